What follows belongs to an exercise in optimizing a design on an open flow for small area; a production flow would make more cautious choices.
RTL that was checked went through simulation tests only; none was proved equivalent to the original.
The runs stand in the order in which they began. Some may have run side by side, so a run need not build on the results above it, and the first need not be the original design.
The series may have gaps, and a smaller design here may also do less where the tests do not look.
The RTL of run 3 was laid out without a check of its function.
Power is estimated from default activity; no workload was simulated.

--- flow/run.sh ---
#!/bin/bash
# synth_recipe.tcl (not shown) runs the flow's synth.tcl, then flattens the netlist and writes it again
# the make line also repeats each setting of config.mk as NAME=value (left out here)
make -C /OpenROAD-flow-scripts/flow DESIGN_CONFIG=/design/flow/config.mk WORK_HOME=/design/flow/orfs CLKGATE_MAP_FILE= SYNTH_SCRIPT=/design/flow/synth_recipe.tcl finish
--- flow/config.mk ---
export PLATFORM = sky130hd
export DESIGN_NAME = top
export DESIGN_NICKNAME = top
export VERILOG_FILES = /design/flow/design.v
export SDC_FILE = /design/flow/constraint.sdc
export NUM_CORES = 4
export LEC_CHECK = 0
export CAP_MARGIN = 20
export CORE_MARGIN = 2
export CORE_UTILIZATION = 40
export SLEW_MARGIN = 20
--- flow/constraint.sdc ---
create_clock -name core_clock -period 40.0 [get_ports {fastclk}]
set_input_delay 8.0000 -clock core_clock [delete_from_list [all_inputs] [get_ports {fastclk}]]
set_output_delay 8.0000 -clock core_clock [all_outputs]
set_load 0.01 [all_outputs]
--- flow/design.v ---
module pwm_led #(
  parameter integer CLK_HZ      = 25_000_000,
  parameter integer PWM_FREQ_HZ = 1_000,
  parameter integer MIN_MM      = 50,     
  parameter integer MAX_MM      = 1000    
)(
  input  wire        clk,
  input  wire        rstn,        
  input  wire [15:0] distance,    
  output wire [3:0]  leds         
);
  localparam integer PWM_PERIOD = (CLK_HZ / PWM_FREQ_HZ);  
  function integer clog2;
    input integer value; integer i;
    begin
      clog2 = 0;
      for (i = value-1; i > 0; i = i >> 1) clog2 = clog2 + 1;
    end
  endfunction
  localparam integer CNT_W = (PWM_PERIOD <= 1) ? 1 : clog2(PWM_PERIOD);
  reg [CNT_W-1:0] pwm_cnt;
  reg [CNT_W-1:0] duty0, duty1, duty2, duty3;
  integer denom;
  integer rel;             
  integer scaled;          
  integer lvl;             
  integer frac_num;        
  integer numer;
  integer partial;         
  localparam integer full = PWM_PERIOD - 1;
  always @(posedge clk) begin
    denom = MAX_MM - MIN_MM;
    if (denom <= 0) begin
      duty0 <= 0;
      duty1 <= 0;
      duty2 <= 0;
      duty3 <= 0;
    end else begin
      if ($unsigned(distance) <= MIN_MM) begin
        rel = 0;
      end else if ($unsigned(distance) >= MAX_MM) begin
        rel = denom;
      end else begin
        rel = $signed($unsigned(distance)) - MIN_MM;
      end
      if (rel == denom) begin
        duty0 <= full;
        duty1 <= full;
        duty2 <= full;
        duty3 <= full;
      end else begin
        scaled = rel * 4;  
        lvl = scaled / denom;          
        frac_num = scaled % denom;     
        numer = frac_num * full;
        partial = (numer + (denom/2)) / denom;  
        case (lvl)
          0: begin duty0 <= partial; duty1 <= 0;      duty2 <= 0;      duty3 <= 0;      end
          1: begin duty0 <= full;    duty1 <= partial; duty2 <= 0;      duty3 <= 0;      end
          2: begin duty0 <= full;    duty1 <= full;    duty2 <= partial; duty3 <= 0;      end
          3: begin duty0 <= full;    duty1 <= full;    duty2 <= full;    duty3 <= partial; end
          default: begin duty0 <= 0; duty1 <= 0; duty2 <= 0; duty3 <= 0; end
        endcase
      end
    end
  end
  always @(posedge clk) begin
    if (!rstn) pwm_cnt <= {CNT_W{1'b0}};
    else begin
      if (pwm_cnt == (PWM_PERIOD - 1)) pwm_cnt <= {CNT_W{1'b0}};
      else pwm_cnt <= pwm_cnt + 1'b1;
    end
  end
  assign leds[0] = (pwm_cnt < duty0);
  assign leds[1] = (pwm_cnt < duty1);
  assign leds[2] = (pwm_cnt < duty2);
  assign leds[3] = (pwm_cnt < duty3);
endmodule
module top(
    input wire fastclk,  
    input wire rstn,
    input wire sda_in,   
    output reg sda_t,    
    output reg scl_t,    
	output wire [3:0] led
);
    localparam integer HALF = 125;  
    reg [15:0] por;
    wire rst = (!rstn) || (por != 16'hFFFF);
    always @(posedge fastclk)
        if (!rstn) por <= 16'd0;
        else if (por != 16'hFFFF) por <= por + 16'd1;
    localparam [6:0] ADDRESS7 = 7'h29;  
    localparam [7:0] REG_TESTE = 8'hC2;  
    localparam integer GAP_TCKS = 500;  
    reg [15:0] cnt;     
    reg [3:0] state;   
    reg [3:0] bitidx;  
    reg [7:0] tx_byte;      
    reg [7:0] rx_byte;      
    reg rx_ready;           
    reg ack_ok;
    reg [31:0] gap;         
    reg [1:0] desired_read_len;   
    reg [1:0] rx_remaining;       
    reg [1:0] rx_byte_idx;        
    localparam [3:0]
        S_IDLE = 4'd0,
        S_START = 4'd1,
        S_TX_BIT_PRE = 4'd2,  
        S_TX_BIT_HIGH = 4'd3,  
        S_TX_ACK = 4'd4,  
        S_STOP = 4'd5,
        S_REP_START = 4'd6,
        S_RX_BIT_PRE = 4'd7,  
        S_RX_BIT_HIGH = 4'd8,  
        S_RX_LAST_ACK = 4'd9, 
        S_DONE = 4'd10;
    reg [3:0] fstate;
    reg ack_from_slave;
    reg send_data_after_reg;  
    reg [7:0] write_data;     
    reg [7:0] reg_target;     
    reg [2:0] seq_state;      
    reg [7:0] msb, lsb;
    reg [15:0] distance;
    localparam [2:0]
        SEQ_IDLE      = 3'd0,
        SEQ_START_WR  = 3'd1,
        SEQ_POLL_INT  = 3'd2,
        SEQ_READ_MSB  = 3'd3, 
        SEQ_CLEAR_INT = 3'd5,
        SEQ_DONE      = 3'd6;
    always @(posedge fastclk) begin
        if (rst) begin
            cnt <= 16'd0;
            state <= S_IDLE;
            tx_byte <= {ADDRESS7, 1'b0};  
            bitidx <= 4'd7;
            sda_t <= 1'b1;
            scl_t <= 1'b1;
            gap <= 32'd0;
            rx_byte <= 8'd0;
            ack_from_slave <= 1'b1;
            rx_ready <= 1'b0;
            ack_ok <= 1'b1;
            send_data_after_reg <= 1'b0;
            write_data <= 8'h00;
            reg_target <= REG_TESTE;
            seq_state <= SEQ_IDLE;
            msb <= 8'h00;
            lsb <= 8'h00;
            distance <= 16'h0000;
            desired_read_len <= 2'd1;
            rx_remaining     <= 2'd0;
            rx_byte_idx      <= 2'd0;
        end else begin
            if (cnt < HALF-1) cnt <= cnt + 16'd1;
            else cnt <= 16'd0;
            rx_ready <= 1'b0;
            case (state)
                S_IDLE: begin
                    sda_t <= 1'b1;
                    scl_t <= 1'b1;
                    if (cnt == 16'd0) begin
                        if (gap < GAP_TCKS) gap <= gap + 32'd1;
                        else begin
                            gap <= 32'd0;
                            tx_byte <= {ADDRESS7, 1'b0};
                            bitidx <= 4'd7;
                            state <= S_START;
                            cnt <= 16'd0;
                        end
                    end
                end
                S_START: begin
                    sda_t <= 1'b0;  
                    scl_t <= 1'b1;  
                    if (cnt == HALF-1) begin
                        state <= S_TX_BIT_PRE;
                        cnt <= 16'd0;
                    end
                end
                S_TX_BIT_PRE: begin
                    scl_t <= 1'b0;  
                    if (cnt == 16'd0) begin
                        sda_t <= tx_byte[bitidx] ? 1'b1 : 1'b0;
                    end
                    if (cnt == HALF-1) begin
                        state <= S_TX_BIT_HIGH;
                        cnt <= 16'd0;
                    end
                end
                S_TX_BIT_HIGH: begin
                    if (cnt == 16'd0) scl_t <= 1'b1;  
                    if (cnt == HALF-1) begin
                        scl_t <= 1'b0;
                        if (bitidx == 0) begin
                            state <= S_TX_ACK;
                            cnt <= 16'd0;
                        end else begin
                            bitidx <= bitidx - 1'b1;
                            state <= S_TX_BIT_PRE;
                            cnt <= 16'd0;
                        end
                    end
                end
                S_TX_ACK: begin
                    if (cnt == 16'd0) begin
                        sda_t <= 1'b1; 
                        scl_t <= 1'b0;
                    end
                    if (cnt == (HALF/4)) scl_t <= 1'b1;
                    if (cnt == (HALF/2)) ack_from_slave <= sda_in;  
                    if (cnt == HALF-1) begin
                        scl_t <= 1'b0;
                        if (tx_byte == {ADDRESS7,1'b0}) begin
                            tx_byte <= reg_target; bitidx <= 4'd7;
                            state <= S_TX_BIT_PRE; cnt <= 16'd0;
                        end else if (tx_byte == reg_target) begin
                            if (send_data_after_reg) begin
                                tx_byte <= write_data; bitidx <= 4'd7;
                                send_data_after_reg <= 1'b0;
                                state <= S_TX_BIT_PRE; cnt <= 16'd0;
                            end else begin
                                state <= S_STOP; cnt <= 16'd0;
                            end
                        end else if (tx_byte == {ADDRESS7,1'b1}) begin
                            bitidx <= 4'd7; rx_byte <= 8'h00;
                            state <= S_RX_BIT_PRE; cnt <= 16'd0;
                        end else begin
                            state <= S_STOP; cnt <= 16'd0;
                        end
                    end
                end
                S_STOP: begin
                    if (cnt == 16'd0) begin
                        scl_t <= 1'b1;
                        sda_t <= 1'b0;
                    end
                    if (cnt == (HALF/4)) begin
                        sda_t <= 1'b1;  
                        if (tx_byte == reg_target) begin
                            gap <= 32'd0;
                            tx_byte <= {ADDRESS7, 1'b1};
                            rx_remaining <= (desired_read_len == 0) ? 2'd1 : desired_read_len;
                            rx_byte_idx  <= 2'd0;
                            state <= S_REP_START;
                        end else begin
                            rx_ready <= 1'b1;
                            state <= S_DONE;
                        end
                        cnt <= 16'd0;
                    end
                end
                S_REP_START: begin
                    if (cnt == 16'd0) begin
                        sda_t <= 1'b1;
                        scl_t <= 1'b1;
                    end
                    if (gap < (GAP_TCKS/20)) gap <= gap + 32'd1;
                    else begin
                        sda_t <= 1'b0;
                        scl_t <= 1'b1;
                        bitidx <= 4'd7;
                        cnt <= 16'd0;
                        state <= S_TX_BIT_PRE;
                    end
                end
                S_RX_BIT_PRE: begin
                    scl_t <= 1'b0;
                    if (cnt == 16'd0) begin
                        sda_t <= 1'b1;  
                    end
                    if (cnt == HALF-1) begin
                        state <= S_RX_BIT_HIGH;
                        cnt <= 16'd0;
                    end
                end
                S_RX_BIT_HIGH: begin
                    if (cnt == 16'd0) scl_t <= 1'b1;
                    if (cnt == (HALF/2)) begin
                        rx_byte[bitidx] <= sda_in;
                    end
                    if (cnt == HALF-1) begin
                        scl_t <= 1'b0;
                        if (bitidx == 0) begin
                            state <= S_RX_LAST_ACK;
                            cnt <= 16'd0;
                        end else begin
                            bitidx <= bitidx - 1'b1;
                            state <= S_RX_BIT_PRE;
                            cnt <= 16'd0;
                        end
                    end
                end
                S_RX_LAST_ACK: begin
                    if (cnt == 16'd0) begin
                        if (rx_byte_idx == 2'd0) msb <= rx_byte; else lsb <= rx_byte;
                        if (rx_remaining > 1) sda_t <= 1'b0; else sda_t <= 1'b1;  
                        scl_t <= 1'b0;
                    end
                    if (cnt == (HALF/4)) scl_t <= 1'b1;
                    if (cnt == HALF-1) begin
                        scl_t <= 1'b0;
                        if (rx_remaining > 1) begin
                            rx_remaining <= rx_remaining - 1'b1;
                            rx_byte_idx  <= rx_byte_idx + 1'b1;
                            bitidx <= 4'd7;
                            state  <= S_RX_BIT_PRE;
                            cnt    <= 16'd0;
                        end else begin
                            state <= S_STOP;
                            cnt   <= 16'd0;
                        end
                    end
                end
                S_DONE: begin
                    if (cnt == 16'd0) begin
                        if (gap < GAP_TCKS) gap <= gap + 32'd1;
                        else begin
                            gap <= 32'd0;
                            tx_byte <= {ADDRESS7, 1'b0};
                            bitidx <= 4'd7;
                            state <= S_IDLE;
                        end
                    end
                end
                default: begin
                    state <= S_IDLE;
                end
            endcase
            case (seq_state)
                SEQ_IDLE: begin
                    reg_target <= 8'h00;  
                    send_data_after_reg <= 1'b1;
                    write_data <= 8'h01;
                    desired_read_len <= 2'd1;
                    seq_state <= SEQ_START_WR;
                end
                SEQ_START_WR: begin
                    if (rx_ready) begin
                        reg_target <= 8'h13;  
                        send_data_after_reg <= 1'b0;
                        desired_read_len <= 2'd1;
                        seq_state <= SEQ_POLL_INT;
                    end
                end
                SEQ_POLL_INT: begin
                    if (rx_ready) begin
                        if (rx_byte != 8'h00) begin
                            reg_target <= 8'h1E;  
                            send_data_after_reg <= 1'b0;
                            desired_read_len <= 2'd2;  
                            seq_state <= SEQ_READ_MSB;
                        end else begin
                            reg_target <= 8'h13;
                            send_data_after_reg <= 1'b0;
                            desired_read_len <= 2'd1;
                        end
                    end
                end
                SEQ_READ_MSB: begin
                    if (rx_ready) begin
                        reg_target <= 8'h0B;
                        send_data_after_reg <= 1'b1;
                        write_data <= 8'h01;
                        desired_read_len <= 2'd1;
                        seq_state <= SEQ_CLEAR_INT;
                    end
                end
                SEQ_CLEAR_INT: begin
                    if (rx_ready) begin
						if({msb, lsb} != 16'h0014) begin
                        distance <= {msb, lsb};
						end
                        seq_state <= SEQ_DONE;
                    end
                end
                SEQ_DONE: begin
                    seq_state <= SEQ_IDLE;
                end
                default: seq_state <= SEQ_IDLE;
            endcase
        end
    end
	pwm_led #(
	  .CLK_HZ(25_000_000),
	  .PWM_FREQ_HZ(1000),
	  .MIN_MM(50),
	  .MAX_MM(1000)
	) u_bar (
	  .clk      (fastclk),
	  .rstn     (!rst),       
	  .distance (distance),
	  .leds     (led)       
	);
endmodule
==> parameters.txt, run 1 <==
Parameter                              Value

Timing
  Accumulated negative setup slack    0 ns
  Fin crit share    91.1%
  Shortest period the worst path allows    36.44 ns
  Count of final setup violators    0
  Number of hold-slack violations in the final timing report    0
  Count of final max-slew check failures    0
  Maximum operating frequency    27.4 MHz
  Worst slew margin relative to its limit    28.5%
  Setup repair after global routing missed its margin    false
  Tightest Pin Transition    1.07 ns
  Setup clock skew after layout    0.0343 ns

GRT
  Vias in the first global route    24191
  Global-route wire length before repair    121 mm
  Antenna violations before repair    0
  GR Util All Layers    19.1%
  Largest net degree at the start of global routing    63
  Total congestion overflow after global routing    0

Worst setup path
  Endpoint kind of the worst setup timing path    flop
  Data required time at the worst endpoint    40.36 ns
  Largest stage delay on the critical path    0.84 ns
  Highest-delay cell along the critical path    a211oi_2
  Classification of the worst setup path    flop to flop
  CP max FO    51
  Category of the worst setup path launch point    flop
  CP most frequent cell    ha_1
  Worst EP arrival    36.81 ns

Synthesis
  Post-synthesis cell type count    129
  Ys Warns    2
  Number of synthesized flops with an enable pin    0
  Sequential element share of the synthesized area    15.1%
  Share of synthesized registers carrying an async set or reset    0%
  Average instance area after synthesis    7.62 µm²
  Area leader, netlist    dfxtp_1
  Post-synthesis instance area    28400 µm²
  Dominant register cell in the synthesized netlist    dfxtp_1
  Gate count of the mapped netlist    3721
  Flip-flop and latch count after synthesis    214
  Largest cells by area after synthesis    dfxtp_1 (15%), ha_1 (9.4%), fa_1 (8.3%), xnor2_1 (6.0%), nor2_1 (5.3%)
  Post-synth top area share    15.1%

Layout
  Final cell count without fillers    4604
  Flip-flop count of the largest register, all copies and words added    32
  Number of nets in the final layout    3984
  Area overhead of the layout relative to synthesis    5.69%
  Leading cell types in the layout, fill and taps excluded    nor2_1 (402), inv_1 (356), nand2_1 (262)
  Commonest non-fill, non-tap cell in the layout    nor2_1
  Most flops, register    gap
  Share of layout cells above drive strength 1    5.92%
  Antenna diode count    0

Placement
  Placed cell count    4566
  Port-buffer cells    8
  Detailed placement HPWL    57.0 mm
  Global placer's final weighted congestion    0.894

CTS
  Clock transition at the registers of the reported paths    0.06 ns
  CTS sink count    214
  Deepest level of the CTS H-tree    1
  Max clock buf depth    3
  Clock tree from TritonCTS    built
  Post-CTS Repair Setup Buffers    0
  Post-CTS sizing    0
  Clock root cell    clkbuf_16
  Source-to-sink clock delay at the later pin of the worst-skew pair    0.53 ns
  Number of hold buffers added after cts    0
  CTS buffer count    23

Floorplan
  Placeable Area    70100 µm²
  Die width    270 µm
  Initial core utilization    40.4%
  Total Die Area    73100 µm²
  Vertical die dimension    270 µm
  Count of standard-cell rows    97
  Number of primary I/O pins    9

Job
  Maximum capacitance violations    0

Routing
  Top layer in use    met4
  DR DRC count    0
  Detail Route met3 WL    2.65 mm
  Count of nets left with antenna violations after detail routing    0
  Routed length per placed instance    15.6 µm
  Met2 routed WL    32.1 mm
  Via count of the routed design    25952
  Met1 WL    36.0 mm
  Initial drt markers    1990
  Router iterations before antenna repair    6
  Via count normalized by instance count    5.64
  Total routed wirelength    72.0 mm

Worst hold path
  Path category of the worst min-delay check    flop to flop

Outcome
  Status    finished clean
## layer usage
layer | up-vias | track usage, %
met4 | 0 | 3.62
met2 | 540 | 31.4
met1 | 12193 | 27.5
met5 | - | 0
met3 | 74 | 1.44
li1 | 13145 | -
## cell usage after synthesis (34+ instances only)
library cell  number
o211ai_1          37
clkbuf_1          95
mux2i_1           85
nand2b_1          50
inv_1            356
nor4_1            34
nor2b_1           37
a21oi_1          240
nor2_1           402
and2_1            42
ha_1             213
o21ai_0          164
fa_1             117
xor2_1            70
nor3_1           102
nand4_1           34
a21o_1            48
nand3_1          119
xnor2_1          193
a31oi_1           52
o21a_1            42
and3_1            51
nand2_1          262
dfxtp_1          214
## area by class of cell
class | instances | area, µm²
inverter | 359 | 1350
clock inverter | 7 | 71.3
fill | 7320 | 40200
tap | 940 | 1180
clock buffer | 31 | 646
sequential | 214 | 4280
multi-input combinational | 3022 | 22200
timing repair buffer | 31 | 253
## critical path, delay by kind of cell (launching register included)
family | cells | cell delay (ns)
flops | 1 | 0.39
buf+inv | 6 | 1.26
compound gates | 49 | 16.45
simple gates | 36 | 8.64
mux | 4 | 1.74
xor+xnor | 11 | 4.37
fa+ha+maj | 9 | 3.32
## cells by family after synthesis
logic type      count (synthesis)  share of synthesized area (%)
compound gates                988                           24.6
xor+xnor                      275                           8.92
fa+ha+maj                     339                           18.0
buf+inv                       500                           6.91
flops                         214                           15.1
mux                           110                           4.08
other cells                     1                         0.0132
simple gates                 1294                           22.5
## metrics by stage
stage | worst slack [ns] | hold slack (ns) | util [%] | cell area [µm²]
detailed placement | 4.02 | 0.451 | 41.7 | 29300
global route | 0.335 | 0.478 | 42.7 | 30000
floorplan | 11.23 | 0.430 | - | 28400
CTS | 3.87 | 0.460 | 42.7 | 30000
global placement | 5.02 | 0.445 | 41.7 | 29300
finish | 3.56 | 0.457 | 42.7 | 30000
## worst paths after layout
kind,start,to,slack (ns),cells past startpoint
setup / recovery,distance[1],u_bar.duty0[4],3.56,115
setup reg to reg,distance[1],u_bar.duty0[4],3.56,115
hold reg to reg,rx_byte_idx[1],rx_byte_idx[1],0.46,2
hold / removal,rx_byte_idx[1],rx_byte_idx[1],0.46,2
Power of run 1 is not shown: default switching activity piles up to over one toggle a cycle in this logic, so the estimate is an artifact.
==> inputs of run 2 (changes only) <==
==> flow/design.v (replaced) <==
module pwm_led(
    input  wire        clk,
    input  wire        rstn,
    output wire        rst,      
    input  wire [15:0] dval,     
    input  wire        init,     
    input  wire        run,      
    input  wire        upd,      
    output wire        dec,      
    output wire [3:0]  leds
);
    reg [14:0] pwm;
    reg pe;
    reg on;
    assign rst = !rstn || !on;
    wire pwm_end = (pwm == 15'd24999);
    always @(posedge clk) begin
        if (!rstn) begin
            on <= 1'b0;
            {pe, pwm} <= 16'd1;
        end else if (!on) begin
            {pe, pwm} <= {pe, pwm} + 16'd1;
            if ({pe, pwm} == 16'hFFFF) on <= 1'b1;
        end else
            pwm <= pwm_end ? 15'd0 : pwm + 15'd1;
    end
    reg [2:0]  lvl_w;
    reg [14:0] p_w;
    reg [9:0]  r_w;
    reg [15:0] d;
    wire active = run && (dval > 16'd50) && !lvl_w[2];
    wire c = (r_w >= 10'd704);
    wire [14:0] pp = p_w + 15'd105 + {14'd0, c};
    wire w = (pp >= 15'd24999);
    always @(posedge clk) begin
        if (init) begin
            lvl_w <= 3'd0;
            p_w <= 15'd0;
            r_w <= 10'd475;
        end else if (active) begin
            r_w <= c ? r_w - 10'd704 : r_w + 10'd246;
            p_w <= w ? pp - 15'd24999 : pp;
            lvl_w <= lvl_w + {2'd0, w};
        end
    end
    assign dec = active;
    reg rst_d;
    reg [2:0]  lvl;
    reg [14:0] p;
    always @(posedge clk) begin
        rst_d <= rst;
        if (rst_d) begin
            lvl <= 3'd0;
            p <= 15'd0;
        end else if (upd) begin
            lvl <= lvl_w;
            p <= p_w;
        end
    end
    wire full = !pwm_end;
    wire part = (pwm < p);
    assign leds[0] = (lvl > 3'd0) ? full : (lvl == 3'd0) & part;
    assign leds[1] = (lvl > 3'd1) ? full : (lvl == 3'd1) & part;
    assign leds[2] = (lvl > 3'd2) ? full : (lvl == 3'd2) & part;
    assign leds[3] = (lvl > 3'd3) ? full : (lvl == 3'd3) & part;
endmodule
module top(
    input wire fastclk,  
    input wire rstn,
    input wire sda_in,   
    output reg sda_t,    
    output reg scl_t,    
    output wire [3:0] led
);
    localparam [3:0]
        S_IDLE = 4'd0, S_START = 4'd1, S_TXP = 4'd2, S_TXH = 4'd3, S_TXA = 4'd4,
        S_STOP = 4'd5, S_REP = 4'd6, S_RXP = 4'd7, S_RXH = 4'd8, S_RXA = 4'd9,
        S_DONE = 4'd10;
    localparam [1:0] T_W00 = 2'd0, T_R13 = 2'd1, T_R1E = 2'd3, T_W0B = 2'd2;
    wire rst, dec;             
    reg [3:0] state;
    reg [6:0] cnt;        
    reg [8:0] gap;        
    reg [2:0] bitidx;
    reg [1:0] pos;        
    reg [1:0] txn;
    reg [15:0] sh;        
    wire is_rd = txn[0];
    wire c0   = (cnt == 7'd0);
    wire c31  = (cnt == 7'd31);
    wire c62  = (cnt == 7'd62);
    wire c124 = (cnt == 7'd124);
    reg [7:0] txb;
    always @* begin
        case (pos)
            2'd0: txb = 8'h52;
            2'd1: case (txn)
                      T_W00: txb = 8'h00;
                      T_R13: txb = 8'h13;
                      T_R1E: txb = 8'h1E;
                      default: txb = 8'h0B;
                  endcase
            default: txb = is_rd ? 8'h53 : 8'h01;
        endcase
    end
    wire ack2 = (txn == T_R1E) && (pos == 2'd2);  
    always @(posedge fastclk) begin
        if (rst) begin
            state <= S_IDLE;
            cnt <= 7'd0;
            gap <= 9'd0;
            bitidx <= 3'd7;
            pos <= 2'd0;
            txn <= T_W00;
            sda_t <= 1'b1;
            scl_t <= 1'b1;
            sh <= 16'd0;
        end else begin
            cnt <= c124 ? 7'd0 : cnt + 7'd1;
            case (state)
                S_IDLE, S_DONE: begin
                    if (c0) begin
                        if (gap != 9'd500) gap <= gap + 9'd1;
                        else begin
                            gap <= 9'd0;
                            pos <= 2'd0;
                            bitidx <= 3'd7;
                            if (state == S_IDLE) begin
                                state <= S_START;
                                cnt <= 7'd0;
                            end else state <= S_IDLE;
                        end
                    end
                end
                S_START: begin
                    if (c0) sda_t <= 1'b0;
                    if (c124) state <= S_TXP;
                end
                S_TXP: begin
                    if (c0) begin
                        scl_t <= 1'b0;
                        sda_t <= txb[bitidx];
                    end
                    if (c124) state <= S_TXH;
                end
                S_TXH, S_RXH: begin
                    if (c0) scl_t <= 1'b1;
                    if (c62 && state == S_RXH) sh <= {sh[14:0], sda_in};
                    if (c124) begin
                        scl_t <= 1'b0;
                        bitidx <= bitidx - 3'd1;
                        if (bitidx == 3'd0) state <= (state == S_TXH) ? S_TXA : S_RXA;
                        else state <= (state == S_TXH) ? S_TXP : S_RXP;
                    end
                end
                S_TXA, S_RXA: begin
                    if (c0) sda_t <= (state == S_RXA) ? !ack2 : 1'b1;
                    if (c31) scl_t <= 1'b1;
                    if (c124) begin
                        scl_t <= 1'b0;
                        bitidx <= 3'd7;
                        if (state == S_RXA) begin
                            if (ack2) begin
                                pos <= 2'd3;
                                state <= S_RXP;
                            end else state <= S_STOP;
                        end else if (pos == 2'd0) begin
                            pos <= 2'd1;
                            state <= S_TXP;
                        end else if (pos == 2'd1) begin
                            if (is_rd) state <= S_STOP;
                            else begin
                                pos <= 2'd2;
                                state <= S_TXP;
                            end
                        end else begin
                            state <= is_rd ? S_RXP : S_STOP;
                        end
                    end
                end
                S_STOP: begin
                    if (c0) begin
                        scl_t <= 1'b1;
                        sda_t <= 1'b0;
                    end
                    if (c31) begin
                        sda_t <= 1'b1;
                        cnt <= 7'd0;
                        if (pos == 2'd1) begin
                            pos <= 2'd2;
                            gap <= 9'd25;
                            state <= S_REP;
                        end else begin
                            state <= S_DONE;
                            case (txn)
                                T_W00: txn <= T_R13;
                                T_R13: if (sh[7:0] != 8'd0) txn <= T_R1E;
                                T_R1E: txn <= T_W0B;
                                default: txn <= T_W00;
                            endcase
                        end
                    end
                end
                S_REP: begin
                    if (cnt == 7'd25) begin
                        sda_t <= 1'b0;
                        cnt <= 7'd0;
                        bitidx <= 3'd7;
                        state <= S_TXP;
                    end
                end
                S_RXP: begin
                    if (c0) sda_t <= 1'b1;
                    if (c124) state <= S_RXH;
                end
                default: state <= S_IDLE;
            endcase
            if (dec) sh <= sh - 16'd1;
        end
    end
    wire upd = (state == S_DONE) && (txn == T_W00) && (cnt == 7'd1) && (gap == 9'd1) &&
               (sh != 16'h0014);
    pwm_led u_bar (
        .clk   (fastclk),
        .rstn  (rstn),
        .rst   (rst),
        .dval  (sh),
        .init  (txn == T_R1E),
        .run   (txn == T_W0B),
        .upd   (upd),
        .dec   (dec),
        .leds  (led)
    );
endmodule
==> run 2 against run 1 <==
  * Via count decreased by 76%
  * Highest routed layer unchanged
  * Non-clock buffer count fell by 18
  * First-iteration DRC count is 81% lower
==> parameters.txt, run 2 <==
Parameter                              Value

Outcome
  Status    finished clean

Synthesis
  Flip-flop and latch count after synthesis    108
  Top cell types by occurrence after synthesis    nor2_1 (111), dfxtp_1 (108), nand2_1 (74), a21oi_1 (67), o21ai_0 (67)
  Dominant register cell in the synthesized netlist    dfxtp_1
  Average instance area after synthesis    7.76 µm²
  Post-synthesis cell type count    79
  Most used standard cell by instance count after synthesis    nor2_1
  Mux cell area share after synthesis    4.41%
  Area leader, netlist    dfxtp_1
  Share of synthesized cell area in and, or, nand and nor gates    25.3%
  Arithmetic-cell share of the synthesized area counting full adders, half adders and majority gates    7.82%
  XOR/XNOR Fraction of Synth Area    4.63%
  Sequential element share of the synthesized area    30.9%
  Main combinational cell family by area after synthesis    simple AND/OR/NAND/NOR gates
  Number of synthesized flops with an enable pin    0
  Compound-gate portion of the synthesized area    22.0%
  Post-synth top area share    30.9%
  Ys Warns    2
  Largest cells by area after synthesis    dfxtp_1 (31%), ha_1 (7.7%), nor2_1 (5.9%), a21oi_1 (4.8%), o21ai_0 (4.8%)
  Share of synthesized registers carrying an async set or reset    0%
  Gate count of the mapped netlist    903
  Post-synthesis instance area    7000 µm²

Worst setup path
  Critical-path cell list    inv_1, ha_1, a21o_1, a21o_1, a21o_1, a21o_1, a211oi_1, o21ai_0, o31ai_1, clkdlybuf4s50_1
  CP max FO    3
  Family with the most delay on the worst path    compound AO/OA/AOI/OAI gates
  RR Startpoint    u_bar.r_w[7]
  Sum of buffers and inverters on the critical path    2
  Largest stage delay on the critical path    0.57 ns
  Crit path launch    u_bar.p[1]
  Critical path destination    led[3]
  Data required time at the worst endpoint    32.00 ns
  Reg-to-reg setup timing slack    35.75 ns
  Number of logic stages on the critical path including buffering    10
  CP most frequent cell    a21o_1
  Category of the worst setup path launch point    flop
  Worst R2R Path Depth    13
  Highest-delay cell along the critical path    clkdlybuf4s50_1
  Capture instance of the worst register-to-register path    u_bar.p_w[4]
  Classification of the worst setup path    flop to output port
  Endpoint kind of the worst setup timing path    output port
  Worst EP arrival    3.10 ns

Layout
  Multi-input logic area    4500 µm²
  Total area of sequential cells    2160 µm²
  Number of nets in the final layout    928
  Area overhead of the layout relative to synthesis    6.81%
  Antenna diode count    0
  Number of fill cells in the layout    1719
  Cell area after layout    7480 µm²
  Share of the core filled with cells    43.4%
  Leading cell types in the layout, fill and taps excluded    nor2_1 (111), dfxtp_1 (108), nand2_1 (74)
  Flip-flop count of the largest register, all copies and words added    16
  Most flops, register    sh
  Commonest non-fill, non-tap cell in the layout    nor2_1
  Share of layout cells above drive strength 1    5.08%

Routing
  Via count normalized by instance count    5.60
  Routed length per placed instance    14.6 µm
  Router iterations before antenna repair    5
  DR DRC count    0
  Count of nets left with antenna violations after detail routing    0
  Total routed wirelength    16.2 mm
  Via count of the routed design    6219
  Initial drt markers    377

Floorplan
  Total Die Area    18600 µm²
  Placeable Area    17200 µm²
  Initial core utilization    40.6%
  Count of standard-cell rows    48
  Number of primary I/O pins    9
  Die width    136 µm
  Vertical die dimension    136 µm

Timing
  Fin crit share    27.8%
  Maximum operating frequency    90.1 MHz
  Accumulated negative setup slack    0 ns
  Tightest Pin Transition    0.889 ns
  Number of hold-slack violations in the final timing report    0
  Count of final setup violators    0
  Post-route worst hold slack    0.487 ns
  Worst slew margin relative to its limit    40.3%
  Setup clock skew after layout    0.00849 ns
  Count of final max-slew check failures    0
  Setup repair after global routing missed its margin    false
  Shortest period the worst path allows    11.10 ns

GRT
  Antenna violations before repair    0
  Largest net degree at the start of global routing    41
  GR Util All Layers    18.4%
  Total congestion overflow after global routing    0
  Vias in the first global route    5732
  Global-route wire length before repair    27.8 mm

Placement
  Port-buffer cells    8
  Detailed placement HPWL    11.5 mm
  Global placer's final weighted congestion    0.847
  Post-detailed-placement cell area    7220 µm²

CTS
  Clock tree from TritonCTS    built
  Deepest level of the CTS H-tree    3
  Max clock buf depth    2
  Number of hold buffers added after cts    0
  CTS sink count    108
  Clock transition at the registers of the reported paths    0.07 ns
  Post-CTS sizing    0
  Source-to-sink clock delay at the later pin of the worst-skew pair    0.36 ns
  Clock root cell    clkbuf_16
  CTS buffer count    9
  Post-CTS Repair Setup Buffers    0

Worst hold path
  Path category of the worst min-delay check    flop to flop

Job
  Maximum capacitance violations    0
run 2: cell types whose count changed after synthesis, sizes merged, moves of 52 or more:
cell and delta:
ha -170, dfxtp -106, nor2 -293, nand2 -190
nand3 -92, mux2i -62, inv -318, xor2 -52
xnor2 -181, o21ai -136, fa -117, nor3 -76
a21oi -177, clkbuf -63
run 2: worst reg2reg max path, stage by stage, from the launching register on:
cell and delay [ns]:
dfxtp_1 0.37, ha_1 0.24, o21ai_1 0.48, ha_1 0.25
inv_1 0.04, ha_1 0.30, and3_1 0.31, o21ai_0 0.22
xnor2_1 0.24, o211ai_1 0.36, and2_1 0.32, or4_1 0.48
a31oi_1 0.19, mux2_2 0.35
run 2: stage by stage:
| step | setup slack (ns) | std cells |
|---|---|---|
| after floorplan | 29.94 | 903 |
| after CTS | 28.92 | 1111 |
| after detailed placement | 29.08 | 1096 |
| final | 28.90 | 1111 |
| after global routing | 28.65 | 1111 |
| after global placement | 29.20 | 1096 |
run 2: kinds of logic (layout without fill, tap and decap cells):
| logic type | after synthesis | count (layout) |
|---|---|---|
| AO/OA/AOI/OAI | 237 | 237 |
| XOR/XNOR | 37 | 37 |
| adder cells (fa/ha/maj) | 44 | 44 |
| buffers and inverters | 87 | 70 |
| flip-flops | 108 | 108 |
| multiplexers | 30 | 30 |
| AND/OR/NAND/NOR | 360 | 360 |
run 2: worst min-delay path by stage:
stage                                end  slack [ns]  cells after the start            from
after floorplan                    sh[0]        0.44                      1           sh[0]
after global placement    u_bar.lvl_w[1]        0.47                      2  u_bar.lvl_w[1]
after detailed placement  u_bar.lvl_w[0]        0.48                      2  u_bar.lvl_w[0]
after CTS                 u_bar.lvl_w[0]        0.49                      2  u_bar.lvl_w[0]
after global routing      u_bar.lvl_w[0]        0.49                      2  u_bar.lvl_w[0]
final                     u_bar.lvl_w[0]        0.49                      2  u_bar.lvl_w[0]
run 2: area by class of cell:
cell class | count | share of cell area (%)
sequential | 108 | 28.9
timing repair buffer | 13 | 1.57
clock inverter | 5 | 0.401
inverter | 42 | 2.11
tap | 225 | 3.76
clock buffer | 10 | 3.06
multi-input combinational | 708 | 60.2
run 2: routing by layer:
layer	routed length, µm	global-route usage (%)
met5	0	0
met2	7520	30.1
met3	621	3.28
met4	168	5.38
met1	7900	24.8
Power of run 2 is not shown: the default activity estimate is doubtful for this run.
==> inputs of run 3 (changes only) <==
==> flow/design.v (replaced) <==
module pwm_led(
    input  wire        clk,
    input  wire        rstn,
    output wire        rst,      
    input  wire        upd,      
    input  wire [2:0]  lvl_n,    
    input  wire [14:0] p_n,      
    output wire [3:0]  leds
);
    reg [14:0] pwm;
    reg pe;
    reg on;
    assign rst = !rstn || !on;
    wire pwm_end = (pwm == 15'd24999);
    always @(posedge clk) begin
        if (!rstn) begin
            on <= 1'b0;
            {pe, pwm} <= 16'd1;
        end else if (!on) begin
            {pe, pwm} <= {pe, pwm} + 16'd1;
            if ({pe, pwm} == 16'hFFFF) on <= 1'b1;
        end else
            pwm <= pwm_end ? 15'd0 : pwm + 15'd1;
    end
    reg rst_d;
    reg [2:0]  lvl;
    reg [14:0] p;
    always @(posedge clk) begin
        rst_d <= rst;
        if (rst_d) begin
            lvl <= 3'd0;
            p <= 15'd0;
        end else if (upd) begin
            lvl <= lvl_n;
            p <= p_n;
        end
    end
    wire full = !pwm_end;
    wire part = (pwm < p);
    assign leds[0] = (lvl > 3'd0) ? full : (lvl == 3'd0) & part;
    assign leds[1] = (lvl > 3'd1) ? full : (lvl == 3'd1) & part;
    assign leds[2] = (lvl > 3'd2) ? full : (lvl == 3'd2) & part;
    assign leds[3] = (lvl > 3'd3) ? full : (lvl == 3'd3) & part;
endmodule
module top(
    input wire fastclk,  
    input wire rstn,
    input wire sda_in,   
    output reg sda_t,    
    output reg scl_t,    
    output wire [3:0] led
);
    localparam [2:0] S_GAP = 3'd0, S_START = 3'd1, S_P = 3'd2, S_H = 3'd3,
                     S_A = 3'd4, S_STOP = 3'd5, S_REP = 3'd6;
    localparam [1:0] T_W00 = 2'b00, T_R13 = 2'b01, T_R1E = 2'b11, T_W0B = 2'b10;
    wire rst;
    reg [2:0] state;
    reg rx;               
    reg [6:0] cnt;        
    reg [9:0] gap;
    localparam [9:0] G_1 = 10'd1, G_501 = 10'd694, G_1001 = 10'd712;
    wire [9:0] gap_n = {gap[8:0], ~(gap[9] ^ gap[6])};
    reg [2:0] bitidx;
    reg [1:0] pos;        
    reg [1:0] txn;
    reg big;              
    reg [9:0]  sh;        
    reg [9:0]  r_w;
    reg [14:0] p_w;
    reg [2:0]  lvl_w;
    reg c;                
    reg w;                
    reg cy;               
    reg lc;               
    reg act;              
    wire rd = txn[0];
    wire c0   = (cnt == 7'd0);
    wire c31  = (cnt == 7'd31);
    wire c62  = (cnt == 7'd62);
    wire c124 = (cnt == 7'd124);
    wire c25  = (cnt == 7'd25);
    wire p0 = (pos == 2'd0), p1 = (pos == 2'd1), p2 = pos[1];
    reg txbit;
    always @* begin
        case (bitidx)
            3'd6: txbit = p0 | (p2 & rd);
            3'd4: txbit = p0 | rd;
            3'd3: txbit = p1 & txn[1];
            3'd2: txbit = p1 & txn[1] & txn[0];
            3'd1: txbit = p0 | (p2 & rd) | (p1 & (txn != T_W00));
            3'd0: txbit = p2 | (p1 & (txn[1] ^ txn[0]));
            default: txbit = 1'b0;
        endcase
    end
    wire ack2 = rx && !pos[0] && txn[1];  
    wire gap_end = (gap == G_1001);
    wire [1:0] fld = cnt[5:4];
    wire [3:0] j = cnt[3:0];
    wire fend = fld[1] ? (j == 4'd14) : (j == 4'd9);
    wire win = act && !cnt[6] && (fld != 2'd3) && (fld[1] ? (j != 4'd15) : (j <= 4'd9));
    reg k1, l1, k2, l2;
    always @* begin
        l1 = (j == 4'd6) || (j == 4'd8);                                
        k1 = c ? l1 : (j == 4'd1) || (j == 4'd2) || (j == 4'd4) ||
                      (j == 4'd5) || (j == 4'd6) || (j == 4'd7);        
        l2 = (j == 4'd1) || (j == 4'd6) || (j == 4'd7) || (j == 4'd9) ||
             (j == 4'd10) || (j == 4'd11) || (j == 4'd12);              
        k2 = w ? l2 : (j == 4'd0) || (j == 4'd3) || (j == 4'd5) || (j == 4'd6);  
    end
    wire ka = (fld == 2'd0) | (fld[0] ? k1 : k2);
    wire la = fld[0] ? l1 : l2;
    wire a = sh[0];
    wire sum = a ^ ka ^ cy;
    wire cyo = (a & ka) | (a & cy) | (ka & cy);
    wire lco = (sum & la) | (sum & lc) | (la & lc);
    always @(posedge fastclk) begin
        if (rst) begin
            state <= S_GAP;
            cnt <= 7'd0;
            gap <= G_501;
            bitidx <= 3'd7;
            txn <= T_W00;
            sda_t <= 1'b1;
            scl_t <= 1'b1;
        end else begin
            cnt <= c124 ? 7'd0 : cnt + 7'd1;
            case (state)
                S_GAP: begin
                    if (c0) begin
                        if (gap_end) begin
                            gap <= 10'd0;
                            pos <= 2'd0;
                            rx <= 1'b0;
                            state <= S_START;
                            cnt <= 7'd0;
                        end else gap <= gap_n;
                    end
                end
                S_START: begin
                    if (c0) sda_t <= 1'b0;
                    if (c124) state <= S_P;
                end
                S_P: begin
                    if (c0) begin
                        scl_t <= 1'b0;
                        sda_t <= rx | txbit;
                    end
                    if (c124) state <= S_H;
                end
                S_H: begin
                    if (c0) scl_t <= 1'b1;
                    if (c124) begin
                        scl_t <= 1'b0;
                        bitidx <= bitidx - 3'd1;
                        state <= (bitidx == 3'd0) ? S_A : S_P;
                    end
                end
                S_A: begin
                    if (c0) begin
                        sda_t <= !ack2;
                        if (ack2) big <= |sh[7:2];
                    end
                    if (c31) scl_t <= 1'b1;
                    if (c124) begin
                        scl_t <= 1'b0;
                        state <= S_P;
                        if (rx) begin
                            if (ack2) pos <= 2'd3;
                            else state <= S_STOP;
                        end else if (pos == 2'd0) begin
                            pos <= 2'd1;
                        end else if (pos == 2'd1) begin
                            if (rd) state <= S_STOP;
                            else pos <= 2'd2;
                        end else begin
                            if (rd) rx <= 1'b1;
                            else state <= S_STOP;
                        end
                    end
                end
                S_STOP: begin
                    if (c0) begin
                        scl_t <= 1'b1;
                        sda_t <= 1'b0;
                    end
                    if (c31) begin
                        sda_t <= 1'b1;
                        cnt <= 7'd0;
                        if (pos == 2'd1) begin
                            pos <= 2'd2;
                            state <= S_REP;
                        end else begin
                            state <= S_GAP;
                            txn[0] <= !txn[1];
                            txn[1] <= txn[0] & (txn[1] | (sh[7:0] != 8'd0));
                        end
                    end
                end
                default: begin  
                    if (c25) begin
                        sda_t <= 1'b0;
                        cnt <= 7'd0;
                        state <= S_P;
                    end else gap <= gap_n;
                end
            endcase
        end
        if (state == S_H && c62 && rx)
            sh <= {sh[8:0], sda_in};
        else if (win)
            {p_w, r_w, sh} <= {sum, p_w, r_w, sh[9:1]};
        if (txn == T_R1E) begin
            p_w <= 15'd0;
            r_w <= 10'd475;
            lvl_w <= 3'd0;
            c <= 1'b0;
            w <= 1'b0;
            cy <= 1'b0;
        end else if (win) begin
            cy <= fend ? (fld[0] & c) : cyo;
            lc <= (fld == 2'd0) ? 1'b0 : lco;
            if (fend && fld[0]) c <= lco;
            if (fend && fld[1]) begin
                w <= lco;
                lvl_w <= lvl_w + {2'd0, w};
            end
        end
        if (c124)
            act <= (txn == T_W0B) && (big || (sh > 10'd50)) && !lvl_w[2];
    end
    wire upd = (state == S_GAP) && (txn == T_W00) && (cnt == 7'd1) && (gap == G_1) &&
               !(!big && sh == 10'h014);
    pwm_led u_bar (
        .clk   (fastclk),
        .rstn  (rstn),
        .rst   (rst),
        .upd   (upd),
        .lvl_n (lvl_w),
        .p_n   (p_w),
        .leds  (led)
    );
endmodule
--- a/flow/config.mk
+++ b/flow/config.mk
@@ -8,4 +8,5 @@
 export CAP_MARGIN = 20
 export CORE_MARGIN = 2
 export CORE_UTILIZATION = 40
+export CTS_BUF_LIST = sky130_fd_sc_hd__clkbuf_8
 export SLEW_MARGIN = 20
==> run 3 against run 2 <==
  * Final cell count down 26%
  * Flip-flop and latch count up 2
  * Critical path type unchanged
  * Via count shrank 28%
  * Worst setup slack better by 0.27 ns
  * Largest cell class unchanged
  * Die area is 18% lower
  * Cell area down 18%
  * Synthesized area decreased by 18%
  * Synthesized cell count decreased by 28%
  * Global-route usage down 1.9 points
  * Register-to-register slack improved by 1.5 ns
  * Sequential share of layout area rose by 9.6 points
==> parameters.txt, run 3 <==
Parameter                              Value

Outcome
  Status    finished clean

Routing
  Met1 WL    5.82 mm
  Routed length per placed instance    14.3 µm
  Via count of the routed design    4477
  Count of nets left with antenna violations after detail routing    0
  DR DRC count    0
  Via count normalized by instance count    5.43
  Top layer in use    met4
  Router iterations before antenna repair    5
  Met2 routed WL    5.43 mm
  Initial drt markers    251
  Detail Route met3 WL    404 µm
  Total routed wirelength    11.8 mm

Worst setup path
  Data required time at the worst endpoint    32.00 ns
  Worst R2R Path Depth    5
  Worst EP arrival    2.83 ns
  Number of logic stages on the critical path including buffering    7
  Highest-delay cell along the critical path    clkdlybuf4s50_1
  Classification of the worst setup path    flop to output port
  Family with the most delay on the worst path    compound AO/OA/AOI/OAI gates
  Largest stage delay on the critical path    0.58 ns
  Category of the worst setup path launch point    flop
  Critical-path cell list    ha_1, a21o_1, a211o_1, a41oi_1, o31ai_1, o31ai_1, clkdlybuf4s50_1
  Capture instance of the worst register-to-register path    cnt[4]
  CP most frequent cell    o31ai_1
  Reg-to-reg setup timing slack    37.21 ns
  RR Startpoint    cnt[2]
  CP max FO    6
  Sum of buffers and inverters on the critical path    1
  Endpoint kind of the worst setup timing path    output port
  Crit path launch    u_bar.pwm[4]

Synthesis
  Area leader, netlist    dfxtp_1
  Post-synth top area share    32.8%
  Dominant register cell in the synthesized netlist    dfxtp_1
  Gate count of the mapped netlist    650
  Top cell types by occurrence after synthesis    dfxtp_1 (94), nand2_1 (87), nor2_1 (79), inv_1 (34)
  Compound-gate portion of the synthesized area    13.4%
  Flip-flop and latch count after synthesis    110
  Arithmetic-cell share of the synthesized area counting full adders, half adders and majority gates    6.86%
  Largest cells by area after synthesis    dfxtp_1 (33%), edfxtp_1 (8.4%), ha_1 (6.3%), nand2_1 (5.7%), mux2i_1 (5.4%)
  Post-synthesis instance area    5730 µm²
  Post-synthesis cell type count    67
  XOR/XNOR Fraction of Synth Area    3.21%
  Main combinational cell family by area after synthesis    simple AND/OR/NAND/NOR gates
  Most used standard cell by instance count after synthesis    dfxtp_1
  Average instance area after synthesis    8.82 µm²
  Share of synthesized registers carrying an async set or reset    0%
  Share of synthesized cell area in and, or, nand and nor gates    22.5%
  Sequential element share of the synthesized area    41.2%
  Number of synthesized flops with an enable pin    16
  Ys Warns    2
  Mux cell area share after synthesis    7.38%

Floorplan
  Initial core utilization    41.1%
  Count of standard-cell rows    43
  Placeable Area    13900 µm²
  Total Die Area    15300 µm²
  Die width    124 µm
  Vertical die dimension    124 µm
  Number of primary I/O pins    9

Layout
  Area overhead of the layout relative to synthesis    6.99%
  Leading cell types in the layout, fill and taps excluded    dfxtp_1 (94), nand2_1 (87), nor2_1 (79)
  Multi-input logic area    3090 µm²
  Final cell count without fillers    824
  Share of layout cells above drive strength 1    6.83%
  Antenna diode count    0
  Cell area after layout    6130 µm²
  Number of fill cells in the layout    1341
  Number of nets in the final layout    672
  Commonest non-fill, non-tap cell in the layout    dfxtp_1
  Total area of sequential cells    2360 µm²

Worst hold path
  Path category of the worst min-delay check    flop to flop
  End of the worst hold path    r_w[2]
  Min-Delay Path Depth    2
  Beginning of the worst hold path    r_w[3]

Placement
  Placed cell count    808
  Port-buffer cells    8
  Global placer's final weighted congestion    0.825
  Post-detailed-placement cell area    5910 µm²
  Detailed placement HPWL    8.34 mm

Timing
  Count of final max-slew check failures    0
  Worst slew margin relative to its limit    51.9%
  Number of hold-slack violations in the final timing report    0
  Accumulated negative setup slack    0 ns
  Setup repair after global routing missed its margin    false
  Setup clock skew after layout    0.0117 ns
  Maximum operating frequency    92.3 MHz
  Count of final setup violators    0
  Shortest period the worst path allows    10.83 ns
  Tightest Pin Transition    0.716 ns
  Fin crit share    27.1%

Pwr
  Pwr Density    30.4 nW/µm²
  Max VDD drop    0.0153 mV
  Standby leakage power    0.00230 µW

GRT
  Total congestion overflow after global routing    0
  Antenna violations before repair    0
  GR Util All Layers    16.5%
  Vias in the first global route    4112
  Global-route wire length before repair    20.0 mm
  Largest net degree at the start of global routing    33

Job
  Maximum capacitance violations    0

CTS
  Post-CTS sizing    0
  Deepest level of the CTS H-tree    3
  Clock transition at the registers of the reported paths    0.11 ns
  Clock root cell    clkbuf_8
  CTS sink count    110
  CTS buffer count    9
  Max clock buf depth    2
  Clock tree from TritonCTS    built
  Source-to-sink clock delay at the later pin of the worst-skew pair    0.39 ns
  Post-CTS Repair Setup Buffers    0
  Number of hold buffers added after cts    0
## run 3: cell types whose count changed after synthesis, moves of 12 or more
cell      change
o21ai_0      -46
dfxtp_1      -14
nand3_1      -18
nor3_1       -20
nand2_1      +13
nor2_1       -32
ha_1         -14
edfxtp_1     +16
a21oi_1      -36
nor2b_1      -12
clkbuf_1     -13
## run 3: final cells by class
class	instances	area share (%)
Multi-Input combinational cell	471	50.4
Tap cell	180	3.67
Inverter	34	2.08
Clock buffer	9	2.02
Timing Repair Buffer	13	1.92
Sequential cell	110	38.5
Clock inverter	7	1.33
## run 3: how the worst max path moves through the flow
stage | endpoint | slack (ns)
after global placement | led[2] | 29.62
after floorplan | led[2] | 30.20
after detailed placement | led[3] | 29.57
after global routing | led[3] | 28.96
final | led[3] | 29.17
after CTS | led[3] | 29.12
## run 3: cells by family after synthesis
family                   after synthesis
multiplexers                          41
flip-flops                           110
AO/OA/AOI/OAI                        114
buffers and inverters                 69
XOR/XNOR                              21
adder cells (fa/ha/maj)               31
AND/OR/NAND/NOR                      264
## run 3: through the flow
step                      util, %  power [µW]  setup WS [ns]  hold WS, ns
after floorplan                 -         117          30.20        0.432
after global placement       42.4         119          29.62        0.443
after detailed placement     42.4         119          29.57        0.452
after CTS                    43.9         189          29.12        0.469
after global routing         44.0         194          28.96        0.494
final                        44.0         186          29.17        0.463
## run 3: worst reg2reg max path, delay by kind of cell, from the launching register on
| kind | cells | cell delay [ns] |
|---|---|---|
| DFF | 1 | 0.71 |
| and+or+nand+nor | 2 | 0.56 |
| AOI/OAI and AO/OA | 3 | 1.40 |
## run 3: where the power goes
group          internal (µW)  switching, µW  leakage [µW]  total [µW]
logic                   1.79           1.79       0.00125        3.58
clock network           29.9           40.5      0.000102        70.4
registers                112          0.484      0.000944         113
## run 3: layer usage
metal  global-route usage [%]  vias to the layer above
met2                     25.7                       53
met3                     4.49                        7
met5                        0                        -
met1                     22.5                     2162
li1                         -                     2255
met4                     4.40                        0
==> inputs of run 4 (changes only) <==
--- a/flow/design.v
+++ b/flow/design.v
@@ -22,12 +22,10 @@
         end else
             pwm <= pwm_end ? 15'd0 : pwm + 15'd1;
     end
-    reg rst_d;
     reg [2:0]  lvl;
     reg [14:0] p;
     always @(posedge clk) begin
-        rst_d <= rst;
-        if (rst_d) begin
+        if (!on) begin
             lvl <= 3'd0;
             p <= 15'd0;
         end else if (upd) begin
@@ -56,29 +54,23 @@
     wire rst;
     reg [2:0] state;
     reg rx;               
-    reg [6:0] cnt;        
+    reg [2:0] hi;         
+    reg [4:0] lo;         
     reg [9:0] gap;
     localparam [9:0] G_1 = 10'd1, G_501 = 10'd694, G_1001 = 10'd712;
     wire [9:0] gap_n = {gap[8:0], ~(gap[9] ^ gap[6])};
     reg [2:0] bitidx;
     reg [1:0] pos;        
     reg [1:0] txn;
-    reg big;              
-    reg [9:0]  sh;        
-    reg [9:0]  r_w;
-    reg [14:0] p_w;
-    reg [2:0]  lvl_w;
-    reg c;                
-    reg w;                
-    reg cy;               
-    reg lc;               
-    reg act;              
+    reg [9:0] sh;         
     wire rd = txn[0];
-    wire c0   = (cnt == 7'd0);
-    wire c31  = (cnt == 7'd31);
-    wire c62  = (cnt == 7'd62);
-    wire c124 = (cnt == 7'd124);
-    wire c25  = (cnt == 7'd25);
+    wire lo0 = (lo == 5'd0);
+    wire lo24 = (lo == 5'd24);
+    wire c0   = (hi == 3'd0) && lo0;
+    wire c31  = (hi == 3'd1) && (lo == 5'd6);
+    wire c62  = (hi == 3'd2) && (lo == 5'd12);
+    wire c124 = (hi == 3'd4) && lo24;
+    wire c25  = (hi == 3'd1) && lo0;
     wire p0 = (pos == 2'd0), p1 = (pos == 2'd1), p2 = pos[1];
     reg txbit;
     always @* begin
@@ -94,36 +86,81 @@
     end
     wire ack2 = rx && !pos[0] && txn[1];  
     wire gap_end = (gap == G_1001);
-    wire [1:0] fld = cnt[5:4];
-    wire [3:0] j = cnt[3:0];
-    wire fend = fld[1] ? (j == 4'd14) : (j == 4'd9);
-    wire win = act && !cnt[6] && (fld != 2'd3) && (fld[1] ? (j != 4'd15) : (j <= 4'd9));
-    reg k1, l1, k2, l2;
+    reg [24:0] X;
+    reg [2:0]  lvl_w;
+    reg c;                
+    reg w;                
+    reg cy;               
+    reg lc;               
+    reg bw;               
+    reg act_q;
+    reg ip;
+    wire run = (txn == T_W0B);
+    wire act = lo0 ? run && (ip || ((sh > 10'd50) && !lvl_w[2])) : act_q;
+    wire fr = (lo <= 5'd9);   
+    reg kr, lr, kp, lp;
     always @* begin
-        l1 = (j == 4'd6) || (j == 4'd8);                                
-        k1 = c ? l1 : (j == 4'd1) || (j == 4'd2) || (j == 4'd4) ||
-                      (j == 4'd5) || (j == 4'd6) || (j == 4'd7);        
-        l2 = (j == 4'd1) || (j == 4'd6) || (j == 4'd7) || (j == 4'd9) ||
-             (j == 4'd10) || (j == 4'd11) || (j == 4'd12);              
-        k2 = w ? l2 : (j == 4'd0) || (j == 4'd3) || (j == 4'd5) || (j == 4'd6);  
-    end
-    wire ka = (fld == 2'd0) | (fld[0] ? k1 : k2);
-    wire la = fld[0] ? l1 : l2;
-    wire a = sh[0];
+        lr = (lo == 5'd6) || (lo == 5'd8);                                       
+        kr = ip ? (lo != 5'd2) && (lo != 5'd5) && (lo != 5'd9)                   
+           : c ? lr : (lo == 5'd1) || (lo == 5'd2) || (lo == 5'd4) ||
+                      (lo == 5'd5) || (lo == 5'd6) || (lo == 5'd7);              
+        lp = (lo == 5'd11) || (lo == 5'd16) || (lo == 5'd17) || (lo == 5'd19) ||
+             (lo == 5'd20) || (lo == 5'd21) || (lo == 5'd22);                    
+        kp = !ip && (w ? lp : (lo == 5'd10) || (lo == 5'd13) || (lo == 5'd15) ||
+                               (lo == 5'd16));                                   
+    end
+    wire ka = act && (fr ? kr : kp);
+    wire la = fr ? lr : lp;
+    wire a = X[0] & !ip;
     wire sum = a ^ ka ^ cy;
     wire cyo = (a & ka) | (a & cy) | (ka & cy);
     wire lco = (sum & la) | (sum & lc) | (la & lc);
+    wire sdec = act && !ip && fr;    
+    wire s0 = sh[0] ^ bw;
+    always @(posedge fastclk) begin
+        X <= {sum, X[24:1]};
+        act_q <= act;
+        if (txn == T_R1E) begin
+            c <= 1'b0;
+            w <= 1'b0;
+            cy <= 1'b0;
+            ip <= 1'b1;
+            if (state == S_A && c0 && ack2) lvl_w <= {|sh[7:2], 2'b00};
+        end else if (act) begin
+            if (lo == 5'd9) begin
+                cy <= c;
+                lc <= lco;
+                if (!ip) c <= lco;
+            end else if (lo24) begin
+                cy <= 1'b0;
+                lc <= 1'b0;
+                ip <= 1'b0;
+                if (!ip) begin
+                    w <= lco;
+                    lvl_w <= lvl_w + {2'd0, w};
+                end
+            end else begin
+                cy <= cyo;
+                lc <= lco;
+            end
+        end
+        bw <= lo24 | (bw & !(sdec & sh[0]));
+    end
     always @(posedge fastclk) begin
         if (rst) begin
             state <= S_GAP;
-            cnt <= 7'd0;
+            hi <= 3'd0;
+            lo <= 5'd0;
             gap <= G_501;
             bitidx <= 3'd7;
             txn <= T_W00;
             sda_t <= 1'b1;
             scl_t <= 1'b1;
         end else begin
-            cnt <= c124 ? 7'd0 : cnt + 7'd1;
+            if (lo24) begin
+                lo <= 5'd0;
+                hi <= (hi == 3'd4) ? 3'd0 : hi + 3'd1;
+            end else lo <= lo + 5'd1;
             case (state)
                 S_GAP: begin
                     if (c0) begin
@@ -132,7 +169,8 @@
                             pos <= 2'd0;
                             rx <= 1'b0;
                             state <= S_START;
-                            cnt <= 7'd0;
+                            hi <= 3'd0;
+                            lo <= 5'd0;
                         end else gap <= gap_n;
                     end
                 end
@@ -156,10 +194,7 @@
                     end
                 end
                 S_A: begin
-                    if (c0) begin
-                        sda_t <= !ack2;
-                        if (ack2) big <= |sh[7:2];
-                    end
+                    if (c0) sda_t <= !ack2;
                     if (c31) scl_t <= 1'b1;
                     if (c124) begin
                         scl_t <= 1'b0;
@@ -185,7 +220,8 @@
                     end
                     if (c31) begin
                         sda_t <= 1'b1;
-                        cnt <= 7'd0;
+                        hi <= 3'd0;
+                        lo <= 5'd0;
                         if (pos == 2'd1) begin
                             pos <= 2'd2;
                             state <= S_REP;
@@ -199,7 +235,8 @@
                 default: begin  
                     if (c25) begin
                         sda_t <= 1'b0;
-                        cnt <= 7'd0;
+                        hi <= 3'd0;
+                        lo <= 5'd0;
                         state <= S_P;
                     end else gap <= gap_n;
                 end
@@ -207,36 +244,18 @@
         end
         if (state == S_H && c62 && rx)
             sh <= {sh[8:0], sda_in};
-        else if (win)
-            {p_w, r_w, sh} <= {sum, p_w, r_w, sh[9:1]};
-        if (txn == T_R1E) begin
-            p_w <= 15'd0;
-            r_w <= 10'd475;
-            lvl_w <= 3'd0;
-            c <= 1'b0;
-            w <= 1'b0;
-            cy <= 1'b0;
-        end else if (win) begin
-            cy <= fend ? (fld[0] & c) : cyo;
-            lc <= (fld == 2'd0) ? 1'b0 : lco;
-            if (fend && fld[0]) c <= lco;
-            if (fend && fld[1]) begin
-                w <= lco;
-                lvl_w <= lvl_w + {2'd0, w};
-            end
-        end
-        if (c124)
-            act <= (txn == T_W0B) && (big || (sh > 10'd50)) && !lvl_w[2];
-    end
-    wire upd = (state == S_GAP) && (txn == T_W00) && (cnt == 7'd1) && (gap == G_1) &&
-               !(!big && sh == 10'h014);
+        else if (sdec)
+            sh <= {s0, sh[9:1]};
+    end
+    wire upd = (state == S_GAP) && (txn == T_W00) && (hi == 3'd0) && (lo == 5'd1) &&
+               (gap == G_1) && !(!lvl_w[2] && sh == 10'h014);
     pwm_led u_bar (
         .clk   (fastclk),
         .rstn  (rstn),
         .rst   (rst),
         .upd   (upd),
         .lvl_n (lvl_w),
-        .p_n   (p_w),
+        .p_n   (X[15:1]),
         .leds  (led)
     );
 endmodule
==> flow/flow/run.sh (new file) <==
#!/bin/bash
# Own layout flow: the standard synthesis, then the combinational logic
# re-mapped for area by Yosys/ABC (registers untouched), then the standard
# layout from the floorplan on. Each tool's output goes to a log file here.
set -euo pipefail
W=$PWD
R=$W/orfs/results/$FLOW_PLATFORM/top/base
LIB=$FLOW_HOME/platforms/$FLOW_PLATFORM/lib/sky130_fd_sc_hd__tt_025C_1v80.lib
YOSYS=$(command -v yosys || true)
[[ -n "$YOSYS" ]] || YOSYS=$FLOW_HOME/../tools/install/yosys/bin/yosys

bash standard.sh synth > $W/1_standard_synth.log 2>&1
cp $R/1_2_yosys.v $W/standard_synth.v
sed -e "s#@LIB@#$LIB#g" -e "s#@IN@#$W/standard_synth.v#g" -e "s#@TOP@#$FLOW_TOP#g" \
    -e "s#@ABC@#$W/flow/strong.abc#g" -e "s#@OUT@#$W/post_synth.v#g" $W/flow/post.ys > $W/post.ys
$YOSYS -s $W/post.ys > $W/2_post_synth_yosys.log 2>&1
cp $W/post_synth.v $R/1_2_yosys.v
rm -f $R/1_synth.odb $R/1_synth.sdc
bash standard.sh > $W/3_standard_layout.log 2>&1
==> flow/flow/post.ys (new file) <==
# Re-map the combinational logic of the standard synthesis with a stronger
# area-oriented ABC script. Flip-flops are kept as they are (same instances,
# names and cell types); only the logic between them is re-optimised.
read_liberty -ignore_miss_func @LIB@
setattr -mod -set keep_hierarchy 1 sky130_fd_sc_hd__df* sky130_fd_sc_hd__edf* sky130_fd_sc_hd__sdf* sky130_fd_sc_hd__sedf* sky130_fd_sc_hd__dl*
read_verilog @IN@
hierarchy -top @TOP@
flatten @TOP@
opt_clean
select @TOP@
abc -liberty @LIB@ -dont_use *lpflow* -dont_use *probe* -dont_use *clkbuf* -dont_use *clkinv* -dont_use *conb* -script @ABC@
opt_clean -purge
hilomap -singleton -hicell sky130_fd_sc_hd__conb_1 HI -locell sky130_fd_sc_hd__conb_1 LO
splitnets
opt_clean -purge
insbuf -buf sky130_fd_sc_hd__buf_4 A X
rename -enumerate
tee -o @OUT@.stat stat -liberty @LIB@
write_verilog -noattr -noexpr -nohex -nodec -selected @OUT@
==> flow/flow/strong.abc (new file) <==
&get -n
&st
&syn2
&dch -f
&nf -R 1000
&put
mfs2
&get -n
&st
&dch -f
&nf -R 1000
&put
==> flow/standard.sh (new file) <==
#!/bin/bash
# synth_recipe.tcl (not shown) runs the flow's synth.tcl, then flattens the netlist and writes it again
# the make line also repeats each setting of config.mk as NAME=value (left out here)
make -C /OpenROAD-flow-scripts/flow DESIGN_CONFIG=/design/flow/config.mk WORK_HOME=/design/flow/orfs CLKGATE_MAP_FILE= SYNTH_SCRIPT=/design/flow/synth_recipe.tcl "${@:-finish}"
removed: flow/run.sh
==> run 4 against run 3 <==
  * Global-route usage decreased by 0.23 points
  * Clock-buffer cell count unchanged
  * Flip-flop and latch count up 1
  * Via count is 13% lower
  * Die area fell by 17%
  * Register-to-register slack worse by 0.14 ns
  * Worst hold slack got worse by 0.13 ns
  * Final cell count decreased by 14%
  * Clock skew up 0.0025 ns
  * Cell area shrank 15%
  * Critical path depth increased by 6
  * Critical path type unchanged
  * Critical endpoint is now led[2]
  * Largest cell class is now sequential cells
==> parameters.txt, run 4 <==
Parameter                              Value

CTS
  Deepest level of the CTS H-tree    3
  Post-CTS Repair Setup Buffers    0
  Clock root cell    clkbuf_8
  Post-CTS sizing    0
  Max clock buf depth    2
  Number of hold buffers added after cts    0
  Clock tree from TritonCTS    built
  Source-to-sink clock delay at the later pin of the worst-skew pair    0.38 ns
  CTS sink count    111
  Clock transition at the registers of the reported paths    0.10 ns
  CTS buffer count    9

Timing
  Accumulated negative setup slack    0 ns
  Maximum operating frequency    89.7 MHz
  Count of final max-slew check failures    0
  Setup clock skew after layout    0.0142 ns
  Worst slew margin relative to its limit    57.6%
  Fin crit share    27.9%
  Count of final setup violators    0
  Tightest Pin Transition    0.635 ns
  Number of hold-slack violations in the final timing report    0
  Setup repair after global routing missed its margin    false
  Shortest period the worst path allows    11.15 ns

Worst setup path
  Worst EP arrival    3.15 ns
  Data required time at the worst endpoint    32.00 ns
  Endpoint kind of the worst setup timing path    output port
  Category of the worst setup path launch point    flop
  CP max FO    5
  Classification of the worst setup path    flop to output port

Outcome
  Status    finished clean

Synthesis
  Average instance area after synthesis    8.72 µm²
  Gate count of the mapped netlist    543
  Post-synthesis instance area    4740 µm²
  Ys Warns    2

Routing
  Routed length per placed instance    14.1 µm
  DR DRC count    0
  Via count normalized by instance count    5.50
  Count of nets left with antenna violations after detail routing    0
  Via count of the routed design    3894
  Total routed wirelength    9.98 mm
  Initial drt markers    247
  Router iterations before antenna repair    4

Floorplan
  Number of primary I/O pins    9
  Die width    113 µm
  Count of standard-cell rows    39
  Initial core utilization    41.3%
  Vertical die dimension    113 µm
  Placeable Area    11500 µm²
  Total Die Area    12700 µm²

GRT
  Antenna violations before repair    0
  Vias in the first global route    3626
  Total congestion overflow after global routing    0
  Largest net degree at the start of global routing    31
  Global-route wire length before repair    17.0 mm
  GR Util All Layers    16.3%

Layout
  Commonest non-fill, non-tap cell in the layout    dfxtp_1
  Antenna diode count    0
  Most flops, register    X
  Number of fill cells in the layout    1100
  Area overhead of the layout relative to synthesis    9.75%
  Flip-flop count of the largest register, all copies and words added    25
  Leading cell types in the layout, fill and taps excluded    dfxtp_1 (94), nor2_1 (71), nand2_1 (62)
  Number of nets in the final layout    563
  Share of layout cells above drive strength 1    3.01%

Placement
  Global placer's final weighted congestion    0.802
  Detailed placement HPWL    6.99 mm
  Port-buffer cells    8

Job
  Maximum capacitance violations    0

Worst hold path
  Path category of the worst min-delay check    flop to flop
-- run 4: changes by cell type in the layout (fill, tap and decap cells not counted), sizes merged, moves of 9 or more --
| cell | change |
|---|---|
| nand3b | -9 |
| a21oi | +17 |
| o21ai | +22 |
| nor3 | +12 |
| inv | -13 |
| mux2i | -31 |
| ha | -29 |
| nand2 | -25 |
-- run 4: metrics by stage --
step / cell area (µm²) / hold slack (ns) / util, % / std cells / worst slack, ns
after CTS: 5190 / 0.338 / 45.2 / 707 / 28.84
after global routing: 5200 / 0.343 / 45.3 / 708 / 28.69
after detailed placement: 4970 / 0.313 / 43.4 / 691 / 29.26
after floorplan: 4740 / 0.310 / - / 543 / 29.95
after global placement: 4970 / 0.311 / 43.4 / 691 / 29.33
final: 5200 / 0.335 / 45.3 / 708 / 28.85
-- run 4: final cells by class --
| cell class | instances | area, µm² | share of cell area, % |
|---|---|---|---|
| flip-flops and latches | 111 | 2390 | 46.0 |
| multi-input cells | 405 | 2230 | 42.9 |
| well taps | 143 | 179 | 3.44 |
| clock buffers | 9 | 124 | 2.38 |
| repair buffers | 10 | 98.8 | 1.90 |
| clock inverters | 7 | 90.1 | 1.73 |
| inverters | 23 | 86.3 | 1.66 |
-- run 4: worst paths after layout --
kind                              startpoint      to  slack, ns  cells past startpoint
worst min register to register         X[18]   X[17]       0.33                      0
worst min-delay path                   X[18]   X[17]       0.33                      0
worst max-delay path            u_bar.pwm[0]  led[2]      28.85                     13
worst max register to register         lo[4]   lo[1]      37.07                      9
-- run 4: layer usage --
metal | global-route usage [%] | vias up | wire [µm]
met5 | 0 | - | 0
met4 | 5.20 | 0 | 96
met3 | 4.87 | 10 | 421
met2 | 26.1 | 69 | 4650
met1 | 21.1 | 1809 | 4820
li1 | - | 2006 | -
-- run 4: critical path, cell delays in order (launching register included) --
cell and delay, ns:
dfxtp_1 0.36, nand2b_1 0.16, maj3_1 0.35, a21oi_1 0.12, or2_0 0.12, a31oi_1 0.07
a221oi_1 0.23, o41ai_1 0.14, nand4_1 0.09, o221ai_1 0.15, nor3_1 0.22, a21oi_1 0.07
o21ai_0 0.16, clkdlybuf4s50_1 0.56
Power of run 4 is not shown: the default activity estimate is doubtful for this run.
==> inputs of run 5 (changes only) <==
--- a/flow/flow/run.sh
+++ b/flow/flow/run.sh
@@ -16,4 +16,6 @@
 $YOSYS -s $W/post.ys > $W/2_post_synth_yosys.log 2>&1
 cp $W/post_synth.v $R/1_2_yosys.v
 rm -f $R/1_synth.odb $R/1_synth.sdc
+# clock tree: the flow's buffer list, without dummy loads
+if [[ -f $W/flow/cts_args ]]; then export CTS_ARGS="$(cat $W/flow/cts_args)"; fi
 bash standard.sh > $W/3_standard_layout.log 2>&1
==> flow/flow/cts_args (new file) <==
-sink_clustering_enable -repair_clock_nets -buf_list sky130_fd_sc_hd__clkbuf_8 -dont_use_dummy_load
--- a/flow/flow/post.ys
+++ b/flow/flow/post.ys
@@ -6,6 +6,9 @@
 read_verilog @IN@
 hierarchy -top @TOP@
 flatten @TOP@
+select @TOP@
+rename -hide w:*.*
+select -clear
 opt_clean
 select @TOP@
 abc -liberty @LIB@ -dont_use *lpflow* -dont_use *probe* -dont_use *clkbuf* -dont_use *clkinv* -dont_use *conb* -script @ABC@
@@ -13,7 +16,8 @@
 hilomap -singleton -hicell sky130_fd_sc_hd__conb_1 HI -locell sky130_fd_sc_hd__conb_1 LO
 splitnets
 opt_clean -purge
+rename -enumerate -pattern _q%_
 insbuf -buf sky130_fd_sc_hd__buf_4 A X
-rename -enumerate
+rename -enumerate -pattern _q%_
 tee -o @OUT@.stat stat -liberty @LIB@
 write_verilog -noattr -noexpr -nohex -nodec -selected @OUT@
==> run 5 against run 4 <==
  * Maximum frequency hardly changed
  * Non-clock buffer count stayed put
  * Sequential share of layout area is 0.81 points higher
  * Via count is 0.23% higher
  * Still clean on timing, DRC and antenna
==> parameters.txt, run 5 <==
Parameter                              Value

CTS
  CTS sink count    111
  Clock tree from TritonCTS    built
  Post-CTS sizing    0
  CTS buffer count    9
  Clock transition at the registers of the reported paths    0.11 ns
  Max clock buf depth    2
  Number of hold buffers added after cts    0
  Clock root cell    clkbuf_8
  Source-to-sink clock delay at the later pin of the worst-skew pair    0.38 ns
  Post-CTS Repair Setup Buffers    0
  Deepest level of the CTS H-tree    3

Layout
  Cell area after layout    5110 µm²
  Multi-input logic area    2230 µm²
  Leading cell types in the layout, fill and taps excluded    dfxtp_1 (94), nor2_1 (71), nand2_1 (62)
  Most flops, register    X
  Flip-flop count of the largest register, all copies and words added    25
  Area overhead of the layout relative to synthesis    8.54%
  Number of nets in the final layout    563
  Antenna diode count    0
  Commonest non-fill, non-tap cell in the layout    dfxtp_1
  Final cell count without fillers    701
  Share of layout cells above drive strength 1    1.97%
  Number of fill cells in the layout    1132
  Total area of sequential cells    2390 µm²

Worst setup path
  Critical-path cell list    nand2b_1, maj3_1, a21oi_1, or2_0, a31oi_1, a221oi_1, o41ai_1, nand4_1, o221ai_1, nor3_1, a21oi_1, o21ai_0, clkdlybuf4s50_1
  CP most frequent cell    a21oi_1
  Sum of buffers and inverters on the critical path    1
  Family with the most delay on the worst path    compound AO/OA/AOI/OAI gates
  Capture instance of the worst register-to-register path    lo[1]
  Crit path launch    u_bar.pwm[0]
  Endpoint kind of the worst setup timing path    output port
  Data required time at the worst endpoint    32.00 ns
  Worst EP arrival    3.15 ns
  Reg-to-reg setup timing slack    37.06 ns
  Category of the worst setup path launch point    flop
  Classification of the worst setup path    flop to output port
  CP max FO    5
  RR Startpoint    lo[4]
  Highest-delay cell along the critical path    clkdlybuf4s50_1
  Largest stage delay on the critical path    0.56 ns
  Worst R2R Path Depth    9

Synthesis
  Average instance area after synthesis    8.73 µm²
  Ys Warns    2
  Post-synthesis instance area    4710 µm²
  Gate count of the mapped netlist    539

Timing
  Setup clock skew after layout    0.0225 ns
  Shortest period the worst path allows    11.15 ns
  Final Worst Setup Slack    28.85 ns
  Worst slew margin relative to its limit    55.5%
  Accumulated negative setup slack    0 ns
  Count of final setup violators    0
  Maximum operating frequency    89.7 MHz
  Tightest Pin Transition    0.658 ns
  Count of final max-slew check failures    0
  Fin crit share    27.9%
  Setup repair after global routing missed its margin    false
  Number of hold-slack violations in the final timing report    0

GRT
  Antenna violations before repair    0
  Global-route wire length before repair    16.8 mm
  Total congestion overflow after global routing    0
  Largest net degree at the start of global routing    31
  Vias in the first global route    3504
  GR Util All Layers    16.2%

Worst hold path
  Path category of the worst min-delay check    flop to flop
  Min-Delay Path Depth    0
  End of the worst hold path    X[19]
  Beginning of the worst hold path    X[20]

Floorplan
  Number of primary I/O pins    9
  Total Die Area    12600 µm²
  Initial core utilization    41.0%
  Vertical die dimension    112 µm
  Count of standard-cell rows    39
  Die width    112 µm
  Placeable Area    11500 µm²

Placement
  Global placer's final weighted congestion    0.823
  Port-buffer cells    8
  Post-detailed-placement cell area    4970 µm²
  Setup slack at placement    29.21 ns
  Placed cell count    691
  Detailed placement HPWL    7.02 mm

Routing
  Count of nets left with antenna violations after detail routing    0
  Total routed wirelength    9.97 mm
  Initial drt markers    218
  Router iterations before antenna repair    5
  Via count normalized by instance count    5.57
  Via count of the routed design    3903
  Routed length per placed instance    14.2 µm
  DR DRC count    0

Job
  Maximum capacitance violations    0

Outcome
  Status    finished clean
run 5: area by class of cell:
type | count | share of cell area [%]
tap | 143 | 3.50
multi-input combinational | 405 | 43.6
clock buffer | 9 | 2.43
sequential | 111 | 46.8
inverter | 23 | 1.69
timing repair buffer | 10 | 1.94
run 5: worst max-delay path by stage:
stage | endpoint | slack (ns) | cells past startpoint
global route | led[2] | 28.53 | 13
floorplan | led[2] | 29.93 | 12
detailed placement | led[2] | 29.21 | 13
CTS | led[2] | 28.79 | 13
global placement | led[2] | 29.31 | 13
finish | led[2] | 28.85 | 13
run 5: layer usage:
metal	vias up	wire (µm)	track usage (%)
met4	0	163	5.12
met1	1822	4870	21.4
li1	2008	-	-
met3	14	348	4.81
met5	-	0	0
met2	59	4590	25.8
run 5: worst register-to-register path: cells and delay by family (launching register included):
family | cells | cell delay (ns)
simple gates | 7 | 2.06
compound gates | 2 | 0.38
flops | 1 | 0.41
run 5: stage by stage:
step           hold slack (ns)  utilization (%)
3_5_place_dp             0.312             43.4
3_3_place_gp             0.311             43.4
2_1_floorplan            0.310                -
5_1_grt                  0.317             44.5
4_1_cts                  0.317             44.4
6_report                 0.322             44.5
Power of run 5 is not shown: the default activity estimate is doubtful for this run.
==> inputs of run 6 (changes only) <==
==> flow/flow/run.sh (replaced) <==
#!/bin/bash
# Own layout flow: the standard synthesis, then the combinational logic
# re-mapped for area by Yosys/ABC (registers untouched, result proven equal to
# the standard netlist, else the standard netlist is kept), then the standard flow's
# standard layout from the floorplan on. Each tool's output goes to a log file here.
set -euo pipefail
W=$PWD
R=$W/orfs/results/$FLOW_PLATFORM/top/base
LIB=$FLOW_HOME/platforms/$FLOW_PLATFORM/lib/sky130_fd_sc_hd__tt_025C_1v80.lib
YOSYS=$(command -v yosys || true)
[[ -n "$YOSYS" ]] || YOSYS=$FLOW_HOME/../tools/install/yosys/bin/yosys

bash standard.sh synth > $W/1_standard_synth.log 2>&1
cp $R/1_2_yosys.v $W/standard_synth.v
sed -e "s#@LIB@#$LIB#g" -e "s#@IN@#$W/standard_synth.v#g" -e "s#@TOP@#$FLOW_TOP#g" \
    -e "s#@ABC@#$W/flow/area.abc#g" -e "s#@OUT@#$W/post_synth.v#g" $W/flow/post.ys > $W/post.ys
sed -e "s#@LIB@#$LIB#g" -e "s#@GOLD@#$W/standard_synth.v#g" -e "s#@GATE@#$W/post_synth.v#g" \
    -e "s#@TOP@#$FLOW_TOP#g" $W/flow/equiv.ys > $W/equiv.ys
if $YOSYS -s $W/post.ys > $W/2_post_synth_yosys.log 2>&1 &&
   $YOSYS -s $W/equiv.ys > $W/3_post_synth_equiv.log 2>&1; then
  cp $W/post_synth.v $R/1_2_yosys.v
  rm -f $R/1_synth.odb $R/1_synth.sdc
  echo "re-mapped netlist used" > $W/post_synth_status.txt
else
  echo "re-mapping failed or not proven: standard netlist kept" > $W/post_synth_status.txt
fi
# clock tree: the flow's buffer list, without dummy loads
if [[ -f $W/flow/cts_args ]]; then export CTS_ARGS="$(cat $W/flow/cts_args)"; fi
bash standard.sh > $W/4_standard_layout.log 2>&1
==> flow/flow/area.abc (new file) <==
strash
&get -n
&deepsyn -T 60
&put
dch -f
amap
mfs2
&get -n
&st
&dch -f
&nf -R 1000
&put
==> flow/flow/equiv.ys (new file) <==
# Prove the re-mapped netlist equal to the standard synthesis (same registers).
read_liberty -ignore_miss_func @LIB@
read_verilog @GOLD@
rename @TOP@ gold
read_verilog @GATE@
rename @TOP@ gate
flatten gold gate
opt_clean
equiv_make gold gate equiv
hierarchy -top equiv
equiv_simple -seq 2
equiv_induct
equiv_status -assert
removed: flow/flow/strong.abc
==> run 6 against run 5 <==
  * First-iteration DRC count is 13% higher
  * Die area down 5.0%
  * Flip-flop and latch count unchanged
  * Final cell count decreased by 10%
  * Routed wire length fell by 13%
  * Maximum frequency decreased by 10%
  * Global-route usage fell by 0.23 points
  * Critical endpoint is now led[1]
  * Highest routed layer unchanged
==> parameters.txt, run 6 <==
Parameter                              Value

Layout
  Number of nets in the final layout    493
  Total area of sequential cells    2390 µm²
  Cell area after layout    4860 µm²
  Area overhead of the layout relative to synthesis    8.83%
  Number of fill cells in the layout    1055
  Leading cell types in the layout, fill and taps excluded    dfxtp_1 (94), nor2_1 (58), nand2_1 (52)
  Flip-flop count of the largest register, all copies and words added    25
  Antenna diode count    0
  Multi-input logic area    2010 µm²
  Most flops, register    X
  Commonest non-fill, non-tap cell in the layout    dfxtp_1
  Share of layout cells above drive strength 1    2.25%

Worst setup path
  Data required time at the worst endpoint    32.00 ns
  Highest-delay cell along the critical path    clkdlybuf4s50_1
  Sum of buffers and inverters on the critical path    3
  Family with the most delay on the worst path    compound AO/OA/AOI/OAI gates
  CP max FO    3
  Worst EP arrival    4.43 ns
  Critical-path cell list    inv_1, a22oi_1, a2bb2oi_1, a21boi_0, o21a_1, o2bb2ai_1, nor2_1, o21ai_0, maj3_1, nor2_1, o21ai_0, nor2_1, o21ai_0, maj3_1, nor2_1, o21ai_0, nor2_1, o21ai_0, maj3_1, inv_1, nand2_1, o31ai_1, clkdlybuf4s50_1
  Largest stage delay on the critical path    0.59 ns
  Endpoint kind of the worst setup timing path    output port
  Category of the worst setup path launch point    flop
  Classification of the worst setup path    flop to output port

Placement
  Detailed placement HPWL    6.36 mm
  Post-detailed-placement cell area    4730 µm²
  Port-buffer cells    8
  Global placer's final weighted congestion    0.843

Routing
  DR DRC count    0
  Count of nets left with antenna violations after detail routing    0
  Via count of the routed design    3376
  Router iterations before antenna repair    5
  Via count normalized by instance count    5.38
  Total routed wirelength    8.71 mm
  Initial drt markers    246
  Routed length per placed instance    13.9 µm

CTS
  CTS buffer count    9
  Clock root cell    clkbuf_8
  Max clock buf depth    2
  Source-to-sink clock delay at the later pin of the worst-skew pair    0.38 ns
  Deepest level of the CTS H-tree    3
  CTS sink count    111
  Post-CTS Repair Setup Buffers    0
  Clock transition at the registers of the reported paths    0.08 ns
  Clock tree from TritonCTS    built
  Number of hold buffers added after cts    0
  Post-CTS sizing    0

Floorplan
  Number of primary I/O pins    9
  Die width    110 µm
  Initial core utilization    41.2%
  Placeable Area    10800 µm²
  Total Die Area    12000 µm²
  Vertical die dimension    110 µm
  Count of standard-cell rows    38

Timing
  Tightest Pin Transition    0.958 ns
  Post-route worst hold slack    0.332 ns
  Count of final setup violators    0
  Count of final max-slew check failures    0
  Worst slew margin relative to its limit    36.1%
  Accumulated negative setup slack    0 ns
  Maximum operating frequency    80.4 MHz
  Shortest period the worst path allows    12.43 ns
  Fin crit share    31.1%
  Setup repair after global routing missed its margin    false
  Setup clock skew after layout    0.0325 ns
  Number of hold-slack violations in the final timing report    0

GRT
  Vias in the first global route    3119
  Global-route wire length before repair    15.0 mm
  Largest net degree at the start of global routing    21
  Total congestion overflow after global routing    0
  Antenna violations before repair    0
  GR Util All Layers    16.0%

Job
  Maximum capacitance violations    0

Outcome
  Status    finished clean

Synthesis
  Post-synthesis instance area    4460 µm²
  Average instance area after synthesis    9.50 µm²
  Ys Warns    2
  Gate count of the mapped netlist    470

Worst hold path
  Path category of the worst min-delay check    flop to flop
-- run 6: cell types whose count changed in the layout (fill, tap and decap cells not counted), sizes merged, moves of 4 or more --
cell and change:
nand2 -10, nand4 -5, nor2 -13, a21oi -19, a22o +21, mux2i +5, a211oi -8, o21ai -20
nand3 -6, and2 +4, a31oi -5, inv -4, o22a +4, a221oi -4
-- run 6: final timing paths --
path         slack [ns]       end  startpoint  cells after the start
max               27.57    led[1]  u_bar.p[1]                     23
min                0.33     X[15]       X[16]                      0
max reg2reg       36.94  state[2]       lo[2]                     10
min reg2reg        0.33     X[15]       X[16]                      0
-- run 6: routing by layer --
layer  vias up  global-route usage [%]  share of wire, %
met4         0                    4.07               1.3
met2        38                    24.9                44
li1       1742                       -                 -
met3         9                    4.68               4.5
met1      1587                    21.8                50
met5         -                       0                 0
-- run 6: per-stage QoR --
step	utilization [%]	setup WS, ns	cells
finish	44.8	27.57	628
global route	44.8	27.14	628
CTS	44.7	27.57	628
detailed placement	43.6	27.99	619
global placement	43.6	28.08	619
floorplan	-	28.68	470
-- run 6: layout make-up --
cell class | instances | share of cell area (%)
Clock buffer | 9 | 2.55
Inverter | 19 | 1.47
Multi-Input combinational cell | 340 | 41.3
Sequential cell | 111 | 49.3
Tap cell | 140 | 3.61
Timing Repair Buffer | 9 | 1.80
Power of run 6 is not shown: the default activity estimate is doubtful for this run.
==> inputs of run 7 (changes only) <==
--- a/flow/design.v
+++ b/flow/design.v
@@ -54,23 +54,29 @@
     wire rst;
     reg [2:0] state;
     reg rx;               
-    reg [2:0] hi;         
-    reg [4:0] lo;         
+    reg [6:0] cnt;        
     reg [9:0] gap;
     localparam [9:0] G_1 = 10'd1, G_501 = 10'd694, G_1001 = 10'd712;
     wire [9:0] gap_n = {gap[8:0], ~(gap[9] ^ gap[6])};
     reg [2:0] bitidx;
     reg [1:0] pos;        
     reg [1:0] txn;
-    reg [9:0] sh;         
+    reg [9:0]  sh;        
+    reg [9:0]  r_w;
+    reg [14:0] p_w;
+    reg [2:0]  lvl_w;
+    reg c;                
+    reg w;                
+    reg cy;               
+    reg lc;               
+    reg act;              
+    reg ip;               
     wire rd = txn[0];
-    wire lo0 = (lo == 5'd0);
-    wire lo24 = (lo == 5'd24);
-    wire c0   = (hi == 3'd0) && lo0;
-    wire c31  = (hi == 3'd1) && (lo == 5'd6);
-    wire c62  = (hi == 3'd2) && (lo == 5'd12);
-    wire c124 = (hi == 3'd4) && lo24;
-    wire c25  = (hi == 3'd1) && lo0;
+    wire c0   = (cnt == 7'd0);
+    wire c31  = (cnt == 7'd31);
+    wire c62  = (cnt == 7'd62);
+    wire c124 = (cnt == 7'd124);
+    wire c25  = (cnt == 7'd25);
     wire p0 = (pos == 2'd0), p1 = (pos == 2'd1), p2 = pos[1];
     reg txbit;
     always @* begin
@@ -86,81 +92,37 @@
     end
     wire ack2 = rx && !pos[0] && txn[1];  
     wire gap_end = (gap == G_1001);
-    reg [24:0] X;
-    reg [2:0]  lvl_w;
-    reg c;                
-    reg w;                
-    reg cy;               
-    reg lc;               
-    reg bw;               
-    reg act_q;
-    reg ip;
-    wire run = (txn == T_W0B);
-    wire act = lo0 ? run && (ip || ((sh > 10'd50) && !lvl_w[2])) : act_q;
-    wire fr = (lo <= 5'd9);   
-    reg kr, lr, kp, lp;
+    wire [1:0] fld = cnt[5:4];
+    wire [3:0] j = cnt[3:0];
+    wire fend = fld[1] ? (j == 4'd14) : (j == 4'd9);
+    wire win = act && !cnt[6] && (fld != 2'd3) && (fld[1] ? (j != 4'd15) : (j <= 4'd9));
+    reg k1, l1, k2, l2;
     always @* begin
-        lr = (lo == 5'd6) || (lo == 5'd8);                                       
-        kr = ip ? (lo != 5'd2) && (lo != 5'd5) && (lo != 5'd9)                   
-           : c ? lr : (lo == 5'd1) || (lo == 5'd2) || (lo == 5'd4) ||
-                      (lo == 5'd5) || (lo == 5'd6) || (lo == 5'd7);              
-        lp = (lo == 5'd11) || (lo == 5'd16) || (lo == 5'd17) || (lo == 5'd19) ||
-             (lo == 5'd20) || (lo == 5'd21) || (lo == 5'd22);                    
-        kp = !ip && (w ? lp : (lo == 5'd10) || (lo == 5'd13) || (lo == 5'd15) ||
-                               (lo == 5'd16));                                   
-    end
-    wire ka = act && (fr ? kr : kp);
-    wire la = fr ? lr : lp;
-    wire a = X[0] & !ip;
+        l1 = (j == 4'd6) || (j == 4'd8);                                
+        k1 = c ? l1 : (j == 4'd1) || (j == 4'd2) || (j == 4'd4) ||
+                      (j == 4'd5) || (j == 4'd6) || (j == 4'd7);        
+        l2 = (j == 4'd1) || (j == 4'd6) || (j == 4'd7) || (j == 4'd9) ||
+             (j == 4'd10) || (j == 4'd11) || (j == 4'd12);              
+        k2 = w ? l2 : (j == 4'd0) || (j == 4'd3) || (j == 4'd5) || (j == 4'd6);  
+    end
+    wire k475 = (j != 4'd2) && (j != 4'd5) && (j != 4'd9);
+    wire ka = ip ? (fld == 2'd1) & k475 : (fld == 2'd0) | (fld[0] ? k1 : k2);
+    wire la = fld[0] ? l1 : l2;
+    wire a = sh[0] & !(ip & (fld != 2'd0));
     wire sum = a ^ ka ^ cy;
     wire cyo = (a & ka) | (a & cy) | (ka & cy);
     wire lco = (sum & la) | (sum & lc) | (la & lc);
-    wire sdec = act && !ip && fr;    
-    wire s0 = sh[0] ^ bw;
-    always @(posedge fastclk) begin
-        X <= {sum, X[24:1]};
-        act_q <= act;
-        if (txn == T_R1E) begin
-            c <= 1'b0;
-            w <= 1'b0;
-            cy <= 1'b0;
-            ip <= 1'b1;
-            if (state == S_A && c0 && ack2) lvl_w <= {|sh[7:2], 2'b00};
-        end else if (act) begin
-            if (lo == 5'd9) begin
-                cy <= c;
-                lc <= lco;
-                if (!ip) c <= lco;
-            end else if (lo24) begin
-                cy <= 1'b0;
-                lc <= 1'b0;
-                ip <= 1'b0;
-                if (!ip) begin
-                    w <= lco;
-                    lvl_w <= lvl_w + {2'd0, w};
-                end
-            end else begin
-                cy <= cyo;
-                lc <= lco;
-            end
-        end
-        bw <= lo24 | (bw & !(sdec & sh[0]));
-    end
     always @(posedge fastclk) begin
         if (rst) begin
             state <= S_GAP;
-            hi <= 3'd0;
-            lo <= 5'd0;
+            cnt <= 7'd0;
             gap <= G_501;
             bitidx <= 3'd7;
             txn <= T_W00;
             sda_t <= 1'b1;
             scl_t <= 1'b1;
         end else begin
-            if (lo24) begin
-                lo <= 5'd0;
-                hi <= (hi == 3'd4) ? 3'd0 : hi + 3'd1;
-            end else lo <= lo + 5'd1;
+            cnt <= c124 ? 7'd0 : cnt + 7'd1;
             case (state)
                 S_GAP: begin
                     if (c0) begin
@@ -169,8 +131,7 @@
                             pos <= 2'd0;
                             rx <= 1'b0;
                             state <= S_START;
-                            hi <= 3'd0;
-                            lo <= 5'd0;
+                            cnt <= 7'd0;
                         end else gap <= gap_n;
                     end
                 end
@@ -194,7 +155,9 @@
                     end
                 end
                 S_A: begin
-                    if (c0) sda_t <= !ack2;
+                    if (c0) begin
+                        sda_t <= !ack2;
+                    end
                     if (c31) scl_t <= 1'b1;
                     if (c124) begin
                         scl_t <= 1'b0;
@@ -220,8 +183,7 @@
                     end
                     if (c31) begin
                         sda_t <= 1'b1;
-                        hi <= 3'd0;
-                        lo <= 5'd0;
+                        cnt <= 7'd0;
                         if (pos == 2'd1) begin
                             pos <= 2'd2;
                             state <= S_REP;
@@ -235,8 +197,7 @@
                 default: begin  
                     if (c25) begin
                         sda_t <= 1'b0;
-                        hi <= 3'd0;
-                        lo <= 5'd0;
+                        cnt <= 7'd0;
                         state <= S_P;
                     end else gap <= gap_n;
                 end
@@ -244,18 +205,38 @@
         end
         if (state == S_H && c62 && rx)
             sh <= {sh[8:0], sda_in};
-        else if (sdec)
-            sh <= {s0, sh[9:1]};
-    end
-    wire upd = (state == S_GAP) && (txn == T_W00) && (hi == 3'd0) && (lo == 5'd1) &&
-               (gap == G_1) && !(!lvl_w[2] && sh == 10'h014);
+        else if (win)
+            {p_w, r_w, sh} <= {sum, p_w, r_w, sh[9:1]};
+        if (txn == T_R1E) begin
+            c <= 1'b0;
+            w <= 1'b0;
+            cy <= 1'b0;
+            ip <= 1'b1;
+            if (state == S_A && c0 && ack2) lvl_w <= {|sh[7:2], 2'b00};
+        end else if (win) begin
+            cy <= fend ? (fld[0] & c) : cyo;
+            lc <= (fld == 2'd0) ? 1'b0 : lco;
+            if (fend && fld[1]) ip <= 1'b0;
+            if (!ip) begin
+                if (fend && fld[0]) c <= lco;
+                if (fend && fld[1]) begin
+                    w <= lco;
+                    lvl_w <= lvl_w + {2'd0, w};
+                end
+            end
+        end
+        if (c124)
+            act <= (txn == T_W0B) && (ip || ((sh > 10'd50) && !lvl_w[2]));
+    end
+    wire upd = (state == S_GAP) && (txn == T_W00) && (cnt == 7'd1) && (gap == G_1) &&
+               !(!lvl_w[2] && sh == 10'h014);
     pwm_led u_bar (
         .clk   (fastclk),
         .rstn  (rstn),
         .rst   (rst),
         .upd   (upd),
         .lvl_n (lvl_w),
-        .p_n   (X[15:1]),
+        .p_n   (p_w),
         .leds  (led)
     );
 endmodule
==> flow/run.sh (new file) <==
#!/bin/bash
# synth_recipe.tcl (not shown) runs the flow's synth.tcl, then flattens the netlist and writes it again
# the make line also repeats each setting of config.mk as NAME=value (left out here)
make -C /OpenROAD-flow-scripts/flow DESIGN_CONFIG=/design/flow/config.mk WORK_HOME=/design/flow/orfs CLKGATE_MAP_FILE= SYNTH_SCRIPT=/design/flow/synth_recipe.tcl finish
removed: flow/flow/run.sh
removed: flow/flow/area.abc
removed: flow/flow/cts_args
removed: flow/flow/equiv.ys
removed: flow/flow/post.ys
removed: flow/standard.sh
==> run 7 against run 6 <==
  * Still clean on timing, DRC and antenna
  * Register-to-register slack worse by 0.21 ns
  * Critical path depth is 16 lower
  * Utilization is 0.94 points lower
  * Flip-flop and latch count is 2 lower
  * Cell area is 24% higher
  * Die area is 24% higher
  * Synthesized cell count is 21% higher
  * Global-route usage is 0.13 points higher
  * Highest routed layer unchanged
==> parameters.txt, run 7 <==
Parameter                              Value

Placement
  Detailed placement HPWL    7.98 mm
  Global placer's final weighted congestion    0.855
  Placed cell count    737
  Port-buffer cells    8
  Setup slack at placement    29.60 ns

Pwr
  Switching Power    43.5 µW
  Standby leakage power    0.00200 µW
  Proportion of power drawn by the clock network    37.6%
  Switching power as a share of total power    22.8%
  Max VDD drop    0.0139 mV
  Sequential share of power    60.5%
  Part of the power in combinational logic    1.9%
  Internal Power    147 µW
  Pwr Density    31.7 nW/µm²

Routing
  DR DRC count    0
  Via count normalized by instance count    5.46
  Routed length per placed instance    15.0 µm
  Total routed wirelength    11.3 mm
  Via count of the routed design    4109
  Count of nets left with antenna violations after detail routing    0
  Router iterations before antenna repair    5
  Initial drt markers    307

Floorplan
  Count of standard-cell rows    43
  Number of primary I/O pins    9
  Die width    122 µm
  Initial core utilization    40.6%
  Placeable Area    13700 µm²
  Total Die Area    14900 µm²
  Vertical die dimension    122 µm

Timing
  Final Worst Setup Slack    29.19 ns
  Setup clock skew after layout    0.0137 ns
  Tightest Pin Transition    0.968 ns
  Count of final max-slew check failures    0
  Count of final setup violators    0
  Number of hold-slack violations in the final timing report    0
  Shortest period the worst path allows    10.81 ns
  Worst slew margin relative to its limit    35.4%
  Fin crit share    27.0%
  Maximum operating frequency    92.5 MHz
  Setup repair after global routing missed its margin    false
  Accumulated negative setup slack    0 ns

Synthesis
  Sequential element share of the synthesized area    46.9%
  Most used standard cell by instance count after synthesis    dfxtp_1
  Gate count of the mapped netlist    571
  Average instance area after synthesis    9.76 µm²
  Post-synthesis instance area    5570 µm²
  Post-synth top area share    23.7%
  Ys Warns    2
  Area leader, netlist    dfxtp_1
  Number of synthesized flops with an enable pin    43
  Share of synthesized registers carrying an async set or reset    0%
  Flip-flop and latch count after synthesis    109
  Post-synthesis cell type count    62
  Dominant register cell in the synthesized netlist    dfxtp_1
  Top cell types by occurrence after synthesis    dfxtp_1 (66), nor2_1 (58), edfxtp_1 (43), nand2_1 (39), inv_1 (32)
  Largest cells by area after synthesis    dfxtp_1 (24%), edfxtp_1 (23%), ha_1 (6.5%), mux2i_1 (4.8%), nor2_1 (3.9%)

Worst setup path
  CP most frequent cell    a21oi_1
  Reg-to-reg setup timing slack    36.73 ns
  CP max FO    6
  Endpoint kind of the worst setup timing path    output port
  Family with the most delay on the worst path    compound AO/OA/AOI/OAI gates
  Classification of the worst setup path    flop to output port
  Critical-path cell list    ha_1, a21oi_1, a21oi_1, o41ai_1, o2111ai_1, o21ai_0, clkdlybuf4s50_1
  Highest-delay cell along the critical path    clkdlybuf4s50_1
  Largest stage delay on the critical path    0.56 ns
  Worst EP arrival    2.81 ns
  Data required time at the worst endpoint    32.00 ns
  Sum of buffers and inverters on the critical path    1
  Category of the worst setup path launch point    flop

CTS
  Clock tree from TritonCTS    built
  Source-to-sink clock delay at the later pin of the worst-skew pair    0.39 ns
  Clock transition at the registers of the reported paths    0.11 ns
  Clock root cell    clkbuf_8
  Post-CTS Repair Setup Buffers    0
  Deepest level of the CTS H-tree    3
  CTS sink count    109
  Max clock buf depth    2
  Number of hold buffers added after cts    0
  Post-CTS sizing    0
  CTS buffer count    9

Layout
  Area overhead of the layout relative to synthesis    7.97%
  Number of nets in the final layout    601
  Antenna diode count    0
  Final cell count without fillers    753
  Leading cell types in the layout, fill and taps excluded    dfxtp_1 (66), nor2_1 (58), edfxtp_1 (43)
  Commonest non-fill, non-tap cell in the layout    dfxtp_1
  Number of fill cells in the layout    1320
  Share of layout cells above drive strength 1    7.50%

GRT
  Vias in the first global route    3885
  Total congestion overflow after global routing    0
  Antenna violations before repair    0
  GR Util All Layers    16.1%
  Largest net degree at the start of global routing    26
  Global-route wire length before repair    19.0 mm

Worst hold path
  Path category of the worst min-delay check    flop to flop

Outcome
  Status    finished clean

Job
  Maximum capacitance violations    0
==> run 7: final timing paths <==
check,start,endpoint,cells past startpoint
worst max-delay path,u_bar.pwm[2],led[2],7
worst max register to register,cnt[0],w,10
worst min-delay path,r_w[7],r_w[6],0
worst min register to register,r_w[7],r_w[6],0
==> run 7: layer usage <==
metal / GRT usage [%] / up-vias / wire (µm) / part of all wire (%)
met5: 0 / - / 0 / 0
met4: 6.61 / 0 / 186 / 1.7
met3: 3.04 / 13 / 368 / 3.3
met2: 24.3 / 73 / 5020 / 45
met1: 22.7 / 1991 / 5690 / 51
li1: - / 2032 / - / -
==> run 7: cells by family (layout without fill, tap and decap cells) <==
group           count (synthesis)  count (layout)  synth area share (%)
simple gates                  217             217                  20.0
buf+inv                        58              60                  4.24
mux                            39              39                  7.27
compound gates                 95              95                  11.1
xor+xnor                       22              22                  3.46
flops                         109             109                  46.9
fa+ha+maj                      31              31                  7.05
==> run 7: final cells by class <==
cell class / count / area [µm²] / area share, %
flip-flops and latches: 109 / 2610 / 43.4
repair buffers: 12 / 110 / 1.83
well taps: 180 / 225 / 3.74
clock inverters: 7 / 88.8 / 1.48
multi-input cells: 404 / 2740 / 45.5
inverters: 32 / 120 / 2.00
clock buffers: 9 / 124 / 2.06
==> run 7: through the flow <==
stage	utilization (%)	hold slack, ns	power (µW)	cell area [µm²]
after floorplan	-	0.400	120	5570
after global placement	42.3	0.402	121	5810
after detailed placement	42.3	0.406	121	5810
after CTS	43.9	0.423	193	6020
after global routing	43.9	0.439	198	6020
final	43.9	0.421	191	6020
==> run 7: power groups by stage <==
stage / Clock [µW] / Combinational [µW] / Sequential, µW
floorplan: 0 / 2.38 / 118
global placement: 0 / 3.43 / 118
detailed placement: 0 / 3.57 / 118
CTS: 74.5 / 3.60 / 115
global route: 78.4 / 4.01 / 115
finish: 71.7 / 3.55 / 115
==> inputs of run 8 (changes only) <==
==> flow/design.v (replaced) <==
module pwm_led(
    input  wire        clk,
    input  wire        rstn,
    output wire        rst,      
    input  wire        upd,      
    input  wire [2:0]  lvl_n,    
    input  wire [14:0] p_n,      
    output wire [3:0]  leds
);
    reg [14:0] pwm;
    reg pe;
    reg on;
    assign rst = !rstn || !on;
    wire pwm_end = (pwm == 15'd24999);
    always @(posedge clk) begin
        if (!rstn) begin
            on <= 1'b0;
            {pe, pwm} <= 16'd1;
        end else if (!on) begin
            {pe, pwm} <= {pe, pwm} + 16'd1;
            if ({pe, pwm} == 16'hFFFF) on <= 1'b1;
        end else
            pwm <= pwm_end ? 15'd0 : pwm + 15'd1;
    end
    reg [2:0]  lvl;
    reg [14:0] p;
    always @(posedge clk) begin
        if (!on) lvl <= 3'd7;
        else if (upd) lvl <= lvl_n;
        if (upd) p <= p_n;
    end
    wire full = !pwm_end && (lvl != 3'd7);
    wire part = (pwm < p);
    assign leds[0] = (lvl > 3'd0) ? full : (lvl == 3'd0) & part;
    assign leds[1] = (lvl > 3'd1) ? full : (lvl == 3'd1) & part;
    assign leds[2] = (lvl > 3'd2) ? full : (lvl == 3'd2) & part;
    assign leds[3] = (lvl > 3'd3) ? full : (lvl == 3'd3) & part;
endmodule
module top(
    input wire fastclk,  
    input wire rstn,
    input wire sda_in,   
    output reg sda_t,    
    output reg scl_t,    
    output wire [3:0] led
);
    localparam [2:0] S_GAP = 3'd0, S_START = 3'd1, S_P = 3'd2, S_H = 3'd3,
                     S_A = 3'd4, S_STOP = 3'd5, S_REP = 3'd6;
    localparam [1:0] T_W00 = 2'b00, T_R13 = 2'b01, T_R1E = 2'b11, T_W0B = 2'b10;
    wire rst;
    reg [2:0] state;
    reg [2:0] hi;         
    reg [4:0] lo;         
    reg [9:0] gap;
    localparam [9:0] G_1 = 10'd1, G_25 = 10'd17, G_501 = 10'd694, G_1001 = 10'd712;
    wire [9:0] gap_n = {gap[8:0], ~(gap[9] ^ gap[6])};
    wire [2:0] bitidx = gap[2:0];
    wire [1:0] pos = gap[4:3];    
    wire rx = gap[5];             
    reg [1:0] txn;
    reg [9:0] sh;         
    wire rd = txn[0];
    wire lo0 = (lo == 5'd0);
    wire lo24 = (lo == 5'd24);
    wire c0   = (hi == 3'd0) && lo0;
    wire c31  = (hi == 3'd1) && (lo == 5'd6);
    wire c62  = (hi == 3'd2) && (lo == 5'd12);
    wire c124 = (hi == 3'd4) && lo24;
    wire c25  = (hi == 3'd1) && lo0;
    wire p0 = (pos == 2'd0), p1 = (pos == 2'd1), p2 = pos[1];
    reg txbit;
    always @* begin
        case (bitidx)
            3'd6: txbit = p0 | (p2 & rd);
            3'd4: txbit = p0 | rd;
            3'd3: txbit = p1 & txn[1];
            3'd2: txbit = p1 & txn[1] & txn[0];
            3'd1: txbit = p0 | (p2 & rd) | (p1 & (txn != T_W00));
            3'd0: txbit = p2 | (p1 & (txn[1] ^ txn[0]));
            default: txbit = 1'b0;
        endcase
    end
    wire ack2 = rx && !pos[0] && txn[1];  
    wire gap_end = (gap == G_1001);
    reg [24:0] X;
    reg [2:0]  lvl_w;
    reg c;                
    reg w;                
    reg cy;               
    reg lc;               
    reg bw;               
    reg act_q;
    reg ip;
    wire run = (txn == T_W0B);
    wire act = lo0 ? run && (ip || ((sh > 10'd50) && !lvl_w[2])) : act_q;
    wire fr = (lo <= 5'd9);   
    reg kr, lr, kp, lp;
    always @* begin
        lr = (lo == 5'd6) || (lo == 5'd8);                                       
        kr = ip ? (lo != 5'd2) && (lo != 5'd5) && (lo != 5'd9)                   
           : c ? lr : (lo == 5'd1) || (lo == 5'd2) || (lo == 5'd4) ||
                      (lo == 5'd5) || (lo == 5'd6) || (lo == 5'd7);              
        lp = (lo == 5'd11) || (lo == 5'd16) || (lo == 5'd17) || (lo == 5'd19) ||
             (lo == 5'd20) || (lo == 5'd21) || (lo == 5'd22);                    
        kp = !ip && (w ? lp : (lo == 5'd10) || (lo == 5'd13) || (lo == 5'd15) ||
                               (lo == 5'd16));                                   
    end
    wire ka = act && (fr ? kr : kp);
    wire la = fr ? lr : lp;
    wire a = X[0] & !ip;
    wire sum = a ^ ka ^ cy;
    wire cyo = (a & ka) | (a & cy) | (ka & cy);
    wire lco = (sum & la) | (sum & lc) | (la & lc);
    wire sdec = act && !ip && fr;    
    wire s0 = sh[0] ^ bw;
    always @(posedge fastclk) begin
        X <= {sum, X[24:1]};
        act_q <= act;
        if (txn == T_R1E) begin
            c <= 1'b0;
            w <= 1'b0;
            cy <= 1'b0;
            ip <= 1'b1;
            if (state == S_A && c0 && ack2) lvl_w <= {|sh[7:2], 2'b00};
        end else if (act) begin
            if (lo == 5'd9) begin
                cy <= c;
                lc <= lco;
                if (!ip) c <= lco;
            end else if (lo24) begin
                cy <= 1'b0;
                lc <= 1'b0;
                ip <= 1'b0;
                if (!ip) begin
                    w <= lco;
                    lvl_w <= lvl_w + {2'd0, w};
                end
            end else begin
                cy <= cyo;
                lc <= lco;
            end
        end
        bw <= lo24 | (bw & !(sdec & sh[0]));
    end
    always @(posedge fastclk) begin
        if (rst) begin
            state <= S_GAP;
            hi <= 3'd0;
            lo <= 5'd0;
            gap <= G_501;
            txn <= T_W00;
            sda_t <= 1'b1;
            scl_t <= 1'b1;
        end else begin
            if (lo24) begin
                lo <= 5'd0;
                hi <= (hi == 3'd4) ? 3'd0 : hi + 3'd1;
            end else lo <= lo + 5'd1;
            case (state)
                S_GAP: begin
                    if (c0) begin
                        if (gap_end) begin
                            gap <= 10'd7;  
                            state <= S_START;
                            hi <= 3'd0;
                            lo <= 5'd0;
                        end else gap <= gap_n;
                    end
                end
                S_START: begin
                    if (c0) sda_t <= 1'b0;
                    if (c124) state <= S_P;
                end
                S_P: begin
                    if (c0) begin
                        scl_t <= 1'b0;
                        sda_t <= rx | txbit;
                    end
                    if (c124) state <= S_H;
                end
                S_H: begin
                    if (c0) scl_t <= 1'b1;
                    if (c124) begin
                        scl_t <= 1'b0;
                        gap[2:0] <= bitidx - 3'd1;
                        state <= (bitidx == 3'd0) ? S_A : S_P;
                    end
                end
                S_A: begin
                    if (c0) sda_t <= !ack2;
                    if (c31) scl_t <= 1'b1;
                    if (c124) begin
                        scl_t <= 1'b0;
                        state <= S_P;
                        if (rx) begin
                            if (ack2) gap[4:3] <= 2'd3;
                            else state <= S_STOP;
                        end else if (pos == 2'd0) begin
                            gap[4:3] <= 2'd1;
                        end else if (pos == 2'd1) begin
                            if (rd) state <= S_STOP;
                            else gap[4:3] <= 2'd2;
                        end else begin
                            if (rd) gap[5] <= 1'b1;
                            else state <= S_STOP;
                        end
                    end
                end
                S_STOP: begin
                    if (c0) begin
                        scl_t <= 1'b1;
                        sda_t <= 1'b0;
                    end
                    if (c31) begin
                        sda_t <= 1'b1;
                        hi <= 3'd0;
                        lo <= 5'd0;
                        if (pos == 2'd1) begin
                            gap[4:3] <= 2'd2;
                            state <= S_REP;
                        end else begin
                            state <= S_GAP;
                            gap <= rd ? G_25 : 10'd0;
                            txn[0] <= !txn[1];
                            txn[1] <= txn[0] & (txn[1] | (sh[7:0] != 8'd0));
                        end
                    end
                end
                default: begin  
                    if (c25) begin
                        sda_t <= 1'b0;
                        hi <= 3'd0;
                        lo <= 5'd0;
                        state <= S_P;
                    end
                end
            endcase
        end
        if (state == S_H && c62 && rx)
            sh <= {sh[8:0], sda_in};
        else if (sdec)
            sh <= {s0, sh[9:1]};
    end
    wire upd = (state == S_GAP) && (txn == T_W00) && (hi == 3'd0) && (lo == 5'd1) &&
               (gap == G_1) && !(!lvl_w[2] && sh == 10'h014);
    pwm_led u_bar (
        .clk   (fastclk),
        .rstn  (rstn),
        .rst   (rst),
        .upd   (upd),
        .lvl_n (lvl_w),
        .p_n   (X[15:1]),
        .leds  (led)
    );
endmodule
==> flow/flow/run.sh (new file) <==
#!/bin/bash
# Own layout flow: the standard synthesis, then the combinational logic
# re-mapped for area by Yosys/ABC (registers untouched, result proven equal to
# the standard netlist, else the standard netlist is kept), then the standard flow's
# standard layout from the floorplan on. Each tool's output goes to a log file here.
set -euo pipefail
W=$PWD
R=$W/orfs/results/$FLOW_PLATFORM/top/base
LIB=$FLOW_HOME/platforms/$FLOW_PLATFORM/lib/sky130_fd_sc_hd__tt_025C_1v80.lib
YOSYS=$(command -v yosys || true)
[[ -n "$YOSYS" ]] || YOSYS=$FLOW_HOME/../tools/install/yosys/bin/yosys

bash standard.sh synth > $W/1_standard_synth.log 2>&1
cp $R/1_2_yosys.v $W/standard_synth.v
sed -e "s#@LIB@#$LIB#g" -e "s#@IN@#$W/standard_synth.v#g" -e "s#@TOP@#$FLOW_TOP#g" \
    -e "s#@ABC@#$W/flow/area.abc#g" -e "s#@OUT@#$W/post_synth.v#g" $W/flow/post.ys > $W/post.ys
sed -e "s#@LIB@#$LIB#g" -e "s#@GOLD@#$W/standard_synth.v#g" -e "s#@GATE@#$W/post_synth.v#g" \
    -e "s#@TOP@#$FLOW_TOP#g" $W/flow/equiv.ys > $W/equiv.ys
if $YOSYS -s $W/post.ys > $W/2_post_synth_yosys.log 2>&1 &&
   $YOSYS -s $W/equiv.ys > $W/3_post_synth_equiv.log 2>&1; then
  cp $W/post_synth.v $R/1_2_yosys.v
  rm -f $R/1_synth.odb $R/1_synth.sdc
  echo "re-mapped netlist used" > $W/post_synth_status.txt
else
  echo "re-mapping failed or not proven: standard netlist kept" > $W/post_synth_status.txt
fi
# clock tree: the flow's buffer list, without dummy loads
if [[ -f $W/flow/cts_args ]]; then export CTS_ARGS="$(cat $W/flow/cts_args)"; fi
bash standard.sh > $W/4_standard_layout.log 2>&1
==> flow/flow/area.abc (new file) <==
strash
&get -n
&deepsyn -T 60
&put
dch -f
amap
mfs2
&get -n
&st
&dch -f
&nf -R 1000
&put
==> flow/flow/cts_args (new file) <==
-sink_clustering_enable -repair_clock_nets -buf_list sky130_fd_sc_hd__clkbuf_8 -dont_use_dummy_load
==> flow/flow/equiv.ys (new file) <==
# Prove the re-mapped netlist equal to the standard synthesis (same registers).
read_liberty -ignore_miss_func @LIB@
read_verilog @GOLD@
rename @TOP@ gold
read_verilog @GATE@
rename @TOP@ gate
flatten gold gate
opt_clean
equiv_make gold gate equiv
hierarchy -top equiv
equiv_simple -seq 2
equiv_induct
equiv_status -assert
==> flow/flow/post.ys (new file) <==
# Re-map the combinational logic of the standard synthesis with a stronger
# area-oriented ABC script. Flip-flops are kept as they are (same instances,
# names and cell types); only the logic between them is re-optimised.
read_liberty -ignore_miss_func @LIB@
setattr -mod -set keep_hierarchy 1 sky130_fd_sc_hd__df* sky130_fd_sc_hd__edf* sky130_fd_sc_hd__sdf* sky130_fd_sc_hd__sedf* sky130_fd_sc_hd__dl*
read_verilog @IN@
hierarchy -top @TOP@
flatten @TOP@
select @TOP@
rename -hide w:*.*
select -clear
opt_clean
select @TOP@
abc -liberty @LIB@ -dont_use *lpflow* -dont_use *probe* -dont_use *clkbuf* -dont_use *clkinv* -dont_use *conb* -script @ABC@
opt_clean -purge
hilomap -singleton -hicell sky130_fd_sc_hd__conb_1 HI -locell sky130_fd_sc_hd__conb_1 LO
splitnets
opt_clean -purge
rename -enumerate -pattern _q%_
insbuf -buf sky130_fd_sc_hd__buf_4 A X
rename -enumerate -pattern _q%_
tee -o @OUT@.stat stat -liberty @LIB@
write_verilog -noattr -noexpr -nohex -nodec -selected @OUT@
==> flow/standard.sh (new file) <==
#!/bin/bash
# synth_recipe.tcl (not shown) runs the flow's synth.tcl, then flattens the netlist and writes it again
# the make line also repeats each setting of config.mk as NAME=value (left out here)
make -C /OpenROAD-flow-scripts/flow DESIGN_CONFIG=/design/flow/config.mk WORK_HOME=/design/flow/orfs CLKGATE_MAP_FILE= SYNTH_SCRIPT=/design/flow/synth_recipe.tcl "${@:-finish}"
removed: flow/run.sh
==> run 8 against run 7 <==
  * Worst hold slack got worse by 0.094 ns
  * Synthesized area fell by 22%
  * Register-to-register slack got worse by 0.37 ns
  * First-iteration DRC count fell by 42%
  * Clock skew rose by 0.015 ns
  * Worst setup slack got worse by 0.94 ns
  * Via count fell by 16%
  * Critical path depth rose by 11
  * Clock-buffer cell count did not move
==> parameters.txt, run 8 <==
Parameter                              Value

Worst setup path
  CP most frequent cell    nor2_1
  RR Startpoint    lo[1]
  Worst R2R Path Depth    9
  Critical-path cell list    inv_1, o21ai_0, o221ai_1, a31oi_1, a221oi_1, o2bb2ai_1, o21ai_0, a222oi_1, nor2_1, a221oi_1, a2bb2oi_1, maj3_1, nor2_1, o21ai_0, nor2_1, a21oi_1, nor2_1, clkdlybuf4s50_1
  Data required time at the worst endpoint    32.00 ns
  Classification of the worst setup path    flop to output port
  Reg-to-reg setup timing slack    36.36 ns
  Family with the most delay on the worst path    compound AO/OA/AOI/OAI gates
  Sum of buffers and inverters on the critical path    2
  Category of the worst setup path launch point    flop
  Largest stage delay on the critical path    0.49 ns
  Endpoint kind of the worst setup timing path    output port
  Highest-delay cell along the critical path    clkdlybuf4s50_1
  CP max FO    5
  Capture instance of the worst register-to-register path    state[1]
  Worst EP arrival    3.75 ns

Routing
  DR DRC count    0
  Via count of the routed design    3432
  Router iterations before antenna repair    5
  Via count normalized by instance count    5.56
  Initial drt markers    178
  Routed length per placed instance    14.8 µm
  Count of nets left with antenna violations after detail routing    0
  Total routed wirelength    9.16 mm

CTS
  Clock transition at the registers of the reported paths    0.09 ns
  CTS sink count    105
  Clock tree from TritonCTS    built
  Post-CTS sizing    0
  Post-CTS Repair Setup Buffers    0
  Max clock buf depth    2
  Deepest level of the CTS H-tree    3
  CTS buffer count    9
  Source-to-sink clock delay at the later pin of the worst-skew pair    0.38 ns
  Number of hold buffers added after cts    0
  Clock root cell    clkbuf_8

Worst hold path
  Min-Delay Path Depth    0
  Path category of the worst min-delay check    flop to flop
  Beginning of the worst hold path    X[20]
  End of the worst hold path    X[19]

GRT
  GR Util All Layers    17.0%
  Total congestion overflow after global routing    0
  Largest net degree at the start of global routing    19
  Global-route wire length before repair    15.5 mm
  Antenna violations before repair    0
  Vias in the first global route    3221

Synthesis
  Post-synthesis instance area    4360 µm²
  Ys Warns    2
  Gate count of the mapped netlist    457
  Average instance area after synthesis    9.54 µm²

Layout
  Number of fill cells in the layout    1075
  Most flops, register    X
  Number of nets in the final layout    482
  Area overhead of the layout relative to synthesis    9.36%
  Multi-input logic area    1890 µm²
  Antenna diode count    0
  Share of layout cells above drive strength 1    2.73%
  Flip-flop count of the largest register, all copies and words added    25
  Commonest non-fill, non-tap cell in the layout    dfxtp_1
  Leading cell types in the layout, fill and taps excluded    dfxtp_1 (76), nand2_1 (50), nor2_1 (48)
  Total area of sequential cells    2390 µm²

Floorplan
  Number of primary I/O pins    9
  Placeable Area    10700 µm²
  Initial core utilization    40.6%
  Count of standard-cell rows    38
  Total Die Area    11700 µm²
  Vertical die dimension    108 µm
  Die width    108 µm

Timing
  Shortest period the worst path allows    11.75 ns
  Maximum operating frequency    85.1 MHz
  Count of final setup violators    0
  Setup clock skew after layout    0.0291 ns
  Post-route worst hold slack    0.327 ns
  Fin crit share    29.4%
  Accumulated negative setup slack    0 ns
  Worst slew margin relative to its limit    41.3%
  Setup repair after global routing missed its margin    false
  Count of final max-slew check failures    0
  Number of hold-slack violations in the final timing report    0
  Tightest Pin Transition    0.868 ns

Placement
  Global placer's final weighted congestion    0.890
  Port-buffer cells    8
  Detailed placement HPWL    6.38 mm

Outcome
  Status    finished clean

Job
  Maximum capacitance violations    0
## run 8: routing by layer
layer | vias to the layer above | GRT usage, % | part of all wire [%] | wire length (µm)
li1 | 1705 | - | - | -
met1 | 1646 | 22.0 | 48 | 4360
met2 | 67 | 27.4 | 47 | 4280
met3 | 14 | 4.22 | 3.7 | 343
met4 | 0 | 7.05 | 1.9 | 174
met5 | - | 0 | 0 | 0
## run 8: cell type report
cell class,instances,area share [%]
flip-flops and latches,105,50.2
multi-input cells,329,39.6
well taps,140,3.68
clock buffers,9,2.60
repair buffers,11,2.15
inverters,23,1.81
## run 8: how the worst max path moves through the flow
stage | cells past startpoint | slack (ns) | startpoint | endpoint
2_1_floorplan | 17 | 29.46 | u_bar.pwm[1] | led[3]
3_3_place_gp | 18 | 28.73 | u_bar.pwm[1] | led[3]
3_5_place_dp | 18 | 28.63 | u_bar.pwm[1] | led[3]
4_1_cts | 18 | 28.21 | u_bar.pwm[1] | led[3]
5_1_grt | 18 | 27.88 | u_bar.pwm[1] | led[3]
6_report | 18 | 28.25 | u_bar.pwm[1] | led[3]
## run 8: stage by stage
stage	setup slack [ns]	instances	utilization (%)	area [µm²]
finish	28.25	617	44.4	4770
global route	27.88	617	44.4	4770
CTS	28.21	617	44.4	4770
detailed placement	28.63	608	43.2	4640
global placement	28.73	608	43.2	4640
floorplan	29.46	457	-	4360
Power of run 8 is not shown: the default activity estimate is doubtful for this run.
==> inputs of run 9 (changes only) <==
--- a/flow/design.v
+++ b/flow/design.v
@@ -1,27 +1,13 @@
 module pwm_led(
     input  wire        clk,
-    input  wire        rstn,
-    output wire        rst,      
+    input  wire        on,       
+    input  wire [14:0] pwm,      
+    input  wire        pwm_end,  
     input  wire        upd,      
     input  wire [2:0]  lvl_n,    
     input  wire [14:0] p_n,      
     output wire [3:0]  leds
 );
-    reg [14:0] pwm;
-    reg pe;
-    reg on;
-    assign rst = !rstn || !on;
-    wire pwm_end = (pwm == 15'd24999);
-    always @(posedge clk) begin
-        if (!rstn) begin
-            on <= 1'b0;
-            {pe, pwm} <= 16'd1;
-        end else if (!on) begin
-            {pe, pwm} <= {pe, pwm} + 16'd1;
-            if ({pe, pwm} == 16'hFFFF) on <= 1'b1;
-        end else
-            pwm <= pwm_end ? 15'd0 : pwm + 15'd1;
-    end
     reg [2:0]  lvl;
     reg [14:0] p;
     always @(posedge clk) begin
@@ -90,7 +76,7 @@
     reg lc;               
     reg bw;               
     reg act_q;
-    reg ip;
+    wire ip = &lvl_w;     
     wire run = (txn == T_W0B);
     wire act = lo0 ? run && (ip || ((sh > 10'd50) && !lvl_w[2])) : act_q;
     wire fr = (lo <= 5'd9);   
@@ -118,10 +104,8 @@
         act_q <= act;
         if (txn == T_R1E) begin
             c <= 1'b0;
-            w <= 1'b0;
             cy <= 1'b0;
-            ip <= 1'b1;
-            if (state == S_A && c0 && ack2) lvl_w <= {|sh[7:2], 2'b00};
+            if (state == S_A && c0 && ack2) lvl_w <= (|sh[7:2]) ? 3'd4 : 3'd7;
         end else if (act) begin
             if (lo == 5'd9) begin
                 cy <= c;
@@ -130,17 +114,34 @@
             end else if (lo24) begin
                 cy <= 1'b0;
                 lc <= 1'b0;
-                ip <= 1'b0;
-                if (!ip) begin
-                    w <= lco;
-                    lvl_w <= lvl_w + {2'd0, w};
-                end
+                lvl_w <= ip ? 3'd0 : lvl_w + {2'd0, w};
             end else begin
                 cy <= cyo;
                 lc <= lco;
             end
         end
         bw <= lo24 | (bw & !(sdec & sh[0]));
+    end
+    reg [14:0] pwm;
+    reg on;
+    assign rst = !rstn || !on;
+    wire pwm_end = (pwm == 15'd24999);
+    wire [15:0] por_n = {w, pwm} + 16'd1;
+    always @(posedge fastclk) begin
+        if (!rstn) begin
+            on <= 1'b0;
+            pwm <= 15'd1;
+        end else if (!on) begin
+            pwm <= por_n[14:0];
+            if ({w, pwm} == 16'hFFFF) on <= 1'b1;
+        end else
+            pwm <= pwm_end ? 15'd0 : pwm + 15'd1;
+    end
+    always @(posedge fastclk) begin
+        if (!rstn) w <= 1'b0;
+        else if (!on) w <= por_n[15];
+        else if (txn == T_R1E) w <= 1'b0;
+        else if (act && lo24 && !ip) w <= lco;
     end
     always @(posedge fastclk) begin
         if (rst) begin
@@ -245,8 +246,9 @@
                (gap == G_1) && !(!lvl_w[2] && sh == 10'h014);
     pwm_led u_bar (
         .clk   (fastclk),
-        .rstn  (rstn),
-        .rst   (rst),
+        .on    (on),
+        .pwm   (pwm),
+        .pwm_end (pwm_end),
         .upd   (upd),
         .lvl_n (lvl_w),
         .p_n   (X[15:1]),
==> flow/flow/area.abc (replaced) <==
strash
&get -n
&deepsyn -I 4 -T 30
&put
dch -f
amap
mfs2
&get -n
&st
&dch -f
&nf -R 1000
&put
==> run 9 against run 8 <==
  * Critical endpoint unchanged
  * Worst hold slack worse by 0.0018 ns
  * Still clean on timing, DRC and antenna
  * Routed wire length down 7.3%
  * Highest routed layer unchanged
  * Worst setup slack improved by 0.099 ns
  * Clock-buffer cell count unchanged
  * Non-clock buffer count unchanged
  * Final cell count fell by 0.65%
==> parameters.txt, run 9 <==
Parameter                              Value

Outcome
  Status    finished clean

Layout
  Commonest non-fill, non-tap cell in the layout    dfxtp_1
  Area overhead of the layout relative to synthesis    9.32%
  Flip-flop count of the largest register, all copies and words added    25
  Most flops, register    X
  Antenna diode count    0
  Leading cell types in the layout, fill and taps excluded    dfxtp_1 (74), nor2_1 (56), nand2_1 (39)
  Number of nets in the final layout    482
  Share of layout cells above drive strength 1    2.73%

Worst setup path
  Endpoint kind of the worst setup timing path    output port
  Highest-delay cell along the critical path    clkdlybuf4s50_1
  Critical-path cell list    inv_1, a2bb2oi_1, a222oi_1, nor2_1, a221oi_1, o2bb2ai_1, maj3_1, a21oi_1, o2bb2ai_1, o21ai_0, a31oi_1, a221oi_1, a2bb2oi_1, nor2_1, a21oi_1, nor2_1, clkdlybuf4s50_1
  Crit path launch    pwm[2]
  Data required time at the worst endpoint    32.00 ns
  Worst R2R Path Depth    14
  Worst EP arrival    3.65 ns
  Capture instance of the worst register-to-register path    state[1]
  CP max FO    3
  Largest stage delay on the critical path    0.49 ns
  Classification of the worst setup path    flop to output port
  Category of the worst setup path launch point    flop
  Reg-to-reg setup timing slack    36.65 ns
  CP most frequent cell    nor2_1
  RR Startpoint    lo[2]

Floorplan
  Count of standard-cell rows    37
  Vertical die dimension    108 µm
  Total Die Area    11700 µm²
  Initial core utilization    41.5%
  Placeable Area    10400 µm²
  Number of primary I/O pins    9
  Die width    108 µm

CTS
  Max clock buf depth    2
  Clock tree from TritonCTS    built
  CTS buffer count    9
  Source-to-sink clock delay at the later pin of the worst-skew pair    0.35 ns
  Number of hold buffers added after cts    0
  Post-CTS Repair Setup Buffers    0
  Clock root cell    clkbuf_8
  Deepest level of the CTS H-tree    3
  Post-CTS sizing    0
  CTS sink count    103
  Clock transition at the registers of the reported paths    0.10 ns

Worst hold path
  Path category of the worst min-delay check    flop to flop
  Beginning of the worst hold path    X[6]
  Min-Delay Path Depth    0
  End of the worst hold path    X[5]

Timing
  Worst slew margin relative to its limit    58.3%
  Accumulated negative setup slack    0 ns
  Maximum operating frequency    85.9 MHz
  Shortest period the worst path allows    11.65 ns
  Count of final setup violators    0
  Count of final max-slew check failures    0
  Setup clock skew after layout    0.0297 ns
  Tightest Pin Transition    0.623 ns
  Fin crit share    29.1%
  Setup repair after global routing missed its margin    false
  Number of hold-slack violations in the final timing report    0

Routing
  Count of nets left with antenna violations after detail routing    0
  Initial drt markers    229
  Routed length per placed instance    13.8 µm
  Router iterations before antenna repair    4
  DR DRC count    0
  Via count normalized by instance count    5.39
  Via count of the routed design    3307
  Total routed wirelength    8.49 mm

Placement
  Port-buffer cells    8
  Global placer's final weighted congestion    0.902
  Detailed placement HPWL    6.11 mm

GRT
  Global-route wire length before repair    14.7 mm
  Total congestion overflow after global routing    0
  Vias in the first global route    3022
  Antenna violations before repair    0
  Largest net degree at the start of global routing    19
  GR Util All Layers    15.8%

Synthesis
  Average instance area after synthesis    9.46 µm²
  Post-synthesis instance area    4320 µm²
  Ys Warns    2
  Gate count of the mapped netlist    457

Job
  Maximum capacitance violations    0
[run 9: through the flow]
step                worst slack, ns  cell area [µm²]  util [%]  cells  hold slack [ns]
floorplan                     29.45             4320         -    457            0.310
global placement              28.77             4600      44.2    604            0.311
detailed placement            28.74             4600      44.2    604            0.312
CTS                           28.32             4730      45.4    613            0.324
global route                  28.02             4730      45.4    613            0.312
finish                        28.35             4730      45.4    613            0.326
[run 9: worst max-delay path: cells and delay by family, from the launching register on]
| family | cells | cell delay, ns |
|---|---|---|
| and+or+nand+nor | 3 | 0.23 |
| buffers and inverters | 2 | 0.55 |
| AOI/OAI and AO/OA | 11 | 1.80 |
| DFF | 1 | 0.36 |
| adders and majority gates | 1 | 0.36 |
[run 9: how the worst max path moves through the flow]
| stage | end | slack (ns) |
|---|---|---|
| floorplan | led[2] | 29.45 |
| global placement | led[3] | 28.77 |
| detailed placement | led[3] | 28.74 |
| CTS | led[3] | 28.32 |
| global route | led[2] | 28.02 |
| finish | led[3] | 28.35 |
[run 9: final cells by class]
cell class,count,area [µm²]
inverter,24,90.1
timing repair buffer,11,103
tap,136,170
multi-input combinational,330,1890
clock buffer,9,124
sequential,103,2350
fill,1032,5690
[run 9: per-layer routing]
| metal | vias to the layer above | GRT usage (%) | wire (µm) |
|---|---|---|---|
| met4 | 0 | 4.58 | 105 |
| met2 | 41 | 25.2 | 3890 |
| met1 | 1541 | 21.9 | 4220 |
| li1 | 1714 | - | - |
| met5 | - | 0 | 0 |
| met3 | 11 | 3.13 | 273 |
Power of run 9 is not shown: the default activity estimate is doubtful for this run.
==> inputs of run 10 (changes only) <==
==> flow/flow/area.abc (replaced) <==
strash
&get -n
&deepsyn -I 1 -J 300
&put
dch -f
amap
mfs2
&get -n
&st
&dch -f
&nf -R 1000
&put
==> run 10 against run 9 <==
  * Flip-flop and latch count unchanged
  * Via count grew 2.5%
  * Still clean
  * Utilization about the same
  * First-iteration DRC count grew 32%
  * Highest routed layer unchanged
==> parameters.txt, run 10 <==
Parameter                              Value

Timing
  Count of final setup violators    0
  Shortest period the worst path allows    11.65 ns
  Fin crit share    29.1%
  Count of final max-slew check failures    0
  Maximum operating frequency    85.8 MHz
  Setup clock skew after layout    0.0248 ns
  Worst slew margin relative to its limit    54.5%
  Tightest Pin Transition    0.675 ns
  Post-route worst hold slack    0.314 ns
  Number of hold-slack violations in the final timing report    0
  Setup repair after global routing missed its margin    false
  Accumulated negative setup slack    0 ns

GRT
  Vias in the first global route    3127
  Global-route wire length before repair    14.8 mm
  GR Util All Layers    16.2%
  Antenna violations before repair    0
  Largest net degree at the start of global routing    19
  Total congestion overflow after global routing    0

Worst setup path
  Critical-path cell list    inv_1, o21ai_0, o221ai_1, a31oi_1, o21ai_0, o221ai_1, a2bb2oi_1, o21ai_0, o2bb2ai_1, nand2_1, a21oi_1, nand2_1, a21oi_1, nor2_1, o21ai_0, nor2_1, o21ai_0, nor2_1, a21oi_1, nor2_1, clkdlybuf4s50_1
  Data required time at the worst endpoint    32.00 ns
  Largest stage delay on the critical path    0.48 ns
  Worst EP arrival    3.65 ns
  Classification of the worst setup path    flop to output port
  Highest-delay cell along the critical path    clkdlybuf4s50_1
  CP max FO    5
  Endpoint kind of the worst setup timing path    output port
  CP most frequent cell    o21ai_0
  Category of the worst setup path launch point    flop

Placement
  Global placer's final weighted congestion    0.862
  Port-buffer cells    8
  Detailed placement HPWL    6.32 mm
  Placed cell count    607

Layout
  Number of nets in the final layout    485
  Most flops, register    X
  Share of layout cells above drive strength 1    2.71%
  Leading cell types in the layout, fill and taps excluded    dfxtp_1 (74), nor2_1 (46), nand2_1 (45)
  Commonest non-fill, non-tap cell in the layout    dfxtp_1
  Antenna diode count    0
  Final cell count without fillers    616
  Area overhead of the layout relative to synthesis    9.31%
  Flip-flop count of the largest register, all copies and words added    25

CTS
  CTS buffer count    9
  Number of hold buffers added after cts    0
  Deepest level of the CTS H-tree    3
  Source-to-sink clock delay at the later pin of the worst-skew pair    0.37 ns
  Clock tree from TritonCTS    built
  Post-CTS Repair Setup Buffers    0
  Post-CTS sizing    0
  CTS sink count    103
  Clock root cell    clkbuf_8
  Clock transition at the registers of the reported paths    0.10 ns
  Max clock buf depth    2

Floorplan
  Total Die Area    11700 µm²
  Placeable Area    10400 µm²
  Initial core utilization    41.5%
  Count of standard-cell rows    37
  Vertical die dimension    108 µm
  Number of primary I/O pins    9
  Die width    108 µm

Routing
  Router iterations before antenna repair    5
  Via count normalized by instance count    5.50
  Routed length per placed instance    14.2 µm
  Initial drt markers    302
  Count of nets left with antenna violations after detail routing    0
  DR DRC count    0
  Via count of the routed design    3390
  Total routed wirelength    8.78 mm

Synthesis
  Gate count of the mapped netlist    460
  Ys Warns    2
  Post-synthesis instance area    4330 µm²
  Average instance area after synthesis    9.40 µm²

Outcome
  Status    finished clean

Job
  Maximum capacitance violations    0

Worst hold path
  Path category of the worst min-delay check    flop to flop
[run 10: final cells by class]
| class | instances | area, µm² |
|---|---|---|
| fill | 1038 | 5690 |
| timing repair buffer | 11 | 103 |
| sequential | 103 | 2350 |
| multi-input combinational | 335 | 1900 |
| tap | 136 | 170 |
| inverter | 22 | 82.6 |
| clock buffer | 9 | 124 |
[run 10: layer usage]
| metal | wire length [µm] | track usage [%] | part of all wire [%] | vias to the layer above |
|---|---|---|---|---|
| met5 | 0 | 0 | 0 | - |
| met1 | 4220 | 21.3 | 48 | 1574 |
| met4 | 201 | 6.96 | 2.3 | 0 |
| met2 | 4020 | 25.5 | 46 | 76 |
| met3 | 340 | 3.74 | 3.9 | 15 |
| li1 | - | - | - | 1725 |
[run 10: critical path: cells and delay by family (launching register included)]
family	cells	cell delay (ns)
AOI/OAI and AO/OA	13	1.98
buffers and inverters	2	0.55
DFF	1	0.38
and+or+nand+nor	6	0.41
[run 10: through the flow]
stage | cell area [µm²] | util, % | setup slack [ns]
global placement | 4600 | 44.2 | 28.85
finish | 4730 | 45.4 | 28.35
floorplan | 4330 | - | 29.50
CTS | 4730 | 45.4 | 28.35
global route | 4730 | 45.4 | 27.91
detailed placement | 4600 | 44.2 | 28.75
[run 10: worst paths after layout]
| check | startpoint | to | slack (ns) | cells after the start |
|---|---|---|---|---|
| worst max-delay path | pwm[1] | led[3] | 28.35 | 21 |
| worst min-delay path | X[19] | X[18] | 0.31 | 0 |
| worst max register to register | lo[0] | lo[4] | 36.45 | 12 |
| worst min register to register | X[19] | X[18] | 0.31 | 0 |
Power of run 10 is not shown: the default activity estimate is doubtful for this run.
==> inputs of run 11 (changes only) <==
==> flow/flow/area.abc (replaced) <==
strash
&get -n
&deepsyn -I 1 -J 300
&put
dch -f
amap
mfs2 -a
&get -n
&st
&dch -f
&nf -R 1000
&put
mfs2 -a
&get -n
&st
&dch -f
&nf -R 1000
&put
mfs2 -a
&get -n
&st
&dch -f
&nf -R 1000
&put
mfs2 -a
&get -n
&st
&dch -f
&nf -R 1000
&put
mfs2 -a
&get -n
&st
&dch -f
&nf -R 1000
&put
==> run 11 against run 10 <==
  * Still clean on timing, DRC and antenna
  * Flip-flop and latch count is the same
  * Non-clock buffer count fell by 1
  * First-iteration DRC count fell by 23%
  * Final cell count shrank 2.9%
  * Cell area shrank 1.4%
  * Maximum frequency is 5.1% higher
  * Critical path depth shrank 6
  * Critical endpoint is now led[2]
  * Highest routed layer unchanged
==> parameters.txt, run 11 <==
Parameter                              Value

Timing
  Post-route worst hold slack    0.321 ns
  Accumulated negative setup slack    0 ns
  Count of final setup violators    0
  Tightest Pin Transition    0.900 ns
  Count of final max-slew check failures    0
  Worst slew margin relative to its limit    39.2%
  Number of hold-slack violations in the final timing report    0
  Setup clock skew after layout    0.0270 ns
  Fin crit share    27.7%
  Setup repair after global routing missed its margin    false
  Shortest period the worst path allows    11.09 ns
  Final Worst Setup Slack    28.91 ns
  Maximum operating frequency    90.2 MHz

Routing
  Routed length per placed instance    15.1 µm
  Via count normalized by instance count    5.54
  Via count of the routed design    3314
  Total routed wirelength    9.02 mm
  Router iterations before antenna repair    5
  DR DRC count    0
  Count of nets left with antenna violations after detail routing    0
  Initial drt markers    234

Floorplan
  Number of primary I/O pins    9
  Placeable Area    10300 µm²
  Total Die Area    11500 µm²
  Vertical die dimension    107 µm
  Initial core utilization    41.4%
  Die width    107 µm
  Count of standard-cell rows    37

Worst hold path
  End of the worst hold path    X[15]
  Path category of the worst min-delay check    flop to flop
  Beginning of the worst hold path    X[16]
  Min-Delay Path Depth    0

Layout
  Most flops, register    X
  Share of layout cells above drive strength 1    2.60%
  Antenna diode count    0
  Area overhead of the layout relative to synthesis    9.23%
  Number of fill cells in the layout    980
  Commonest non-fill, non-tap cell in the layout    dfxtp_1
  Leading cell types in the layout, fill and taps excluded    dfxtp_1 (74), nor2_1 (42), a21oi_1 (37), nand2_1 (37), edfxtp_1 (29)
  Flip-flop count of the largest register, all copies and words added    25
  Number of nets in the final layout    467
  Final cell count without fillers    598

Placement
  Port-buffer cells    8
  Setup slack at placement    29.30 ns
  Placed cell count    589
  Global placer's final weighted congestion    0.887
  Detailed placement HPWL    6.53 mm

Worst setup path
  Category of the worst setup path launch point    flop
  Endpoint kind of the worst setup timing path    output port
  Data required time at the worst endpoint    32.00 ns
  RR Startpoint    lo[0]
  CP max FO    5
  Worst R2R Path Depth    12
  Reg-to-reg setup timing slack    36.44 ns
  Classification of the worst setup path    flop to output port
  Worst EP arrival    3.09 ns
  Capture instance of the worst register-to-register path    gap[0]

CTS
  Number of hold buffers added after cts    0
  CTS buffer count    9
  Clock tree from TritonCTS    built
  Clock root cell    clkbuf_8
  Source-to-sink clock delay at the later pin of the worst-skew pair    0.38 ns
  Max clock buf depth    2
  Deepest level of the CTS H-tree    3
  Post-CTS sizing    0
  Post-CTS Repair Setup Buffers    0
  CTS sink count    103
  Clock transition at the registers of the reported paths    0.10 ns

GRT
  Total congestion overflow after global routing    0
  Global-route wire length before repair    15.4 mm
  Largest net degree at the start of global routing    19
  Vias in the first global route    3127
  Antenna violations before repair    0
  GR Util All Layers    17.2%

Synthesis
  Gate count of the mapped netlist    443
  Average instance area after synthesis    9.64 µm²
  Ys Warns    2
  Post-synthesis instance area    4270 µm²

Job
  Maximum capacitance violations    0

Outcome
  Status    finished clean
==> run 11: how the worst max path moves through the flow <==
stage / start / end / slack [ns] / depth (start not counted)
floorplan: pwm[1] / led[2] / 29.98 / 14
global placement: pwm[1] / led[2] / 29.34 / 15
detailed placement: pwm[1] / led[2] / 29.30 / 15
CTS: pwm[1] / led[2] / 28.89 / 15
global route: pwm[1] / led[2] / 28.59 / 15
finish: pwm[1] / led[2] / 28.91 / 15
==> run 11: area by class of cell <==
class	count	area, µm²	area share (%)
multi-input combinational	315	1830	39.2
clock buffer	9	124	2.66
sequential	103	2350	50.4
timing repair buffer	10	95.1	2.04
inverter	25	93.8	2.01
tap	136	170	3.65
==> run 11: worst max-delay path, cell delays in order, from the launching register on <==
cell	delay (ns)
dfxtp_1	0.34
inv_1	0.07
o21ai_0	0.07
o21ai_0	0.14
o221ai_1	0.13
a21oi_1	0.14
a221oi_1	0.06
o21a_1	0.20
o21a_1	0.18
o21ai_0	0.17
o221ai_1	0.13
o2bb2ai_1	0.18
nor2_1	0.14
nand2_1	0.07
o22ai_1	0.12
clkdlybuf4s50_1	0.55
==> run 11: layer usage <==
| layer | part of all wire [%] | global-route usage [%] | wire, µm | vias up |
|---|---|---|---|---|
| met5 | 0 | 0 | 0 | - |
| li1 | - | - | - | 1682 |
| met1 | 52 | 25.8 | 4660 | 1545 |
| met2 | 41 | 23.4 | 3690 | 74 |
| met4 | 1.5 | 6.40 | 131 | 0 |
| met3 | 5.9 | 4.78 | 534 | 13 |
==> run 11: stage by stage <==
stage	utilization [%]	cell area, µm²
after floorplan	-	4270
after global placement	44.0	4540
after detailed placement	44.0	4540
after CTS	45.2	4660
after global routing	45.2	4660
final	45.2	4660
Power of run 11 is not shown: the default activity estimate is doubtful for this run.
==> inputs of run 12 (changes only) <==
==> flow/flow/cts_args (replaced) <==
-repair_clock_nets -buf_list sky130_fd_sc_hd__clkbuf_8 -dont_use_dummy_load
==> run 12 against run 11 <==
  * Flip-flop and latch count unchanged
  * Register-to-register slack barely moved
  * Cell area is the same
  * Worst setup slack unchanged
  * Non-clock buffer count unchanged
  * Final cell count unchanged
  * Clock skew unchanged
  * Critical path type unchanged
  * Still clean
  * Via count unchanged
==> parameters.txt, run 12 <==
Parameter                              Value

Timing
  Fin crit share    27.7%
  Count of final max-slew check failures    0
  Shortest period the worst path allows    11.09 ns
  Setup clock skew after layout    0.0270 ns
  Maximum operating frequency    90.2 MHz
  Setup repair after global routing missed its margin    false
  Count of final setup violators    0
  Final Worst Setup Slack    28.91 ns
  Post-route worst hold slack    0.321 ns
  Accumulated negative setup slack    0 ns
  Number of hold-slack violations in the final timing report    0
  Worst slew margin relative to its limit    39.2%
  Tightest Pin Transition    0.900 ns

Layout
  Number of fill cells in the layout    980
  Share of layout cells above drive strength 1    2.60%
  Final cell count without fillers    598
  Commonest non-fill, non-tap cell in the layout    dfxtp_1
  Multi-input logic area    1830 µm²
  Total area of sequential cells    2350 µm²
  Leading cell types in the layout, fill and taps excluded    dfxtp_1 (74), nor2_1 (42), a21oi_1 (37), nand2_1 (37), edfxtp_1 (29)
  Most flops, register    X
  Antenna diode count    0
  Flip-flop count of the largest register, all copies and words added    25
  Area overhead of the layout relative to synthesis    9.23%
  Number of nets in the final layout    467

Synthesis
  Gate count of the mapped netlist    443
  Post-synthesis instance area    4270 µm²
  Ys Warns    2
  Average instance area after synthesis    9.64 µm²

Floorplan
  Die width    107 µm
  Number of primary I/O pins    9
  Total Die Area    11500 µm²
  Initial core utilization    41.4%
  Vertical die dimension    107 µm
  Placeable Area    10300 µm²
  Count of standard-cell rows    37

Routing
  Via count of the routed design    3314
  Via count normalized by instance count    5.54
  Router iterations before antenna repair    5
  Routed length per placed instance    15.1 µm
  DR DRC count    0
  Total routed wirelength    9.02 mm
  Count of nets left with antenna violations after detail routing    0
  Initial drt markers    234

Placement
  Setup slack at placement    29.30 ns
  Global placer's final weighted congestion    0.887
  Placed cell count    589
  Detailed placement HPWL    6.53 mm
  Port-buffer cells    8

CTS
  Clock root cell    clkbuf_8
  CTS buffer count    9
  Source-to-sink clock delay at the later pin of the worst-skew pair    0.38 ns
  Post-CTS sizing    0
  Number of hold buffers added after cts    0
  Max clock buf depth    2
  Deepest level of the CTS H-tree    3
  Post-CTS Repair Setup Buffers    0
  Clock tree from TritonCTS    built
  CTS sink count    103
  Clock transition at the registers of the reported paths    0.10 ns

Worst hold path
  Path category of the worst min-delay check    flop to flop

Worst setup path
  Classification of the worst setup path    flop to output port
  Category of the worst setup path launch point    flop
  Worst EP arrival    3.09 ns
  CP max FO    5
  Endpoint kind of the worst setup timing path    output port
  Data required time at the worst endpoint    32.00 ns

GRT
  Global-route wire length before repair    15.4 mm
  Total congestion overflow after global routing    0
  GR Util All Layers    17.2%
  Largest net degree at the start of global routing    19
  Antenna violations before repair    0
  Vias in the first global route    3127

Job
  Maximum capacitance violations    0

Outcome
  Status    finished clean
-- run 12: critical path, stage by stage, from the launching register on --
cell,delay (ns)
dfxtp_1,0.34
inv_1,0.07
o21ai_0,0.07
o21ai_0,0.14
o221ai_1,0.13
a21oi_1,0.14
a221oi_1,0.06
o21a_1,0.20
o21a_1,0.18
o21ai_0,0.17
o221ai_1,0.13
o2bb2ai_1,0.18
nor2_1,0.14
nand2_1,0.07
o22ai_1,0.12
clkdlybuf4s50_1,0.55
-- run 12: final timing paths --
path / startpoint / endpoint / slack, ns / cells past startpoint
max: pwm[1] / led[2] / 28.91 / 15
min: X[16] / X[15] / 0.32 / 0
max reg2reg: lo[0] / gap[0] / 36.44 / 12
min reg2reg: X[16] / X[15] / 0.32 / 0
-- run 12: final cells by class --
cell class	count	area share [%]
clock buffer	9	2.66
inverter	25	2.01
multi-input combinational	315	39.2
sequential	103	50.4
tap	136	3.65
timing repair buffer	10	2.04
-- run 12: metrics by stage --
| stage | instance area (µm²) | utilization, % |
|---|---|---|
| 6_report | 4660 | 45.2 |
| 5_1_grt | 4660 | 45.2 |
| 4_1_cts | 4660 | 45.2 |
| 3_5_place_dp | 4540 | 44.0 |
| 3_3_place_gp | 4540 | 44.0 |
| 2_1_floorplan | 4270 | - |
-- run 12: layer usage --
metal | GRT usage, % | part of all wire (%)
met3 | 4.78 | 5.9
met5 | 0 | 0
met2 | 23.4 | 41
met4 | 6.40 | 1.5
met1 | 25.8 | 52
Power of run 12 is not shown: the default activity estimate is doubtful for this run.
==> inputs of run 13 (changes only) <==
==> flow/flow/cts_args (replaced) <==
-sink_clustering_enable -repair_clock_nets -buf_list {sky130_fd_sc_hd__clkbuf_4 sky130_fd_sc_hd__clkbuf_8} -dont_use_dummy_load
==> run 13 against run 12 <==
  * Worst setup slack unchanged
  * Highest routed layer unchanged
  * Still clean
  * Clock-buffer cell count did not move
  * Synthesized cell count unchanged
  * First-iteration DRC count did not move
  * Flip-flop and latch count did not move
  * Cell area unchanged
==> parameters.txt, run 13 <==
Parameter                              Value

Outcome
  Status    finished clean

Floorplan
  Placeable Area    10300 µm²
  Count of standard-cell rows    37
  Die width    107 µm
  Total Die Area    11500 µm²
  Initial core utilization    41.4%
  Vertical die dimension    107 µm
  Number of primary I/O pins    9

CTS
  Number of hold buffers added after cts    0
  Clock transition at the registers of the reported paths    0.10 ns
  Max clock buf depth    2
  CTS sink count    103
  Deepest level of the CTS H-tree    3
  Clock root cell    clkbuf_8
  Clock tree from TritonCTS    built
  Post-CTS Repair Setup Buffers    0
  Post-CTS sizing    0
  Source-to-sink clock delay at the later pin of the worst-skew pair    0.38 ns
  CTS buffer count    9

Worst setup path
  CP max FO    5
  Category of the worst setup path launch point    flop
  Endpoint kind of the worst setup timing path    output port
  Family with the most delay on the worst path    compound AO/OA/AOI/OAI gates
  Classification of the worst setup path    flop to output port
  Worst EP arrival    3.09 ns
  Highest-delay cell along the critical path    clkdlybuf4s50_1
  Largest stage delay on the critical path    0.55 ns
  Data required time at the worst endpoint    32.00 ns
  Sum of buffers and inverters on the critical path    2
  Critical-path cell list    inv_1, o21ai_0, o21ai_0, o221ai_1, a21oi_1, a221oi_1, o21a_1, o21a_1, o21ai_0, o221ai_1, o2bb2ai_1, nor2_1, nand2_1, o22ai_1, clkdlybuf4s50_1
  CP most frequent cell    o21ai_0

Placement
  Global placer's final weighted congestion    0.887
  Detailed placement HPWL    6.53 mm
  Port-buffer cells    8

Timing
  Shortest period the worst path allows    11.09 ns
  Worst slew margin relative to its limit    39.2%
  Accumulated negative setup slack    0 ns
  Setup clock skew after layout    0.0270 ns
  Count of final max-slew check failures    0
  Setup repair after global routing missed its margin    false
  Count of final setup violators    0
  Maximum operating frequency    90.2 MHz
  Fin crit share    27.7%
  Number of hold-slack violations in the final timing report    0
  Tightest Pin Transition    0.900 ns

GRT
  GR Util All Layers    17.2%
  Total congestion overflow after global routing    0
  Global-route wire length before repair    15.4 mm
  Largest net degree at the start of global routing    19
  Vias in the first global route    3127
  Antenna violations before repair    0

Synthesis
  Average instance area after synthesis    9.64 µm²
  Gate count of the mapped netlist    443
  Ys Warns    2
  Post-synthesis instance area    4270 µm²

Job
  Maximum capacitance violations    0

Layout
  Antenna diode count    0
  Most flops, register    X
  Commonest non-fill, non-tap cell in the layout    dfxtp_1
  Area overhead of the layout relative to synthesis    9.23%
  Leading cell types in the layout, fill and taps excluded    dfxtp_1 (74), nor2_1 (42), a21oi_1 (37), nand2_1 (37), edfxtp_1 (29)
  Number of nets in the final layout    467
  Share of layout cells above drive strength 1    2.60%
  Flip-flop count of the largest register, all copies and words added    25

Routing
  Router iterations before antenna repair    5
  Via count of the routed design    3314
  Total routed wirelength    9.02 mm
  Initial drt markers    234
  Routed length per placed instance    15.1 µm
  Via count normalized by instance count    5.54
  DR DRC count    0
  Count of nets left with antenna violations after detail routing    0

Worst hold path
  Path category of the worst min-delay check    flop to flop
==> run 13: final timing paths <==
path         depth (start not counted)      to  slack, ns  startpoint
min reg2reg                          0   X[15]       0.32       X[16]
max                                 15  led[2]      28.91      pwm[1]
min                                  0   X[15]       0.32       X[16]
max reg2reg                         12  gap[0]      36.44       lo[0]
==> run 13: area by class of cell <==
cell class | count | area [µm²]
Clock buffer | 9 | 124
Fill cell | 980 | 5660
Inverter | 25 | 93.8
Multi-Input combinational cell | 315 | 1830
Sequential cell | 103 | 2350
Tap cell | 136 | 170
Timing Repair Buffer | 10 | 95.1
==> run 13: through the flow <==
step	hold slack [ns]	setup slack (ns)	instance area (µm²)	std cells	utilization [%]
final	0.321	28.91	4660	598	45.2
after global routing	0.332	28.59	4660	598	45.2
after CTS	0.324	28.89	4660	598	45.2
after detailed placement	0.314	29.30	4540	589	44.0
after global placement	0.311	29.34	4540	589	44.0
after floorplan	0.310	29.98	4270	443	-
==> run 13: per-layer routing <==
| metal | share of wire (%) | global-route usage, % | vias to the layer above |
|---|---|---|---|
| li1 | - | - | 1682 |
| met1 | 52 | 25.8 | 1545 |
| met2 | 41 | 23.4 | 74 |
| met3 | 5.9 | 4.78 | 13 |
| met4 | 1.5 | 6.40 | 0 |
| met5 | 0 | 0 | - |
Power of run 13 is not shown: the default activity estimate is doubtful for this run.

port drivers added, routing unchanged:
The results above use ideal ports. As a check the final layouts listed here were re-extracted and re-timed, cells and wires unchanged.
Step 1: set_driving_cell puts a clkbuf_16 on fastclk and a buf_2 on each other input, an assumption about the parent block.
Step 2 moves the port delays by t, midway between the first and last clock arrival at a register: inputs arrive t later, outputs are due t later. That takes back most of the time a late clock gives input paths.
a / b / c = no drivers / after step 1 / after step 2; a / b = the first two.
run | t, ns | setup slack, ns | worst setup path after step 2 | clock arrival spread, ns | pins driven straight from the clock port
run 1 | 0.564 | 3.558 / 3.558 / 3.558 | register to register | 0.035 / 0.034 | 1
run 2 | 0.397 | 28.899 / 28.858 / 29.146 | input to register | 0.008 / 0.009 | 1
run 3 | 0.417 | 29.169 / 29.133 / 29.550 | register to output | 0.012 / 0.012 | 1
run 4 | 0.402 | 28.847 / 28.814 / 29.217 | register to output | 0.015 / 0.015 | 1
run 5 | 0.406 | 28.848 / 28.810 / 29.216 | register to output | 0.032 / 0.032 | 1
run 6 | 0.394 | 27.568 / 27.534 / 27.928 | register to output | 0.032 / 0.032 | 1
run 7 | 0.420 | 29.190 / 29.152 / 29.573 | register to output | 0.015 / 0.015 | 1
run 8 | 0.405 | 28.253 / 28.217 / 28.622 | register to output | 0.029 / 0.030 | 1
run 9 | 0.371 | 28.352 / 28.319 / 28.690 | register to output | 0.030 / 0.030 | 1
run 10 | 0.392 | 28.346 / 28.311 / 28.703 | register to output | 0.026 / 0.025 | 1
run 11 | 0.402 | 28.912 / 28.878 / 29.280 | register to output | 0.027 / 0.028 | 1
run 12 | 0.402 | 28.912 / 28.878 / 29.280 | register to output | 0.027 / 0.028 | 1
run 13 | 0.402 | 28.912 / 28.878 / 29.280 | register to output | 0.027 / 0.028 | 1
After both steps every run listed still meets setup and hold.
